From an optimization exercise on the open Yosys and OpenROAD flow, aimed at small area and a short achievable clock period; shortcuts taken in it are not production practice.
Where RTL was checked, it was by simulation tests only, not by an equivalence proof against the original.
Order is by start time. A run may have started before the one above it ended, and the first run may already hold edits.
The series may have gaps, and a smaller design here may also do less where the tests do not look.
Only the layout flow was run in runs 2 to 11, 15 and 21; the RTL was not checked for function there.
No activity file was given, so power comes from the tool's default toggle rates.

==> flow/design.v <==
module alu(input wire [1:0] op,input wire [15:0]i0,i1,output wire [15:0] o,output wire cout);
	wire [14:0] c;
	alu_slice _i0(op,i0[0],i1[0],op[0],o[0],c[0]);
	alu_slice _i1(op,i0[1],i1[1],c[0],o[1],c[1]);
	alu_slice _i2(op,i0[2],i1[2],c[1],o[2],c[2]);
	alu_slice _i3(op,i0[3],i1[3],c[2],o[3],c[3]);
	alu_slice _i4(op,i0[4],i1[4],c[3],o[4],c[4]);
	alu_slice _i5(op,i0[5],i1[5],c[4],o[5],c[5]);	
	alu_slice _i6(op,i0[6],i1[6],c[5],o[6],c[6]);
	alu_slice _i7(op,i0[7],i1[7],c[6],o[7],c[7]);	
	alu_slice _i8(op,i0[8],i1[8],c[7],o[8],c[8]);
	alu_slice _i9(op,i0[9],i1[9],c[8],o[9],c[9]);	
	alu_slice _i10(op,i0[10],i1[10],c[9],o[10],c[10]);
	alu_slice _i11(op,i0[11],i1[11],c[10],o[11],c[11]);
	alu_slice _i12(op,i0[12],i1[12],c[11],o[12],c[12]);
	alu_slice _i13(op,i0[13],i1[13],c[12],o[13],c[13]);
	alu_slice _i14(op,i0[14],i1[14],c[13],o[14],c[14]);
	alu_slice _i15(op,i0[15],i1[15],c[14],o[15],cout);
endmodule
module fa(input wire i0,i1,cin,output wire sum,cout);
	wire t0,t1,t2;
	xor _i0(sum,i0,i1,cin);
	and _i1(t0,i0,i1);
	and _i2(t1,i1,cin);
	and _t3(t2,cin,i0);
	or _i4(cout,t0,t1,t2);
endmodule 
module addsub(input wire addsub,i0,i1,cin,output wire sumdiff,cout);
	wire t;
	xor _i1(t,i1,addsub);
	fa _i0(i0,t,cin,sumdiff,cout);
endmodule
module alu_slice(input wire[1:0] op,input wire i0,i1,cin,output wire o,cout);
	wire t_sumdiff,t_and,t_or,t_andor;
	addsub _i0(op[0],i0,i1,cin,t_sumdiff,cout);
	and _i1(t_and,i0,i1);
	or _i2(t_or,i0,i1);
	mux2 _i3(t_and,t_or,op[0],t_andor);
	mux2 _i4(t_sumdiff,t_andor,op[1],o);
endmodule
module mux2(D0, D1, S, Y);
output Y;
input D0, D1, S;
wire T1, T2, Sbar;
and (T1, D1, S), (T2, D0, Sbar);
not (Sbar, S);
or (Y, T1, T2);
endmodule
module invert (input wire i, output wire o);
   assign o = !i;
endmodule
module and2 (input wire i0, i1, output wire o);
  assign o = i0 & i1;
endmodule
module or2 (input wire i0, i1, output wire o);
  assign o = i0 | i1;
endmodule
module xor2 (input wire i0, i1, output wire o);
  assign o = i0 ^ i1;
endmodule
module nand2 (input wire i0, i1, output wire o);
   wire t;
   and2 and2_0 (i0, i1, t);
   invert invert_0 (t, o);
endmodule
module nor2 (input wire i0, i1, output wire o);
   wire t;
   or2 or2_0 (i0, i1, t);
   invert invert_0 (t, o);
endmodule
module xnor2 (input wire i0, i1, output wire o);
   wire t;
   xor2 xor2_0 (i0, i1, t);
   invert invert_0 (t, o);
endmodule
module and3 (input wire i0, i1, i2, output wire o);
   wire t;
   and2 and2_0 (i0, i1, t);
   and2 and2_1 (i2, t, o);
endmodule
module or3 (input wire i0, i1, i2, output wire o);
   wire t;
   or2 or2_0 (i0, i1, t);
   or2 or2_1 (i2, t, o);
endmodule
module nor3 (input wire i0, i1, i2, output wire o);
   wire t;
   or2 or2_0 (i0, i1, t);
   nor2 nor2_0 (i2, t, o);
endmodule
module nand3 (input wire i0, i1, i2, output wire o);
   wire t;
   and2 and2_0 (i0, i1, t);
   nand2 nand2_1 (i2, t, o);
endmodule
module xor3 (input wire i0, i1, i2, output wire o);
   wire t;
   xor2 xor2_0 (i0, i1, t);
   xor2 xor2_1 (i2, t, o);
endmodule
module xnor3 (input wire i0, i1, i2, output wire o);
   wire t;
   xor2 xor2_0 (i0, i1, t);
   xnor2 xnor2_0 (i2, t, o);
endmodule
module mux4 (input wire [0:3] i, input wire j1, j0, output wire o);
  wire  t0, t1;
  mux2 mux2_0 (i[0], i[1], j1, t0);
  mux2 mux2_1 (i[2], i[3], j1, t1);
  mux2 mux2_2 (t0, t1, j0, o);
endmodule
module mux8 (input wire [0:7] i, input wire j2, j1, j0, output wire o);
  wire  t0, t1;
  mux4 mux4_0 (i[0:3], j2, j1, t0);
  mux4 mux4_1 (i[4:7], j2, j1, t1);
  mux2 mux2_0 (t0, t1, j0, o);
endmodule
module demux2 (input wire i, j, output wire o0, o1);
  assign o0 = (j==0)?i:1'b0;
  assign o1 = (j==1)?i:1'b0;
endmodule
module demux4 (input wire i, j1, j0, output wire [0:3] o);
  wire  t0, t1;
  demux2 demux2_0 (i, j1, t0, t1);
  demux2 demux2_1 (t0, j0, o[0], o[1]);
  demux2 demux2_2 (t1, j0, o[2], o[3]);
endmodule
module demux8 (input wire i, j2, j1, j0, output wire [0:7] o);
  wire  t0, t1;
  demux2 demux2_0 (i, j2, t0, t1);
  demux4 demux4_0 (t0, j1, j0, o[0:3]);
  demux4 demux4_1 (t1, j1, j0, o[4:7]);
endmodule
module df (input wire clk, in, output wire out);
  reg df_out;
  always@(posedge clk) df_out <= in;
  assign out = df_out;
endmodule
module dfr (input wire clk, reset, in, output wire out);
  wire reset_, df_in;
  invert invert_0 (reset, reset_);
  and2 and2_0 (in, reset_, df_in);
  df df_0 (clk, df_in, out);
endmodule
module dfrl (input wire clk, reset, load, in, output wire out);
  wire _in;
  mux2 mux2_0(out, in, load, _in);
  dfr dfr_1(clk, reset, _in, out);
endmodule
module reg16(input wire clk,reset,load,input wire [15:0]din,output wire [15:0]r);
	dfrl d0(clk,reset,load,din[0],r[0]);
	dfrl d1(clk,reset,load,din[1],r[1]);
	dfrl d2(clk,reset,load,din[2],r[2]);
	dfrl d3(clk,reset,load,din[3],r[3]);
	dfrl d4(clk,reset,load,din[4],r[4]);
	dfrl d5(clk,reset,load,din[5],r[5]);
	dfrl d6(clk,reset,load,din[6],r[6]);
	dfrl d7(clk,reset,load,din[7],r[7]);
	dfrl d8(clk,reset,load,din[8],r[8]);
	dfrl d9(clk,reset,load,din[9],r[9]);
	dfrl d10(clk,reset,load,din[10],r[10]);
	dfrl d11(clk,reset,load,din[11],r[11]);
	dfrl d12(clk,reset,load,din[12],r[12]);
	dfrl d13(clk,reset,load,din[13],r[13]);
	dfrl d14(clk,reset,load,din[14],r[14]);
	dfrl d15(clk,reset,load,din[15],r[15]);
endmodule
module reg_file (input wire clk, reset, wr, input wire [2:0] rd_addr_a, rd_addr_b, wr_addr, input wire [15:0] d_in, output wire [15:0] d_out_a, d_out_b);
	wire [0:7]load;
	wire [0:15]r0,r1,r2,r3,r4,r5,r6,r7;
	demux8 dmx(wr,wr_addr[2],wr_addr[1],wr_addr[0],load);
	reg16 reg0(clk,reset,load[0],d_in,r0);
	reg16 reg1(clk,reset,load[1],d_in,r1);
	reg16 reg2(clk,reset,load[2],d_in,r2);
	reg16 reg3(clk,reset,load[3],d_in,r3);
	reg16 reg4(clk,reset,load[4],d_in,r4);
	reg16 reg5(clk,reset,load[5],d_in,r5);
	reg16 reg6(clk,reset,load[6],d_in,r6);
	reg16 reg7(clk,reset,load[7],d_in,r7);
	mux128_16 mm0(r0,r1,r2,r3,r4,r5,r6,r7,rd_addr_a[2],rd_addr_a[1],rd_addr_a[0],d_out_a);
	mux128_16 mm1(r0,r1,r2,r3,r4,r5,r6,r7,rd_addr_b[2],rd_addr_b[1],rd_addr_b[0],d_out_b);
endmodule
module mux128_16(input wire [15:0]i0,i1,i2,i3,i4,i5,i6,i7,input wire s0,s1,s2,output wire [15:0]o);
	mux8 mx0({i0[0],i1[0],i2[0],i3[0],i4[0],i5[0],i6[0],i7[0]},s2,s1,s0,o[0]);
	mux8 mx1({i0[1],i1[1],i2[1],i3[1],i4[1],i5[1],i6[1],i7[1]},s2,s1,s0,o[1]);
	mux8 mx2({i0[2],i1[2],i2[2],i3[2],i4[2],i5[2],i6[2],i7[2]},s2,s1,s0,o[2]);
	mux8 mx3({i0[3],i1[3],i2[3],i3[3],i4[3],i5[3],i6[3],i7[3]},s2,s1,s0,o[3]);
	mux8 mx4({i0[4],i1[4],i2[4],i3[4],i4[4],i5[4],i6[4],i7[4]},s2,s1,s0,o[4]);
	mux8 mx5({i0[5],i1[5],i2[5],i3[5],i4[5],i5[5],i6[5],i7[5]},s2,s1,s0,o[5]);
	mux8 mx6({i0[6],i1[6],i2[6],i3[6],i4[6],i5[6],i6[6],i7[6]},s2,s1,s0,o[6]);
	mux8 mx7({i0[7],i1[7],i2[7],i3[7],i4[7],i5[7],i6[7],i7[7]},s2,s1,s0,o[7]);
	mux8 mx8({i0[8],i1[8],i2[8],i3[8],i4[8],i5[8],i6[8],i7[8]},s2,s1,s0,o[8]);
	mux8 mx9({i0[9],i1[9],i2[9],i3[9],i4[9],i5[9],i6[9],i7[9]},s2,s1,s0,o[9]);
	mux8 mx10({i0[10],i1[10],i2[10],i3[10],i4[10],i5[10],i6[10],i7[10]},s2,s1,s0,o[10]);
	mux8 mx11({i0[11],i1[11],i2[11],i3[11],i4[11],i5[11],i6[11],i7[11]},s2,s1,s0,o[11]);
	mux8 mx12({i0[12],i1[12],i2[12],i3[12],i4[12],i5[12],i6[12],i7[12]},s2,s1,s0,o[12]);
	mux8 mx13({i0[13],i1[13],i2[13],i3[13],i4[13],i5[13],i6[13],i7[13]},s2,s1,s0,o[13]);
	mux8 mx14({i0[14],i1[14],i2[14],i3[14],i4[14],i5[14],i6[14],i7[14]},s2,s1,s0,o[14]);
	mux8 mx15({i0[15],i1[15],i2[15],i3[15],i4[15],i5[15],i6[15],i7[15]},s2,s1,s0,o[15]);
endmodule
module mux2for16(input wire [15:0] din_regular, alu_out, input wire selector, output wire [15:0]din_final);
	mux2 m0(din_regular[0], alu_out[0], selector, din_final[0]);
	mux2 m1(din_regular[1], alu_out[1], selector, din_final[1]);
	mux2 m2(din_regular[2], alu_out[2], selector, din_final[2]);
	mux2 m3(din_regular[3], alu_out[3], selector, din_final[3]);
	mux2 m4(din_regular[4], alu_out[4], selector, din_final[4]);
	mux2 m5(din_regular[5], alu_out[5], selector, din_final[5]);
	mux2 m6(din_regular[6], alu_out[6], selector, din_final[6]);
	mux2 m7(din_regular[7], alu_out[7], selector, din_final[7]);
	mux2 m8(din_regular[8], alu_out[8], selector, din_final[8]);
	mux2 m9(din_regular[9], alu_out[9], selector, din_final[9]);
	mux2 m10(din_regular[10], alu_out[10], selector, din_final[10]);
	mux2 m11(din_regular[11], alu_out[11], selector, din_final[11]);
	mux2 m12(din_regular[12], alu_out[12], selector, din_final[12]);
	mux2 m13(din_regular[13], alu_out[13], selector, din_final[13]);
	mux2 m14(din_regular[14], alu_out[14], selector, din_final[14]);
	mux2 m15(din_regular[15], alu_out[15], selector, din_final[15]);
endmodule
module reg_alu (input wire clk, reset, sel, wr, input wire [1:0] op, input wire [2:0] rd_addr_a,
		rd_addr_b, wr_addr, input wire [15:0] d_in, output wire [15:0] d_out_a, d_out_b, output wire cout);
	wire [15:0] alu_out;
	wire [15:0] newdin;
	mux2for16 select(d_in, alu_out, sel, newdin);
	reg_file new_reg(clk, reset, wr, rd_addr_a, rd_addr_b, wr_addr, newdin, d_out_a, d_out_b);
	alu calc(op, d_out_a, d_out_b, alu_out, cout);
endmodule
==> flow/run.sh <==
#!/bin/bash
# synth_recipe.tcl (not shown) runs the flow's synth.tcl, then flattens the netlist and writes it again
# the make line also repeats each setting of config.mk as NAME=value (left out here)
make -C /OpenROAD-flow-scripts/flow DESIGN_CONFIG=/design/flow/config.mk WORK_HOME=/design/flow/orfs CLKGATE_MAP_FILE= SYNTH_SCRIPT=/design/flow/synth_recipe.tcl finish
==> flow/config.mk <==
export PLATFORM = sky130hd
export DESIGN_NAME = reg_alu
export DESIGN_NICKNAME = reg_alu
export VERILOG_FILES = /design/flow/design.v
export SDC_FILE = /design/flow/constraint.sdc
export NUM_CORES = 4
export LEC_CHECK = 0
export ABC_CLOCK_PERIOD_IN_PS = 5000
export CAP_MARGIN = 20
export CORE_MARGIN = 2
export CORE_UTILIZATION = 40
export SETUP_SLACK_MARGIN = 4
export SLEW_MARGIN = 20
==> flow/constraint.sdc <==
create_clock -name core_clock -period 12.0 [get_ports {clk}]
set_input_delay 2.4000 -clock core_clock [delete_from_list [all_inputs] [get_ports {clk}]]
set_output_delay 2.4000 -clock core_clock [all_outputs]
set_load 0.01 [all_outputs]
==> results_dict.tcl, run 1 <==
set metrics [dict create \
    status "timing/DRC/antenna clean" \
    rsz0062_at_grt "true" \
    drt-total-wl_um 23800 \
    synthCells 901 \
    critPathSlowestCell "mux4_2" \
    cp_top_family "adder cells" \
    grt_pass1_wl_um 36900 \
    vias 6639 \
    syn_avg_cell_area_um2 9.01 \
    hold_violations 0 \
    ios 64 \
    drt_iter0_drc 567 \
    required_ns 9.60 \
    fp-row-count 52 \
    synth-seq-cells 128 \
    final_max_slew_viol_count 0 \
    gp_congestion 0.849 \
    grt_pass1_vias 6360 \
    fin_nets 966 \
    drt-wirelength-per-cell_um 19.8 \
    cp-end-kind "output pin" \
    path_max_fanout 6 \
    n_antenna_cell 0 \
    setup_viol 0 \
    dieArea_um2 21500 \
    portBuffers 63 \
    period_needed_ns 11.32 \
    setup_ws_ns 0.679 \
    max_slew_margin_pct 23.0 \
    multiInputGateArea_um2 5110 \
    grt_max_degree 66 \
    clk_latency_ns 0.42 \
    max_stage_delay_ns 0.55 \
    cts.sinks 128 \
    antenna_found_initial 2 \
    die_x_um 146 \
    power_density_nw_per_um2 115 \
    worstPathCellList "buf_12 > mux4_2 > mux2i_4 > xnor2_2 > fa_2 > inv_2 > fa_2 > fa_2 > fa_2 > fa_2 > fa_2 > fa_2 > fa_2 > fa_2 > fa_2 > fa_2 > fa_2 > fa_2 > fa_2 > fa_2 > inv_2 > clkdlybuf4s15_2" \
    synth_cell_types 36 \
    postCtsHoldBufs 0 \
    p_leak_nw 3.60 \
    syn_to_final_growth_pct 18.4 \
    cts_tree "built" \
    path_buf_inv 4 \
    max_cap_viol_count 0 \
    grt_usage_pct 22.3 \
    clockBufferDepth 2 \
    ys_seq_area_share_pct 31.6 \
    hp-class "reg2reg" \
    ff2ff_setup_slack_ns 4.67 \
    ys_warn_count 1 \
    worstMarginPinSlew_ns 1.15 \
    crit_path_frequent_cell "fa_2" \
    die_h_um 146 \
    finClkSkew_ns 0.0103 \
    clk_pin_slew_worst_paths_ns 0.05 \
    via_per_inst 5.53 \
    firstDrtPassIters 5 \
    crit_type "in2out" \
    finalCritPeriodShare_pct 94.3 \
    post-route-drc-count 0 \
    fin_setup_tns_ns 0 \
    cts_buffers 17 \
    drive_gt1_share_pct 20.6 \
    regArea_um2 2560 \
    synth_area_um2 8120 \
    vdd_drop_max_uv 60.4 \
    fmax_mhz 88.3 \
    fillers 1868 \
    hpwl_um 15900 \
    core-area_um2 20100 \
    start_util_pct 40.4 \
    syn_nets 947 \
    h-tree-depth 4 \
    cp.arrival_ns 8.92 \
    cts-root-buf "clkbuf_16" \
    antenna_left 0 \
    start_kind "primary input" \
    grt.overflow.total 0 \
    dp_slack_ns 0.150 \
]
==> Yosys cell counts <==
cell,count,area (µm²)
nand4_1,2,12.5
clkbuf_1,37,139
nand3_1,7,35.0
maj3_2,2,22.5
dfxtp_1,128,2560
a41oi_1,1,8.76
clkinv_1,1,3.75
o21ai_0,21,105
maj3_1,12,120
nor2b_1,8,50.1
mux2i_1,39,390
buf_2,7,35.0
o211ai_2,1,12.5
fa_1,15,300
buf_1,3,11.3
buf_12,2,40.0
o22ai_1,1,6.26
a31oi_4,13,277
inv_1,37,139
a21oi_1,114,571
xnor2_1,15,131
a22oi_1,10,75.1
and2_1,1,6.26
a211oi_1,8,60.1
o21ai_1,4,20.0
nor3_1,3,15.0
nor2_1,41,154
or2_1,1,6.26
nand2b_1,5,31.3
nand2_1,253,950
a22oi_2,1,12.5
nand3b_1,2,15.0
buf_4,36,270
mux4_1,21,552
buf_6,11,124
mux4_2,38,856
==> tightest hold or removal path, delay by kind of cell, from the launching register on <==
family	cells	cell delay (ns)
flip-flops	1	0.32
AND/OR/NAND/NOR	1	0.05
AO/OA/AOI/OAI	1	0.05
==> cell usage in the layout, fill, tap and decap left out, drive strengths merged, types with 25 or more instances in the layout <==
cell type | netlist | routed
clkdlybuf4s50 | 0 | 55
inv | 37 | 37
nor2 | 41 | 41
clkbuf | 37 | 25
dfxtp | 128 | 128
mux4 | 59 | 59
a21oi | 114 | 114
mux2i | 39 | 39
nand2 | 253 | 253
buf | 59 | 37
o21ai | 25 | 25
==> metrics by stage <==
stage	power, mW	utilization [%]	hold WS, ns	instances	instance area, µm²
final	1.10	47.8	0.469	1201	9610
after global routing	1.14	47.8	0.484	1201	9610
after CTS	1.10	47.2	0.467	1199	9480
after detailed placement	0.613	43.5	0.460	1166	8750
after global placement	0.612	43.5	0.456	1166	8750
after floorplan	0.569	-	0.440	901	8220
==> cell type report <==
type / count / area share (%)
clock buffer: 24 / 5.12
inverter: 38 / 1.48
sequential: 128 / 26.7
tap: 270 / 3.52
clock inverter: 6 / 0.599
multi-input combinational: 639 / 53.2
timing repair buffer: 96 / 9.44
==> worst paths after layout <==
path              cells after the start                               from                                  to
setup reg to reg                     24  new_reg.reg7.d1.dfr_1.df_0.df_out  new_reg.reg3.d15.dfr_1.df_0.df_out
hold reg to reg                       2  new_reg.reg4.d4.dfr_1.df_0.df_out   new_reg.reg4.d4.dfr_1.df_0.df_out
setup / recovery                     22                       rd_addr_b[0]                                cout
hold / removal                        2  new_reg.reg4.d4.dfr_1.df_0.df_out   new_reg.reg4.d4.dfr_1.df_0.df_out
==> power by group <==
| group | leakage [nW] | switching, mW | internal [mW] |
|---|---|---|---|
| clock | 0.272 | 0.184 | 0.303 |
| sequential | 1.04 | 0.00784 | 0.435 |
| combinational | 2.29 | 0.103 | 0.0722 |
==> cell families after synthesis <==
logic type | Yosys count | synth area share [%]
AO/OA/AOI/OAI | 174 | 14.1
multiplexers | 98 | 22.1
AND/OR/NAND/NOR | 323 | 15.7
buffers and inverters | 134 | 9.38
adder cells (fa/ha/maj) | 29 | 5.46
flip-flops | 128 | 31.6
XOR/XNOR | 15 | 1.62
==> what timing repair did <==
| action | 4_1_cts | 5_1_grt |
|---|---|---|
| pin swaps | 7 | 11 |
| setup endpoints to repair | 33 | 34 |
| gates resized for setup | 46 | 31 |
| buffers inserted | 3 | 2 |
| cloned | 0 | 0 |
==> metal layers <==
layer / routed length (µm) / global-route usage, % / vias to the layer above
met5: 26 / 0 / -
met4: 247 / 5.78 / 4
met3: 1800 / 4.59 / 26
met2: 10700 / 34.2 / 262
met1: 10900 / 32.3 / 3225
li1: - / - / 3122
==> run 2, diff against run 1 <==
==> flow/design.v (replaced) <==
module alu (input wire reset, sel, input wire [1:0] op, input wire [15:0] a, b, d,
	    output wire [15:0] w, output wire cout);
	wire inv = op[0] & ~op[1];
	wire [15:0] bx = b ^ {16{inv}};
	wire [15:0] g = a & bx;
	wire [15:0] t = a | bx;
	wire [15:0] p = a ^ bx;
	wire [16:0] c;
	wire [3:0] gg, pp;
	assign c[0] = inv;
	genvar k;
	generate
		for (k = 0; k < 4; k = k + 1) begin : grp
			wire [3:0] gi = g[4*k +: 4], ti = t[4*k +: 4];
			assign gg[k] = gi[3] | (ti[3] & gi[2]) | (ti[3] & ti[2] & gi[1]) | (ti[3] & ti[2] & ti[1] & gi[0]);
			assign pp[k] = &ti;
			assign c[4*k+1] = gi[0] | (ti[0] & c[4*k]);
			assign c[4*k+2] = gi[1] | (ti[1] & gi[0]) | (ti[1] & ti[0] & c[4*k]);
			assign c[4*k+3] = gi[2] | (ti[2] & gi[1]) | (ti[2] & ti[1] & gi[0]) | (ti[2] & ti[1] & ti[0] & c[4*k]);
		end
	endgenerate
	assign c[4]  = gg[0] | (pp[0] & c[0]);
	assign c[8]  = gg[1] | (pp[1] & gg[0]) | (pp[1] & pp[0] & c[0]);
	assign c[12] = gg[2] | (pp[2] & gg[1]) | (pp[2] & pp[1] & gg[0]) | (pp[2] & pp[1] & pp[0] & c[0]);
	assign c[16] = gg[3] | (pp[3] & gg[2]) | (pp[3] & pp[2] & gg[1]) | (pp[3] & pp[2] & pp[1] & gg[0])
	             | (pp[3] & pp[2] & pp[1] & pp[0] & c[0]);
	assign cout = c[16];
	wire [15:0] s = p ^ c[15:0];
	wire [15:0] r = op[1] ? (op[0] ? t : g) : s;
	assign w = (sel ? r : d) & {16{~reset}};
endmodule
module wrdec (input wire reset, wr, input wire [2:0] addr, output wire [7:0] ld, nld);
	genvar i;
	generate
		for (i = 0; i < 8; i = i + 1) begin : g
			assign ld[i] = (wr & (addr == i)) | reset;
			assign nld[i] = ~ld[i];
		end
	endgenerate
endmodule
module dec3 (input wire [2:0] addr, output wire [7:0] y);
	genvar i;
	generate
		for (i = 0; i < 8; i = i + 1) begin : g
			assign y[i] = (addr == i);
		end
	endgenerate
endmodule
module hold16 (input wire ld, nld, input wire [15:0] d, q, output wire [15:0] y);
	assign y = ({16{ld}} & d) | ({16{nld}} & q);
endmodule
module rdmux (input wire [7:0] sel, input wire [127:0] q, output wire [15:0] o);
	assign o = ({16{sel[0]}} & q[15:0])    | ({16{sel[1]}} & q[31:16])
	         | ({16{sel[2]}} & q[47:32])   | ({16{sel[3]}} & q[63:48])
	         | ({16{sel[4]}} & q[79:64])   | ({16{sel[5]}} & q[95:80])
	         | ({16{sel[6]}} & q[111:96])  | ({16{sel[7]}} & q[127:112]);
endmodule
module reg_alu (input wire clk, reset, sel, wr, input wire [1:0] op, input wire [2:0] rd_addr_a,
		rd_addr_b, wr_addr, input wire [15:0] d_in, output wire [15:0] d_out_a, d_out_b, output wire cout);
	wire [15:0] wdata;
	wire [7:0] ld, nld, ra, rb;
	wire [127:0] y;
	reg [15:0] r0, r1, r2, r3, r4, r5, r6, r7;
	wire [127:0] q = {r7, r6, r5, r4, r3, r2, r1, r0};
	wrdec wdec (.reset(reset), .wr(wr), .addr(wr_addr), .ld(ld), .nld(nld));
	dec3 adec (.addr(rd_addr_a), .y(ra));
	dec3 bdec (.addr(rd_addr_b), .y(rb));
	genvar i;
	generate
		for (i = 0; i < 8; i = i + 1) begin : row
			hold16 h (.ld(ld[i]), .nld(nld[i]), .d(wdata), .q(q[16*i +: 16]), .y(y[16*i +: 16]));
		end
	endgenerate
	always @(posedge clk) begin
		r0 <= y[15:0];
		r1 <= y[31:16];
		r2 <= y[47:32];
		r3 <= y[63:48];
		r4 <= y[79:64];
		r5 <= y[95:80];
		r6 <= y[111:96];
		r7 <= y[127:112];
	end
	rdmux ma (.sel(ra), .q(q), .o(d_out_a));
	rdmux mb (.sel(rb), .q(q), .o(d_out_b));
	alu calc (.reset(reset), .sel(sel), .op(op), .a(d_out_a), .b(d_out_b), .d(d_in), .w(wdata), .cout(cout));
endmodule
--- a/flow/config.mk
+++ b/flow/config.mk
@@ -12,2 +12,3 @@
 export SETUP_SLACK_MARGIN = 4
 export SLEW_MARGIN = 20
+export SYNTH_HIERARCHICAL = 1
==> run 2 against run 1 <==
- total power increased by 30%
- wire length increased by 14%
- worst hold slack improved by 0.035 ns
- critical endpoint unchanged
- largest cell class unchanged
- largest power group is now registers
==> results_dict.tcl, run 2 <==
set metrics [dict create \
    status "timing/DRC/antenna clean" \
    firstDrtPassIters 6 \
    gp_congestion 0.923 \
    cts.sinks 128 \
    hpwl_um 17400 \
    synth_area_um2 7650 \
    ys_top_cells_by_count "dfxtp_1, a22oi_1, a22o_1" \
    antenna_found_initial 0 \
    syn_nets 825 \
    ios 64 \
    synthTopCellsByArea "dfxtp_1, a22oi_1, a22o_1" \
    path_buf_inv 3 \
    synth_edf_count 0 \
    cts-root-buf "clkbuf_16" \
    max_stage_delay_ns 0.50 \
    fin_nets 888 \
    synth-seq-cells 128 \
    cts_buffers 17 \
    postPlaceCellArea_um2 7950 \
    cp_top_family "compound AO/OA/AOI/OAI gates" \
    fin_setup_tns_ns 0 \
    hp-class "reg2reg" \
    grt_pass1_vias 7028 \
    clk_pin_slew_worst_paths_ns 0.06 \
    drive_gt1_share_pct 22.7 \
    p_leak_nw 3.62 \
    final_max_slew_viol_count 0 \
    synth_most_common_cell "dfxtp_1" \
    worstPathCellList "buf_2 > nor3b_4 > buf_6 > a22oi_2 > nand4_1 > or3b_4 > a2111o_1 > a2111oi_4 > nor4_4 > o21ai_2 > a21oi_1 > o21bai_1 > clkbuf_2" \
    core-area_um2 18800 \
    vias 7053 \
    max_cap_viol_count 0 \
    grt.overflow.total 0 \
    h-tree-depth 4 \
    period_needed_ns 7.85 \
    max_slew_margin_pct 19.6 \
    worstMarginPinSlew_ns 1.21 \
    die_x_um 142 \
    vdd_drop_max_uv 96.9 \
    synthCells 762 \
    clk_latency_ns 0.43 \
    setup_viol 0 \
    path_max_fanout 9 \
    grt_usage_pct 26.6 \
    yosys_most_used_dff "dfxtp_1" \
    finClkSkew_ns 0.00717 \
    drt-total-wl_um 27100 \
    via_per_inst 6.58 \
    syn_avg_cell_area_um2 10.0 \
    antenna_left 0 \
    dieArea_um2 20300 \
    cp-end-kind "output pin" \
    rsz0062_at_grt "false" \
    required_ns 9.60 \
    cp.arrival_ns 5.45 \
    drt_iter0_drc 779 \
    final_common_cell "dfxtp_1" \
    hold_violations 0 \
    fmax_mhz 127 \
    ys_warn_count 7 \
    cts_tree "built" \
    ys_seq_area_share_pct 33.5 \
    finalCritPeriodShare_pct 65.4 \
    n_antenna_cell 0 \
    layout_common_cells "dfxtp_1, a22oi_1, a22o_1, clkdlybuf4s50_1, buf_4" \
    syn_to_final_growth_pct 17.4 \
    synth_top_area_share_pct 33.5 \
    postCtsHoldBufs 0 \
    die_h_um 142 \
    start_kind "primary input" \
    clockBufferDepth 2 \
    critPathSlowestCell "a2111oi_4" \
    grt_max_degree 33 \
    crit_type "in2out" \
    start_util_pct 40.8 \
    grt_pass1_wl_um 40700 \
    synth_cell_types 53 \
    portBuffers 63 \
    fp-row-count 50 \
    design_area_um2 8980 \
    drt-wirelength-per-cell_um 25.2 \
    post-route-drc-count 0 \
    yosysTopAreaCell "dfxtp_1" \
    synthArstFlopShare_pct 0 \
    power_density_nw_per_um2 161 \
]
-- run 2: changes by cell type after synthesis, sizes merged, moves of 26 or more --
cell / previous run / this run
a21oi: 114 / 18
nand2: 253 / 17
clkbuf: 37 / 9
mux4: 59 / 0
a22o: 0 / 128
a22oi: 11 / 128
mux2i: 39 / 13
nand4: 2 / 33
ha: 0 / 29
-- run 2: final timing paths --
| kind | cells after the start | slack [ns] | startpoint | end |
|---|---|---|---|---|
| max reg2reg | 14 | 7.27 | r6[0] | r4[13] |
| min reg2reg | 1 | 0.50 | r3[10] | r3[10] |
| max | 13 | 4.15 | rd_addr_b[0] | cout |
| min | 1 | 0.50 | r3[10] | r3[10] |
-- run 2: area by class of cell --
type / count / area (µm²)
well taps: 234 / 293
multi-input cells: 512 / 4260
flip-flops and latches: 128 / 2560
inverters: 41 / 154
repair buffers: 125 / 1160
fillers: 1731 / 9790
clock buffers: 22 / 464
clock inverters: 10 / 87.6
-- run 2: worst reg2reg max path: stages, from the launching register on --
cell	delay, ns
dfxtp_1	0.35
a22oi_2	0.23
nand4_1	0.28
or3b_4	0.47
a2111o_1	0.48
a2111oi_4	0.50
nor4_4	0.09
buf_4	0.15
nor3_1	0.18
nor2_1	0.09
fa_1	0.41
xnor2_1	0.20
nand2_1	0.09
a311oi_2	0.88
a22o_1	0.28
-- run 2: layer usage --
layer	share of wire [%]	track usage (%)
met5	0	0
met1	40	32.8
met4	4.4	14.7
met3	8.8	6.22
met2	47	42.9
-- run 2: cell families (layout without fill, tap and decap cells) --
group | Yosys count | count (layout) | share of synthesized area [%]
AOI/OAI and AO/OA | 328 | 328 | 34.7
DFF | 128 | 128 | 33.5
buffers and inverters | 122 | 198 | 13.1
and+or+nand+nor | 114 | 114 | 8.59
adders and majority gates | 32 | 32 | 5.53
xor gates and xnor gates | 23 | 23 | 2.63
muxes | 15 | 15 | 2.00
-- run 2: report_power, final --
group	internal [mW]	switching, mW	leakage (nW)
registers	0.486	0.0557	1.06
clock network	0.294	0.190	0.270
logic	0.191	0.225	2.29
-- run 2: modules after synthesis (local to each module, per instance) --
| module | flops+latches | cell area [µm²] |
|---|---|---|
| alu | 0 | 1650 |
| dec3 | 0 | 65.1 |
| hold16 | 0 | 196 |
| rdmux | 0 | 779 |
| reg_alu | 128 | 2560 |
| wrdec | 0 | 180 |
-- run 2: timing repair --
item	CTS	global route
cloned	0	1
buffers inserted	35	5
setup endpoints to repair	1	1
gates resized for setup	41	19
hold endpoints to repair	0	0
pin swaps	10	7
-- run 2: through the flow --
step / worst slack [ns] / std cells / hold slack, ns / power (mW) / utilization [%]
2_1_floorplan: 4.24 / 762 / 0.464 / 0.801 / -
3_3_place_gp: 2.61 / 997 / 0.476 / 0.912 / 42.2
4_1_cts: 4.06 / 1066 / 0.502 / 1.42 / 47.5
6_report: 4.15 / 1072 / 0.504 / 1.44 / 47.8
5_1_grt: 4.01 / 1072 / 0.521 / 1.50 / 47.8
3_5_place_dp: 2.81 / 999 / 0.483 / 0.926 / 42.4
==> run 3, diff against run 2 <==
==> flow/design.v (replaced) <==
module alu (input wire reset, sel, input wire [1:0] op, input wire [15:0] a, b, d,
	    output wire [15:0] w, output wire cout);
	wire inv, s_d, s_sum, s_lg, s_or;
	wire [15:0] g, p;
	wire [16:0] c;
	wire [3:0] gg, pp;
	aluctl ctl (.reset(reset), .sel(sel), .op(op), .inv(inv), .s_d(s_d), .s_sum(s_sum), .s_lg(s_lg), .s_or(s_or));
	assign c[0] = inv;
	genvar i, k;
	generate
		for (i = 0; i < 16; i = i + 1) begin : bs
			pgen pg (.a(a[i]), .b(b[i]), .inv(inv), .g(g[i]), .p(p[i]));
			wsel ws (.s_d(s_d), .s_sum(s_sum), .s_lg(s_lg), .s_or(s_or), .d(d[i]), .p(p[i]), .g(g[i]), .c(c[i]), .w(w[i]));
		end
		for (k = 0; k < 4; k = k + 1) begin : grp
			cla4 cl (.g(g[4*k +: 4]), .t(p[4*k +: 4]), .ci(c[4*k]), .c(c[4*k+1 +: 3]), .gg(gg[k]), .pp(pp[k]));
		end
	endgenerate
	cla4top ct (.g(gg), .p(pp), .ci(c[0]), .c4(c[4]), .c8(c[8]), .c12(c[12]), .c16(c[16]));
	assign cout = c[16];
endmodule
module aluctl (input wire reset, sel, input wire [1:0] op, output wire inv, s_d, s_sum, s_lg, s_or);
	assign inv = op[0] & ~op[1];
	assign s_d = ~sel & ~reset;
	assign s_sum = sel & ~op[1] & ~reset;
	assign s_lg = sel & op[1] & ~reset;
	assign s_or = sel & op[1] & op[0] & ~reset;
endmodule
module pgen (input wire a, b, inv, output wire g, p);
	wire bx = b ^ inv;
	assign g = a & bx;
	assign p = a ^ bx;
endmodule
module wsel (input wire s_d, s_sum, s_lg, s_or, d, p, g, c, output wire w);
	assign w = (s_d & d) | (s_sum & (p ^ c)) | (s_lg & g) | (s_or & p);
endmodule
module cla4 (input wire [3:0] g, t, input wire ci, output wire [2:0] c, output wire gg, pp);
	assign c[0] = g[0] | (t[0] & ci);
	assign c[1] = g[1] | (t[1] & g[0]) | (t[1] & t[0] & ci);
	assign c[2] = g[2] | (t[2] & g[1]) | (t[2] & t[1] & g[0]) | (t[2] & t[1] & t[0] & ci);
	assign gg = g[3] | (t[3] & g[2]) | (t[3] & t[2] & g[1]) | (t[3] & t[2] & t[1] & g[0]);
	assign pp = &t;
endmodule
module cla4top (input wire [3:0] g, p, input wire ci, output wire c4, c8, c12, c16);
	assign c4  = g[0] | (p[0] & ci);
	assign c8  = g[1] | (p[1] & g[0]) | (p[1] & p[0] & ci);
	assign c12 = g[2] | (p[2] & g[1]) | (p[2] & p[1] & g[0]) | (p[2] & p[1] & p[0] & ci);
	assign c16 = g[3] | (p[3] & g[2]) | (p[3] & p[2] & g[1]) | (p[3] & p[2] & p[1] & g[0])
	           | (p[3] & p[2] & p[1] & p[0] & ci);
endmodule
module wrdec (input wire reset, wr, input wire [2:0] addr, output wire [7:0] ld, nld);
	genvar i;
	generate
		for (i = 0; i < 8; i = i + 1) begin : g
			assign ld[i] = (wr & (addr == i)) | reset;
			assign nld[i] = ~ld[i];
		end
	endgenerate
endmodule
module dec3 (input wire [2:0] addr, output wire [7:0] y);
	genvar i;
	generate
		for (i = 0; i < 8; i = i + 1) begin : g
			assign y[i] = (addr == i);
		end
	endgenerate
endmodule
module hold1 (input wire ld, nld, d, q, output wire y);
	assign y = (ld & d) | (nld & q);
endmodule
module rd8 (input wire [7:0] s, q, output wire o);
	assign o = |(s & q);
endmodule
module reg_alu (input wire clk, reset, sel, wr, input wire [1:0] op, input wire [2:0] rd_addr_a,
		rd_addr_b, wr_addr, input wire [15:0] d_in, output wire [15:0] d_out_a, d_out_b, output wire cout);
	wire [15:0] wdata;
	wire [7:0] ld, nld, ra, rb;
	wire [127:0] y;
	reg [15:0] r0, r1, r2, r3, r4, r5, r6, r7;
	wire [127:0] q = {r7, r6, r5, r4, r3, r2, r1, r0};
	wrdec wdec (.reset(reset), .wr(wr), .addr(wr_addr), .ld(ld), .nld(nld));
	dec3 adec (.addr(rd_addr_a), .y(ra));
	dec3 bdec (.addr(rd_addr_b), .y(rb));
	genvar i, j;
	generate
		for (i = 0; i < 8; i = i + 1) begin : row
			for (j = 0; j < 16; j = j + 1) begin : col
				hold1 h (.ld(ld[i]), .nld(nld[i]), .d(wdata[j]), .q(q[16*i+j]), .y(y[16*i+j]));
			end
		end
		for (j = 0; j < 16; j = j + 1) begin : rd
			rd8 ma (.s(ra), .q({q[112+j], q[96+j], q[80+j], q[64+j], q[48+j], q[32+j], q[16+j], q[j]}), .o(d_out_a[j]));
			rd8 mb (.s(rb), .q({q[112+j], q[96+j], q[80+j], q[64+j], q[48+j], q[32+j], q[16+j], q[j]}), .o(d_out_b[j]));
		end
	endgenerate
	always @(posedge clk) begin
		r0 <= y[15:0];
		r1 <= y[31:16];
		r2 <= y[47:32];
		r3 <= y[63:48];
		r4 <= y[79:64];
		r5 <= y[95:80];
		r6 <= y[111:96];
		r7 <= y[127:112];
	end
	alu calc (.reset(reset), .sel(sel), .op(op), .a(d_out_a), .b(d_out_b), .d(d_in), .w(wdata), .cout(cout));
endmodule
--- a/flow/config.mk
+++ b/flow/config.mk
@@ -10,5 +10,5 @@
 export CORE_MARGIN = 2
 export CORE_UTILIZATION = 40
-export SETUP_SLACK_MARGIN = 4
+export SETUP_SLACK_MARGIN = 5
 export SLEW_MARGIN = 20
 export SYNTH_HIERARCHICAL = 1
==> run 3 against run 2 <==
- non-clock buffer count rose by 16
- clock power rose by 15%
- sequential cell count did not move
- combinational power rose by 12%
- final cell count fell by 11%
- synthesized cell count fell by 21%
- total power rose by 10%
- first-iteration DRC count rose by 39%
- sequential share of layout area rose by 0.89 points
- via count fell by 4.2%
- maximum frequency rose by 10%
- clock-buffer cell count fell by 4
==> results_dict.tcl, run 3 <==
set metrics [dict create \
    status "timing/DRC/antenna clean" \
    start_kind "primary input" \
    core-area_um2 15200 \
    grt.overflow.total 0 \
    rr_worst_depth 15 \
    synth_top_area_share_pct 41.1 \
    gp_congestion 0.891 \
    drt_iter0_drc 1080 \
    die_x_um 129 \
    n_antenna_cell 0 \
    path_max_fanout 8 \
    die_h_um 129 \
    setup_ws_ns 4.88 \
    worstMarginPinSlew_ns 1.10 \
    setup_viol 0 \
    power_density_nw_per_um2 182 \
    vias 6754 \
    max_cap_viol_count 0 \
    grt_pass1_vias 6527 \
    cp-startpoint "rd_addr_b[2]" \
    ff2ff_setup_slack_ns 8.31 \
    ys_warn_count 7 \
    cp.arrival_ns 4.72 \
    hp-class "reg2reg" \
    r2r-start "r3[1]" \
    portBuffers 63 \
    via_per_inst 7.05 \
    finClkSkew_ns 0.00982 \
    synth_area_um2 6240 \
    ys_top_cells_by_count "a22o_1, a22oi_1, dfxtp_1" \
    max_slew_margin_pct 26.7 \
    layout_common_cells "a22o_1, dfxtp_1, a22oi_1, buf_4, clkdlybuf4s50_1" \
    clk_latency_ns 0.43 \
    fin_setup_tns_ns 0 \
    synth_edf_count 0 \
    synthCells 602 \
    syn_to_final_growth_pct 39.5 \
    syn_nets 649 \
    cts_buffers 17 \
    cts_tree "built" \
    required_ns 9.60 \
    clk_pin_slew_worst_paths_ns 0.06 \
    dp_slack_ns 3.39 \
    start_util_pct 41.1 \
    final_max_slew_viol_count 0 \
    crit_type "in2out" \
    fin_nets 805 \
    fin_cells 958 \
    grt_usage_pct 30.5 \
    post-route-drc-count 0 \
    multiInputGateArea_um2 3880 \
    fillers 1294 \
    cp-end-kind "output pin" \
    vdd_drop_max_uv 116 \
    hold_start "r0[12]" \
    period_needed_ns 7.12 \
    yosys_most_used_dff "dfxtp_1" \
    synth_cell_types 28 \
    h-tree-depth 4 \
    hold_violations 0 \
    hpwl_um 14600 \
    min_path_cells 1 \
    ios 64 \
    regArea_um2 2560 \
    dpl.cell_count 864 \
    antenna_found_initial 0 \
    fp-row-count 45 \
    clockBufferDepth 2 \
    p_leak_nw 3.47 \
    syn_avg_cell_area_um2 10.4 \
    antenna_left 0 \
    timing.hold.ws_ns 0.499 \
    fmax_mhz 141 \
    yosysTopAreaCell "dfxtp_1" \
    grt_max_degree 20 \
    cts-root-buf "clkbuf_16" \
    finalCritPeriodShare_pct 59.3 \
    ys_seq_area_share_pct 41.1 \
    firstDrtPassIters 6 \
    drt-wirelength-per-cell_um 27.0 \
    rsz0062_at_grt "true" \
    grt_pass1_wl_um 38000 \
    cts.sinks 128 \
    drive_gt1_share_pct 22.1 \
    drt-total-wl_um 25900 \
    dieArea_um2 16600 \
    synthArstFlopShare_pct 0 \
    synth-seq-cells 128 \
    synthTopCellsByArea "dfxtp_1, a22o_1, a22oi_1" \
]
run 3: cell types whose count changed after synthesis, sizes merged, moves of 6 or more:
cell | before | now
a21o | 5 | 19
a21oi | 18 | 11
a222oi | 0 | 16
buf | 72 | 4
clkbuf | 9 | 0
ha | 29 | 16
inv | 41 | 17
mux2i | 13 | 0
nand2 | 17 | 8
nor2 | 24 | 6
o211ai | 6 | 0
o21ai | 12 | 20
xnor2 | 7 | 16
run 3: Yosys stat by module (local to each module, per instance), a selection:
module / cells / flip-flops and latches / times used / cell area, µm²
aluctl: 5 / 0 / 1 / 37.5
hold1: 1 / 0 / 128 / 8.76
rd8: 5 / 0 / 32 / 36.3
pgen: 2 / 0 / 16 / 21.3
reg_alu: 128 / 128 / 1 / 2560
cla4: 10 / 0 / 4 / 57.6
dec3: 8 / 0 / 2 / 65.1
cla4top: 5 / 0 / 1 / 38.8
wrdec: 24 / 0 / 1 / 180
wsel: 4 / 0 / 16 / 27.5
run 3: final timing paths:
path / end
worst min-delay path: r0[12]
worst min register to register: r0[12]
worst max register to register: r6[15]
worst max-delay path: cout
run 3: critical path, stage by stage:
cell     delay, ns
buf_12        0.12
nor3b_4       0.15
buf_4         0.18
a22oi_2       0.15
nand4_1       0.26
xor2_4        0.27
ha_4          0.23
a21oi_2       0.14
o21ai_2       0.07
a21o_1        0.18
a21o_1        0.23
a31o_1        0.21
buf_2         0.13
run 3: area by class of cell:
class | instances | area share (%)
Clock buffer | 18 | 5.04
Clock inverter | 13 | 2.16
Inverter | 17 | 0.733
Multi-Input combinational cell | 453 | 44.6
Sequential cell | 128 | 29.4
Tap cell | 188 | 2.70
Timing Repair Buffer | 141 | 15.4
run 3: cell families (layout without fill, tap and decap cells):
group,count (synthesis),in the layout,share of synthesized area [%]
compound gates,336,336,42.5
buf+inv,21,189,1.58
simple gates,69,69,7.18
fa+ha+maj,16,16,3.21
flops,128,128,41.1
xor+xnor,32,32,4.49
run 3: repair_timing:
item / in CTS / in global routing
hold buffers: 0 / 0
gates resized for setup: 79 / 23
buffers inserted: 56 / 7
endpoints found under the setup margin: 17 / 2
pin swaps: 30 / 21
run 3: power breakdown:
part	leakage, nW	internal [mW]	switching [mW]	total [mW]
Sequential	1.06	0.501	0.0669	0.568
Clock	0.298	0.352	0.203	0.555
Combinational	2.12	0.233	0.232	0.465
run 3: metrics by stage:
stage | total power [mW] | util [%] | instance area, µm²
after floorplan | 0.806 | - | 6310
after CTS | 1.55 | 56.1 | 8530
final | 1.59 | 57.3 | 8710
after global placement | 0.941 | 47.8 | 7270
after global routing | 1.64 | 57.3 | 8710
after detailed placement | 0.950 | 47.8 | 7270
run 3: routing by layer:
metal | track usage, % | up-vias | routed length [µm]
li1 | - | 2878 | -
met1 | 39.3 | 3264 | 10300
met2 | 47.1 | 497 | 11700
met3 | 7.07 | 115 | 2530
met4 | 17.3 | 0 | 1380
met5 | 0 | - | 0
==> run 4, diff against run 3 <==
--- a/flow/config.mk
+++ b/flow/config.mk
@@ -10,5 +10,5 @@
 export CORE_MARGIN = 2
 export CORE_UTILIZATION = 40
-export SETUP_SLACK_MARGIN = 5
+export SETUP_SLACK_MARGIN = 4
 export SLEW_MARGIN = 20
 export SYNTH_HIERARCHICAL = 1
==> run 4 against run 3 <==
- core utilization is 4.9 points lower
- via count is 4.1% lower
- largest power group unchanged
- critical path depth is 2 lower
- area after synthesis stayed put
- critical endpoint unchanged
- largest cell class unchanged
==> results_dict.tcl, run 4 <==
set metrics [dict create \
    vdd_drop_max_uv 106 \
    synth_cell_types 28 \
    yosysTopAreaCell "dfxtp_1" \
    p_leak_nw 3.14 \
    cts.sinks 128 \
    drive_gt1_share_pct 11.9 \
    fin_setup_tns_ns 0 \
    grt_usage_pct 29.9 \
    drt-total-wl_um 25000 \
    grt_pass1_vias 6162 \
    cts_tree "built" \
    drt-wirelength-per-cell_um 27.4 \
    start_kind "primary input" \
    postCtsHoldBufs 0 \
    power_mw 1.49 \
    ys_top_cells_by_count "a22o_1, a22oi_1, dfxtp_1" \
    firstDrtPassIters 8 \
    synthTopCellsByArea "dfxtp_1, a22o_1, a22oi_1" \
    hp-class "reg2reg" \
    hold_violations 0 \
    syn_nets 649 \
    period_needed_ns 7.82 \
    grt_pass1_wl_um 36500 \
    portBuffers 63 \
    cts-root-buf "clkbuf_16" \
    grt.overflow.total 0 \
    start_util_pct 41.1 \
    antenna_left 0 \
    cp-end-kind "output pin" \
    h-tree-depth 4 \
    finalCritPeriodShare_pct 65.2 \
    path_max_fanout 16 \
    synthArstFlopShare_pct 0 \
    finClkSkew_ns 0.00888 \
    final_max_slew_viol_count 0 \
    design_area_um2 7970 \
    critPathSlowestCell "clkdlybuf4s50_1" \
    fp-row-count 45 \
    cts_buffers 17 \
    yosys_most_used_dff "dfxtp_1" \
    rsz0062_at_grt "false" \
    max_slew_margin_pct 25.6 \
    synthCells 602 \
    syn_avg_cell_area_um2 10.4 \
    path_buf_inv 2 \
    vias 6474 \
    die_x_um 129 \
    post-route-drc-count 0 \
    syn_to_final_growth_pct 27.7 \
    clk_latency_ns 0.43 \
    synth-seq-cells 128 \
    cp.arrival_ns 5.42 \
    ios 64 \
    synth_edf_count 0 \
    crit_type "in2out" \
    setup_viol 0 \
    postPlaceCellArea_um2 7260 \
    fin_cells 911 \
    gp_congestion 0.904 \
    dieArea_um2 16600 \
    clk_pin_slew_worst_paths_ns 0.06 \
    synth_area_um2 6240 \
    grt_max_degree 20 \
    hpwl_um 14400 \
    drt_iter0_drc 1169 \
    fmax_mhz 128 \
    dp_slack_ns 3.74 \
    worstMarginPinSlew_ns 1.12 \
    fin_nets 756 \
    required_ns 9.60 \
    worstPathCellList "dlygate4sd2_1 > and3b_4 > a22oi_1 > nand4_1 > ha_1 > a21oi_1 > o21ai_1 > a21o_1 > a21o_1 > a31o_1 > clkdlybuf4s50_1" \
    core-area_um2 15200 \
    ys_seq_area_share_pct 41.1 \
    status "timing/DRC/antenna clean" \
    synth_top_area_share_pct 41.1 \
    antenna_found_initial 1 \
    power_density_nw_per_um2 187 \
    dpl.cell_count 868 \
    setup_ws_ns 4.18 \
    ys_warn_count 7 \
    cp_top_family "compound AO/OA/AOI/OAI gates" \
    layout_common_cells "a22oi_1, a22o_1, dfxtp_1, clkdlybuf4s50_1, nand4_1" \
    die_h_um 129 \
    clockBufferDepth 2 \
    max_cap_viol_count 0 \
    max_stage_delay_ns 0.47 \
    crit_path_frequent_cell "a21o_1" \
    via_per_inst 7.11 \
]
## run 4: cell count changes in the layout (fill, tap and decap cells not counted), sizes merged
cell | before | now
diode | 0 | 1
clkbuf | 18 | 21
buf | 85 | 29
dlymetal6s2s | 1 | 0
clkinv | 5 | 8
clkinvlp | 3 | 2
dlygate4sd2 | 1 | 3
clkdlybuf4s50 | 54 | 57
bufinv | 4 | 3
## run 4: per-layer routing
metal	part of all wire, %	vias to the layer above	GRT usage, %	wire length, µm
met3	12	71	11.2	3110
li1	-	2783	-	-
met2	42	483	42.7	10500
met4	3.2	0	12.8	791
met1	42	3137	40.4	10500
met5	0	-	1.18	0
## run 4: cell type report
cell class                 count  area (µm²)
fill                        1345        7230
multi-input combinational    453        3650
timing repair buffer          92         850
antenna                        1        2.50
inverter                      17        63.8
sequential                   128        2560
tap                          188         235
clock inverter                14         165
clock buffer                  18         439
## run 4: worst paths after layout
kind	start	endpoint	slack [ns]	depth (start not counted)
max	rd_addr_a[2]	cout	4.18	11
max reg2reg	r0[1]	r2[15]	8.42	14
min	r0[8]	r0[8]	0.50	1
min reg2reg	r0[8]	r0[8]	0.50	1
## run 4: cells by family (layout without fill, tap and decap cells)
group | count (synthesis) | in the layout | share of synthesized area, %
compound gates | 336 | 336 | 42.5
xor+xnor | 32 | 32 | 4.49
fa+ha+maj | 16 | 16 | 3.21
buf+inv | 21 | 141 | 1.58
flops | 128 | 128 | 41.1
other cells | 0 | 1 | 0
simple gates | 69 | 69 | 7.18
## run 4: worst reg2reg max path, stage by stage, from the launching register on
cell and delay (ns):
dfxtp_1 0.33, a22oi_1 0.18, nand4_1 0.18, xor2_1 0.18, ha_1 0.37, a21oi_1 0.18
o21ai_1 0.08, a21o_1 0.19, a21o_1 0.28, a21o_1 0.23, a21o_1 0.20, a31o_1 0.24
xnor2_1 0.12, o21ai_1 0.49, a22o_1 0.25
## run 4: through the flow
step	utilization, %	hold WS [ns]
after detailed placement	47.8	0.483
final	52.4	0.503
after CTS	51.9	0.499
after global routing	52.4	0.512
after global placement	47.8	0.476
after floorplan	-	0.463
## run 4: repair_timing
item | in CTS | in global routing
endpoints found under the setup margin | 1 | 1
pin swaps | 0 | 0
gates resized for setup | 14 | 8
buffers inserted | 0 | 10
## run 4: report_power, final
group	switching, mW	internal (mW)	total (mW)
logic	0.210	0.185	0.395
registers	0.0632	0.501	0.564
clock network	0.201	0.331	0.532
total	0.474	1.02	1.49
## run 4: modules after synthesis, one instance, submodules excluded, excerpt
module / flops+latches / copies in the design / cell area (µm²) / cells
wsel: 0 / 16 / 27.5 / 4
pgen: 0 / 16 / 21.3 / 2
dec3: 0 / 2 / 65.1 / 8
rd8: 0 / 32 / 36.3 / 5
wrdec: 0 / 1 / 180 / 24
aluctl: 0 / 1 / 37.5 / 5
hold1: 0 / 128 / 8.76 / 1
cla4top: 0 / 1 / 38.8 / 5
reg_alu: 128 / 1 / 2560 / 128
cla4: 0 / 4 / 57.6 / 10
==> run 5, diff against run 4 <==
==> flow/flow/run.sh (new file) <==
#!/bin/bash
set -e
echo 'export BUFFER_PORTS_ARGS = -buffer_cell sky130_fd_sc_hd__buf_2' >> config.mk
bash standard.sh > standard.log 2>&1
==> flow/standard.sh (new file) <==
#!/bin/bash
# synth_recipe.tcl (not shown) runs the flow's synth.tcl, then flattens the netlist and writes it again
# the make line also repeats each setting of config.mk as NAME=value (left out here)
make -C /OpenROAD-flow-scripts/flow DESIGN_CONFIG=/design/flow/config.mk WORK_HOME=/design/flow/orfs CLKGATE_MAP_FILE= SYNTH_SCRIPT=/design/flow/synth_recipe.tcl "${@:-finish}"
--- a/flow/config.mk
+++ b/flow/config.mk
@@ -10,5 +10,8 @@
 export CORE_MARGIN = 2
 export CORE_UTILIZATION = 40
+export CTS_BUF_LIST = sky130_fd_sc_hd__clkbuf_4
+export CTS_CLUSTER_SIZE = 16
 export SETUP_SLACK_MARGIN = 4
 export SLEW_MARGIN = 20
 export SYNTH_HIERARCHICAL = 1
+export BUFFER_PORTS_ARGS = -buffer_cell sky130_fd_sc_hd__buf_2
removed: flow/run.sh
==> run 5 against run 4 <==
- still clean
- wire length fell by 2.7%
- clock-buffer cell count unchanged
- clock power fell by 35%
- sequential power hardly changed
- area after synthesis did not move
- die area unchanged
- sequential cell count unchanged
- clock skew rose by 0.0099 ns
- critical path depth grew 1
- highest routed layer unchanged
==> results_dict.tcl, run 5 <==
set metrics [dict create \
    status "timing/DRC/antenna clean" \
    die_h_um 129 \
    use_met3_pct 8.98 \
    ios 64 \
    synthTopCellsByArea "dfxtp_1, a22o_1, a22oi_1" \
    clk_pin_slew_worst_paths_ns 0.11 \
    firstDrtPassIters 8 \
    grt_max_degree 20 \
    syn_avg_cell_area_um2 10.4 \
    met2_usage_pct 45.5 \
    p_leak_nw 3.01 \
    hold_violations 0 \
    top_usage_layer "met2" \
    syn_to_final_growth_pct 16.7 \
    drt-total-wl_um 24300 \
    power_density_nw_per_um2 175 \
    cts_tree "built" \
    fmax_mhz 128 \
    regArea_um2 2560 \
    synth_cell_types 28 \
    synth_top_area_share_pct 41.1 \
    fin_nets 744 \
    intPower_uw 842 \
    start_util_pct 41.1 \
    synthCells 602 \
    grt_pass1_vias 6263 \
    grt_usage_pct 29.1 \
    start_kind "primary input" \
    synth-seq-cells 128 \
    synthArstFlopShare_pct 0 \
    fin_setup_tns_ns 0 \
    cp.arrival_ns 5.40 \
    max_cap_viol_count 0 \
    cp-end-kind "output pin" \
    gp_congestion 0.892 \
    syn_nets 649 \
    hpwl_um 14700 \
    die_x_um 129 \
    vdd_drop_max_uv 74.1 \
    synth_area_um2 6240 \
    core-area_um2 15200 \
    ys_top_cells_by_count "a22o_1, a22oi_1, dfxtp_1" \
    min_path_cells 1 \
    timing.hold.ws_ns 0.515 \
    cts-root-buf "clkbuf_4" \
    use_met1_pct 37.2 \
    clk_latency_ns 0.56 \
    period_needed_ns 7.80 \
    required_ns 9.60 \
    yosysTopAreaCell "dfxtp_1" \
    antenna_found_initial 1 \
    clockPowerShare_pct 27.2 \
    antenna_left 0 \
    final_max_slew_viol_count 0 \
    setup_viol 0 \
    max_slew_margin_pct 31.7 \
    worstMarginPinSlew_ns 1.02 \
    hp-class "reg2reg" \
    finClkSkew_ns 0.0188 \
    fillers 1452 \
    postCtsHoldBufs 0 \
    path_max_fanout 16 \
    ff2ff_setup_slack_ns 8.37 \
    min_to "r7[4]" \
    hold_start "r7[4]" \
    drt-wirelength-per-cell_um 27.0 \
    layout_common_cells "a22oi_1, a22o_1, dfxtp_1, buf_2, nand4_1" \
    ys_seq_area_share_pct 41.1 \
    via_per_inst 7.21 \
    portBuffers 63 \
    p_seq_share_pct 44.1 \
    ys_warn_count 7 \
    fp-row-count 45 \
    p_switching_uw 433 \
    drive_gt1_share_pct 18.5 \
    combPwrFrac_pct 28.8 \
    grt_pass1_wl_um 36400 \
    synth_edf_count 0 \
    multiInputGateArea_um2 3650 \
    vias 6471 \
    dieArea_um2 16600 \
    post_cts_buffers 0 \
    grt.overflow.total 0 \
    yosys_most_used_dff "dfxtp_1" \
    swShare_pct 33.9 \
    h-tree-depth 4 \
    rr_worst_depth 14 \
    cts.sinks 128 \
    cts_buffers 17 \
    r2r-start "r0[1]" \
    ctsResizeCount 0 \
    crit_type "in2out" \
    drt_iter0_drc 941 \
    finalCritPeriodShare_pct 65.0 \
    post-route-drc-count 0 \
    rsz0062_at_grt "false" \
    clockBufferDepth 2 \
    r2r_end "r6[15]" \
]
-- run 5: cell counts after synthesis --
No cell type changed its count.
-- run 5: metal layers --
layer | share of wire, % | vias to the layer above
met1 | 41 | 3162
li1 | - | 2765
met4 | 3.7 | 0
met2 | 45 | 451
met5 | 0 | -
met3 | 10 | 93
-- run 5: power groups by stage --
stage / logic, mW / clock network, mW / registers [mW]
global route: 0.396 / 0.366 / 0.569
finish: 0.367 / 0.346 / 0.562
CTS: 0.359 / 0.348 / 0.558
detailed placement: 0.357 / 0 / 0.567
floorplan: 0.254 / 0 / 0.551
global placement: 0.347 / 0 / 0.564
-- run 5: Yosys stat by module (local to each module, per instance), a selection --
| module | cell area [µm²] | flops+latches | copies in the design |
|---|---|---|---|
| wsel | 27.5 | 0 | 16 |
| reg_alu | 2560 | 128 | 1 |
| hold1 | 8.76 | 0 | 128 |
| dec3 | 65.1 | 0 | 2 |
| rd8 | 36.3 | 0 | 32 |
| aluctl | 37.5 | 0 | 1 |
| wrdec | 180 | 0 | 1 |
| pgen | 21.3 | 0 | 16 |
| cla4top | 38.8 | 0 | 1 |
| cla4 | 57.6 | 0 | 4 |
-- run 5: worst max-delay path, stage by stage --
cell and delay (ns):
buf_2 0.18, nor3b_4 0.83, a22oi_1 0.18, nand4_1 0.20
xor2_1 0.17, ha_1 0.32, a21oi_1 0.18, o21ai_1 0.09
a21o_1 0.20, a21o_1 0.26, a31o_1 0.24, buf_2 0.13
-- run 5: worst max path at each step --
stage          depth (start not counted)   end         start
6_report                              12  cout  rd_addr_b[2]
5_1_grt                               12  cout  rd_addr_b[2]
4_1_cts                               12  cout  rd_addr_b[2]
3_5_place_dp                          12  cout  rd_addr_b[2]
3_3_place_gp                          12  cout  rd_addr_b[2]
2_1_floorplan                         10  cout  rd_addr_b[2]
-- run 5: cells by family (layout without fill, tap and decap cells) --
group | after synthesis | count (layout) | synth area share [%]
compound gates | 336 | 336 | 42.5
xor+xnor | 32 | 32 | 4.49
fa+ha+maj | 16 | 16 | 3.21
buf+inv | 21 | 128 | 1.58
flops | 128 | 128 | 41.1
other cells | 0 | 1 | 0
simple gates | 69 | 69 | 7.18
-- run 5: final cells by class --
type	count	area share (%)
Sequential cell	128	35.2
Clock inverter	13	2.66
Clock buffer	18	1.86
Multi-Input combinational cell	453	50.1
Inverter	17	0.876
Antenna cell	1	0.0344
Tap cell	188	3.23
Timing Repair Buffer	80	6.08
-- run 5: metrics by stage --
step           cell area [µm²]  utilization, %  setup slack [ns]  std cells  total power [mW]
2_1_floorplan             6240               -              4.48        602             0.805
3_3_place_gp              6940            45.7              4.06        866             0.911
3_5_place_dp              6950            45.7              4.33        866             0.924
4_1_cts                   7280            47.9              4.30        897              1.26
5_1_grt                   7280            47.9              4.12        898              1.33
6_report                  7280            47.9              4.20        898              1.27
==> run 6, diff against run 5 <==
==> flow/flow/run.sh (replaced) <==
#!/bin/bash
set -e
echo 'export BUFFER_PORTS_ARGS = -buffer_cell sky130_fd_sc_hd__buf_1' >> config.mk
bash standard.sh > standard.log 2>&1
--- a/flow/config.mk
+++ b/flow/config.mk
@@ -15,3 +15,3 @@
 export SLEW_MARGIN = 20
 export SYNTH_HIERARCHICAL = 1
-export BUFFER_PORTS_ARGS = -buffer_cell sky130_fd_sc_hd__buf_2
+export BUFFER_PORTS_ARGS = -buffer_cell sky130_fd_sc_hd__buf_1
==> run 6 against run 5 <==
- via count is 1.2% lower
- register-to-register slack worse by 0.05 ns
- critical endpoint unchanged
- sequential share of layout area is 0.43 points higher
- largest cell class unchanged
- wire length is 1.6% lower
==> results_dict.tcl, run 6 <==
set metrics [dict create \
    synth_edf_count 0 \
    layout_common_cells "a22oi_1, a22o_1, dfxtp_1, buf_1, nand4_1" \
    synth_top_area_share_pct 41.1 \
    finalCritPeriodShare_pct 63.7 \
    final_max_slew_viol_count 0 \
    critPathSlowestCell "and3b_2" \
    fin_nets 746 \
    combPwrFrac_pct 28.5 \
    synth_area_um2 6240 \
    grt_pass1_wl_um 35200 \
    finClkSkew_ns 0.0157 \
    drt-total-wl_um 23900 \
    drt_iter0_drc 1082 \
    fmax_mhz 131 \
    die_x_um 129 \
    clk_pin_slew_worst_paths_ns 0.10 \
    clockPowerShare_pct 26.6 \
    max_stage_delay_ns 0.45 \
    cp-startpoint "rd_addr_b[1]" \
    hp-class "reg2reg" \
    ios 64 \
    p_switching_uw 431 \
    clockBufferDepth 2 \
    h-tree-depth 4 \
    power_density_nw_per_um2 174 \
    setup_ws_ns 4.36 \
    start_kind "primary input" \
    ys_warn_count 7 \
    cp-end-kind "output pin" \
    grt_max_degree 20 \
    path_buf_inv 2 \
    p_seq_share_pct 45.0 \
    intPower_uw 821 \
    rsz0062_at_grt "false" \
    p_leak_nw 2.81 \
    clk_latency_ns 0.56 \
    crit_type "in2out" \
    required_ns 9.60 \
    dieArea_um2 16600 \
    swShare_pct 34.4 \
    path_max_fanout 16 \
    worstPathCellList "buf_1 > and3b_2 > a22oi_1 > nand4_1 > xor2_1 > ha_1 > a21oi_1 > o21ai_1 > a21o_1 > a21o_1 > a31o_1 > buf_1" \
    cts-root-buf "clkbuf_4" \
    dp_slack_ns 4.44 \
    r2r-start "r0[1]" \
    syn_avg_cell_area_um2 10.4 \
    antenna_found_initial 1 \
    gp_congestion 0.894 \
    vias 6395 \
    vdd_drop_max_uv 60.2 \
    die_h_um 129 \
    synthCells 602 \
    via_per_inst 7.10 \
    cp_top_family "compound AO/OA/AOI/OAI gates" \
    synth_cell_types 28 \
    period_needed_ns 7.64 \
    hpwl_um 14300 \
    drive_gt1_share_pct 9.97 \
    yosysTopAreaCell "dfxtp_1" \
    syn_nets 649 \
    fin_setup_tns_ns 0 \
    yosys_most_used_dff "dfxtp_1" \
    setup_viol 0 \
    drt-wirelength-per-cell_um 26.5 \
    start_util_pct 41.1 \
    syn_to_final_growth_pct 15.3 \
    core-area_um2 15200 \
    hold_violations 0 \
    ys_top_cells_by_count "a22o_1, a22oi_1, dfxtp_1" \
    max_cap_viol_count 0 \
    firstDrtPassIters 6 \
    cts_tree "built" \
    cp.arrival_ns 5.24 \
    grt_pass1_vias 5941 \
    portBuffers 63 \
    cts_buffers 17 \
    max_slew_margin_pct 27.4 \
    grt.overflow.total 0 \
    fp-row-count 45 \
    status "timing/DRC/antenna clean" \
    hold_start "r5[13]" \
    ys_seq_area_share_pct 41.1 \
    worstMarginPinSlew_ns 1.09 \
    postCtsHoldBufs 0 \
    grt_usage_pct 28.6 \
    synth-seq-cells 128 \
    synthArstFlopShare_pct 0 \
    antenna_left 0 \
    ctsResizeCount 0 \
    post_cts_buffers 0 \
    synthTopCellsByArea "dfxtp_1, a22o_1, a22oi_1" \
    post-route-drc-count 0 \
    cts.sinks 128 \
]
[run 6: cell counts after synthesis]
No cell type changed its count.
[run 6: modules after synthesis, one instance, submodules excluded, excerpt]
| module | flops+latches | cell area [µm²] | copies in the design | cells |
|---|---|---|---|---|
| wrdec | 0 | 180 | 1 | 24 |
| cla4 | 0 | 57.6 | 4 | 10 |
| hold1 | 0 | 8.76 | 128 | 1 |
| pgen | 0 | 21.3 | 16 | 2 |
| dec3 | 0 | 65.1 | 2 | 8 |
| reg_alu | 128 | 2560 | 1 | 128 |
[run 6: layout make-up]
cell class / instances / area (µm²)
Inverter: 17 / 63.8
Sequential cell: 128 / 2560
Fill cell: 1455 / 8010
Antenna cell: 1 / 2.50
Tap cell: 188 / 235
Clock buffer: 20 / 150
Clock inverter: 12 / 166
Multi-Input combinational cell: 453 / 3640
Timing Repair Buffer: 82 / 379
[run 6: cell families (layout without fill, tap and decap cells)]
logic type | Yosys count | in the layout | synth area share [%]
DFF | 128 | 128 | 41.1
and+or+nand+nor | 69 | 69 | 7.18
xor gates and xnor gates | 32 | 32 | 4.49
buffers and inverters | 21 | 131 | 1.58
other | 0 | 1 | 0
adders and majority gates | 16 | 16 | 3.21
AOI/OAI and AO/OA | 336 | 336 | 42.5
[run 6: final timing paths]
path	to	slack, ns	depth (start not counted)
max	cout	4.36	12
min	r5[13]	0.51	1
max reg2reg	r6[15]	8.32	14
min reg2reg	r5[13]	0.51	1
[run 6: metal layers]
metal / vias to the layer above / GRT usage, % / wire [µm]
met3: 58 / 8.57 / 3090
met5: - / 0 / 0
met4: 0 / 11.1 / 669
met1: 3080 / 39.3 / 9790
met2: 489 / 41.9 / 10300
li1: 2768 / - / -
[run 6: stage by stage]
step	cell area [µm²]	instances	hold slack (ns)	power (mW)	utilization, %
after floorplan	6240	602	0.463	0.805	-
after global placement	6880	868	0.476	0.906	45.2
after detailed placement	6880	868	0.481	0.916	45.2
after CTS	7190	900	0.512	1.24	47.3
after global routing	7200	901	0.532	1.31	47.3
final	7200	901	0.513	1.25	47.3
[run 6: power groups by stage]
stage	Combinational, mW	Clock (mW)	Sequential, mW
after floorplan	0.254	0	0.551
after global placement	0.341	0	0.565
after detailed placement	0.349	0	0.567
after CTS	0.351	0.333	0.558
after global routing	0.383	0.354	0.570
final	0.356	0.332	0.563
==> run 7, diff against run 6 <==
--- a/flow/design.v
+++ b/flow/design.v
@@ -2,21 +2,48 @@
 	    output wire [15:0] w, output wire cout);
 	wire inv, s_d, s_sum, s_lg, s_or;
-	wire [15:0] g, p;
-	wire [16:0] c;
-	wire [3:0] gg, pp;
+	wire [15:0] ng, nt, p;            
+	wire [7:0] g2, t2;                
+	wire [3:0] ng4, nt4;              
+	wire [1:0] g8, t8;                
+	wire [15:0] c;                    
 	aluctl ctl (.reset(reset), .sel(sel), .op(op), .inv(inv), .s_d(s_d), .s_sum(s_sum), .s_lg(s_lg), .s_or(s_or));
-	assign c[0] = inv;
-	genvar i, k;
+	genvar i;
 	generate
-		for (i = 0; i < 16; i = i + 1) begin : bs
-			pgen pg (.a(a[i]), .b(b[i]), .inv(inv), .g(g[i]), .p(p[i]));
-			wsel ws (.s_d(s_d), .s_sum(s_sum), .s_lg(s_lg), .s_or(s_or), .d(d[i]), .p(p[i]), .g(g[i]), .c(c[i]), .w(w[i]));
+		pgen0 pg0 (.a(a[0]), .b(b[0]), .inv(inv), .ng(ng[0]), .nt(nt[0]), .p(p[0]));
+		for (i = 1; i < 16; i = i + 1) begin : bs
+			pgen pg (.a(a[i]), .b(b[i]), .inv(inv), .ng(ng[i]), .nt(nt[i]), .p(p[i]));
 		end
-		for (k = 0; k < 4; k = k + 1) begin : grp
-			cla4 cl (.g(g[4*k +: 4]), .t(p[4*k +: 4]), .ci(c[4*k]), .c(c[4*k+1 +: 3]), .gg(gg[k]), .pp(pp[k]));
+		for (i = 0; i < 8; i = i + 1) begin : l1
+			gtn2p n (.ngh(ng[2*i+1]), .nth(nt[2*i+1]), .ngl(ng[2*i]), .ntl(nt[2*i]), .g(g2[i]), .t(t2[i]));
+		end
+		for (i = 0; i < 4; i = i + 1) begin : l2
+			gtp2n n (.gh(g2[2*i+1]), .th(t2[2*i+1]), .gl(g2[2*i]), .tl(t2[2*i]), .ng(ng4[i]), .nt(nt4[i]));
+		end
+		for (i = 0; i < 2; i = i + 1) begin : l3
+			gtn2p n (.ngh(ng4[2*i+1]), .nth(nt4[2*i+1]), .ngl(ng4[2*i]), .ntl(nt4[2*i]), .g(g8[i]), .t(t8[i]));
 		end
 	endgenerate
-	cla4top ct (.g(gg), .p(pp), .ci(c[0]), .c4(c[4]), .c8(c[8]), .c12(c[12]), .c16(c[16]));
-	assign cout = c[16];
+	gtp g16 (.g(g8[1]), .t(t8[1]), .c(g8[0]), .co(cout));
+	assign c[0] = inv;
+	ninv c1i (.a(ng[0]), .y(c[1]));
+	assign c[2] = g2[0];
+	gtn c3i (.ng(ng[2]), .nt(nt[2]), .c(c[2]), .co(c[3]));
+	ninv c4i (.a(ng4[0]), .y(c[4]));
+	gtn c5i (.ng(ng[4]), .nt(nt[4]), .c(c[4]), .co(c[5]));
+	gtp c6i (.g(g2[2]), .t(t2[2]), .c(c[4]), .co(c[6]));
+	gtn c7i (.ng(ng[6]), .nt(nt[6]), .c(c[6]), .co(c[7]));
+	assign c[8] = g8[0];
+	gtn c9i (.ng(ng[8]), .nt(nt[8]), .c(c[8]), .co(c[9]));
+	gtp c10i (.g(g2[4]), .t(t2[4]), .c(c[8]), .co(c[10]));
+	gtn c11i (.ng(ng[10]), .nt(nt[10]), .c(c[10]), .co(c[11]));
+	gtn c12i (.ng(ng4[2]), .nt(nt4[2]), .c(c[8]), .co(c[12]));
+	gtn c13i (.ng(ng[12]), .nt(nt[12]), .c(c[12]), .co(c[13]));
+	gtp c14i (.g(g2[6]), .t(t2[6]), .c(c[12]), .co(c[14]));
+	gtn c15i (.ng(ng[14]), .nt(nt[14]), .c(c[14]), .co(c[15]));
+	generate
+		for (i = 0; i < 16; i = i + 1) begin : ws
+			wsel s (.s_d(s_d), .s_sum(s_sum), .s_lg(s_lg), .s_or(s_or), .d(d[i]), .p(p[i]), .ng(ng[i]), .c(c[i]), .w(w[i]));
+		end
+	endgenerate
 endmodule
 module aluctl (input wire reset, sel, input wire [1:0] op, output wire inv, s_d, s_sum, s_lg, s_or);
@@ -27,25 +54,51 @@
 	assign s_or = sel & op[1] & op[0] & ~reset;
 endmodule
-module pgen (input wire a, b, inv, output wire g, p);
-	wire bx = b ^ inv;
-	assign g = a & bx;
-	assign p = a ^ bx;
+module pgen (input wire a, b, inv, output wire ng, nt, p);
+	wire bx;
+	xor2m x (.a(b), .b(inv), .y(bx));
+	gtbit gt (.a(a), .b(bx), .ng(ng), .nt(nt), .p(p));
 endmodule
-module wsel (input wire s_d, s_sum, s_lg, s_or, d, p, g, c, output wire w);
-	assign w = (s_d & d) | (s_sum & (p ^ c)) | (s_lg & g) | (s_or & p);
+module xor2m (input wire a, b, output wire y);
+	assign y = a ^ b;
 endmodule
-module cla4 (input wire [3:0] g, t, input wire ci, output wire [2:0] c, output wire gg, pp);
-	assign c[0] = g[0] | (t[0] & ci);
-	assign c[1] = g[1] | (t[1] & g[0]) | (t[1] & t[0] & ci);
-	assign c[2] = g[2] | (t[2] & g[1]) | (t[2] & t[1] & g[0]) | (t[2] & t[1] & t[0] & ci);
-	assign gg = g[3] | (t[3] & g[2]) | (t[3] & t[2] & g[1]) | (t[3] & t[2] & t[1] & g[0]);
-	assign pp = &t;
+module gtbit (input wire a, b, output wire ng, nt, p);
+	assign ng = ~(a & b);
+	assign nt = ~(a | b);
+	xor2m pp (.a(a), .b(b), .y(p));
 endmodule
-module cla4top (input wire [3:0] g, p, input wire ci, output wire c4, c8, c12, c16);
-	assign c4  = g[0] | (p[0] & ci);
-	assign c8  = g[1] | (p[1] & g[0]) | (p[1] & p[0] & ci);
-	assign c12 = g[2] | (p[2] & g[1]) | (p[2] & p[1] & g[0]) | (p[2] & p[1] & p[0] & ci);
-	assign c16 = g[3] | (p[3] & g[2]) | (p[3] & p[2] & g[1]) | (p[3] & p[2] & p[1] & g[0])
-	           | (p[3] & p[2] & p[1] & p[0] & ci);
+module pgen0 (input wire a, b, inv, output wire ng, nt, p);
+	wire bx;
+	xor2m x (.a(b), .b(inv), .y(bx));
+	gtbit0 gt (.a(a), .b(bx), .ci(inv), .ng(ng), .nt(nt), .p(p));
+endmodule
+module gtbit0 (input wire a, b, ci, output wire ng, nt, p);
+	wire ng0;
+	assign ng0 = ~(a & b);
+	assign nt = ~(a | b);
+	xor2m pp (.a(a), .b(b), .y(p));
+	gtn2p1 cg (.ng(ng0), .nt(nt), .nci(~ci), .ngo(ng));
+endmodule
+module gtn2p1 (input wire ng, nt, nci, output wire ngo);
+	assign ngo = ng & (nt | nci);
+endmodule
+module gtn2p (input wire ngh, nth, ngl, ntl, output wire g, t);
+	assign g = ~(ngh & (nth | ngl));
+	assign t = ~(nth | ntl);
+endmodule
+module gtp2n (input wire gh, th, gl, tl, output wire ng, nt);
+	assign ng = ~(gh | (th & gl));
+	assign nt = ~(th & tl);
+endmodule
+module gtp (input wire g, t, c, output wire co);
+	assign co = g | (t & c);
+endmodule
+module gtn (input wire ng, nt, c, output wire co);
+	assign co = ~ng | (~nt & c);
+endmodule
+module ninv (input wire a, output wire y);
+	assign y = ~a;
+endmodule
+module wsel (input wire s_d, s_sum, s_lg, s_or, d, p, ng, c, output wire w);
+	assign w = (s_d & d) | (s_sum & (p ^ c)) | (s_lg & ~ng) | (s_or & p);
 endmodule
 module wrdec (input wire reset, wr, input wire [2:0] addr, output wire [7:0] ld, nld);
==> run 7 against run 6 <==
- largest cell class unchanged
- via count grew 1.3%
- largest power group unchanged
- final cell count grew 6.7%
- die area grew 2.5%
- synthesized cell count grew 6.0%
==> results_dict.tcl, run 7 <==
set metrics [dict create \
    vdd_drop_max_uv 81.3 \
    start_kind "primary input" \
    crit_type "in2out" \
    syn_nets 669 \
    fin_setup_tns_ns 0 \
    setup_viol 0 \
    drt_iter0_drc 847 \
    ys_warn_count 7 \
    grt_max_degree 20 \
    cts.sinks 128 \
    fmax_mhz 133 \
    synth_area_um2 6410 \
    fp-row-count 46 \
    dieArea_um2 17000 \
    drt-wirelength-per-cell_um 24.8 \
    grt_pass1_vias 6176 \
    worstMarginPinSlew_ns 1.14 \
    clk_latency_ns 0.54 \
    die_x_um 131 \
    max_cap_viol_count 0 \
    grt_usage_pct 27.8 \
    setup_ws_ns 4.46 \
    finalCritPeriodShare_pct 62.8 \
    finClkSkew_ns 0.0245 \
    max_slew_margin_pct 24.3 \
    post_cts_buffers 0 \
    rsz0062_at_grt "false" \
    clockBufferDepth 2 \
    p_leak_nw 2.99 \
    synthCells 638 \
    fin_nets 763 \
    status "timing/DRC/antenna clean" \
    period_needed_ns 7.54 \
    ctsResizeCount 0 \
    clk_pin_slew_worst_paths_ns 0.10 \
    gp_congestion 0.905 \
    syn_avg_cell_area_um2 10.0 \
    die_h_um 131 \
    post-route-drc-count 0 \
    grt_pass1_wl_um 35600 \
    start_util_pct 40.6 \
    cts_buffers 17 \
    core-area_um2 15800 \
    firstDrtPassIters 6 \
    final_max_slew_viol_count 0 \
    grt.overflow.total 0 \
    antenna_found_initial 0 \
    required_ns 9.60 \
    layout_common_cells "a22o_1, a22oi_1, dfxtp_1, buf_1, xor2_1" \
    vias 6478 \
    power_density_nw_per_um2 168 \
    ios 64 \
    h-tree-depth 4 \
    antenna_left 0 \
    hpwl_um 14600 \
    portBuffers 63 \
    final_common_cell "a22o_1" \
    cts_tree "built" \
    cp-end-kind "output pin" \
    n_antenna_cell 0 \
    via_per_inst 6.74 \
    postCtsHoldBufs 0 \
    hp-class "reg2reg" \
    drive_gt1_share_pct 12.2 \
    dp_slack_ns 4.52 \
    cts-root-buf "clkbuf_4" \
    path_max_fanout 16 \
    syn_to_final_growth_pct 14.6 \
    drt-total-wl_um 23800 \
    cp.arrival_ns 5.14 \
    hold_violations 0 \
]
[run 7: per-stage QoR]
| step | std cells | area [µm²] | utilization (%) | power [mW] | hold WS, ns |
|---|---|---|---|---|---|
| after global routing | 961 | 7340 | 46.6 | 1.29 | 0.526 |
| after CTS | 961 | 7340 | 46.6 | 1.23 | 0.511 |
| after detailed placement | 929 | 7060 | 44.7 | 0.927 | 0.481 |
| after floorplan | 638 | 6410 | - | 0.816 | 0.463 |
| final | 961 | 7340 | 46.6 | 1.23 | 0.516 |
| after global placement | 929 | 7060 | 44.7 | 0.917 | 0.477 |
[run 7: power by group]
group / total (mW) / internal, mW / switching, mW
registers: 0.564 / 0.500 / 0.0640
clock network: 0.304 / 0.146 / 0.159
logic: 0.366 / 0.143 / 0.223
[run 7: layout make-up]
class | instances | area [µm²]
Inverter | 28 | 105
Fill cell | 1550 | 8430
Multi-Input combinational cell | 478 | 3760
Sequential cell | 128 | 2560
Timing Repair Buffer | 79 | 357
Tap cell | 216 | 270
Clock buffer | 19 | 143
Clock inverter | 13 | 145
[run 7: per-layer routing]
metal | wire length [µm] | vias up | global-route usage [%]
li1 | - | 2829 | -
met1 | 10000 | 3147 | 37.9
met2 | 10600 | 442 | 42.7
met3 | 2490 | 60 | 5.86
met4 | 735 | 0 | 12.0
met5 | 0 | - | 0
[run 7: critical path, stage by stage]
cell and delay, ns:
buf_1 0.27, and3b_2 0.55, a22oi_1 0.16, nand4_1 0.15, xor2_1 0.26, nor2_1 0.08, o21a_1 0.22, o21ai_2 0.24
a21oi_2 0.11, o21ai_2 0.36, a21o_1 0.17, buf_1 0.15
[run 7: path summary, 6_finish.rpt]
check	from	to	slack, ns	cells past startpoint
worst min register to register	r2[6]	r2[6]	0.52	1
worst max register to register	r0[0]	r7[15]	8.51	16
worst max-delay path	rd_addr_b[0]	cout	4.46	12
worst min-delay path	r2[6]	r2[6]	0.52	1
==> run 8, diff against run 7 <==
--- a/flow/design.v
+++ b/flow/design.v
@@ -128,11 +128,13 @@
 		rd_addr_b, wr_addr, input wire [15:0] d_in, output wire [15:0] d_out_a, d_out_b, output wire cout);
 	wire [15:0] wdata;
-	wire [7:0] ld, nld, ra, rb;
+	wire [7:0] ld, nld, ra0, ra1, rb0, rb1;
 	wire [127:0] y;
 	reg [15:0] r0, r1, r2, r3, r4, r5, r6, r7;
 	wire [127:0] q = {r7, r6, r5, r4, r3, r2, r1, r0};
 	wrdec wdec (.reset(reset), .wr(wr), .addr(wr_addr), .ld(ld), .nld(nld));
-	dec3 adec (.addr(rd_addr_a), .y(ra));
-	dec3 bdec (.addr(rd_addr_b), .y(rb));
+	dec3 adec0 (.addr(rd_addr_a), .y(ra0));
+	dec3 adec1 (.addr(rd_addr_a), .y(ra1));
+	dec3 bdec0 (.addr(rd_addr_b), .y(rb0));
+	dec3 bdec1 (.addr(rd_addr_b), .y(rb1));
 	genvar i, j;
 	generate
@@ -143,6 +145,6 @@
 		end
 		for (j = 0; j < 16; j = j + 1) begin : rd
-			rd8 ma (.s(ra), .q({q[112+j], q[96+j], q[80+j], q[64+j], q[48+j], q[32+j], q[16+j], q[j]}), .o(d_out_a[j]));
-			rd8 mb (.s(rb), .q({q[112+j], q[96+j], q[80+j], q[64+j], q[48+j], q[32+j], q[16+j], q[j]}), .o(d_out_b[j]));
+			rd8 ma (.s(j < 8 ? ra0 : ra1), .q({q[112+j], q[96+j], q[80+j], q[64+j], q[48+j], q[32+j], q[16+j], q[j]}), .o(d_out_a[j]));
+			rd8 mb (.s(j < 8 ? rb0 : rb1), .q({q[112+j], q[96+j], q[80+j], q[64+j], q[48+j], q[32+j], q[16+j], q[j]}), .o(d_out_b[j]));
 		end
 	endgenerate
--- a/flow/config.mk
+++ b/flow/config.mk
@@ -10,6 +10,5 @@
 export CORE_MARGIN = 2
 export CORE_UTILIZATION = 40
-export CTS_BUF_LIST = sky130_fd_sc_hd__clkbuf_4
-export CTS_CLUSTER_SIZE = 16
+export CTS_BUF_LIST = sky130_fd_sc_hd__clkbuf_8
 export SETUP_SLACK_MARGIN = 4
 export SLEW_MARGIN = 20
==> run 8 against run 7 <==
- largest cell class unchanged
- clock skew down 0.0088 ns
- clock-buffer cell count up 2
- non-clock buffer count increased by 6
- sequential power barely moved
- area after synthesis increased by 2.0%
- combinational power is 4% higher
- clock power increased by 31%
- wire length is 4.2% higher
==> results_dict.tcl, run 8 <==
set metrics [dict create \
    status "timing/DRC/antenna clean" \
    layout_common_cells "a22o_1, a22oi_1, dfxtp_1, buf_1, xor2_1" \
    syn_avg_cell_area_um2 9.99 \
    cts_buffers 17 \
    vdd_drop_max_uv 74.3 \
    cts-root-buf "clkbuf_8" \
    ctsResizeCount 0 \
    antenna_found_initial 0 \
    fmax_mhz 131 \
    fin_setup_tns_ns 0 \
    path_max_fanout 16 \
    drive_gt1_share_pct 13.0 \
    firstDrtPassIters 6 \
    max_slew_margin_pct 22.7 \
    syn_nets 685 \
    portBuffers 63 \
    hp-class "reg2reg" \
    final_common_cell "a22o_1" \
    p_leak_nw 3.13 \
    critPathSlowestCell "nor3_2" \
    grt.overflow.total 0 \
    ios 64 \
    postCtsHoldBufs 0 \
    timing.hold.ws_ns 0.504 \
    crit_type "in2out" \
    clk_pin_slew_worst_paths_ns 0.07 \
    drt_iter0_drc 965 \
    max_cap_viol_count 0 \
    die_x_um 132 \
    final_max_slew_viol_count 0 \
    finClkSkew_ns 0.0157 \
    grt_usage_pct 28.2 \
    grt_pass1_vias 6306 \
    path_buf_inv 2 \
    core-area_um2 15900 \
    vias 6676 \
    die_h_um 132 \
    dpl.cell_count 950 \
    via_per_inst 6.79 \
    post-route-drc-count 0 \
    worstPathCellList "buf_1 > nor3_2 > a22oi_1 > nand4_1 > xor2_1 > nor2_1 > o21a_1 > o21ai_2 > a21oi_2 > o21ai_2 > a21o_1 > buf_1" \
    start_kind "primary input" \
    synth_area_um2 6540 \
    fin_nets 785 \
    cts.sinks 128 \
    max_stage_delay_ns 0.72 \
    start_util_pct 41.0 \
    dieArea_um2 17400 \
    cp-end-kind "output pin" \
    cp_top_family "compound AO/OA/AOI/OAI gates" \
    period_needed_ns 7.66 \
    gp_congestion 0.923 \
    required_ns 9.60 \
    drt-total-wl_um 24800 \
    worstMarginPinSlew_ns 1.15 \
    power_density_nw_per_um2 176 \
    grt_pass1_wl_um 37600 \
    post_cts_buffers 0 \
    hold_violations 0 \
    grt_max_degree 20 \
    clk_latency_ns 0.46 \
    hpwl_um 16300 \
    clockBufferDepth 2 \
    antenna_left 0 \
    cts_tree "built" \
    syn_to_final_growth_pct 16.6 \
    finalCritPeriodShare_pct 63.8 \
    drt-wirelength-per-cell_um 25.3 \
    h-tree-depth 4 \
    synthCells 654 \
    n_antenna_cell 0 \
    fin_cells 983 \
    fp-row-count 46 \
    rsz0062_at_grt "false" \
    setup_viol 0 \
    ys_warn_count 7 \
    cp.arrival_ns 5.26 \
]
-- run 8: worst paths after layout --
| check | slack, ns | depth (start not counted) | startpoint | endpoint |
|---|---|---|---|---|
| max | 4.34 | 12 | rd_addr_b[1] | cout |
| min | 0.50 | 1 | r7[11] | r7[11] |
| max reg2reg | 8.51 | 16 | r5[0] | r6[15] |
| min reg2reg | 0.50 | 1 | r7[11] | r7[11] |
-- run 8: final cells by class --
cell class	count	area [µm²]
inverter	28	105
fill	1530	8320
tap	216	270
sequential	128	2560
timing repair buffer	85	399
clock buffer	21	289
multi-input combinational	494	3860
clock inverter	11	138
-- run 8: metal layers --
layer,part of all wire (%),vias up,track usage [%]
met5,0,-,0
met4,3.0,0,9.84
met3,13,74,9.88
met2,42,448,40.8
met1,43,3239,39.0
li1,-,2915,-
-- run 8: power breakdown --
part           internal, mW  switching [mW]  leakage, nW  total [mW]
logic                 0.146           0.235         1.86       0.381
registers             0.500          0.0633         1.06       0.564
clock network         0.225           0.172        0.212       0.397
-- run 8: stage by stage --
stage	setup slack, ns	utilization, %	power (mW)	area (µm²)
final	4.34	47.8	1.34	7620
after global routing	4.13	47.8	1.40	7620
after CTS	4.18	47.7	1.33	7600
after detailed placement	4.24	45.0	0.939	7180
after global placement	4.13	45.0	0.922	7170
after floorplan	4.88	-	0.817	6540
-- run 8: worst reg2reg max path: cells and delay by family (launching register included) --
kind	cells	cell delay, ns
compound gates	10	2.27
buf+inv	2	0.17
simple gates	2	0.28
xor+xnor	2	0.36
flops	1	0.32
==> run 9, diff against run 8 <==
--- a/flow/config.mk
+++ b/flow/config.mk
@@ -11,5 +11,5 @@
 export CORE_UTILIZATION = 40
 export CTS_BUF_LIST = sky130_fd_sc_hd__clkbuf_8
-export SETUP_SLACK_MARGIN = 4
+export SETUP_SLACK_MARGIN = 4.5
 export SLEW_MARGIN = 20
 export SYNTH_HIERARCHICAL = 1
==> run 9 against run 8 <==
- still clean
- sequential power about the same
- final cell count stayed put
- die area is the same
- clock skew fell by 0.0033 ns
- area after synthesis is the same
- global-route usage about the same
- first-iteration DRC count decreased by 7.2%
- critical path type unchanged
==> results_dict.tcl, run 9 <==
set metrics [dict create \
    status "timing/DRC/antenna clean" \
    cts-root-buf "clkbuf_8" \
    cts.sinks 128 \
    syn_nets 685 \
    max_stage_delay_ns 0.33 \
    start_util_pct 41.0 \
    synth_area_um2 6540 \
    drt-total-wl_um 24900 \
    ys_warn_count 7 \
    fin_setup_tns_ns 0 \
    cts_tree "built" \
    die_h_um 132 \
    gp_congestion 0.923 \
    grt_pass1_wl_um 37600 \
    die_x_um 132 \
    clockBufferDepth 2 \
    ios 64 \
    via_per_inst 6.78 \
    max_cap_viol_count 0 \
    dieArea_um2 17400 \
    cp-end-kind "output pin" \
    drt-wirelength-per-cell_um 25.3 \
    grt_usage_pct 28.2 \
    required_ns 9.60 \
    hp-class "reg2reg" \
    vias 6664 \
    fp-row-count 46 \
    hold_violations 0 \
    hpwl_um 16300 \
    wl_met2_um 10300 \
    vdd_drop_max_uv 74.0 \
    syn_to_final_growth_pct 17.2 \
    antenna_left 0 \
    n_antenna_cell 0 \
    worstMarginPinSlew_ns 1.13 \
    multiInputGateArea_um2 3890 \
    post-route-drc-count 0 \
    path_max_fanout 16 \
    final_common_cell "a22o_1" \
    fmax_mhz 137 \
    clk_latency_ns 0.46 \
    critPathSlowestCell "and3b_2" \
    wirelength_met1_um 10700 \
    portBuffers 63 \
    syn_avg_cell_area_um2 9.99 \
    finalCritPeriodShare_pct 60.8 \
    clk_pin_slew_worst_paths_ns 0.07 \
    path_buf_inv 2 \
    cts_buffers 17 \
    worstPathCellList "buf_2 > and3b_2 > a22oi_1 > nand4_1 > xor2_2 > nor2_1 > o21a_1 > o21ai_2 > a21oi_2 > o21ai_2 > a21o_1 > buf_1" \
    final_util_pct 48.1 \
    fillers 1520 \
    rsz0062_at_grt "false" \
    highest_layer "met4" \
    crit_path_frequent_cell "o21ai_2" \
    drive_gt1_share_pct 14.1 \
    ff2ff_setup_slack_ns 8.55 \
    h-tree-depth 4 \
    regArea_um2 2560 \
    antenna_found_initial 0 \
    layout_common_cells "a22o_1, a22oi_1, dfxtp_1, buf_1, xor2_1" \
    power_density_nw_per_um2 175 \
    cp.arrival_ns 4.89 \
    synthCells 654 \
    start_kind "primary input" \
    cp_top_family "compound AO/OA/AOI/OAI gates" \
    p_leak_nw 3.15 \
    final_max_slew_viol_count 0 \
    firstDrtPassIters 8 \
    grt_pass1_vias 6327 \
    fin_nets 785 \
    core-area_um2 15900 \
    setup_viol 0 \
    finClkSkew_ns 0.0125 \
    max_slew_margin_pct 24.0 \
    met3_length_um 3150 \
    grt.overflow.total 0 \
    crit_type "in2out" \
    period_needed_ns 7.29 \
    drt_iter0_drc 896 \
    power_mw 1.34 \
    grt_max_degree 20 \
]
[run 9: power breakdown]
part / leakage (nW) / switching, mW / internal, mW
clock network: 0.212 / 0.171 / 0.225
registers: 1.06 / 0.0638 / 0.500
logic: 1.88 / 0.236 / 0.147
total: 3.15 / 0.472 / 0.872
[run 9: area by class of cell]
class,instances,area share (%)
multi-input cells,494,50.8
flip-flops and latches,128,33.4
repair buffers,85,5.34
clock buffers,21,3.77
well taps,216,3.53
clock inverters,11,1.80
inverters,28,1.37
[run 9: timing repair]
item,in CTS,in global routing
gates resized for setup,4,8
endpoints found under the setup margin,1,1
pin swaps,0,1
setup buffers,0,1
hold buffers,0,0
[run 9: worst paths after layout]
| check | from | end | cells after the start |
|---|---|---|---|
| worst min register to register | r7[11] | r7[11] | 1 |
| worst min-delay path | r7[11] | r7[11] | 1 |
| worst max register to register | r5[0] | r5[15] | 16 |
| worst max-delay path | rd_addr_b[1] | cout | 12 |
[run 9: per-layer routing]
metal  vias to the layer above  track usage [%]
li1                       2913                -
met2                       459             40.7
met5                         -                0
met3                        61             10.0
met1                      3231             39.0
met4                         0             9.96
[run 9: through the flow]
| step | hold slack, ns | area, µm² | worst slack, ns | instances |
|---|---|---|---|---|
| after detailed placement | 0.482 | 7180 | 4.24 | 950 |
| final | 0.503 | 7660 | 4.71 | 983 |
| after CTS | 0.503 | 7620 | 4.52 | 982 |
| after global routing | 0.520 | 7660 | 4.55 | 983 |
| after floorplan | 0.463 | 6540 | 4.88 | 654 |
| after global placement | 0.476 | 7170 | 4.13 | 950 |
==> run 10, diff against run 9 <==
--- a/flow/config.mk
+++ b/flow/config.mk
@@ -11,5 +11,5 @@
 export CORE_UTILIZATION = 40
 export CTS_BUF_LIST = sky130_fd_sc_hd__clkbuf_8
-export SETUP_SLACK_MARGIN = 4.5
+export SETUP_SLACK_MARGIN = 5
 export SLEW_MARGIN = 20
 export SYNTH_HIERARCHICAL = 1
==> run 10 against run 9 <==
- register-to-register slack improved by 0.03 ns
- synthesized cell count unchanged
- clock-buffer cell count fell by 3
- worst setup slack improved by 0.28 ns
- final area rose by 8.5%
- clock skew shrank 0.00077 ns
- area after synthesis stayed put
- critical endpoint unchanged
- via count grew 3.8%
- global-route usage down 0.089 points
- die area unchanged
==> results_dict.tcl, run 10 <==
set metrics [dict create \
    status "timing/DRC/antenna clean" \
    grt_max_degree 20 \
    cp.arrival_ns 4.62 \
    drt-total-wl_um 25700 \
    start_util_pct 41.0 \
    final_max_slew_viol_count 0 \
    syn_to_final_growth_pct 27.2 \
    grt_usage_pct 28.2 \
    vdd_drop_max_uv 80.3 \
    cp_top_family "simple AND/OR/NAND/NOR gates" \
    synth_area_um2 6540 \
    power_density_nw_per_um2 168 \
    max_stage_delay_ns 0.32 \
    ys_warn_count 7 \
    setup_viol 0 \
    p_leak_nw 3.45 \
    synthCells 654 \
    hold_violations 0 \
    hp-class "reg2reg" \
    fin_nets 824 \
    fp-row-count 46 \
    dpl.cell_count 945 \
    vias 6918 \
    dieArea_um2 17400 \
    syn_nets 685 \
    finClkSkew_ns 0.0117 \
    worstPathCellList "buf_12 > buf_8 > and3b_2 > buf_4 > a22oi_2 > nand4_1 > xor2_2 > nor2_2 > nor2_2 > nand2_2 > o21ai_4 > a21o_1 > clkbuf_2" \
    path_buf_inv 4 \
    ios 64 \
    die_h_um 132 \
    start_kind "primary input" \
    die_x_um 132 \
    drt-wirelength-per-cell_um 25.1 \
    final_common_cell "a22o_1" \
    hpwl_um 16400 \
    gp_congestion 0.913 \
    post-route-drc-count 0 \
    cp-end-kind "output pin" \
    clockBufferDepth 2 \
    grt.overflow.total 0 \
    fin_cells 1023 \
    required_ns 9.60 \
    postPlaceCellArea_um2 7140 \
    worstMarginPinSlew_ns 1.17 \
    path_max_fanout 7 \
    drt_iter0_drc 989 \
    max_cap_viol_count 0 \
    antenna_left 0 \
    rsz0062_at_grt "true" \
    cts_tree "built" \
    critPathSlowestCell "xor2_2" \
    antenna_found_initial 0 \
    finalCritPeriodShare_pct 58.5 \
    firstDrtPassIters 7 \
    cts_buffers 17 \
    postCtsHoldBufs 0 \
    fillers 1466 \
    crit_path_frequent_cell "nor2_2" \
    syn_avg_cell_area_um2 9.99 \
    portBuffers 63 \
    via_per_inst 6.76 \
    clk_pin_slew_worst_paths_ns 0.07 \
    cts-root-buf "clkbuf_8" \
    grt_pass1_vias 6409 \
    max_slew_margin_pct 21.4 \
    final_util_pct 52.2 \
    drive_gt1_share_pct 22.2 \
    design_area_um2 8310 \
    layout_common_cells "a22o_1, dfxtp_1, a22oi_1, buf_1, buf_4" \
    fmax_mhz 143 \
    grt_pass1_wl_um 37700 \
    core-area_um2 15900 \
    period_needed_ns 7.02 \
    clk_latency_ns 0.44 \
    power_mw 1.40 \
    h-tree-depth 4 \
    crit_type "in2out" \
    fin_setup_tns_ns 0 \
    cts.sinks 128 \
]
-- run 10: routing by layer --
layer / part of all wire, % / wire [µm] / up-vias / track usage, %
met2: 43 / 11000 / 475 / 40.7
met5: 0 / 0 / - / 0
met4: 3.0 / 760 / 0 / 11.5
met1: 43 / 11000 / 3409 / 39.8
li1: - / - / 2969 / -
met3: 11 / 2910 / 65 / 7.19
-- run 10: repair_timing --
| action | in CTS | in global routing |
|---|---|---|
| buffers inserted | 24 | 19 |
| pin swaps | 8 | 26 |
| gates resized for setup | 35 | 51 |
| endpoints found under the setup margin | 3 | 2 |
| gates cloned | 0 | 2 |
-- run 10: report_power, final --
group	total, mW	switching (mW)	internal, mW	leakage [nW]
Sequential	0.568	0.0676	0.500	1.06
Clock	0.397	0.169	0.228	0.218
Combinational	0.432	0.252	0.180	2.18
-- run 10: metrics by stage --
| stage | setup WS, ns | hold WS, ns |
|---|---|---|
| finish | 4.98 | 0.505 |
| global route | 4.94 | 0.514 |
| CTS | 4.99 | 0.501 |
| detailed placement | 3.94 | 0.480 |
| global placement | 4.12 | 0.476 |
| floorplan | 5.12 | 0.463 |
-- run 10: worst register-to-register path: stages (launching register included) --
cell and delay, ns:
dfxtp_1 0.37, a22oi_2 0.18, nand4_1 0.22, xor2_2 0.23, nor2_1 0.07, o21a_1 0.21, o21ai_2 0.19, a21oi_2 0.11
o21ai_4 0.20, buf_4 0.17, inv_1 0.05, o21ai_2 0.18, a21o_1 0.18, inv_1 0.06, o21ai_2 0.12, xor2_1 0.08
a221o_1 0.45, a22o_1 0.26
-- run 10: area by class of cell --
class / count / area (µm²) / area share (%)
clock buffer: 18 / 248 / 2.98
multi-input combinational: 494 / 4100 / 49.3
tap: 216 / 270 / 3.25
sequential: 128 / 2560 / 30.8
timing repair buffer: 124 / 853 / 10.3
antenna: 1 / 2.50 / 0.0301
clock inverter: 14 / 174 / 2.09
inverter: 28 / 105 / 1.26
-- run 10: path summary, 6_finish.rpt --
kind	from	to	slack, ns	depth (start not counted)
worst max-delay path	rd_addr_b[0]	cout	4.98	13
worst min-delay path	r7[15]	r7[15]	0.50	1
worst max register to register	r2[0]	r5[15]	8.58	17
worst min register to register	r7[15]	r7[15]	0.50	1
==> run 11, diff against run 10 <==
==> flow/flow/run.sh (replaced) <==
#!/bin/bash
# The standard layout with two changes:
#  - the port buffers placed at global placement use the smallest buffer
#    cell instead of the delay cell buffer_ports picks by default (every
#    input and output port still gets its own buffer; later repair steps
#    resize them as timing needs);
#  - after the standard synthesis, each combinational cell is swapped to the
#    smallest drive strength of its family (flow/downsize.tcl), so that
#    sizing is left to the placement-aware repair steps.
set -e
echo 'export BUFFER_PORTS_ARGS = -buffer_cell sky130_fd_sc_hd__buf_1' >> config.mk
bash standard.sh synth > synth.log 2>&1
ODB_FILE=orfs/results/sky130hd/reg_alu/base/1_synth.odb openroad -no_init -exit flow/downsize.tcl > downsize.log 2>&1
bash standard.sh > standard.log 2>&1
==> flow/flow/downsize.tcl (new file) <==
# Swap each combinational cell of the synthesized netlist to the smallest
# drive strength of its family (same function and pins). Yosys/ABC sizes
# gates against a fixed load model; the placement-aware repair steps that
# follow in the standard flow upsize again where timing needs it.
set odb_file $::env(ODB_FILE)
read_db $odb_file
set db [ord::get_db]
set block [ord::get_db_block]
set swapped 0
foreach inst [$block getInsts] {
  set master [$inst getMaster]
  set name [$master getName]
  if {![regexp {^(sky130_fd_sc_hd__[a-z0-9]+)_([0-9]+)$} $name -> base drive]} { continue }
  if {[regexp {__(df|dl|sdf|edf|sedf|conb|tap|fill|decap|clk|lpflow|probe|dly)} $name]} { continue }
  set best $master
  foreach n {0 1 2 3 4 6 8 12 16} {
    set m [$db findMaster ${base}_$n]
    if {$m eq "NULL" || $m eq ""} { continue }
    if {[$m getWidth] < [$best getWidth]} { set best $m }
  }
  if {$best ne $master} {
    if {[$inst swapMaster $best]} { incr swapped }
  }
}
puts "downsize: swapped $swapped instances"
write_db $odb_file
--- a/flow/config.mk
+++ b/flow/config.mk
@@ -11,5 +11,5 @@
 export CORE_UTILIZATION = 40
 export CTS_BUF_LIST = sky130_fd_sc_hd__clkbuf_8
-export SETUP_SLACK_MARGIN = 5
+export SETUP_SLACK_MARGIN = 4.5
 export SLEW_MARGIN = 20
 export SYNTH_HIERARCHICAL = 1
==> run 11 against run 10 <==
- total power is 1.4% higher
- global-route usage is 0.85 points higher
- final area fell by 7.4%
- non-clock buffer count decreased by 39
- highest routed layer unchanged
- first-iteration DRC count fell by 11%
- worst setup slack lost 0.35 ns
- still clean on timing, DRC and antenna
- combinational power down 15%
- clock skew about the same
==> results_dict.tcl, run 11 <==
set metrics [dict create \
    status "timing/DRC/antenna clean" \
    cp-end-kind "output pin" \
    max_cap_viol_count 0 \
    power_density_nw_per_um2 184 \
    crit_cells 11 \
    die_h_um 130 \
    critPathSlowestCell "and3b_1" \
    gp_congestion 0.897 \
    cp_top_family "compound AO/OA/AOI/OAI gates" \
    ios 64 \
    fin_nets 785 \
    setup_viol 0 \
    r2r_end "r0[15]" \
    min_path_cells 1 \
    ys_warn_count 7 \
    start_kind "primary input" \
    fin_setup_tns_ns 0 \
    via_per_inst 6.82 \
    dp_slack_ns 3.12 \
    max_slew_margin_pct 23.8 \
    drt_iter0_drc 881 \
    finalCritPeriodShare_pct 61.4 \
    firstDrtPassIters 6 \
    clk_latency_ns 0.46 \
    dieArea_um2 17000 \
    met2_usage_pct 41.2 \
    cts.sinks 128 \
    start_util_pct 40.6 \
    n_antenna_cell 0 \
    antenna_left 0 \
    h-tree-depth 4 \
    worstPathCellList "buf_2 > and3b_1 > a22oi_1 > nand4_1 > xor2_1 > nor2_1 > o21ai_1 > a21oi_1 > o21ai_0 > a21o_1 > buf_1" \
    power_mw 1.42 \
    vdd_drop_max_uv 88.2 \
    final_max_slew_viol_count 0 \
    fp-row-count 46 \
    rr_worst_depth 16 \
    fin_cells 982 \
    fmax_mhz 136 \
    finClkSkew_ns 0.0116 \
    drt-wirelength-per-cell_um 25.2 \
    grt_max_degree 20 \
    post-route-drc-count 0 \
    cp.arrival_ns 4.96 \
    cts_buffers 17 \
    syn_avg_cell_area_um2 9.79 \
    grt_usage_pct 29.0 \
    max_stage_delay_ns 0.40 \
    vias 6695 \
    synthCells 654 \
    use_met3_pct 7.78 \
    cts_tree "built" \
    grt_pass1_wl_um 36700 \
    clk_pin_slew_worst_paths_ns 0.08 \
    core-area_um2 15800 \
    synth_area_um2 6400 \
    layout_common_cells "a22o_1, a22oi_1, dfxtp_1, buf_1, xor2_1" \
    hold_violations 0 \
    path_buf_inv 2 \
    final_common_cell "a22o_1" \
    period_needed_ns 7.36 \
    top_usage_layer "met2" \
    clockBufferDepth 2 \
    p_leak_nw 3.19 \
    drt-total-wl_um 24700 \
    r2r-start "r0[4]" \
    grt.overflow.total 0 \
    worstMarginPinSlew_ns 1.14 \
    ff2ff_setup_slack_ns 8.07 \
    syn_to_final_growth_pct 20.4 \
    use_met1_pct 40.9 \
    hold_start "r7[9]" \
    min_to "r7[9]" \
    path_max_fanout 16 \
    die_x_um 130 \
    rsz0062_at_grt "false" \
    drive_gt1_share_pct 10.2 \
    dpl.cell_count 947 \
    required_ns 9.60 \
    portBuffers 63 \
    cts-root-buf "clkbuf_8" \
    hpwl_um 16200 \
    postCtsHoldBufs 0 \
    syn_nets 685 \
    hp-class "reg2reg" \
    cp-startpoint "rd_addr_b[1]" \
    crit_type "in2out" \
    setup_ws_ns 4.64 \
    antenna_found_initial 0 \
    grt_pass1_vias 6250 \
]
run 11: what timing repair did:
item / 4_1_cts / 5_1_grt
setup buffers: 2 / 2
resized for setup: 26 / 6
endpoints found under the setup margin: 1 / 1
pin swaps: 1 / 0
run 11: through the flow:
stage / util, % / hold slack [ns] / area (µm²)
5_1_grt: 48.8 / 0.517 / 7700
6_report: 48.8 / 0.508 / 7700
3_5_place_dp: 44.7 / 0.484 / 7050
2_1_floorplan: - / 0.463 / 6400
4_1_cts: 48.6 / 0.504 / 7670
3_3_place_gp: 44.7 / 0.475 / 7050
run 11: final cells by class:
cell class                      count  area, µm²
Fill cell                        1481       8070
Multi-Input combinational cell    494       3840
Sequential cell                   128       2560
Timing Repair Buffer               85        412
Tap cell                          216        270
Clock buffer                       19        262
Clock inverter                     12        254
Inverter                           28        105
run 11: worst max path at each step:
stage	end
3_3_place_gp	cout
3_5_place_dp	cout
4_1_cts	cout
2_1_floorplan	cout
6_report	cout
5_1_grt	cout
run 11: metal layers:
metal,up-vias,share of wire (%)
met4,0,3.8
met3,90,11
met5,-,0
met2,494,42
li1,2908,-
met1,3203,43
run 11: power by group:
group / internal (mW) / switching, mW / total (mW)
clock network: 0.302 / 0.179 / 0.481
registers: 0.500 / 0.0670 / 0.567
logic: 0.144 / 0.224 / 0.368
==> run 12, diff against run 11 <==
--- a/flow/design.v
+++ b/flow/design.v
@@ -1,5 +1,5 @@
 module alu (input wire reset, sel, input wire [1:0] op, input wire [15:0] a, b, d,
 	    output wire [15:0] w, output wire cout);
-	wire inv, s_d, s_sum, s_lg, s_or;
+	wire inv, s_d, s_sum, nslg, s_or;
 	wire [15:0] ng, nt, p;            
 	wire [7:0] g2, t2;                
@@ -7,5 +7,5 @@
 	wire [1:0] g8, t8;                
 	wire [15:0] c;                    
-	aluctl ctl (.reset(reset), .sel(sel), .op(op), .inv(inv), .s_d(s_d), .s_sum(s_sum), .s_lg(s_lg), .s_or(s_or));
+	aluctl ctl (.reset(reset), .sel(sel), .op(op), .inv(inv), .s_d(s_d), .s_sum(s_sum), .nslg(nslg), .s_or(s_or));
 	genvar i;
 	generate
@@ -24,5 +24,7 @@
 		end
 	endgenerate
-	gtp g16 (.g(g8[1]), .t(t8[1]), .c(g8[0]), .co(cout));
+	wire g8c;
+	gn2p l3c (.ngh(ng4[1]), .nth(nt4[1]), .ngl(ng4[0]), .g(g8c));
+	gtp g16 (.g(g8[1]), .t(t8[1]), .c(g8c), .co(cout));
 	assign c[0] = inv;
 	ninv c1i (.a(ng[0]), .y(c[1]));
@@ -43,13 +45,13 @@
 	generate
 		for (i = 0; i < 16; i = i + 1) begin : ws
-			wsel s (.s_d(s_d), .s_sum(s_sum), .s_lg(s_lg), .s_or(s_or), .d(d[i]), .p(p[i]), .ng(ng[i]), .c(c[i]), .w(w[i]));
+			wsel s (.s_d(s_d), .s_sum(s_sum), .nslg(nslg), .s_or(s_or), .d(d[i]), .p(p[i]), .ng(ng[i]), .c(c[i]), .w(w[i]));
 		end
 	endgenerate
 endmodule
-module aluctl (input wire reset, sel, input wire [1:0] op, output wire inv, s_d, s_sum, s_lg, s_or);
+module aluctl (input wire reset, sel, input wire [1:0] op, output wire inv, s_d, s_sum, nslg, s_or);
 	assign inv = op[0] & ~op[1];
 	assign s_d = ~sel & ~reset;
 	assign s_sum = sel & ~op[1] & ~reset;
-	assign s_lg = sel & op[1] & ~reset;
+	assign nslg = ~(sel & op[1] & ~reset);
 	assign s_or = sel & op[1] & op[0] & ~reset;
 endmodule
@@ -86,4 +88,7 @@
 	assign t = ~(nth | ntl);
 endmodule
+module gn2p (input wire ngh, nth, ngl, output wire g);
+	assign g = ~(ngh & (nth | ngl));
+endmodule
 module gtp2n (input wire gh, th, gl, tl, output wire ng, nt);
 	assign ng = ~(gh | (th & gl));
@@ -99,6 +104,6 @@
 	assign y = ~a;
 endmodule
-module wsel (input wire s_d, s_sum, s_lg, s_or, d, p, ng, c, output wire w);
-	assign w = (s_d & d) | (s_sum & (p ^ c)) | (s_lg & ~ng) | (s_or & p);
+module wsel (input wire s_d, s_sum, nslg, s_or, d, p, ng, c, output wire w);
+	assign w = (s_d & d) | (s_sum & (p ^ c)) | (~nslg & ~ng) | (s_or & p);
 endmodule
 module wrdec (input wire reset, wr, input wire [2:0] addr, output wire [7:0] ld, nld);
==> flow/flow/run.sh (replaced) <==
#!/bin/bash
set -e
echo 'export BUFFER_PORTS_ARGS = -buffer_cell sky130_fd_sc_hd__buf_1' >> config.mk
bash standard.sh > standard.log 2>&1
--- a/flow/config.mk
+++ b/flow/config.mk
@@ -11,4 +11,6 @@
 export CORE_UTILIZATION = 40
 export CTS_BUF_LIST = sky130_fd_sc_hd__clkbuf_8
+export CTS_CLUSTER_DIAMETER = 80
+export CTS_CLUSTER_SIZE = 30
 export SETUP_SLACK_MARGIN = 4.5
 export SLEW_MARGIN = 20
removed: flow/flow/downsize.tcl
==> run 12 against run 11 <==
- still clean on timing, DRC and antenna
- synthesized cell count decreased by 2.3%
- clock-buffer cell count unchanged
- final cell count decreased by 1.9%
- non-clock buffer count decreased by 5
- critical endpoint unchanged
==> results_dict.tcl, run 12 <==
set metrics [dict create \
    synth_area_um2 6480 \
    cp.arrival_ns 4.95 \
    critPathSlowestCell "buf_1" \
    clk_latency_ns 0.44 \
    fin_setup_tns_ns 0 \
    required_ns 9.60 \
    cts.sinks 128 \
    rsz0062_at_grt "false" \
    layout_common_cells "a22oi_1, a22o_1, dfxtp_1, buf_1, xor2_1" \
    via_per_inst 6.73 \
    hold_violations 0 \
    gp_congestion 0.984 \
    power_density_nw_per_um2 175 \
    hpwl_um 16200 \
    finalCritPeriodShare_pct 61.3 \
    cp-startpoint "rd_addr_a[1]" \
    synthCells 639 \
    max_cap_viol_count 0 \
    cp-end-kind "output pin" \
    syn_to_final_growth_pct 17.1 \
    start_kind "primary input" \
    grt_pass1_vias 6091 \
    fillers 1555 \
    max_stage_delay_ns 0.55 \
    drt-total-wl_um 23600 \
    fp-row-count 46 \
    grt_usage_pct 26.7 \
    post-route-drc-count 0 \
    r2r-start "r0[0]" \
    r2r_end "r1[15]" \
    finClkSkew_ns 0.0102 \
    ff2ff_setup_slack_ns 8.52 \
    cts-root-buf "clkbuf_8" \
    core-area_um2 15900 \
    postCtsHoldBufs 0 \
    vias 6477 \
    rr_worst_depth 16 \
    cts_buffers 17 \
    grt.overflow.total 0 \
    hp-class "reg2reg" \
    firstDrtPassIters 8 \
    cts_tree "built" \
    syn_avg_cell_area_um2 10.1 \
    ys_warn_count 7 \
    drt_iter0_drc 913 \
    final_max_slew_viol_count 0 \
    crit_type "in2out" \
    grt_max_degree 20 \
    crit_path_frequent_cell "buf_1" \
    antenna_left 0 \
    die_h_um 131 \
    drive_gt1_share_pct 13.7 \
    die_x_um 131 \
    max_slew_margin_pct 31.3 \
    h-tree-depth 4 \
    status "timing/DRC/antenna clean" \
    dieArea_um2 17200 \
    grt_pass1_wl_um 36000 \
    path_max_fanout 16 \
    n_antenna_cell 0 \
    drt-wirelength-per-cell_um 24.5 \
    setup_viol 0 \
    p_leak_nw 2.95 \
    worstMarginPinSlew_ns 1.03 \
    clockBufferDepth 2 \
    clk_pin_slew_worst_paths_ns 0.07 \
    fin_nets 765 \
    power_mw 1.33 \
    vdd_drop_max_uv 79.3 \
    crit_path_end "cout" \
    fmax_mhz 136 \
    period_needed_ns 7.35 \
    syn_nets 670 \
    portBuffers 63 \
    ios 64 \
    worstPathCellList "buf_1 > nor3b_4 > a22oi_1 > nand4_1 > nor2_1 > o21a_1 > o21ai_2 > a21oi_2 > o21ai_1 > a21o_1 > buf_1" \
    dp_slack_ns 4.19 \
    start_util_pct 40.8 \
    post_cts_buffers 0 \
    antenna_found_initial 0 \
    setup_ws_ns 4.65 \
]
[run 12: cell types whose count changed in the layout (fill, tap and decap cells not counted), moves of 4 or more]
cell | before | now
a21oi_2 | 0 | 5
and3b_2 | 3 | 12
bufinv_16 | 7 | 3
buf_4 | 22 | 17
o21ai_0 | 15 | 0
o2bb2ai_1 | 0 | 16
a22o_1 | 144 | 128
o21ai_2 | 2 | 18
a21oi_1 | 7 | 2
clkinv_2 | 0 | 4
inv_1 | 28 | 15
and3b_1 | 10 | 0
[run 12: repair_timing]
action,in CTS,in global routing
gates resized for setup,7,6
endpoints found under the hold margin,0,0
endpoints found under the setup margin,1,1
[run 12: worst min path at each step]
stage | from | end | slack [ns] | depth (start not counted)
final | r7[9] | r7[9] | 0.51 | 1
after global placement | r0[10] | r0[10] | 0.48 | 1
after floorplan | r0[0] | r0[0] | 0.46 | 1
after CTS | r7[2] | r7[2] | 0.50 | 1
after global routing | r0[3] | r0[3] | 0.52 | 1
after detailed placement | r7[2] | r7[2] | 0.48 | 1
[run 12: cell type report]
class	instances	area [µm²]	area share, %
Multi-Input combinational cell	495	3930	51.8
Timing Repair Buffer	80	368	4.85
Tap cell	216	270	3.56
Sequential cell	128	2560	33.8
Inverter	12	45.0	0.594
Clock buffer	19	262	3.45
Clock inverter	13	146	1.93
[run 12: report_power, final]
part           internal, mW  switching [mW]
combinational         0.145           0.233
sequential            0.501          0.0646
clock                 0.213           0.170
total                 0.859           0.468
[run 12: through the flow]
stage / util (%) / area (µm²) / instances / hold slack [ns]
6_report: 47.7 / 7580 / 963 / 0.506
4_1_cts: 47.5 / 7550 / 963 / 0.500
3_5_place_dp: 44.7 / 7110 / 931 / 0.481
3_3_place_gp: 44.7 / 7100 / 931 / 0.476
5_1_grt: 47.7 / 7580 / 963 / 0.520
2_1_floorplan: - / 6480 / 639 / 0.463
[run 12: worst max-delay path, delay by kind of cell]
| family | cells | cell delay, ns |
|---|---|---|
| buf+inv | 2 | 0.69 |
| compound gates | 6 | 1.08 |
| simple gates | 3 | 0.77 |
[run 12: routing by layer]
metal	GRT usage, %	share of wire [%]
met1	38.3	45
met4	9.60	2.3
met2	39.3	43
met3	5.90	9.8
met5	0	0
==> run 13, diff against run 12 <==
--- a/flow/config.mk
+++ b/flow/config.mk
@@ -11,6 +11,4 @@
 export CORE_UTILIZATION = 40
 export CTS_BUF_LIST = sky130_fd_sc_hd__clkbuf_8
-export CTS_CLUSTER_DIAMETER = 80
-export CTS_CLUSTER_SIZE = 30
 export SETUP_SLACK_MARGIN = 4.5
 export SLEW_MARGIN = 20
==> run 13 against run 12 <==
- final cell count stayed put
- critical path depth stayed put
- sequential power hardly changed
- clock skew stayed put
- via count stayed put
- combinational power hardly changed
- sequential cell count stayed put
- global-route usage stayed put
- largest power group unchanged
==> results_dict.tcl, run 13 <==
set metrics [dict create \
    dieArea_um2 17200 \
    syn_nets 670 \
    p_leak_nw 2.95 \
    cp.arrival_ns 4.95 \
    cts-root-buf "clkbuf_8" \
    path_buf_inv 2 \
    layout_common_cells "a22oi_1, a22o_1, dfxtp_1, buf_1, xor2_1" \
    grt_pass1_wl_um 36000 \
    cp_top_family "compound AO/OA/AOI/OAI gates" \
    start_util_pct 40.8 \
    finalCritPeriodShare_pct 61.3 \
    power_density_nw_per_um2 175 \
    regArea_um2 2560 \
    die_x_um 131 \
    fin_cells 963 \
    period_needed_ns 7.35 \
    drt_iter0_drc 913 \
    rsz0062_at_grt "false" \
    fmax_mhz 136 \
    cts_buffers 17 \
    firstDrtPassIters 8 \
    grt.overflow.total 0 \
    ios 64 \
    path_max_fanout 16 \
    cts_tree "built" \
    finClkSkew_ns 0.0102 \
    via_per_inst 6.73 \
    hp-class "reg2reg" \
    clk_latency_ns 0.44 \
    drt-wirelength-per-cell_um 24.5 \
    fp-row-count 46 \
    syn_to_final_growth_pct 17.1 \
    cp-end-kind "output pin" \
    drive_gt1_share_pct 13.7 \
    grt_max_degree 20 \
    grt_usage_pct 26.7 \
    clk_pin_slew_worst_paths_ns 0.07 \
    fin_nets 765 \
    syn_avg_cell_area_um2 10.1 \
    max_cap_viol_count 0 \
    dpl.cell_count 931 \
    gp_congestion 0.984 \
    post_cts_buffers 0 \
    fillers 1555 \
    hold_violations 0 \
    final_max_slew_viol_count 0 \
    crit_type "in2out" \
    ys_warn_count 7 \
    crit_path_frequent_cell "buf_1" \
    die_h_um 131 \
    vias 6477 \
    antenna_found_initial 0 \
    required_ns 9.60 \
    vdd_drop_max_uv 79.3 \
    hpwl_um 16200 \
    post-route-drc-count 0 \
    status "timing/DRC/antenna clean" \
    multiInputGateArea_um2 3930 \
    n_antenna_cell 0 \
    antenna_left 0 \
    synth_area_um2 6480 \
    portBuffers 63 \
    setup_viol 0 \
    max_stage_delay_ns 0.55 \
    synthCells 639 \
    h-tree-depth 4 \
    cts.sinks 128 \
    core-area_um2 15900 \
    worstMarginPinSlew_ns 1.03 \
    fin_setup_tns_ns 0 \
    start_kind "primary input" \
    drt-total-wl_um 23600 \
    grt_pass1_vias 6091 \
    max_slew_margin_pct 31.3 \
    critPathSlowestCell "buf_1" \
    worstPathCellList "buf_1 > nor3b_4 > a22oi_1 > nand4_1 > nor2_1 > o21a_1 > o21ai_2 > a21oi_2 > o21ai_1 > a21o_1 > buf_1" \
    clockBufferDepth 2 \
]
[run 13: worst reg2reg max path: cells and delay by family, from the launching register on]
family          cells  cell delay [ns]
compound gates     10             2.23
xor+xnor            2             0.36
buf+inv             2             0.14
flops               1             0.34
simple gates        2             0.30
[run 13: cell type report]
class	count	area share (%)
inverter	12	0.594
clock buffer	19	3.45
sequential	128	33.8
multi-input combinational	495	51.8
tap	216	3.56
clock inverter	13	1.93
timing repair buffer	80	4.85
[run 13: final timing paths]
path                start  endpoint  slack (ns)  depth (start not counted)
max          rd_addr_a[1]      cout        4.65                         11
min                 r7[9]     r7[9]        0.51                          1
max reg2reg         r0[0]    r1[15]        8.52                         16
min reg2reg         r7[9]     r7[9]        0.51                          1
[run 13: routing by layer]
metal	routed length, µm	vias to the layer above	track usage (%)
li1	-	2863	-
met1	10500	3189	38.3
met2	10200	378	39.3
met3	2310	47	5.90
met4	544	0	9.60
met5	0	-	0
[run 13: what timing repair did]
item	4_1_cts	5_1_grt
hold buffers	0	0
gates resized for setup	7	6
setup endpoints to repair	1	1
pin swaps	0	0
[run 13: stage by stage]
step | instance area [µm²] | utilization (%) | total power, mW | hold slack (ns) | setup slack (ns)
after CTS | 7550 | 47.5 | 1.32 | 0.500 | 4.51
after global placement | 7100 | 44.7 | 0.921 | 0.476 | 4.32
after global routing | 7580 | 47.7 | 1.38 | 0.520 | 4.50
final | 7580 | 47.7 | 1.33 | 0.506 | 4.65
after floorplan | 6480 | - | 0.817 | 0.463 | 4.98
after detailed placement | 7110 | 44.7 | 0.937 | 0.481 | 4.19
[run 13: power by group]
group | total [mW] | leakage [nW] | switching [mW] | internal [mW]
Sequential | 0.566 | 1.06 | 0.0646 | 0.501
Clock | 0.383 | 0.219 | 0.170 | 0.213
Combinational | 0.378 | 1.67 | 0.233 | 0.145
Total | 1.33 | 2.95 | 0.468 | 0.859
==> run 14, diff against run 13 <==
--- a/flow/config.mk
+++ b/flow/config.mk
@@ -9,6 +9,7 @@
 export CAP_MARGIN = 20
 export CORE_MARGIN = 2
-export CORE_UTILIZATION = 40
+export CORE_UTILIZATION = 65
 export CTS_BUF_LIST = sky130_fd_sc_hd__clkbuf_8
+export PLACE_DENSITY = 0.75
 export SETUP_SLACK_MARGIN = 4.5
 export SLEW_MARGIN = 20
==> run 14 against run 13 <==
- non-clock buffer count fell by 3
- critical path depth rose by 1
- clock-buffer cell count rose by 1
- area after synthesis did not move
- largest cell class unchanged
==> results_dict.tcl, run 14 <==
set metrics [dict create \
    p_leak_nw 2.93 \
    cp-startpoint "rd_addr_b[0]" \
    vias 6798 \
    grt_pass1_wl_um 34300 \
    p_switching_uw 474 \
    firstDrtPassIters 7 \
    r2r-start "r3[0]" \
    clockPowerShare_pct 28.2 \
    gp_congestion 0.977 \
    antenna_left 0 \
    fmax_mhz 136 \
    finClkSkew_ns 0.00676 \
    ios 64 \
    finalCritPeriodShare_pct 61.3 \
    clockBufferDepth 2 \
    cts_tree "built" \
    timing.hold.ws_ns 0.503 \
    setup_viol 0 \
    die_x_um 104 \
    n_antenna_cell 0 \
    drive_gt1_share_pct 14.1 \
    power_density_nw_per_um2 177 \
    drt_iter0_drc 1185 \
    max_slew_margin_pct 24.4 \
    hpwl_um 15000 \
    rsz0062_at_grt "false" \
    swShare_pct 36.0 \
    core-area_um2 9730 \
    worstMarginPinSlew_ns 1.13 \
    ys_warn_count 7 \
    clk_latency_ns 0.45 \
    max_cap_viol_count 0 \
    portBuffers 63 \
    vdd_drop_max_uv 84.4 \
    synthCells 639 \
    syn_to_final_growth_pct 15.1 \
    path_max_fanout 16 \
    via_per_inst 7.76 \
    fin_cells 876 \
    hold_violations 0 \
    die_h_um 104 \
    start_util_pct 66.6 \
    required_ns 9.60 \
    r2r_end "r2[15]" \
    drt-wirelength-per-cell_um 26.3 \
    p_seq_share_pct 43.0 \
    crit_type "in2out" \
    grt_max_degree 20 \
    syn_nets 670 \
    h-tree-depth 4 \
    cts.sinks 128 \
    crit_path_end "cout" \
    setup_ws_ns 4.64 \
    period_needed_ns 7.36 \
    intPower_uw 844 \
    hp-class "reg2reg" \
    final_max_slew_viol_count 0 \
    cts-root-buf "clkbuf_8" \
    fin_nets 762 \
    ff2ff_setup_slack_ns 8.41 \
    layout_common_cells "a22oi_1, a22o_1, dfxtp_1, buf_1, xor2_1" \
    dpl.cell_count 845 \
    syn_avg_cell_area_um2 10.1 \
    drt-total-wl_um 23000 \
    antenna_found_initial 0 \
    post_cts_buffers 0 \
    fin_setup_tns_ns 0 \
    status "timing/DRC/antenna clean" \
    grt.overflow.total 0 \
    grt_pass1_vias 6176 \
    fillers 725 \
    clk_pin_slew_worst_paths_ns 0.07 \
    fp-row-count 36 \
    dp_slack_ns 4.07 \
    start_kind "primary input" \
    cp.arrival_ns 4.96 \
    post-route-drc-count 0 \
    combPwrFrac_pct 28.8 \
    rr_worst_depth 16 \
    grt_usage_pct 41.2 \
    cts_buffers 17 \
    synth_area_um2 6480 \
    cp-end-kind "output pin" \
    dieArea_um2 10800 \
]
run 14: final cells by class:
cell class | count | area [µm²] | share of cell area (%)
Sequential cell | 128 | 2560 | 34.4
Timing Repair Buffer | 77 | 349 | 4.68
Tap cell | 133 | 166 | 2.23
Inverter | 12 | 45.0 | 0.604
Clock buffer | 20 | 275 | 3.69
Multi-Input combinational cell | 495 | 3940 | 52.9
Clock inverter | 11 | 115 | 1.54
run 14: per-layer routing:
layer	vias to the layer above	global-route usage, %	wire, µm
li1	2860	-	-
met1	3215	57.1	8800
met2	616	56.8	9470
met3	107	17.2	3880
met4	0	16.2	889
met5	-	0.476	0
run 14: through the flow:
step	power (mW)	area (µm²)	util, %
after floorplan	0.817	6480	-
after global placement	0.911	6960	71.6
after detailed placement	0.930	6970	71.6
after CTS	1.29	7410	76.2
after global routing	1.36	7460	76.6
final	1.32	7460	76.6
run 14: worst min-delay path by stage:
stage | start | end | slack [ns] | cells past startpoint
floorplan | r0[0] | r0[0] | 0.46 | 1
global placement | r2[10] | r2[10] | 0.48 | 1
detailed placement | r5[7] | r5[7] | 0.48 | 1
CTS | r7[0] | r7[0] | 0.50 | 1
global route | r7[14] | r7[14] | 0.52 | 1
finish | r3[14] | r3[14] | 0.50 | 1
run 14: timing repair:
item                                    4_1_cts  5_1_grt
resized for setup                            11       13
hold buffers                                  0        0
gates cloned                                  0        0
endpoints found under the setup margin        1        1
run 14: power by group through the flow:
stage	registers, mW	clock network, mW	logic [mW]
floorplan	0.553	0	0.265
global placement	0.565	0	0.346
detailed placement	0.569	0	0.361
CTS	0.562	0.369	0.364
global route	0.573	0.386	0.402
finish	0.567	0.372	0.379
run 14: worst max-delay path, cell delays in order:
cell,delay [ns]
buf_2,0.26
nor3b_4,0.54
a22oi_1,0.14
nand4_1,0.23
xor2_1,0.28
nor2_1,0.08
o21a_1,0.21
o21ai_2,0.21
a21oi_2,0.10
o21ai_1,0.21
a21o_1,0.14
buf_1,0.14
==> run 15, diff against run 14 <==
--- a/flow/design.v
+++ b/flow/design.v
@@ -128,5 +128,11 @@
 endmodule
 module rd8 (input wire [7:0] s, q, output wire o);
-	assign o = |(s & q);
+	wire y0, y1;
+	aoi222 u0 (.a0(s[0]), .b0(q[0]), .a1(s[1]), .b1(q[1]), .a2(s[2]), .b2(q[2]), .y(y0));
+	aoi222 u1 (.a0(s[3]), .b0(q[3]), .a1(s[4]), .b1(q[4]), .a2(s[5]), .b2(q[5]), .y(y1));
+	assign o = ~(y0 & y1 & ~((s[6] & q[6]) | (s[7] & q[7])));
+endmodule
+module aoi222 (input wire a0, b0, a1, b1, a2, b2, output wire y);
+	assign y = ~((a0 & b0) | (a1 & b1) | (a2 & b2));
 endmodule
 module reg_alu (input wire clk, reset, sel, wr, input wire [1:0] op, input wire [2:0] rd_addr_a,
--- a/flow/config.mk
+++ b/flow/config.mk
@@ -9,7 +9,6 @@
 export CAP_MARGIN = 20
 export CORE_MARGIN = 2
-export CORE_UTILIZATION = 65
+export CORE_UTILIZATION = 40
 export CTS_BUF_LIST = sky130_fd_sc_hd__clkbuf_8
-export PLACE_DENSITY = 0.75
 export SETUP_SLACK_MARGIN = 4.5
 export SLEW_MARGIN = 20
==> run 15 against run 14 <==
- total power increased by 0.57%
- worst hold slack got worse by 0.00072 ns
- sequential share of layout area is 0.087 points higher
- clock power increased by 5%
- synthesized cell count fell by 5.0%
- combinational power decreased by 2%
- largest power group unchanged
- highest routed layer unchanged
==> results_dict.tcl, run 15 <==
set metrics [dict create \
    status "timing/DRC/antenna clean" \
    cp.arrival_ns 4.96 \
    drt-total-wl_um 21300 \
    die_h_um 130 \
    hold_violations 0 \
    vias 6246 \
    grt.overflow.total 0 \
    ff2ff_setup_slack_ns 8.24 \
    drive_gt1_share_pct 15.1 \
    crit_cells 12 \
    via_per_inst 6.76 \
    die_x_um 130 \
    cp-end-kind "output pin" \
    max_stage_delay_ns 0.50 \
    antenna_found_initial 0 \
    cp_top_family "compound AO/OA/AOI/OAI gates" \
    path_max_fanout 16 \
    p_leak_nw 2.94 \
    drt-wirelength-per-cell_um 23.1 \
    critPathSlowestCell "a222oi_1" \
    synthCells 607 \
    syn_to_final_growth_pct 17.0 \
    design_area_um2 7440 \
    clk_latency_ns 0.44 \
    portBuffers 63 \
    ys_warn_count 7 \
    dp_slack_ns 4.14 \
    start_kind "primary input" \
    crit_path_end "cout" \
    final_max_slew_viol_count 0 \
    cts_tree "built" \
    syn_nets 638 \
    finClkSkew_ns 0.0103 \
    fin_nets 726 \
    cts_buffers 17 \
    ios 64 \
    firstDrtPassIters 7 \
    h-tree-depth 4 \
    setup_viol 0 \
    start_util_pct 40.5 \
    vdd_drop_max_uv 69.1 \
    final_util_pct 47.3 \
    core-area_um2 15700 \
    cts-root-buf "clkbuf_8" \
    postCtsHoldBufs 0 \
    finalCritPeriodShare_pct 61.3 \
    max_cap_viol_count 0 \
    required_ns 9.60 \
    cp-startpoint "rd_addr_b[1]" \
    worstMarginPinSlew_ns 0.951 \
    syn_avg_cell_area_um2 10.5 \
    drt_iter0_drc 1092 \
    layout_common_cells "a22o_1, dfxtp_1, a222oi_1, buf_1, xor2_1" \
    power_density_nw_per_um2 178 \
    hpwl_um 15300 \
    crit_type "in2out" \
    power_mw 1.33 \
    setup_ws_ns 4.64 \
    grt_usage_pct 25.2 \
    max_slew_margin_pct 36.1 \
    clk_pin_slew_worst_paths_ns 0.07 \
    path_buf_inv 2 \
    grt_max_degree 20 \
    period_needed_ns 7.36 \
    antenna_left 0 \
    rr_worst_depth 16 \
    dieArea_um2 16900 \
    hp-class "reg2reg" \
    postPlaceCellArea_um2 6920 \
    n_antenna_cell 0 \
    cts.sinks 128 \
    gp_congestion 0.920 \
    worstPathCellList "buf_4 > and3b_2 > a222oi_1 > nand3_1 > xor2_2 > nor2_1 > o21a_1 > o21ai_2 > a21oi_2 > o21ai_2 > a21o_1 > clkbuf_2" \
    grt_pass1_vias 5824 \
    fin_setup_tns_ns 0 \
    grt_pass1_wl_um 33300 \
    r2r-start "r3[0]" \
    clockBufferDepth 2 \
    r2r_end "r2[15]" \
    fp-row-count 46 \
    synth_area_um2 6360 \
    fmax_mhz 136 \
    crit_path_frequent_cell "o21ai_2" \
    rsz0062_at_grt "false" \
    post-route-drc-count 0 \
]
run 15: cell count changes in the layout (fill, tap and decap cells not counted), sizes merged:
cell and delta:
a222oi +64, a22oi -96, buf -1, bufinv +1, clkbuf -5, clkinv +1
inv +1, nand3 +32, nand4 -32
run 15: per-stage QoR:
step	cells	hold slack (ns)
floorplan	607	0.460
global placement	892	0.475
global route	924	0.515
finish	924	0.502
CTS	924	0.503
detailed placement	892	0.481
run 15: area by class of cell:
class / count / area (µm²)
well taps: 216 / 270
fillers: 1486 / 8270
clock buffers: 18 / 248
multi-input cells: 463 / 3810
inverters: 12 / 45.0
clock inverters: 14 / 166
repair buffers: 73 / 332
flip-flops and latches: 128 / 2560
run 15: where the power goes:
group / switching, mW / leakage [nW] / internal (mW)
Clock: 0.178 / 0.206 / 0.210
Sequential: 0.0653 / 1.06 / 0.501
Combinational: 0.224 / 1.68 / 0.146
Total: 0.468 / 2.94 / 0.858
run 15: per-layer routing:
metal	vias up	share of wire, %	GRT usage, %
li1	2784	-	-
met1	3064	46	38.0
met5	-	0	0
met4	0	0.81	6.58
met2	376	43	36.1
met3	22	10	5.58
run 15: worst min path at each step:
stage	start	to	depth (start not counted)
after floorplan	r0[0]	r0[0]	1
after global placement	r4[1]	r4[1]	1
after detailed placement	r6[1]	r6[1]	1
after CTS	r6[1]	r6[1]	1
after global routing	r7[0]	r7[0]	1
final	r5[0]	r5[0]	1
run 15: worst reg2reg max path, stage by stage (launching register included):
cell      delay, ns
dfxtp_1        0.33
a222oi_1       0.46
nand3_1        0.25
xor2_2         0.28
nor2_1         0.07
o21a_1         0.21
o21ai_2        0.20
a21oi_2        0.13
o21ai_2        0.27
inv_1          0.08
o21ai_2        0.20
a21o_1         0.17
inv_1          0.05
o21ai_2        0.11
xor2_1         0.08
a221o_1        0.47
a22o_1         0.26
run 15: repair_timing:
action	in CTS	in global routing
resized for setup	18	12
setup buffers	0	0
setup endpoints to repair	1	1
pin swaps	0	5
gates cloned	0	0
==> run 16, diff against run 15 <==
--- a/flow/design.v
+++ b/flow/design.v
@@ -72,15 +72,10 @@
 	wire bx;
 	xor2m x (.a(b), .b(inv), .y(bx));
-	gtbit0 gt (.a(a), .b(bx), .ci(inv), .ng(ng), .nt(nt), .p(p));
+	xor2m pp (.a(a), .b(bx), .y(p));
+	ngc0 cg (.a(a), .b(b), .ci(inv), .ng(ng));
+	assign nt = ~(a | bx);
 endmodule
-module gtbit0 (input wire a, b, ci, output wire ng, nt, p);
-	wire ng0;
-	assign ng0 = ~(a & b);
-	assign nt = ~(a | b);
-	xor2m pp (.a(a), .b(b), .y(p));
-	gtn2p1 cg (.ng(ng0), .nt(nt), .nci(~ci), .ngo(ng));
-endmodule
-module gtn2p1 (input wire ng, nt, nci, output wire ngo);
-	assign ngo = ng & (nt | nci);
+module ngc0 (input wire a, b, ci, output wire ng);
+	assign ng = ~((a & (b | ci)) | (ci & ~b));
 endmodule
 module gtn2p (input wire ngh, nth, ngl, ntl, output wire g, t);
@@ -139,13 +134,11 @@
 		rd_addr_b, wr_addr, input wire [15:0] d_in, output wire [15:0] d_out_a, d_out_b, output wire cout);
 	wire [15:0] wdata;
-	wire [7:0] ld, nld, ra0, ra1, rb0, rb1;
+	wire [7:0] ld, nld, ra, rb;
 	wire [127:0] y;
 	reg [15:0] r0, r1, r2, r3, r4, r5, r6, r7;
 	wire [127:0] q = {r7, r6, r5, r4, r3, r2, r1, r0};
 	wrdec wdec (.reset(reset), .wr(wr), .addr(wr_addr), .ld(ld), .nld(nld));
-	dec3 adec0 (.addr(rd_addr_a), .y(ra0));
-	dec3 adec1 (.addr(rd_addr_a), .y(ra1));
-	dec3 bdec0 (.addr(rd_addr_b), .y(rb0));
-	dec3 bdec1 (.addr(rd_addr_b), .y(rb1));
+	dec3 adec (.addr(rd_addr_a), .y(ra));
+	dec3 bdec (.addr(rd_addr_b), .y(rb));
 	genvar i, j;
 	generate
@@ -156,6 +149,6 @@
 		end
 		for (j = 0; j < 16; j = j + 1) begin : rd
-			rd8 ma (.s(j < 8 ? ra0 : ra1), .q({q[112+j], q[96+j], q[80+j], q[64+j], q[48+j], q[32+j], q[16+j], q[j]}), .o(d_out_a[j]));
-			rd8 mb (.s(j < 8 ? rb0 : rb1), .q({q[112+j], q[96+j], q[80+j], q[64+j], q[48+j], q[32+j], q[16+j], q[j]}), .o(d_out_b[j]));
+			rd8 ma (.s(ra), .q({q[112+j], q[96+j], q[80+j], q[64+j], q[48+j], q[32+j], q[16+j], q[j]}), .o(d_out_a[j]));
+			rd8 mb (.s(rb), .q({q[112+j], q[96+j], q[80+j], q[64+j], q[48+j], q[32+j], q[16+j], q[j]}), .o(d_out_b[j]));
 		end
 	endgenerate
==> run 16 against run 15 <==
- still clean on timing, DRC and antenna
- sequential cell count did not move
- clock skew about the same
- combinational power about the same
==> results_dict.tcl, run 16 <==
set metrics [dict create \
    status "timing/DRC/antenna clean" \
    core-area_um2 15200 \
    start_kind "primary input" \
    synth_area_um2 6220 \
    rr_worst_depth 15 \
    power_mw 1.31 \
    dp_slack_ns 4.55 \
    firstDrtPassIters 9 \
    cts_tree "built" \
    max_cap_viol_count 0 \
    synthCells 588 \
    setup_ws_ns 4.62 \
    vdd_drop_max_uv 92.0 \
    die_h_um 129 \
    clk_latency_ns 0.44 \
    grt_usage_pct 28.7 \
    grt_pass1_wl_um 35800 \
    grt.overflow.total 0 \
    ios 64 \
    syn_nets 619 \
    ys_warn_count 7 \
    fp-row-count 45 \
    p_leak_nw 2.91 \
    fmax_mhz 136 \
    cp-startpoint "rd_addr_b[1]" \
    drive_gt1_share_pct 14.1 \
    portBuffers 63 \
    cts-root-buf "clkbuf_8" \
    fin_setup_tns_ns 0 \
    n_antenna_cell 0 \
    antenna_found_initial 0 \
    die_x_um 129 \
    final_max_slew_viol_count 0 \
    gp_congestion 0.831 \
    cp.arrival_ns 4.98 \
    dieArea_um2 16600 \
    crit_path_end "cout" \
    drt-wirelength-per-cell_um 27.0 \
    drt-total-wl_um 23900 \
    cts_buffers 17 \
    design_area_um2 7280 \
    postPlaceCellArea_um2 6850 \
    syn_avg_cell_area_um2 10.6 \
    crit_type "in2out" \
    r2r-start "r0[1]" \
    fin_nets 716 \
    ff2ff_setup_slack_ns 8.35 \
    clk_pin_slew_worst_paths_ns 0.07 \
    cp-end-kind "output pin" \
    max_slew_margin_pct 19.9 \
    antenna_left 0 \
    r2r_end "r3[15]" \
    finalCritPeriodShare_pct 61.5 \
    path_max_fanout 16 \
    fillers 1435 \
    start_util_pct 40.9 \
    post-route-drc-count 0 \
    hp-class "reg2reg" \
    vias 6422 \
    grt_pass1_vias 6151 \
    layout_common_cells "a22o_1, dfxtp_1, a222oi_1, buf_1, xor2_1" \
    clockBufferDepth 2 \
    rsz0062_at_grt "false" \
    syn_to_final_growth_pct 17.0 \
    power_density_nw_per_um2 179 \
    h-tree-depth 4 \
    worstMarginPinSlew_ns 1.20 \
    timing.hold.ws_ns 0.499 \
    hold_violations 0 \
    cts.sinks 128 \
    finClkSkew_ns 0.00985 \
    hpwl_um 14300 \
    period_needed_ns 7.38 \
    via_per_inst 7.26 \
    grt_max_degree 20 \
    setup_viol 0 \
    drt_iter0_drc 1216 \
    required_ns 9.60 \
]
-- run 16: changes by cell type in the layout (fill, tap and decap cells not counted), moves of 4 or more --
cell / change
clkbuf_8: +5
and3b_2: -8
buf_4: +7
clkbuf_2: +4
-- run 16: area by class of cell --
type,count,area [µm²],share of cell area [%]
sequential,128,2560,35.2
multi-input combinational,445,3650,50.1
clock buffer,23,317,4.35
clock inverter,8,86.3,1.19
tap,188,235,3.23
timing repair buffer,82,387,5.31
inverter,11,41.3,0.567
-- run 16: worst min path at each step --
stage | start | end | slack, ns | depth (start not counted)
after global routing | r7[3] | r7[3] | 0.51 | 1
after detailed placement | r3[7] | r3[7] | 0.48 | 1
after CTS | r3[7] | r3[7] | 0.50 | 1
final | r4[8] | r4[8] | 0.50 | 1
after floorplan | r0[0] | r0[0] | 0.46 | 1
after global placement | r0[5] | r0[5] | 0.47 | 1
-- run 16: per-layer routing --
metal / global-route usage, % / wire length (µm) / up-vias
met5: 0 / 0 / -
met4: 12.7 / 635 / 0
met3: 7.11 / 2740 / 63
met2: 45.4 / 11000 / 482
met1: 37.1 / 9480 / 3140
li1: - / - / 2737
-- run 16: report_power, final --
group	leakage, nW	internal (mW)	switching, mW
clock	0.221	0.214	0.162
sequential	1.06	0.501	0.0615
combinational	1.63	0.145	0.223
total	2.91	0.860	0.446
-- run 16: repair_timing --
action | in CTS | in global routing
setup buffers | 0 | 0
setup endpoints to repair | 0 | 1
gates resized for setup | 0 | 10
hold buffers | 0 | 0
-- run 16: through the flow --
stage	cells	util [%]
finish	885	47.9
global route	885	47.9
CTS	885	47.7
detailed placement	854	45.1
global placement	854	45.1
floorplan	588	-
-- run 16: worst max-delay path, cell delays in order --
cell and delay, ns:
clkbuf_2 0.15, nor3b_2 0.18, buf_4 0.21, a222oi_1 0.36
nand3_1 0.21, xor2_1 0.28, nor2_1 0.10, o21ai_2 0.26
a21oi_2 0.16, o21ai_1 0.34, a21o_1 0.17, buf_1 0.15
==> run 17, diff against run 16 <==
--- a/flow/config.mk
+++ b/flow/config.mk
@@ -11,5 +11,5 @@
 export CORE_UTILIZATION = 40
 export CTS_BUF_LIST = sky130_fd_sc_hd__clkbuf_8
-export SETUP_SLACK_MARGIN = 4.5
+export SETUP_SLACK_MARGIN = 4.8
 export SLEW_MARGIN = 20
 export SYNTH_HIERARCHICAL = 1
==> run 17 against run 16 <==
- clock power barely moved
- register-to-register slack better by 0.07 ns
- first-iteration DRC count down 1.3%
- die area stayed put
- worst hold slack improved by 0.0017 ns
- wire length grew 0.13%
- sequential share of layout area decreased by 0.77 points
- clock skew shrank 0.00058 ns
- clock-buffer cell count did not move
- sequential cell count is the same
- maximum frequency is 2.9% higher
- critical path type unchanged
- largest cell class unchanged
- highest routed layer unchanged
==> results_dict.tcl, run 17 <==
set metrics [dict create \
    status "timing/DRC/antenna clean" \
    hp-class "reg2reg" \
    syn_nets 619 \
    worstMarginPinSlew_ns 1.24 \
    start_kind "primary input" \
    power_density_nw_per_um2 178 \
    synthCells 588 \
    dieArea_um2 16600 \
    multiInputGateArea_um2 3770 \
    required_ns 9.60 \
    syn_avg_cell_area_um2 10.6 \
    antenna_found_initial 0 \
    vdd_drop_max_uv 92.2 \
    crit_type "in2out" \
    finClkSkew_ns 0.00927 \
    grt.overflow.total 0 \
    clockBufferDepth 2 \
    hold_violations 0 \
    clk_latency_ns 0.43 \
    max_cap_viol_count 0 \
    via_per_inst 7.15 \
    cts-root-buf "clkbuf_8" \
    p_leak_nw 2.95 \
    die_x_um 129 \
    cts_buffers 17 \
    vias 6369 \
    drive_gt1_share_pct 16.6 \
    period_needed_ns 7.17 \
    postCtsHoldBufs 0 \
    firstDrtPassIters 8 \
    cts.sinks 128 \
    drt_iter0_drc 1200 \
    fillers 1418 \
    core-area_um2 15200 \
    start_util_pct 40.9 \
    postPlaceCellArea_um2 6850 \
    antenna_left 0 \
    drt-total-wl_um 23900 \
    rsz0062_at_grt "false" \
    fmax_mhz 140 \
    gp_congestion 0.831 \
    die_h_um 129 \
    swShare_pct 34.3 \
    cts_tree "built" \
    final_max_slew_viol_count 0 \
    n_antenna_cell 0 \
    combPwrFrac_pct 29.0 \
    ios 64 \
    path_max_fanout 16 \
    grt_usage_pct 28.7 \
    clockPowerShare_pct 28.4 \
    layout_common_cells "a22o_1, dfxtp_1, a222oi_1, buf_1, xor2_1" \
    portBuffers 63 \
    p_seq_share_pct 42.6 \
    fp-row-count 45 \
    synth_area_um2 6220 \
    grt_pass1_wl_um 35900 \
    regArea_um2 2560 \
    max_slew_margin_pct 17.4 \
    hpwl_um 14300 \
    ys_warn_count 7 \
    fin_setup_tns_ns 0 \
    p_switching_uw 453 \
    syn_to_final_growth_pct 19.6 \
    grt_max_degree 20 \
    clk_pin_slew_worst_paths_ns 0.07 \
    h-tree-depth 4 \
    grt_pass1_vias 6160 \
    drt-wirelength-per-cell_um 26.8 \
    post-route-drc-count 0 \
    cp-end-kind "output pin" \
    setup_viol 0 \
    finalCritPeriodShare_pct 59.7 \
    design_area_um2 7440 \
    intPower_uw 869 \
    cp.arrival_ns 4.77 \
    fin_nets 722 \
]
==> run 17: changes by cell type in the layout (fill, tap and decap cells not counted), sizes merged <==
cell	delta
buf	+12
clkbuf	-6
==> run 17: layout make-up <==
type	instances	share of cell area (%)
sequential	128	34.4
tap	188	3.16
timing repair buffer	88	5.80
multi-input combinational	445	50.6
clock inverter	8	1.16
inverter	11	0.555
clock buffer	23	4.25
==> run 17: worst paths after layout <==
path,depth (start not counted),from,endpoint,slack (ns)
worst max-delay path,12,rd_addr_b[1],cout,4.83
worst min-delay path,1,r4[8],r4[8],0.50
worst max register to register,14,r0[0],r3[15],8.42
worst min register to register,1,r4[8],r4[8],0.50
==> run 17: per-stage QoR <==
step	setup slack (ns)	power [mW]	hold WS (ns)	utilization [%]	instances
after floorplan	4.90	0.814	0.460	-	588
after global placement	4.65	0.909	0.473	45.1	854
after detailed placement	4.55	0.925	0.479	45.1	854
after CTS	4.81	1.30	0.501	47.9	885
after global routing	4.78	1.38	0.514	48.9	891
final	4.83	1.32	0.501	48.9	891
==> run 17: critical path: stages <==
cell and delay (ns):
buf_2 0.15, nor3b_2 0.17, buf_4 0.21, a222oi_1 0.46, nand3_1 0.22, xor2_1 0.22
nor2_1 0.23, o21ai_2 0.09, a21oi_2 0.24, o21ai_2 0.09, a21o_1 0.16, buf_1 0.12
==> run 17: per-layer routing <==
layer / vias up / routed length (µm) / GRT usage, %
met5: - / 0 / 0
met4: 0 / 567 / 12.5
met3: 51 / 2670 / 7.32
met2: 439 / 11200 / 45.4
met1: 3138 / 9430 / 37.2
li1: 2741 / - / -
==> run 17: power by group through the flow <==
stage / registers (mW) / logic [mW] / clock network (mW)
floorplan: 0.551 / 0.263 / 0
global placement: 0.562 / 0.347 / 0
detailed placement: 0.567 / 0.358 / 0
CTS: 0.559 / 0.362 / 0.379
global route: 0.570 / 0.412 / 0.401
finish: 0.563 / 0.383 / 0.376
==> run 17: repair_timing <==
item,in CTS,in global routing
gates resized for setup,13,15
endpoints found under the setup margin,1,1
buffers inserted,0,6
pin swaps,0,12
==> run 18, diff against run 17 <==
--- a/flow/config.mk
+++ b/flow/config.mk
@@ -11,5 +11,5 @@
 export CORE_UTILIZATION = 40
 export CTS_BUF_LIST = sky130_fd_sc_hd__clkbuf_8
-export SETUP_SLACK_MARGIN = 4.8
+export SETUP_SLACK_MARGIN = 5
 export SLEW_MARGIN = 20
 export SYNTH_HIERARCHICAL = 1
==> run 18 against run 17 <==
- die area is the same
- synthesized cell count is the same
- wire length grew 4.0%
- area after synthesis is the same
- maximum frequency grew 3.2%
- final cell count grew 1.0%
- still clean on timing, DRC and antenna
==> results_dict.tcl, run 18 <==
set metrics [dict create \
    firstDrtPassIters 10 \
    cp-end-kind "output pin" \
    drt-total-wl_um 24800 \
    vias 6472 \
    final_max_slew_viol_count 0 \
    cts_tree "built" \
    ys_warn_count 7 \
    layout_common_cells "a22o_1, dfxtp_1, a222oi_1, buf_1, xor2_1" \
    antenna_left 0 \
    dieArea_um2 16600 \
    cts_buffers 17 \
    fin_cells 900 \
    syn_to_final_growth_pct 23.5 \
    grt_usage_pct 28.9 \
    hold_violations 0 \
    cts-root-buf "clkbuf_8" \
    required_ns 9.60 \
    drt-wirelength-per-cell_um 27.6 \
    fp-row-count 45 \
    setup_viol 0 \
    via_per_inst 7.19 \
    h-tree-depth 4 \
    cp.arrival_ns 4.54 \
    status "timing/DRC/antenna clean" \
    grt_pass1_wl_um 35600 \
    path_max_fanout 8 \
    syn_avg_cell_area_um2 10.6 \
    period_needed_ns 6.94 \
    ios 64 \
    clk_latency_ns 0.44 \
    worstMarginPinSlew_ns 1.06 \
    core-area_um2 15200 \
    crit_type "in2out" \
    gp_congestion 0.891 \
    fmax_mhz 144 \
    die_h_um 129 \
    dpl.cell_count 854 \
    finClkSkew_ns 0.00885 \
    power_density_nw_per_um2 184 \
    drive_gt1_share_pct 21.2 \
    portBuffers 63 \
    die_x_um 129 \
    hpwl_um 14300 \
    synth_area_um2 6220 \
    max_slew_margin_pct 29.3 \
    post-route-drc-count 0 \
    finalCritPeriodShare_pct 57.9 \
    grt.overflow.total 0 \
    antenna_found_initial 0 \
    vdd_drop_max_uv 88.7 \
    hp-class "reg2reg" \
    synthCells 588 \
    start_util_pct 40.9 \
    p_leak_nw 3.04 \
    syn_nets 619 \
    start_kind "primary input" \
    fillers 1353 \
    clockBufferDepth 2 \
    drt_iter0_drc 1240 \
    grt_max_degree 20 \
    cts.sinks 128 \
    max_cap_viol_count 0 \
    rsz0062_at_grt "true" \
    fin_nets 731 \
    fin_setup_tns_ns 0 \
    n_antenna_cell 0 \
    grt_pass1_vias 6224 \
    clk_pin_slew_worst_paths_ns 0.07 \
]
==> run 18: area by class of cell <==
type	instances	area, µm²	area share, %
Multi-Input combinational cell	445	3830	49.9
Sequential cell	128	2560	33.4
Timing Repair Buffer	97	531	6.91
Clock buffer	19	262	3.41
Tap cell	188	235	3.06
Clock inverter	12	214	2.79
Inverter	11	41.3	0.538
==> run 18: final timing paths <==
| path | endpoint | from | cells past startpoint | slack [ns] |
|---|---|---|---|---|
| worst max-delay path | cout | rd_addr_b[0] | 11 | 5.06 |
| worst min-delay path | r7[4] | r7[4] | 1 | 0.51 |
| worst max register to register | r7[15] | r0[0] | 15 | 8.43 |
| worst min register to register | r7[4] | r7[4] | 1 | 0.51 |
==> run 18: per-stage QoR <==
step	instance area (µm²)	hold slack, ns	total power [mW]	util [%]	worst slack (ns)
final	7680	0.507	1.42	50.5	5.06
after global routing	7680	0.516	1.47	50.5	4.96
after CTS	7470	0.501	1.38	49.2	5.01
after detailed placement	6860	0.481	0.926	45.1	4.69
after global placement	6860	0.474	0.909	45.1	4.78
after floorplan	6240	0.460	0.815	-	5.02
==> run 18: timing repair <==
item | CTS | global route
setup endpoints to repair | 1 | 1
hold buffers | 0 | 0
resized for setup | 24 | 41
pin swaps | 14 | 28
gates cloned | 0 | 2
setup buffers | 3 | 10
==> run 18: worst max-delay path: stages <==
cell and delay (ns):
buf_4 0.15, nor3_4 0.07, clkbuf_4 0.22, a222oi_1 0.40, nand3_1 0.25, mux2i_2 0.23, o21ai_2 0.27, a21oi_2 0.11
o21ai_2 0.19, a21o_1 0.14, buf_2 0.12
==> run 18: where the power goes <==
| part | internal (mW) | switching [mW] | total, mW | leakage (nW) |
|---|---|---|---|---|
| Clock | 0.276 | 0.171 | 0.448 | 0.239 |
| Sequential | 0.501 | 0.0621 | 0.563 | 1.06 |
| Combinational | 0.165 | 0.240 | 0.404 | 1.74 |
| Total | 0.942 | 0.473 | 1.42 | 3.04 |
==> run 18: metal layers <==
| metal | GRT usage, % | part of all wire, % | vias to the layer above | wire (µm) |
|---|---|---|---|---|
| met2 | 41.5 | 43 | 461 | 10600 |
| li1 | - | - | 2762 | - |
| met3 | 8.73 | 12 | 87 | 2910 |
| met1 | 38.8 | 41 | 3162 | 10200 |
| met5 | 0.882 | 0 | - | 0 |
| met4 | 15.2 | 4.5 | 0 | 1120 |
==> run 19, diff against run 18 <==
==> flow/flow/run.sh (replaced) <==
#!/bin/bash
# The standard layout with two changes:
#  - the port buffers placed at global placement use the smallest buffer
#    cell instead of the delay cell buffer_ports picks by default (every
#    input and output port still gets its own buffer; later repair steps
#    resize them as timing needs);
#  - clock tree synthesis uses a strong root buffer and small leaf buffers.
set -e
echo 'export BUFFER_PORTS_ARGS = -buffer_cell sky130_fd_sc_hd__buf_1' >> config.mk
echo 'export CTS_ARGS = -sink_clustering_enable -repair_clock_nets -root_buf sky130_fd_sc_hd__clkbuf_16 -buf_list sky130_fd_sc_hd__clkbuf_4 -sink_clustering_buffer sky130_fd_sc_hd__clkbuf_4' >> config.mk
bash standard.sh > standard.log 2>&1
--- a/flow/config.mk
+++ b/flow/config.mk
@@ -10,7 +10,7 @@
 export CORE_MARGIN = 2
 export CORE_UTILIZATION = 40
-export CTS_BUF_LIST = sky130_fd_sc_hd__clkbuf_8
-export SETUP_SLACK_MARGIN = 5
+export SETUP_SLACK_MARGIN = 4.5
 export SLEW_MARGIN = 20
 export SYNTH_HIERARCHICAL = 1
 export BUFFER_PORTS_ARGS = -buffer_cell sky130_fd_sc_hd__buf_1
+export CTS_ARGS = -sink_clustering_enable -repair_clock_nets -root_buf sky130_fd_sc_hd__clkbuf_16 -buf_list sky130_fd_sc_hd__clkbuf_4 -sink_clustering_buffer sky130_fd_sc_hd__clkbuf_4
==> run 19 against run 18 <==
- maximum frequency down 5.8%
- worst hold slack is essentially flat
- still clean
- sequential power about the same
- worst setup slack got worse by 0.43 ns
==> results_dict.tcl, run 19 <==
set metrics [dict create \
    status "timing/DRC/antenna clean" \
    fin_setup_tns_ns 0 \
    drt-total-wl_um 23900 \
    portBuffers 63 \
    clk_pin_slew_worst_paths_ns 0.10 \
    crit_type "in2out" \
    finalCritPeriodShare_pct 61.4 \
    max_cap_viol_count 0 \
    dieArea_um2 16600 \
    vdd_drop_max_uv 74.3 \
    layout_common_cells "a22o_1, dfxtp_1, a222oi_1, buf_1, xor2_1" \
    grt_pass1_vias 6208 \
    ios 64 \
    hold_start "r4[8]" \
    cp-end-kind "output pin" \
    hp-class "reg2reg" \
    swShare_pct 35.9 \
    firstDrtPassIters 8 \
    core-area_um2 15200 \
    synthCells 588 \
    period_needed_ns 7.37 \
    clockBufferDepth 2 \
    syn_to_final_growth_pct 14.8 \
    p_leak_nw 2.84 \
    cts_tree "built" \
    max_slew_margin_pct 18.7 \
    drive_gt1_share_pct 13.6 \
    final_max_slew_viol_count 0 \
    grt_usage_pct 28.6 \
    fillers 1460 \
    path_max_fanout 16 \
    gp_congestion 0.831 \
    antenna_found_initial 0 \
    start_util_pct 40.9 \
    intPower_uw 783 \
    post_cts_buffers 0 \
    ff2ff_setup_slack_ns 8.36 \
    regArea_um2 2560 \
    setup_ws_ns 4.63 \
    fp-row-count 45 \
    fmax_mhz 136 \
    setup_viol 0 \
    dp_slack_ns 4.55 \
    ys_warn_count 7 \
    hpwl_um 14300 \
    power_density_nw_per_um2 171 \
    h-tree-depth 4 \
    multiInputGateArea_um2 3650 \
    grt_max_degree 20 \
    syn_avg_cell_area_um2 10.6 \
    hold_violations 0 \
    top_usage_layer "met2" \
    via_per_inst 7.19 \
    power_mw 1.22 \
    use_met1_pct 36.5 \
    grt_pass1_wl_um 35700 \
    r2r_end "r3[15]" \
    die_h_um 129 \
    rsz0062_at_grt "false" \
    start_kind "primary input" \
    grt.overflow.total 0 \
    die_x_um 129 \
    cts-root-buf "clkbuf_16" \
    post-route-drc-count 0 \
    p_seq_share_pct 46.0 \
    synth_area_um2 6220 \
    required_ns 9.60 \
    combPwrFrac_pct 30.1 \
    fin_nets 716 \
    cp-startpoint "rd_addr_b[1]" \
    p_switching_uw 438 \
    rr_worst_depth 14 \
    cp.arrival_ns 4.97 \
    clockPowerShare_pct 23.9 \
    drt_iter0_drc 1126 \
    worstMarginPinSlew_ns 1.22 \
    crit_path_end "cout" \
    antenna_left 0 \
    met2_usage_pct 45.3 \
    n_antenna_cell 0 \
    clk_latency_ns 0.36 \
    cts.sinks 128 \
    finClkSkew_ns 0.0121 \
    drt-wirelength-per-cell_um 27.0 \
    r2r-start "r0[0]" \
    syn_nets 619 \
    vias 6363 \
    use_met3_pct 8.57 \
    cts_buffers 17 \
]
run 19: stage by stage:
stage	std cells	area [µm²]	util, %	hold slack [ns]
2_1_floorplan	588	6220	-	0.460
3_3_place_gp	854	6850	45.1	0.473
3_5_place_dp	854	6850	45.1	0.479
4_1_cts	885	7120	46.8	0.509
5_1_grt	885	7140	47.0	0.523
6_report	885	7140	47.0	0.508
run 19: critical path, stage by stage:
cell and delay (ns):
clkbuf_2 0.16, nor3b_2 0.19, buf_4 0.22, a222oi_1 0.40, nand3_1 0.24, mux2i_2 0.24, o21ai_2 0.31, a21oi_2 0.16
o21ai_1 0.34, a21o_1 0.17, buf_1 0.15
run 19: final cells by class:
type,count,area share [%]
multi-input combinational,445,51.1
sequential,128,35.9
timing repair buffer,82,5.41
tap,188,3.29
clock buffer,20,2.35
clock inverter,11,1.37
inverter,11,0.578
run 19: what timing repair did:
action                                 4_1_cts  5_1_grt
endpoints found under the hold margin        0        0
hold buffers                                 0        0
setup endpoints to repair                    0        1
gates resized for setup                      0       11
run 19: power by group through the flow:
stage | Clock, mW | Combinational (mW) | Sequential, mW
3_3_place_gp | 0 | 0.347 | 0.562
3_5_place_dp | 0 | 0.358 | 0.567
4_1_cts | 0.292 | 0.360 | 0.558
2_1_floorplan | 0 | 0.263 | 0.551
6_report | 0.291 | 0.368 | 0.562
5_1_grt | 0.315 | 0.395 | 0.570
run 19: worst min path at each step:
| stage | end | slack [ns] | cells past startpoint |
|---|---|---|---|
| after detailed placement | r3[7] | 0.48 | 1 |
| after CTS | r0[1] | 0.51 | 1 |
| final | r4[8] | 0.51 | 1 |
| after global routing | r7[3] | 0.52 | 1 |
| after global placement | r0[5] | 0.47 | 1 |
| after floorplan | r0[0] | 0.46 | 1 |
run 19: routing by layer:
metal / routed length (µm) / vias to the layer above
li1: - / 2744
met1: 9730 / 3146
met2: 11200 / 423
met3: 2460 / 50
met4: 518 / 0
met5: 0 / -
==> run 20, diff against run 19 <==
--- a/flow/flow/run.sh
+++ b/flow/flow/run.sh
@@ -8,4 +8,4 @@
 set -e
 echo 'export BUFFER_PORTS_ARGS = -buffer_cell sky130_fd_sc_hd__buf_1' >> config.mk
-echo 'export CTS_ARGS = -sink_clustering_enable -repair_clock_nets -root_buf sky130_fd_sc_hd__clkbuf_16 -buf_list sky130_fd_sc_hd__clkbuf_4 -sink_clustering_buffer sky130_fd_sc_hd__clkbuf_4' >> config.mk
+echo 'export CTS_ARGS = -sink_clustering_enable -sink_clustering_size 8 -sink_clustering_max_diameter 40 -repair_clock_nets -root_buf sky130_fd_sc_hd__clkbuf_16 -buf_list sky130_fd_sc_hd__clkbuf_4 -sink_clustering_buffer sky130_fd_sc_hd__clkbuf_4' >> config.mk
 bash standard.sh > standard.log 2>&1
==> flow/config.mk (replaced) <==
export PLATFORM = sky130hd
export DESIGN_NAME = reg_alu
export DESIGN_NICKNAME = reg_alu
export VERILOG_FILES = /design/flow/design.v
export SDC_FILE = /design/flow/constraint.sdc
export NUM_CORES = 4
export LEC_CHECK = 0
export ABC_CLOCK_PERIOD_IN_PS = 5000
export CAP_MARGIN = 20
export CORE_MARGIN = 2
export CORE_UTILIZATION = 40
export SETUP_SLACK_MARGIN = 4.8
export SLEW_MARGIN = 20
export SYNTH_HIERARCHICAL = 1
export BUFFER_PORTS_ARGS = -buffer_cell sky130_fd_sc_hd__buf_1
export CTS_ARGS = -sink_clustering_enable -sink_clustering_size 8 -sink_clustering_max_diameter 40 -repair_clock_nets -root_buf sky130_fd_sc_hd__clkbuf_16 -buf_list sky130_fd_sc_hd__clkbuf_4 -sink_clustering_buffer sky130_fd_sc_hd__clkbuf_4
==> run 20 against run 19 <==
- clock power hardly changed
- clock skew is 0.0049 ns higher
- still clean on timing, DRC and antenna
- global-route usage hardly changed
- die area stayed put
- sequential share of layout area is 0.79 points lower
- first-iteration DRC count is 12% higher
- via count is 0.75% higher
==> results_dict.tcl, run 20 <==
set metrics [dict create \
    use_met1_pct 36.6 \
    final_max_slew_viol_count 0 \
    cts-root-buf "clkbuf_16" \
    drt-total-wl_um 23800 \
    vias 6411 \
    max_slew_margin_pct 17.1 \
    hpwl_um 14300 \
    antenna_found_initial 0 \
    clockBufferDepth 2 \
    ys_warn_count 7 \
    required_ns 9.60 \
    hold_violations 0 \
    portBuffers 63 \
    synthCells 588 \
    design_area_um2 7300 \
    core-area_um2 15200 \
    met2_usage_pct 45.2 \
    finClkSkew_ns 0.0170 \
    dieArea_um2 16600 \
    hold_start "r1[2]" \
    syn_avg_cell_area_um2 10.6 \
    grt_usage_pct 28.6 \
    fmax_mhz 140 \
    post-route-drc-count 0 \
    setup_viol 0 \
    firstDrtPassIters 8 \
    cp.arrival_ns 4.74 \
    r2r-start "r0[0]" \
    antenna_left 0 \
    cp-end-kind "output pin" \
    clk_pin_slew_worst_paths_ns 0.10 \
    drt-wirelength-per-cell_um 26.8 \
    path_buf_inv 3 \
    p_leak_nw 2.87 \
    drive_gt1_share_pct 16.2 \
    finalCritPeriodShare_pct 59.5 \
    vdd_drop_max_uv 73.3 \
    via_per_inst 7.20 \
    cts.sinks 128 \
    grt_max_degree 20 \
    rsz0062_at_grt "false" \
    power_density_nw_per_um2 169 \
    cp-startpoint "rd_addr_b[1]" \
    start_util_pct 40.9 \
    fin_setup_tns_ns 0 \
    fin_nets 722 \
    fillers 1445 \
    status "timing/DRC/antenna clean" \
    grt_pass1_vias 6219 \
    period_needed_ns 7.14 \
    crit_type "in2out" \
    postCtsHoldBufs 0 \
    max_cap_viol_count 0 \
    cts_buffers 17 \
    critPathSlowestCell "a222oi_1" \
    cts_tree "built" \
    cp_top_family "compound AO/OA/AOI/OAI gates" \
    drt_iter0_drc 1265 \
    gp_congestion 0.831 \
    ios 64 \
    postPlaceCellArea_um2 6850 \
    die_h_um 129 \
    syn_to_final_growth_pct 17.4 \
    worstPathCellList "buf_2 > nor3b_2 > buf_4 > a222oi_1 > nand3_1 > xor2_1 > nor2_1 > o21ai_2 > a21oi_2 > o21ai_2 > a21o_1 > buf_1" \
    layout_common_cells "a22o_1, dfxtp_1, a222oi_1, buf_1, xor2_1" \
    h-tree-depth 4 \
    path_max_fanout 16 \
    syn_nets 619 \
    grt.overflow.total 0 \
    die_x_um 129 \
    hp-class "reg2reg" \
    clk_latency_ns 0.36 \
    top_usage_layer "met2" \
    fp-row-count 45 \
    crit_path_frequent_cell "o21ai_2" \
    max_stage_delay_ns 0.45 \
    synth_area_um2 6220 \
    grt_pass1_wl_um 35700 \
    n_antenna_cell 0 \
    start_kind "primary input" \
    use_met3_pct 8.81 \
    worstMarginPinSlew_ns 1.24 \
]
## run 20: changes by cell type in the layout (fill, tap and decap cells not counted), moves of 6 or more
cell and change:
buf_2 +6, buf_4 +6, clkbuf_2 -6, xor2_1 -11
xor2_2 +11
## run 20: per-layer routing
layer | wire length, µm | share of wire (%)
met1 | 9640 | 40
met2 | 11000 | 46
met3 | 2530 | 11
met4 | 655 | 2.7
met5 | 0 | 0
## run 20: where the power goes
group / leakage [nW] / switching, mW / internal [mW]
Clock: 0.149 / 0.153 / 0.137
Sequential: 1.06 / 0.0616 / 0.501
Combinational: 1.67 / 0.229 / 0.154
## run 20: final cells by class
type	instances	area [µm²]	area share, %
Multi-Input combinational cell	445	3770	51.6
Timing Repair Buffer	88	432	5.91
Tap cell	188	235	3.22
Sequential cell	128	2560	35.1
Clock buffer	20	168	2.30
Clock inverter	11	97.6	1.34
Inverter	11	41.3	0.565
## run 20: path summary, 6_finish.rpt
path	end	slack, ns	cells past startpoint
worst min-delay path	r1[2]	0.51	1
worst min register to register	r1[2]	0.51	1
worst max-delay path	cout	4.86	12
worst max register to register	r3[15]	8.42	14
## run 20: what timing repair did
action / in CTS / in global routing
pin swaps: 0 / 13
endpoints found under the setup margin: 1 / 1
buffers inserted: 0 / 6
gates resized for setup: 13 / 15
## run 20: through the flow
step	hold slack, ns	utilization [%]	cells	power [mW]	worst slack [ns]
6_report	0.510	48.0	891	1.24	4.86
5_1_grt	0.523	48.0	891	1.30	4.78
4_1_cts	0.509	47.0	885	1.21	4.81
3_5_place_dp	0.479	45.1	854	0.925	4.55
3_3_place_gp	0.473	45.1	854	0.909	4.65
2_1_floorplan	0.460	-	588	0.814	4.90
==> run 21, diff against run 20 <==
--- a/flow/design.v
+++ b/flow/design.v
@@ -123,11 +123,5 @@
 endmodule
 module rd8 (input wire [7:0] s, q, output wire o);
-	wire y0, y1;
-	aoi222 u0 (.a0(s[0]), .b0(q[0]), .a1(s[1]), .b1(q[1]), .a2(s[2]), .b2(q[2]), .y(y0));
-	aoi222 u1 (.a0(s[3]), .b0(q[3]), .a1(s[4]), .b1(q[4]), .a2(s[5]), .b2(q[5]), .y(y1));
-	assign o = ~(y0 & y1 & ~((s[6] & q[6]) | (s[7] & q[7])));
-endmodule
-module aoi222 (input wire a0, b0, a1, b1, a2, b2, output wire y);
-	assign y = ~((a0 & b0) | (a1 & b1) | (a2 & b2));
+	assign o = |(s & q);
 endmodule
 module reg_alu (input wire clk, reset, sel, wr, input wire [1:0] op, input wire [2:0] rd_addr_a,
--- a/flow/flow/run.sh
+++ b/flow/flow/run.sh
@@ -8,4 +8,4 @@
 set -e
 echo 'export BUFFER_PORTS_ARGS = -buffer_cell sky130_fd_sc_hd__buf_1' >> config.mk
-echo 'export CTS_ARGS = -sink_clustering_enable -sink_clustering_size 8 -sink_clustering_max_diameter 40 -repair_clock_nets -root_buf sky130_fd_sc_hd__clkbuf_16 -buf_list sky130_fd_sc_hd__clkbuf_4 -sink_clustering_buffer sky130_fd_sc_hd__clkbuf_4' >> config.mk
+echo 'export CTS_ARGS = -sink_clustering_enable -repair_clock_nets -root_buf sky130_fd_sc_hd__clkbuf_16 -buf_list sky130_fd_sc_hd__clkbuf_4 -sink_clustering_buffer sky130_fd_sc_hd__clkbuf_4' >> config.mk
 bash standard.sh > standard.log 2>&1
--- a/flow/config.mk
+++ b/flow/config.mk
@@ -14,3 +14,3 @@
 export SYNTH_HIERARCHICAL = 1
 export BUFFER_PORTS_ARGS = -buffer_cell sky130_fd_sc_hd__buf_1
-export CTS_ARGS = -sink_clustering_enable -sink_clustering_size 8 -sink_clustering_max_diameter 40 -repair_clock_nets -root_buf sky130_fd_sc_hd__clkbuf_16 -buf_list sky130_fd_sc_hd__clkbuf_4 -sink_clustering_buffer sky130_fd_sc_hd__clkbuf_4
+export CTS_ARGS = -sink_clustering_enable -repair_clock_nets -root_buf sky130_fd_sc_hd__clkbuf_16 -buf_list sky130_fd_sc_hd__clkbuf_4 -sink_clustering_buffer sky130_fd_sc_hd__clkbuf_4
==> run 21 against run 20 <==
- non-clock buffer count decreased by 4
- worst setup slack improved by 0.0065 ns
- final area increased by 1.9%
- clock power increased by 33%
- critical path depth decreased by 2
- largest cell class unchanged
==> results_dict.tcl, run 21 <==
set metrics [dict create \
    status "timing/DRC/antenna clean" \
    max_slew_margin_pct 32.1 \
    portBuffers 63 \
    ys_warn_count 7 \
    clockBufferDepth 2 \
    drt-total-wl_um 24300 \
    hpwl_um 14300 \
    layout_common_cells "a22oi_1, a22o_1, dfxtp_1, buf_1, xor2_1" \
    core-area_um2 15700 \
    h-tree-depth 4 \
    synthCells 620 \
    rsz0062_at_grt "false" \
    vias 6433 \
    fmax_mhz 140 \
    finalCritPeriodShare_pct 59.4 \
    syn_to_final_growth_pct 17.4 \
    fp-row-count 46 \
    clk_pin_slew_worst_paths_ns 0.11 \
    syn_nets 651 \
    max_stage_delay_ns 0.60 \
    power_density_nw_per_um2 177 \
    multiInputGateArea_um2 3780 \
    drt_iter0_drc 735 \
    drt-wirelength-per-cell_um 25.6 \
    period_needed_ns 7.13 \
    max_cap_viol_count 0 \
    vdd_drop_max_uv 89.3 \
    power_mw 1.32 \
    dpl.cell_count 914 \
    clk_latency_ns 0.38 \
    required_ns 9.60 \
    setup_viol 0 \
    antenna_found_initial 0 \
    via_per_inst 6.79 \
    finClkSkew_ns 0.0151 \
    die_h_um 130 \
    synth_area_um2 6340 \
    fin_setup_tns_ns 0 \
    grt_usage_pct 28.7 \
    syn_avg_cell_area_um2 10.2 \
    die_x_um 130 \
    cts.sinks 128 \
    final_max_slew_viol_count 0 \
    postPlaceCellArea_um2 7010 \
    dieArea_um2 16900 \
    hp-class "reg2reg" \
    grt_pass1_wl_um 35800 \
    cts_tree "built" \
    ios 64 \
    p_leak_nw 2.85 \
    postCtsHoldBufs 0 \
    fin_cells 948 \
    n_antenna_cell 0 \
    gp_congestion 0.879 \
    timing.hold.ws_ns 0.510 \
    start_kind "primary input" \
    worstMarginPinSlew_ns 1.02 \
    critPathSlowestCell "and3_2" \
    antenna_left 0 \
    grt_pass1_vias 6307 \
    start_util_pct 40.3 \
    regArea_um2 2560 \
    cts_buffers 17 \
    cts-root-buf "clkbuf_16" \
    cp-end-kind "output pin" \
    design_area_um2 7440 \
    fillers 1473 \
    crit_path_frequent_cell "buf_1" \
    post-route-drc-count 0 \
    firstDrtPassIters 6 \
    worstPathCellList "buf_1 > and3_2 > a22oi_1 > nand4_1 > mux2i_2 > o21ai_2 > a21oi_2 > o21ai_1 > a21o_1 > buf_1" \
    crit_type "in2out" \
    cp.arrival_ns 4.73 \
    grt.overflow.total 0 \
    fin_nets 750 \
    path_max_fanout 16 \
    drive_gt1_share_pct 13.8 \
    grt_max_degree 20 \
    hold_violations 0 \
]
run 21: changes by cell type in the layout (fill, tap and decap cells not counted), sizes merged, moves of 7 or more:
| cell | previous run | this run |
|---|---|---|
| a22oi | 32 | 128 |
| a222oi | 64 | 0 |
| nand3 | 32 | 0 |
| nand4 | 0 | 32 |
| buf | 88 | 81 |
run 21: metal layers:
layer / up-vias / GRT usage (%) / part of all wire (%)
met4: 0 / 15.9 / 5.1
met1: 3083 / 35.1 / 38
met2: 416 / 46.9 / 48
met3: 124 / 6.48 / 9.1
li1: 2810 / - / -
met5: - / 0 / 0
run 21: layout make-up:
type                            count  share of cell area (%)
Tap cell                          216                    3.63
Multi-Input combinational cell    477                    50.8
Clock buffer                       17                    1.95
Clock inverter                     15                    3.24
Inverter                           11                   0.555
Sequential cell                   128                    34.4
Timing Repair Buffer               84                    5.35
run 21: worst paths after layout:
check,slack [ns],startpoint,cells past startpoint,end
worst min-delay path,0.51,r5[7],1,r5[7]
worst max-delay path,4.87,rd_addr_a[2],10,cout
worst max register to register,8.64,r2[2],15,r5[15]
worst min register to register,0.51,r5[7],1,r5[7]
run 21: through the flow:
step,setup slack [ns],util [%]
3_3_place_gp,4.85,44.6
5_1_grt,4.80,47.4
2_1_floorplan,4.92,-
4_1_cts,4.83,47.1
3_5_place_dp,4.80,44.6
6_report,4.87,47.4
run 21: critical path, delay by kind of cell:
family / cells / cell delay [ns]
multiplexers: 1 / 0.13
buffers and inverters: 2 / 0.42
AND/OR/NAND/NOR: 2 / 0.83
AO/OA/AOI/OAI: 5 / 0.94
run 21: where the power goes:
group | leakage, nW | total (mW) | switching (mW) | internal (mW)
clock network | 0.189 | 0.387 | 0.169 | 0.219
logic | 1.60 | 0.367 | 0.223 | 0.144
registers | 1.06 | 0.563 | 0.0619 | 0.501
run 21: what timing repair did:
item,4_1_cts,5_1_grt
pin swaps,0,0
resized for setup,4,7
buffers inserted,0,2
setup endpoints to repair,1,1
==> run 22, diff against run 21 <==
--- a/flow/design.v
+++ b/flow/design.v
@@ -123,5 +123,11 @@
 endmodule
 module rd8 (input wire [7:0] s, q, output wire o);
-	assign o = |(s & q);
+	wire y0, y1;
+	aoi222 u0 (.a0(s[0]), .b0(q[0]), .a1(s[1]), .b1(q[1]), .a2(s[2]), .b2(q[2]), .y(y0));
+	aoi222 u1 (.a0(s[3]), .b0(q[3]), .a1(s[4]), .b1(q[4]), .a2(s[5]), .b2(q[5]), .y(y1));
+	assign o = ~(y0 & y1 & ~((s[6] & q[6]) | (s[7] & q[7])));
+endmodule
+module aoi222 (input wire a0, b0, a1, b1, a2, b2, output wire y);
+	assign y = ~((a0 & b0) | (a1 & b1) | (a2 & b2));
 endmodule
 module reg_alu (input wire clk, reset, sel, wr, input wire [1:0] op, input wire [2:0] rd_addr_a,
==> run 22 against run 21 <==
- first-iteration DRC count is 72% higher
- area after synthesis shrank 1.9%
- die area is 1.8% lower
- still clean on timing, DRC and antenna
- core utilization is 0.67 points higher
- sequential share of layout area grew 0.66 points
- combinational power increased by 4%
- clock power shrank 25%
- non-clock buffer count up 4
- final cell count is 6.0% lower
- sequential power barely moved
==> results_dict.tcl, run 22 <==
set metrics [dict create \
    die_x_um 129 \
    fmax_mhz 140 \
    status "timing/DRC/antenna clean" \
    ys_warn_count 7 \
    vias 6411 \
    hpwl_um 14300 \
    clk_latency_ns 0.36 \
    cts.sinks 128 \
    clockBufferDepth 2 \
    core-area_um2 15200 \
    power_density_nw_per_um2 169 \
    cp.arrival_ns 4.74 \
    cts_tree "built" \
    drt-wirelength-per-cell_um 26.8 \
    cts_buffers 17 \
    grt_pass1_wl_um 35700 \
    drive_gt1_share_pct 16.2 \
    min_path_cells 1 \
    timing.hold.ws_ns 0.510 \
    vdd_drop_max_uv 73.3 \
    min_to "r1[2]" \
    setup_viol 0 \
    die_h_um 129 \
    ios 64 \
    design_area_um2 7300 \
    fp-row-count 45 \
    hold_start "r1[2]" \
    r2r-start "r0[0]" \
    final_max_slew_viol_count 0 \
    layout_common_cells "a22o_1, dfxtp_1, a222oi_1, buf_1, xor2_1" \
    n_antenna_cell 0 \
    finClkSkew_ns 0.0170 \
    grt.overflow.total 0 \
    synth_area_um2 6220 \
    antenna_found_initial 0 \
    required_ns 9.60 \
    fin_nets 722 \
    power_mw 1.24 \
    period_needed_ns 7.14 \
    setup_ws_ns 4.86 \
    max_slew_margin_pct 17.1 \
    grt_usage_pct 28.6 \
    syn_to_final_growth_pct 17.4 \
    grt_max_degree 20 \
    rsz0062_at_grt "false" \
    ff2ff_setup_slack_ns 8.42 \
    via_per_inst 7.20 \
    dp_slack_ns 4.55 \
    drt_iter0_drc 1265 \
    r2r_end "r3[15]" \
    cp-end-kind "output pin" \
    synthCells 588 \
    finalCritPeriodShare_pct 59.5 \
    hp-class "reg2reg" \
    portBuffers 63 \
    p_leak_nw 2.87 \
    path_max_fanout 16 \
    cts-root-buf "clkbuf_16" \
    gp_congestion 0.831 \
    fin_setup_tns_ns 0 \
    hold_violations 0 \
    postPlaceCellArea_um2 6850 \
    antenna_left 0 \
    postCtsHoldBufs 0 \
    rr_worst_depth 14 \
    crit_type "in2out" \
    clk_pin_slew_worst_paths_ns 0.10 \
    worstMarginPinSlew_ns 1.24 \
    h-tree-depth 4 \
    grt_pass1_vias 6219 \
    dieArea_um2 16600 \
    post-route-drc-count 0 \
    max_cap_viol_count 0 \
    drt-total-wl_um 23800 \
    start_kind "primary input" \
    firstDrtPassIters 8 \
    start_util_pct 40.9 \
    syn_avg_cell_area_um2 10.6 \
    syn_nets 619 \
]
run 22: per-stage QoR:
step                      utilization, %  cells
after floorplan                        -    588
after global placement              45.1    854
after detailed placement            45.1    854
after CTS                           47.0    885
after global routing                48.0    891
final                               48.0    891
run 22: timing repair:
item                                    4_1_cts  5_1_grt
buffers inserted                              0        6
endpoints found under the setup margin        1        1
pin swaps                                     0       13
resized for setup                            13       15
endpoints found under the hold margin         0        0
run 22: worst max path at each step:
stage / cells past startpoint / start / endpoint / slack [ns]
final: 12 / rd_addr_b[1] / cout / 4.86
after detailed placement: 11 / rd_addr_b[2] / cout / 4.55
after global placement: 10 / rd_addr_a[2] / cout / 4.65
after CTS: 12 / rd_addr_b[1] / cout / 4.81
after floorplan: 8 / rd_addr_b[2] / cout / 4.90
after global routing: 11 / rd_addr_b[1] / cout / 4.78
run 22: worst max-delay path, stage by stage:
cell and delay, ns:
buf_2 0.15, nor3b_2 0.17, buf_4 0.21, a222oi_1 0.45, nand3_1 0.22, xor2_1 0.21, nor2_1 0.23, o21ai_2 0.09
a21oi_2 0.23, o21ai_2 0.09, a21o_1 0.16, buf_1 0.12
run 22: report_power, final:
| group | internal (mW) | switching, mW | total (mW) |
|---|---|---|---|
| Clock | 0.137 | 0.153 | 0.290 |
| Combinational | 0.154 | 0.229 | 0.383 |
| Sequential | 0.501 | 0.0616 | 0.562 |
| Total | 0.792 | 0.444 | 1.24 |
run 22: cell type report:
class | instances | area [µm²]
sequential | 128 | 2560
clock inverter | 11 | 97.6
timing repair buffer | 88 | 432
clock buffer | 20 | 168
tap | 188 | 235
fill | 1445 | 7900
inverter | 11 | 41.3
multi-input combinational | 445 | 3770
run 22: routing by layer:
layer  wire, µm  share of wire [%]  GRT usage [%]  up-vias
li1           -                  -              -     2741
met1       9640                 40           36.6     3149
met2      11000                 46           45.2      451
met3       2530                 11           8.81       70
met4        655                2.7           11.4        0
met5          0                  0              0        -
==> run 23, diff against run 22 <==
--- a/flow/config.mk
+++ b/flow/config.mk
@@ -10,5 +10,5 @@
 export CORE_MARGIN = 2
 export CORE_UTILIZATION = 40
-export SETUP_SLACK_MARGIN = 4.8
+export SETUP_SLACK_MARGIN = 5
 export SLEW_MARGIN = 20
 export SYNTH_HIERARCHICAL = 1
==> run 23 against run 22 <==
- via count grew 2.4%
- area after synthesis is the same
- worst setup slack gained 0.18 ns
- worst hold slack gained 0.0039 ns
- critical endpoint unchanged
- largest cell class unchanged
==> results_dict.tcl, run 23 <==
set metrics [dict create \
    status "timing/DRC/antenna clean" \
    clockPowerShare_pct 28.2 \
    p_seq_share_pct 41.8 \
    portBuffers 63 \
    synth_area_um2 6220 \
    fin_nets 731 \
    cts_tree "built" \
    ys_warn_count 7 \
    drt-wirelength-per-cell_um 27.8 \
    cts.sinks 128 \
    final_max_slew_viol_count 0 \
    die_h_um 129 \
    dieArea_um2 16600 \
    combPwrFrac_pct 30.0 \
    max_cap_viol_count 0 \
    antenna_left 0 \
    worstPathCellList "buf_12 > nor3b_4 > buf_6 > a222oi_1 > nand3_1 > xor2_2 > nor2_2 > o21ai_2 > a21oi_2 > o21ai_2 > a21o_1 > buf_2" \
    drive_gt1_share_pct 20.9 \
    cts-root-buf "clkbuf_16" \
    hp-class "reg2reg" \
    crit_path_frequent_cell "o21ai_2" \
    cp.arrival_ns 4.56 \
    grt_pass1_wl_um 35700 \
    grt_max_degree 20 \
    p_leak_nw 2.99 \
    grt_pass1_vias 6258 \
    crit_type "in2out" \
    finalCritPeriodShare_pct 58.0 \
    power_density_nw_per_um2 178 \
    hold_violations 0 \
    post-route-drc-count 0 \
    firstDrtPassIters 7 \
    grt_usage_pct 28.9 \
    power_mw 1.35 \
    final_util_pct 49.9 \
    worstMarginPinSlew_ns 1.06 \
    cp-end-kind "output pin" \
    clk_pin_slew_worst_paths_ns 0.11 \
    syn_nets 619 \
    intPower_uw 884 \
    gp_congestion 0.891 \
    max_stage_delay_ns 0.37 \
    fin_cells 900 \
    drt-total-wl_um 25000 \
    ios 64 \
    cts_buffers 17 \
    clockBufferDepth 2 \
    hpwl_um 14300 \
    fmax_mhz 144 \
    core-area_um2 15200 \
    layout_common_cells "a22o_1, dfxtp_1, a222oi_1, buf_1, xor2_1" \
    fp-row-count 45 \
    vias 6562 \
    path_buf_inv 3 \
    cp_top_family "compound AO/OA/AOI/OAI gates" \
    finClkSkew_ns 0.0113 \
    required_ns 9.60 \
    start_kind "primary input" \
    syn_avg_cell_area_um2 10.6 \
    syn_to_final_growth_pct 22.0 \
    dpl.cell_count 854 \
    drt_iter0_drc 1135 \
    vdd_drop_max_uv 78.3 \
    via_per_inst 7.29 \
    clk_latency_ns 0.37 \
    swShare_pct 34.5 \
    path_max_fanout 8 \
    period_needed_ns 6.96 \
    h-tree-depth 4 \
    timing.hold.ws_ns 0.514 \
    start_util_pct 40.9 \
    die_x_um 129 \
    critPathSlowestCell "a222oi_1" \
    n_antenna_cell 0 \
    p_switching_uw 465 \
    setup_viol 0 \
    synthCells 588 \
    grt.overflow.total 0 \
    antenna_found_initial 0 \
    fin_setup_tns_ns 0 \
    rsz0062_at_grt "true" \
    max_slew_margin_pct 29.5 \
]
[run 23: timing repair]
item	CTS	global route
cloned	0	3
endpoints found under the setup margin	1	1
hold buffers	0	0
gates resized for setup	24	44
buffers inserted	4	8
pin swaps	16	27
[run 23: path summary, 6_finish.rpt]
path	start	endpoint	slack, ns	cells past startpoint
hold reg to reg	r0[1]	r0[1]	0.51	1
setup reg to reg	r3[1]	r7[15]	8.41	16
hold / removal	r0[1]	r0[1]	0.51	1
setup / recovery	rd_addr_b[1]	cout	5.04	12
[run 23: per-layer routing]
metal | GRT usage (%) | vias up | routed length [µm]
met5 | 0.882 | - | 0
li1 | - | 2755 | -
met4 | 14.6 | 0 | 1040
met2 | 41.5 | 514 | 10800
met1 | 38.6 | 3213 | 10200
met3 | 9.85 | 80 | 3090
[run 23: through the flow]
step	worst slack, ns	area (µm²)
3_5_place_dp	4.69	6860
3_3_place_gp	4.78	6860
4_1_cts	5.01	7370
5_1_grt	4.95	7590
2_1_floorplan	5.02	6240
6_report	5.04	7590
[run 23: layout make-up]
type	instances	area, µm²
well taps	188	235
clock inverters	13	218
flip-flops and latches	128	2560
inverters	11	41.3
clock buffers	18	153
repair buffers	97	541
fillers	1360	7620
multi-input cells	445	3840
[run 23: power by group through the flow]
stage          Clock [mW]  Sequential, mW  Combinational, mW
4_1_cts             0.383           0.559              0.372
3_3_place_gp            0           0.563              0.346
3_5_place_dp            0           0.568              0.359
6_report            0.380           0.563              0.405
5_1_grt             0.400           0.571              0.432
2_1_floorplan           0           0.551              0.263
==> run 24, diff against run 23 <==
--- a/flow/design.v
+++ b/flow/design.v
@@ -1,5 +1,6 @@
 module alu (input wire reset, sel, input wire [1:0] op, input wire [15:0] a, b, d,
 	    output wire [15:0] w, output wire cout);
-	wire inv, s_d, s_sum, nslg, s_or;
+	wire inv, s_d, s_sum, nsand, s_or;
+	wire [15:0] o;
 	wire [15:0] ng, nt, p;            
 	wire [7:0] g2, t2;                
@@ -7,5 +8,5 @@
 	wire [1:0] g8, t8;                
 	wire [15:0] c;                    
-	aluctl ctl (.reset(reset), .sel(sel), .op(op), .inv(inv), .s_d(s_d), .s_sum(s_sum), .nslg(nslg), .s_or(s_or));
+	aluctl ctl (.reset(reset), .sel(sel), .op(op), .inv(inv), .s_d(s_d), .s_sum(s_sum), .nsand(nsand), .s_or(s_or));
 	genvar i;
 	generate
@@ -45,13 +46,14 @@
 	generate
 		for (i = 0; i < 16; i = i + 1) begin : ws
-			wsel s (.s_d(s_d), .s_sum(s_sum), .nslg(nslg), .s_or(s_or), .d(d[i]), .p(p[i]), .ng(ng[i]), .c(c[i]), .w(w[i]));
+			or2m orr (.a(a[i]), .b(b[i]), .y(o[i]));
+			wsel s (.s_d(s_d), .s_sum(s_sum), .nsand(nsand), .s_or(s_or), .d(d[i]), .p(p[i]), .ng(ng[i]), .o(o[i]), .c(c[i]), .w(w[i]));
 		end
 	endgenerate
 endmodule
-module aluctl (input wire reset, sel, input wire [1:0] op, output wire inv, s_d, s_sum, nslg, s_or);
-	assign inv = op[0] & ~op[1];
+module aluctl (input wire reset, sel, input wire [1:0] op, output wire inv, s_d, s_sum, nsand, s_or);
+	assign inv = op[0];
 	assign s_d = ~sel & ~reset;
 	assign s_sum = sel & ~op[1] & ~reset;
-	assign nslg = ~(sel & op[1] & ~reset);
+	assign nsand = ~(sel & op[1] & ~op[0] & ~reset);
 	assign s_or = sel & op[1] & op[0] & ~reset;
 endmodule
@@ -99,6 +101,9 @@
 	assign y = ~a;
 endmodule
-module wsel (input wire s_d, s_sum, nslg, s_or, d, p, ng, c, output wire w);
-	assign w = (s_d & d) | (s_sum & (p ^ c)) | (~nslg & ~ng) | (s_or & p);
+module wsel (input wire s_d, s_sum, nsand, s_or, d, p, ng, o, c, output wire w);
+	assign w = (s_d & d) | (s_sum & (p ^ c)) | (~nsand & ~ng) | (s_or & o);
+endmodule
+module or2m (input wire a, b, output wire y);
+	assign y = a | b;
 endmodule
 module wrdec (input wire reset, wr, input wire [2:0] addr, output wire [7:0] ld, nld);
--- a/flow/config.mk
+++ b/flow/config.mk
@@ -10,5 +10,5 @@
 export CORE_MARGIN = 2
 export CORE_UTILIZATION = 40
-export SETUP_SLACK_MARGIN = 5
+export SETUP_SLACK_MARGIN = 4.8
 export SLEW_MARGIN = 20
 export SYNTH_HIERARCHICAL = 1
==> run 24 against run 23 <==
- wire length grew 1.1%
- register-to-register slack better by 0.05 ns
- synthesized cell count is 2.7% higher
- total power decreased by 0.31%
- critical path type unchanged
- highest routed layer unchanged
==> results_dict.tcl, run 24 <==
set metrics [dict create \
    status "timing/DRC/antenna clean" \
    fmax_mhz 140 \
    postPlaceCellArea_um2 6970 \
    postCtsHoldBufs 0 \
    worstMarginPinSlew_ns 1.05 \
    die_h_um 130 \
    period_needed_ns 7.16 \
    portBuffers 63 \
    final_max_slew_viol_count 0 \
    dieArea_um2 16800 \
    drt-total-wl_um 25300 \
    max_slew_margin_pct 29.9 \
    ios 64 \
    drt-wirelength-per-cell_um 26.8 \
    max_cap_viol_count 0 \
    start_util_pct 41.3 \
    grt_pass1_vias 6251 \
    hold_start "r6[6]" \
    h-tree-depth 4 \
    cts-root-buf "clkbuf_16" \
    wl_met2_um 11400 \
    wirelength_met1_um 10200 \
    cp-startpoint "rd_addr_b[1]" \
    firstDrtPassIters 9 \
    antenna_left 0 \
    synthCells 604 \
    cp.arrival_ns 4.76 \
    clk_pin_slew_worst_paths_ns 0.11 \
    hp-class "reg2reg" \
    grt_max_degree 21 \
    finClkSkew_ns 0.0159 \
    cp-end-kind "output pin" \
    fin_nets 751 \
    start_kind "primary input" \
    die_x_um 130 \
    final_util_pct 49.8 \
    cts_buffers 17 \
    path_max_fanout 16 \
    syn_to_final_growth_pct 20.5 \
    rsz0062_at_grt "false" \
    ys_warn_count 7 \
    syn_avg_cell_area_um2 10.5 \
    core-area_um2 15300 \
    hpwl_um 14500 \
    via_per_inst 7.03 \
    layout_common_cells "a22o_1, dfxtp_1, a222oi_1, buf_1, buf_4" \
    drt_iter0_drc 1412 \
    crit_type "in2out" \
    cts_tree "built" \
    gp_congestion 0.850 \
    r2r-start "r3[1]" \
    design_area_um2 7630 \
    required_ns 9.60 \
    p_leak_nw 2.98 \
    fp-row-count 45 \
    setup_viol 0 \
    synth_area_um2 6330 \
    highest_layer "met4" \
    vias 6633 \
    antenna_found_initial 0 \
    grt_usage_pct 29.0 \
    power_density_nw_per_um2 176 \
    vdd_drop_max_uv 100 \
    post-route-drc-count 0 \
    clk_latency_ns 0.37 \
    drive_gt1_share_pct 19.1 \
    fin_setup_tns_ns 0 \
    cts.sinks 128 \
    grt_pass1_wl_um 36500 \
    syn_nets 635 \
    grt.overflow.total 0 \
    hold_violations 0 \
    finalCritPeriodShare_pct 59.7 \
    n_antenna_cell 0 \
    met3_length_um 2880 \
    clockBufferDepth 2 \
]
-- run 24: path summary, 6_finish.rpt --
check,to,slack [ns],cells past startpoint
worst min-delay path,r6[6],0.51,1
worst max register to register,r2[15],8.46,15
worst min register to register,r6[6],0.51,1
worst max-delay path,cout,4.84,11
-- run 24: power breakdown --
part           switching, mW  internal (mW)
registers             0.0648          0.504
logic                  0.263          0.189
clock network          0.168          0.155
-- run 24: layer usage --
| layer | track usage [%] | vias to the layer above |
|---|---|---|
| met2 | 46.5 | 484 |
| met5 | 0 | - |
| met1 | 38.3 | 3258 |
| li1 | - | 2813 |
| met4 | 10.4 | 0 |
| met3 | 6.68 | 78 |
-- run 24: layout make-up --
| type | count | area, µm² |
|---|---|---|
| Inverter | 11 | 41.3 |
| Clock buffer | 17 | 145 |
| Sequential cell | 128 | 2560 |
| Fill cell | 1472 | 7690 |
| Multi-Input combinational cell | 461 | 3900 |
| Tap cell | 211 | 264 |
| Clock inverter | 15 | 166 |
| Timing Repair Buffer | 101 | 549 |
-- run 24: what timing repair did --
item | CTS | global route
pin swaps | 1 | 20
buffers inserted | 2 | 18
setup endpoints to repair | 1 | 1
gates resized for setup | 11 | 27
gates cloned | 0 | 1
-- run 24: worst max-delay path: stages --
cell and delay, ns:
buf_2 0.23, and3b_4 0.35, a222oi_1 0.39, nand3_1 0.23, xor2_2 0.23, nor2_1 0.09, o21ai_2 0.28, a21oi_4 0.12
o21ai_2 0.17, a21o_1 0.14, clkbuf_2 0.13
-- run 24: stage by stage --
stage / worst slack, ns / power (mW) / std cells / hold WS [ns]
floorplan: 4.89 / 0.858 / 604 / 0.460
global placement: 4.08 / 0.964 / 890 / 0.473
detailed placement: 4.42 / 0.979 / 890 / 0.477
CTS: 4.82 / 1.30 / 924 / 0.509
global route: 4.77 / 1.41 / 944 / 0.532
finish: 4.84 / 1.34 / 944 / 0.514
==> run 25, diff against run 24 <==
==> flow/flow/run.sh (replaced) <==
#!/bin/bash
# The standard layout with two changes:
#  - the port buffers placed at global placement use the smallest buffer
#    cell instead of the delay cell buffer_ports picks by default (every
#    input and output port still gets its own buffer; later repair steps
#    resize them as timing needs);
#  - clock tree synthesis uses a strong root buffer and small leaf buffers,
#    and adds no dummy loads to balance the leaves.
set -e
echo 'export BUFFER_PORTS_ARGS = -buffer_cell sky130_fd_sc_hd__buf_1' >> config.mk
echo 'export CTS_ARGS = -sink_clustering_enable -repair_clock_nets -dont_use_dummy_load -root_buf sky130_fd_sc_hd__clkbuf_16 -buf_list sky130_fd_sc_hd__clkbuf_4 -sink_clustering_buffer sky130_fd_sc_hd__clkbuf_4' >> config.mk
bash standard.sh > standard.log 2>&1
--- a/flow/config.mk
+++ b/flow/config.mk
@@ -14,3 +14,3 @@
 export SYNTH_HIERARCHICAL = 1
 export BUFFER_PORTS_ARGS = -buffer_cell sky130_fd_sc_hd__buf_1
-export CTS_ARGS = -sink_clustering_enable -repair_clock_nets -root_buf sky130_fd_sc_hd__clkbuf_16 -buf_list sky130_fd_sc_hd__clkbuf_4 -sink_clustering_buffer sky130_fd_sc_hd__clkbuf_4
+export CTS_ARGS = -sink_clustering_enable -repair_clock_nets -dont_use_dummy_load -root_buf sky130_fd_sc_hd__clkbuf_16 -buf_list sky130_fd_sc_hd__clkbuf_4 -sink_clustering_buffer sky130_fd_sc_hd__clkbuf_4
==> run 25 against run 24 <==
- worst setup slack improved by 0.022 ns
- wire length decreased by 0.19%
- non-clock buffer count unchanged
- maximum frequency increased by 0.30%
- synthesized cell count unchanged
- area after synthesis unchanged
- combinational power about the same
- critical endpoint unchanged
==> results_dict.tcl, run 25 <==
set metrics [dict create \
    status "timing/DRC/antenna clean" \
    max_cap_viol_count 0 \
    ys_warn_count 7 \
    die_x_um 130 \
    rsz0062_at_grt "false" \
    finClkSkew_ns 0.0503 \
    start_kind "primary input" \
    grt_pass1_wl_um 36300 \
    syn_avg_cell_area_um2 10.5 \
    grt_pass1_vias 6194 \
    final_max_slew_viol_count 0 \
    power_mw 1.24 \
    vias 6635 \
    hold_violations 0 \
    syn_to_final_growth_pct 17.9 \
    h-tree-depth 4 \
    fp-row-count 45 \
    power_density_nw_per_um2 166 \
    gp_congestion 0.850 \
    postCtsHoldBufs 0 \
    portBuffers 63 \
    hp-class "reg2reg" \
    cts.sinks 128 \
    clk_latency_ns 0.38 \
    crit_type "in2out" \
    start_util_pct 41.3 \
    finalCritPeriodShare_pct 59.5 \
    hold_start "r4[11]" \
    fin_setup_tns_ns 0 \
    clockBufferDepth 2 \
    core-area_um2 15300 \
    hpwl_um 14500 \
    drt_iter0_drc 1442 \
    grt.overflow.total 0 \
    layout_common_cells "a22o_1, dfxtp_1, a222oi_1, buf_1, buf_4" \
    setup_viol 0 \
    fin_nets 751 \
    clk_pin_slew_worst_paths_ns 0.08 \
    dieArea_um2 16800 \
    grt_max_degree 21 \
    vdd_drop_max_uv 83.6 \
    path_max_fanout 16 \
    drive_gt1_share_pct 17.8 \
    cp-startpoint "rd_addr_b[1]" \
    fmax_mhz 140 \
    max_slew_margin_pct 27.8 \
    antenna_found_initial 0 \
    die_h_um 130 \
    cp-end-kind "output pin" \
    via_per_inst 7.14 \
    cts-root-buf "clkbuf_16" \
    post-route-drc-count 0 \
    r2r-start "r3[1]" \
    timing.hold.ws_ns 0.507 \
    worstMarginPinSlew_ns 1.08 \
    cts_buffers 17 \
    drt-wirelength-per-cell_um 27.2 \
    syn_nets 635 \
    period_needed_ns 7.14 \
    n_antenna_cell 0 \
    synthCells 604 \
    p_leak_nw 2.92 \
    grt_usage_pct 29.0 \
    fin_cells 929 \
    cts_tree "built" \
    cp.arrival_ns 4.74 \
    final_util_pct 48.7 \
    synth_area_um2 6330 \
    dpl.cell_count 890 \
    required_ns 9.60 \
    antenna_left 0 \
    firstDrtPassIters 10 \
    drt-total-wl_um 25300 \
    ios 64 \
]
[run 25: worst paths after layout]
| path | endpoint | depth (start not counted) | slack, ns |
|---|---|---|---|
| setup reg to reg | r2[15] | 15 | 8.49 |
| setup / recovery | cout | 12 | 4.86 |
| hold reg to reg | r4[11] | 1 | 0.51 |
| hold / removal | r4[11] | 1 | 0.51 |
[run 25: worst max-delay path, stage by stage]
cell      delay [ns]
buf_2           0.18
nor3b_2         0.18
buf_4           0.23
a222oi_1        0.39
nand3_1         0.23
xor2_2          0.21
nor2_1          0.20
nor2_1          0.11
a21oi_2         0.24
o21ai_2         0.08
a21o_1          0.17
clkbuf_2        0.12
[run 25: power breakdown]
group          internal (mW)  leakage, nW  total, mW  switching, mW
clock network         0.0775       0.0859      0.215          0.137
registers              0.504         1.06      0.569         0.0645
logic                  0.189         1.77      0.452          0.263
[run 25: stage by stage]
stage / setup slack, ns / instance area [µm²]
finish: 4.86 / 7460
CTS: 4.82 / 7160
global route: 4.77 / 7460
floorplan: 4.89 / 6330
global placement: 4.08 / 6960
detailed placement: 4.42 / 6970
[run 25: layer usage]
layer	part of all wire (%)	wire length, µm	global-route usage (%)	up-vias
li1	-	-	-	2793
met1	39	9940	38.1	3231
met2	46	11600	46.5	544
met3	12	3070	7.01	67
met4	2.8	717	10.2	0
met5	0	0	0	-
[run 25: final cells by class]
| type | instances | area, µm² |
|---|---|---|
| clock buffers | 17 | 145 |
| fillers | 1485 | 7850 |
| inverters | 11 | 41.3 |
| multi-input cells | 461 | 3900 |
| flip-flops and latches | 128 | 2560 |
| well taps | 211 | 264 |
| repair buffers | 101 | 549 |
[run 25: timing repair]
item,4_1_cts,5_1_grt
endpoints found under the setup margin,1,1
gates resized for setup,11,27
endpoints found under the hold margin,0,0
buffers inserted,2,18
pin swaps,1,20
cloned,0,1
==> run 26, diff against run 25 <==
==> flow/flow/run.sh (replaced) <==
#!/bin/bash
# The standard layout with two changes:
#  - the port buffers placed at global placement use the smallest buffer
#    cell instead of the delay cell buffer_ports picks by default (every
#    input and output port still gets its own buffer; later repair steps
#    resize them as timing needs);
#  - clock tree synthesis uses a strong root buffer and mid-size leaf buffers,
#    and adds no dummy loads to balance the leaves.
set -e
echo 'export BUFFER_PORTS_ARGS = -buffer_cell sky130_fd_sc_hd__buf_1' >> config.mk
echo 'export CTS_ARGS = -sink_clustering_enable -repair_clock_nets -dont_use_dummy_load -root_buf sky130_fd_sc_hd__clkbuf_16 -buf_list sky130_fd_sc_hd__clkbuf_8 -sink_clustering_buffer sky130_fd_sc_hd__clkbuf_8' >> config.mk
bash standard.sh > standard.log 2>&1
--- a/flow/config.mk
+++ b/flow/config.mk
@@ -14,3 +14,3 @@
 export SYNTH_HIERARCHICAL = 1
 export BUFFER_PORTS_ARGS = -buffer_cell sky130_fd_sc_hd__buf_1
-export CTS_ARGS = -sink_clustering_enable -repair_clock_nets -dont_use_dummy_load -root_buf sky130_fd_sc_hd__clkbuf_16 -buf_list sky130_fd_sc_hd__clkbuf_4 -sink_clustering_buffer sky130_fd_sc_hd__clkbuf_4
+export CTS_ARGS = -sink_clustering_enable -repair_clock_nets -dont_use_dummy_load -root_buf sky130_fd_sc_hd__clkbuf_16 -buf_list sky130_fd_sc_hd__clkbuf_8 -sink_clustering_buffer sky130_fd_sc_hd__clkbuf_8
==> run 26 against run 25 <==
- area after synthesis unchanged
- final cell count is 0.11% lower
- synthesized cell count is the same
- highest routed layer unchanged
- global-route usage rose by 0.19 points
- worst setup slack worse by 0.027 ns
- via count is 0.92% lower
- critical path depth decreased by 1
- clock power increased by about 30%
- maximum frequency decreased by 0.38%
- critical endpoint unchanged
- largest cell class unchanged
- combinational power about the same
==> results_dict.tcl, run 26 <==
set metrics [dict create \
    status "timing/DRC/antenna clean" \
    hold_violations 0 \
    synth_area_um2 6330 \
    worstMarginPinSlew_ns 1.03 \
    finClkSkew_ns 0.0306 \
    postCtsHoldBufs 0 \
    syn_to_final_growth_pct 19.3 \
    final_util_pct 49.3 \
    dieArea_um2 16800 \
    n_antenna_cell 0 \
    critPathSlowestCell "a222oi_1" \
    via_per_inst 7.08 \
    portBuffers 63 \
    rsz0062_at_grt "false" \
    p_switching_uw 474 \
    h-tree-depth 4 \
    path_max_fanout 16 \
    highest_layer "met4" \
    setup_viol 0 \
    clockBufferDepth 2 \
    drt-total-wl_um 25400 \
    clk_pin_slew_worst_paths_ns 0.06 \
    die_x_um 130 \
    crit_type "in2out" \
    fin_nets 750 \
    start_kind "primary input" \
    die_h_um 130 \
    vias 6574 \
    wl_met2_um 11400 \
    syn_avg_cell_area_um2 10.5 \
    path_buf_inv 2 \
    hp-class "reg2reg" \
    grt_pass1_wl_um 36400 \
    p_seq_share_pct 43.9 \
    fp-row-count 45 \
    cp-end-kind "output pin" \
    multiInputGateArea_um2 3900 \
    antenna_left 0 \
    combPwrFrac_pct 34.7 \
    required_ns 9.60 \
    hpwl_um 14500 \
    core-area_um2 15300 \
    finalCritPeriodShare_pct 59.7 \
    start_util_pct 41.3 \
    post-route-drc-count 0 \
    cts.sinks 128 \
    firstDrtPassIters 10 \
    antenna_found_initial 0 \
    drive_gt1_share_pct 17.7 \
    grt_pass1_vias 6230 \
    intPower_uw 826 \
    swShare_pct 36.4 \
    clockPowerShare_pct 21.5 \
    final_max_slew_viol_count 0 \
    max_stage_delay_ns 0.38 \
    max_cap_viol_count 0 \
    max_slew_margin_pct 31.2 \
    syn_nets 635 \
    p_leak_nw 2.95 \
    fillers 1473 \
    vdd_drop_max_uv 92.0 \
    period_needed_ns 7.17 \
    grt_usage_pct 29.1 \
    drt_iter0_drc 1496 \
    drt-wirelength-per-cell_um 27.4 \
    cp.arrival_ns 4.77 \
    grt_max_degree 21 \
    gp_congestion 0.850 \
    ys_warn_count 7 \
    regArea_um2 2560 \
    crit_path_frequent_cell "nor2_1" \
    clk_latency_ns 0.37 \
    power_density_nw_per_um2 172 \
    met3_length_um 3290 \
    cts-root-buf "clkbuf_16" \
    cts_buffers 17 \
    fmax_mhz 139 \
    cts_tree "built" \
    layout_common_cells "a22o_1, dfxtp_1, a222oi_1, buf_1, buf_4" \
    synthCells 604 \
    worstPathCellList "buf_2 > and3b_4 > a222oi_1 > nand3_1 > xor2_2 > nor2_1 > nor2_1 > a21oi_2 > o21ai_2 > a21o_1 > clkbuf_2" \
    grt.overflow.total 0 \
    wirelength_met1_um 9910 \
    ios 64 \
    fin_setup_tns_ns 0 \
    cp_top_family "simple AND/OR/NAND/NOR gates" \
]
run 26: worst reg2reg max path: stages, from the launching register on:
cell,delay (ns)
dfxtp_1,0.33
a222oi_1,0.37
nand3_1,0.23
xor2_2,0.23
nor2_1,0.09
o21ai_2,0.27
a21oi_4,0.12
o21ai_2,0.28
inv_1,0.08
o21ai_2,0.27
a21o_1,0.19
inv_1,0.05
o21ai_2,0.11
xor2_1,0.08
a221o_1,0.46
a22o_1,0.27
run 26: layout make-up:
type                       instances  share of cell area [%]
timing repair buffer             100                    7.14
clock buffer                      17                    3.25
multi-input combinational        461                    51.6
sequential                       128                    33.9
inverter                          11                   0.547
tap                              211                    3.50
run 26: final timing paths:
check	to	from	slack [ns]	cells past startpoint
setup reg to reg	r2[15]	r3[1]	8.46	15
setup / recovery	cout	rd_addr_b[1]	4.83	11
hold reg to reg	r1[9]	r1[9]	0.50	1
hold / removal	r1[9]	r1[9]	0.50	1
run 26: stage by stage:
step	setup WS, ns	cell area [µm²]	cells	hold slack, ns	power [mW]
after floorplan	4.89	6330	604	0.460	0.858
after global placement	4.08	6960	890	0.473	0.964
after detailed placement	4.42	6970	890	0.477	0.979
after CTS	4.82	7260	909	0.497	1.26
after global routing	4.76	7550	928	0.519	1.36
final	4.83	7550	928	0.501	1.30
run 26: routing by layer:
layer / track usage [%] / up-vias
met5: 0 / -
met4: 9.99 / 0
met3: 8.12 / 74
met2: 46.7 / 550
met1: 37.9 / 3157
li1: - / 2793
run 26: timing repair:
action,in CTS,in global routing
cloned,0,1
buffers inserted,2,17
endpoints found under the setup margin,1,1
resized for setup,11,26
pin swaps,1,23
run 26: power groups by stage:
stage	registers (mW)	clock network (mW)	logic (mW)
final	0.570	0.279	0.451
after global routing	0.577	0.302	0.480
after CTS	0.565	0.283	0.410
after detailed placement	0.573	0	0.406
after global placement	0.569	0	0.395
after floorplan	0.557	0	0.301
==> run 27, diff against run 26 <==
==> flow/flow/run.sh (replaced) <==
#!/bin/bash
# The standard layout with two changes:
#  - the port buffers placed at global placement use the smallest buffer
#    cell instead of the delay cell buffer_ports picks by default (every
#    input and output port still gets its own buffer; later repair steps
#    resize them as timing needs);
#  - clock tree synthesis uses a strong root buffer and small leaf buffers,
#    and adds no dummy loads to balance the leaves.
set -e
echo 'export BUFFER_PORTS_ARGS = -buffer_cell sky130_fd_sc_hd__buf_1' >> config.mk
echo 'export CTS_ARGS = -sink_clustering_enable -repair_clock_nets -dont_use_dummy_load -root_buf sky130_fd_sc_hd__clkbuf_16 -buf_list sky130_fd_sc_hd__clkbuf_4 -sink_clustering_buffer sky130_fd_sc_hd__clkbuf_4' >> config.mk
bash standard.sh > standard.log 2>&1
==> flow/config.mk (replaced) <==
export PLATFORM = sky130hd
export DESIGN_NAME = reg_alu
export DESIGN_NICKNAME = reg_alu
export VERILOG_FILES = /design/flow/design.v
export SDC_FILE = /design/flow/constraint.sdc
export NUM_CORES = 4
export LEC_CHECK = 0
export ABC_CLOCK_PERIOD_IN_PS = 5000
export CAP_MARGIN = 20
export CORE_MARGIN = 2
export CORE_UTILIZATION = 40
export SETUP_SLACK_MARGIN = 5
export SLEW_MARGIN = 20
export SYNTH_HIERARCHICAL = 1
export BUFFER_PORTS_ARGS = -buffer_cell sky130_fd_sc_hd__buf_1
export CTS_ARGS = -sink_clustering_enable -repair_clock_nets -dont_use_dummy_load -root_buf sky130_fd_sc_hd__clkbuf_16 -buf_list sky130_fd_sc_hd__clkbuf_4 -sink_clustering_buffer sky130_fd_sc_hd__clkbuf_4
==> run 27 against run 26 <==
- still clean on timing, DRC and antenna
- synthesized cell count unchanged
- die area is the same
- clock-buffer cell count is the same
- final cell count increased by 1.6%
- critical endpoint unchanged
- largest power group unchanged
==> results_dict.tcl, run 27 <==
set metrics [dict create \
    worstMarginPinSlew_ns 1.09 \
    fin_cells 943 \
    highest_layer "met4" \
    synthCells 604 \
    power_density_nw_per_um2 164 \
    cts_tree "built" \
    grt_usage_pct 30.3 \
    dp_slack_ns 4.64 \
    die_x_um 130 \
    ys_warn_count 7 \
    vdd_drop_max_uv 82.5 \
    rsz0062_at_grt "true" \
    grt_pass1_wl_um 37600 \
    start_util_pct 41.3 \
    cts.sinks 128 \
    required_ns 9.60 \
    core-area_um2 15300 \
    status "timing/DRC/antenna clean" \
    clk_pin_slew_worst_paths_ns 0.07 \
    firstDrtPassIters 10 \
    grt.overflow.total 0 \
    p_leak_nw 3.04 \
    setup_ws_ns 4.94 \
    period_needed_ns 7.06 \
    crit_path_frequent_cell "buf_2" \
    clockBufferDepth 2 \
    crit_type "in2out" \
    antenna_found_initial 0 \
    syn_avg_cell_area_um2 10.5 \
    portBuffers 63 \
    multiInputGateArea_um2 3960 \
    power_mw 1.26 \
    setup_viol 0 \
    cts-root-buf "clkbuf_16" \
    critPathSlowestCell "a222oi_1" \
    drt-wirelength-per-cell_um 27.9 \
    max_stage_delay_ns 0.45 \
    fp-row-count 45 \
    fmax_mhz 142 \
    drt-total-wl_um 26300 \
    n_antenna_cell 0 \
    antenna_left 0 \
    start_kind "primary input" \
    max_cap_viol_count 0 \
    syn_to_final_growth_pct 21.2 \
    finClkSkew_ns 0.0354 \
    layout_common_cells "a22o_1, dfxtp_1, a222oi_1, buf_1, buf_4" \
    drt_iter0_drc 1438 \
    path_max_fanout 16 \
    vias 6674 \
    wl_met2_um 11400 \
    syn_nets 635 \
    die_h_um 130 \
    grt_max_degree 21 \
    post-route-drc-count 0 \
    gp_congestion 0.885 \
    max_slew_margin_pct 27.2 \
    met3_length_um 3510 \
    grt_pass1_vias 6333 \
    cp.arrival_ns 4.66 \
    fin_setup_tns_ns 0 \
    hpwl_um 14900 \
    clk_latency_ns 0.37 \
    hp-class "reg2reg" \
    dpl.cell_count 889 \
    h-tree-depth 4 \
    dieArea_um2 16800 \
    worstPathCellList "buf_2 > nor3b_2 > buf_4 > a222oi_1 > nand3_2 > nor2_2 > o21ai_2 > a21oi_2 > o21ai_1 > a21o_1 > buf_2" \
    drive_gt1_share_pct 20.6 \
    wirelength_met1_um 10500 \
    via_per_inst 7.08 \
    fillers 1427 \
    fin_nets 765 \
    finalCritPeriodShare_pct 58.8 \
    hold_violations 0 \
    cp-end-kind "output pin" \
    final_max_slew_viol_count 0 \
    synth_area_um2 6330 \
    timing.hold.ws_ns 0.508 \
    ios 64 \
    cts_buffers 17 \
    regArea_um2 2560 \
]
## run 27: changes by cell type in the layout (fill, tap and decap cells not counted), sizes merged
| cell | before | now |
|---|---|---|
| buf | 98 | 112 |
| and3b | 7 | 8 |
## run 27: layout make-up
cell class | instances | area share [%]
flip-flops and latches | 128 | 33.4
clock buffers | 17 | 1.89
inverters | 11 | 0.538
repair buffers | 114 | 9.15
multi-input cells | 462 | 51.6
well taps | 211 | 3.44
## run 27: worst paths after layout
check | depth (start not counted) | to | start | slack, ns
worst min register to register | 1 | r0[12] | r0[12] | 0.51
worst max-delay path | 11 | cout | rd_addr_a[1] | 4.94
worst min-delay path | 1 | r0[12] | r0[12] | 0.51
worst max register to register | 16 | r7[15] | r0[1] | 8.35
## run 27: per-stage QoR
step / utilization [%] / instance area, µm²
2_1_floorplan: - / 6350
3_3_place_gp: 45.4 / 6960
3_5_place_dp: 45.5 / 6970
4_1_cts: 48.8 / 7470
5_1_grt: 50.1 / 7670
6_report: 50.1 / 7670
## run 27: worst max-delay path, delay by kind of cell
family,cells,cell delay [ns]
compound gates,5,1.10
simple gates,3,0.62
buf+inv,3,0.52
## run 27: routing by layer
metal | GRT usage, % | up-vias
li1 | - | 2830
met1 | 39.8 | 3194
met2 | 46.9 | 571
met3 | 9.68 | 79
met4 | 10.8 | 0
met5 | 0 | -
## run 27: where the power goes
part,switching (mW),total [mW],internal (mW)
registers,0.0645,0.569,0.504
clock network,0.138,0.215,0.0775
logic,0.271,0.472,0.201
total,0.474,1.26,0.783
## run 27: timing repair
item / in CTS / in global routing
setup buffers: 21 / 11
hold buffers: 0 / 0
cloned: 2 / 3
setup endpoints to repair: 1 / 1
hold endpoints to repair: 0 / 0
resized for setup: 42 / 23
pin swaps: 32 / 15
==> run 28, diff against run 27 <==
--- a/flow/config.mk
+++ b/flow/config.mk
@@ -10,5 +10,5 @@
 export CORE_MARGIN = 2
 export CORE_UTILIZATION = 40
-export SETUP_SLACK_MARGIN = 5
+export SETUP_SLACK_MARGIN = 4.6
 export SLEW_MARGIN = 20
 export SYNTH_HIERARCHICAL = 1
==> run 28 against run 27 <==
- still clean
- synthesized cell count did not move
- global-route usage fell by 1.3 points
- total power down 4.4%
- clock power barely moved
- combinational power down 11%
- worst setup slack got worse by 0.25 ns
- clock-buffer cell count did not move
- first-iteration DRC count decreased by 3.1%
==> results_dict.tcl, run 28 <==
set metrics [dict create \
    syn_nets 635 \
    max_cap_viol_count 0 \
    hold_violations 0 \
    ys_warn_count 7 \
    ff2ff_setup_slack_ns 8.48 \
    die_h_um 130 \
    syn_avg_cell_area_um2 10.5 \
    hp-class "reg2reg" \
    status "timing/DRC/antenna clean" \
    setup_ws_ns 4.69 \
    crit_path_end "cout" \
    portBuffers 63 \
    dpl.cell_count 890 \
    vdd_drop_max_uv 83.9 \
    period_needed_ns 7.31 \
    fp-row-count 45 \
    crit_type "in2out" \
    max_slew_margin_pct 28.5 \
    die_x_um 130 \
    fmax_mhz 137 \
    drive_gt1_share_pct 12.3 \
    power_density_nw_per_um2 167 \
    gp_congestion 0.850 \
    worstPathCellList "clkbuf_2 > and3b_2 > a222oi_1 > nand3_1 > xor2_1 > nor2_1 > o21ai_2 > a21oi_2 > o21ai_1 > a21o_1 > buf_1" \
    drt-wirelength-per-cell_um 27.4 \
    h-tree-depth 4 \
    clockBufferDepth 2 \
    vias 6501 \
    cts_buffers 17 \
    fin_setup_tns_ns 0 \
    fillers 1504 \
    cts_tree "built" \
    finClkSkew_ns 0.0478 \
    hpwl_um 14500 \
    cp.arrival_ns 4.91 \
    cts-root-buf "clkbuf_16" \
    dp_slack_ns 4.42 \
    fin_cells 910 \
    setup_viol 0 \
    p_leak_nw 2.80 \
    grt_pass1_wl_um 36300 \
    max_stage_delay_ns 0.43 \
    postCtsHoldBufs 0 \
    worstMarginPinSlew_ns 1.07 \
    grt_pass1_vias 6190 \
    start_util_pct 41.3 \
    firstDrtPassIters 10 \
    r2r-start "r3[1]" \
    required_ns 9.60 \
    layout_common_cells "a22o_1, dfxtp_1, a222oi_1, buf_1, xor2_1" \
    grt_max_degree 21 \
    core-area_um2 15300 \
    synthCells 604 \
    clk_pin_slew_worst_paths_ns 0.09 \
    cp-startpoint "rd_addr_b[1]" \
    rr_worst_depth 15 \
    path_max_fanout 16 \
    cp-end-kind "output pin" \
    syn_to_final_growth_pct 13.4 \
    drt_iter0_drc 1394 \
    fin_nets 732 \
    ios 64 \
    rsz0062_at_grt "false" \
    synth_area_um2 6330 \
    cts.sinks 128 \
    dieArea_um2 16800 \
    final_max_slew_viol_count 0 \
    via_per_inst 7.14 \
    post-route-drc-count 0 \
    critPathSlowestCell "and3b_2" \
    grt.overflow.total 0 \
    start_kind "primary input" \
    drt-total-wl_um 24900 \
    n_antenna_cell 0 \
    finalCritPeriodShare_pct 60.9 \
    r2r_end "r2[15]" \
    antenna_found_initial 0 \
    antenna_left 0 \
    clk_latency_ns 0.37 \
    grt_usage_pct 28.9 \
]
==> run 28: worst max-delay path: cells and delay by family <==
kind                      cells  cell delay [ns]
buffers and inverters         2             0.36
AOI/OAI and AO/OA             5             1.13
and+or+nand+nor               3             0.72
xor gates and xnor gates      1             0.28
==> run 28: through the flow <==
stage	area, µm²	power [mW]	hold WS (ns)	utilization, %
final	7180	1.20	0.508	46.9
after global placement	6960	0.964	0.473	45.4
after global routing	7180	1.26	0.525	46.9
after CTS	7140	1.19	0.502	46.7
after detailed placement	6970	0.979	0.477	45.5
after floorplan	6330	0.858	0.460	-
==> run 28: worst min path at each step <==
stage	start	end	slack [ns]	depth (start not counted)
after floorplan	r0[0]	r0[0]	0.46	1
after global placement	r0[13]	r0[13]	0.47	1
after detailed placement	r4[5]	r4[5]	0.48	1
after CTS	r0[0]	r0[0]	0.50	1
after global routing	r6[13]	r6[13]	0.53	1
final	r6[6]	r6[6]	0.51	1
==> run 28: what timing repair did <==
item / CTS / global route
setup buffers: 2 / 0
endpoints found under the hold margin: 0 / 0
endpoints found under the setup margin: 1 / 1
gates resized for setup: 2 / 8
pin swaps: 1 / 0
==> run 28: metal layers <==
layer,global-route usage [%],share of wire (%),vias to the layer above
met5,0,0,-
met4,10.2,2.5,0
met3,7.01,12,55
met2,46.5,45,497
met1,38.1,40,3181
li1,-,-,2768
==> run 28: final cells by class <==
class	instances	area, µm²	area share (%)
well taps	211	264	3.68
multi-input cells	460	3760	52.3
repair buffers	83	408	5.68
flip-flops and latches	128	2560	35.7
clock buffers	17	145	2.02
inverters	11	41.3	0.575
==> run 28: report_power, final <==
group	internal (mW)	switching, mW
Clock	0.0774	0.136
Sequential	0.504	0.0646
Combinational	0.168	0.251
Total	0.750	0.452
==> run 29, diff against run 28 <==
--- a/flow/config.mk
+++ b/flow/config.mk
@@ -10,5 +10,5 @@
 export CORE_MARGIN = 2
 export CORE_UTILIZATION = 40
-export SETUP_SLACK_MARGIN = 4.6
+export SETUP_SLACK_MARGIN = 4.4
 export SLEW_MARGIN = 20
 export SYNTH_HIERARCHICAL = 1
==> run 29 against run 28 <==
- still clean
- non-clock buffer count down 1
- critical path depth down 1
- via count down 0.43%
- global-route usage about the same
- area after synthesis unchanged
- clock power about the same
- total power down 0.25%
- maximum frequency down 2.3%
- first-iteration DRC count down 1.4%
- die area unchanged
- largest cell class unchanged
==> results_dict.tcl, run 29 <==
set metrics [dict create \
    power_density_nw_per_um2 168 \
    dpl.cell_count 890 \
    period_needed_ns 7.48 \
    min_path_cells 1 \
    max_slew_margin_pct 29.9 \
    fillers 1506 \
    intPower_uw 748 \
    via_per_inst 7.12 \
    post-route-drc-count 0 \
    rsz0062_at_grt "false" \
    vdd_drop_max_uv 84.3 \
    swShare_pct 37.6 \
    crit_path_frequent_cell "buf_1" \
    grt_usage_pct 28.9 \
    p_leak_nw 2.79 \
    syn_avg_cell_area_um2 10.5 \
    fin_cells 909 \
    multiInputGateArea_um2 3730 \
    regArea_um2 2560 \
    path_max_fanout 16 \
    cp_top_family "compound AO/OA/AOI/OAI gates" \
    gp_congestion 0.850 \
    worstPathCellList "buf_1 > and3b_2 > a222oi_1 > nand3_1 > mux2i_1 > o21ai_2 > a21oi_2 > o21ai_1 > a21o_1 > buf_1" \
    drt-wirelength-per-cell_um 27.4 \
    syn_to_final_growth_pct 12.8 \
    status "timing/DRC/antenna clean" \
    firstDrtPassIters 9 \
    hold_start "r2[9]" \
    dp_slack_ns 4.42 \
    cp.arrival_ns 5.08 \
    grt_pass1_wl_um 36300 \
    fp-row-count 45 \
    die_x_um 130 \
    critPathSlowestCell "and3b_2" \
    vias 6473 \
    crit_cells 10 \
    ios 64 \
    clockBufferDepth 2 \
    setup_ws_ns 4.52 \
    hpwl_um 14500 \
    p_switching_uw 450 \
    clk_pin_slew_worst_paths_ns 0.06 \
    max_stage_delay_ns 0.45 \
    finalCritPeriodShare_pct 62.3 \
    r2r-start "r3[1]" \
    worstMarginPinSlew_ns 1.05 \
    cts-root-buf "clkbuf_16" \
    core-area_um2 15300 \
    start_kind "primary input" \
    syn_nets 635 \
    fmax_mhz 134 \
    cp-end-kind "output pin" \
    combPwrFrac_pct 34.7 \
    rr_worst_depth 15 \
    synth_area_um2 6330 \
    required_ns 9.60 \
    grt_max_degree 21 \
    hold_violations 0 \
    synthCells 604 \
    h-tree-depth 4 \
    dieArea_um2 16800 \
    grt.overflow.total 0 \
    max_cap_viol_count 0 \
    ys_warn_count 7 \
    fin_setup_tns_ns 0 \
    power_mw 1.20 \
    finClkSkew_ns 0.0475 \
    grt_pass1_vias 6189 \
    portBuffers 63 \
    n_antenna_cell 0 \
    ff2ff_setup_slack_ns 8.49 \
    die_h_um 130 \
    cts_tree "built" \
    setup_viol 0 \
    path_buf_inv 2 \
    r2r_end "r2[15]" \
    clk_latency_ns 0.37 \
    crit_type "in2out" \
    layout_common_cells "a22o_1, dfxtp_1, a222oi_1, buf_1, xor2_1" \
    cts.sinks 128 \
    hp-class "reg2reg" \
    antenna_found_initial 0 \
    antenna_left 0 \
    final_max_slew_viol_count 0 \
    start_util_pct 41.3 \
    drt-total-wl_um 24900 \
    min_to "r2[9]" \
    drive_gt1_share_pct 11.5 \
    clockPowerShare_pct 17.8 \
    fin_nets 731 \
    p_seq_share_pct 47.5 \
    cts_buffers 17 \
    drt_iter0_drc 1374 \
]
-- run 29: layout make-up --
class | count | share of cell area, %
inverter | 11 | 0.578
timing repair buffer | 82 | 5.55
sequential | 128 | 35.9
tap | 211 | 3.70
clock buffer | 17 | 2.03
multi-input combinational | 460 | 52.3
-- run 29: power groups by stage --
stage | sequential, mW | combinational [mW] | clock (mW)
floorplan | 0.557 | 0.301 | 0
global placement | 0.569 | 0.395 | 0
detailed placement | 0.573 | 0.406 | 0
CTS | 0.565 | 0.408 | 0.217
global route | 0.577 | 0.445 | 0.236
finish | 0.569 | 0.416 | 0.213
-- run 29: through the flow --
stage | instance area (µm²) | utilization, % | hold slack [ns]
floorplan | 6330 | - | 0.460
global placement | 6960 | 45.4 | 0.473
detailed placement | 6970 | 45.5 | 0.477
CTS | 7110 | 46.4 | 0.502
global route | 7140 | 46.6 | 0.525
finish | 7140 | 46.6 | 0.505
-- run 29: timing repair --
item                                    in CTS  in global routing
setup buffers                                0                  1
gates resized for setup                      0                  1
hold buffers                                 0                  0
endpoints found under the setup margin       0                  1
-- run 29: how the worst max path moves through the flow --
stage	startpoint	endpoint	slack, ns
final	rd_addr_b[1]	cout	4.52
after global routing	rd_addr_a[2]	cout	4.40
after CTS	rd_addr_b[2]	cout	4.46
after detailed placement	rd_addr_b[2]	cout	4.42
after global placement	rd_addr_b[2]	cout	4.08
after floorplan	rd_addr_b[2]	cout	4.89
-- run 29: routing by layer --
layer | track usage, % | vias to the layer above | wire [µm]
met5 | 0 | - | 0
met4 | 10.4 | 0 | 560
met3 | 7.26 | 60 | 3030
met2 | 46.4 | 501 | 11300
met1 | 37.8 | 3153 | 10000
li1 | - | 2759 | -

==> what the ideal ports hide <==
The results above use ideal ports. As a check the final layouts listed here were re-extracted and re-timed, cells and wires unchanged.
Step 1: set_driving_cell puts a clkbuf_16 on clk and a buf_2 on each other input, an assumption about the parent block.
Step 2 moves the port delays by t, midway between the first and last clock arrival at a register: inputs arrive t later, outputs are due t later. That takes back most of the time a late clock gives input paths.
Slacks: no drivers / after step 1 / after step 2; pairs: no drivers / after step 1.
run	t (ns)	setup WS [ns]	worst data-port slew with drivers (ns)
run 1	0.457	0.679 / 0.544 / 0.544	0.13
run 2	0.470	4.149 / 4.128 / 4.128	0.05
run 3	0.465	4.883 / 4.837 / 4.837	0.06
run 4	0.467	4.176 / 4.146 / 4.146	0.04
run 5	0.587	4.205 / 4.182 / 4.182	0.04
run 6	0.585	4.358 / 4.336 / 4.336	0.04
run 7	0.564	4.459 / 4.421 / 4.421	0.05
run 8	0.491	4.339 / 4.301 / 4.301	0.06
run 9	0.488	4.706 / 4.670 / 4.670	0.06
run 10	0.467	4.983 / 4.892 / 4.892	0.14
run 11	0.487	4.638 / 4.603 / 4.603	0.04
run 12	0.468	4.648 / 4.601 / 4.601	0.05
run 13	0.468	4.648 / 4.601 / 4.601	0.05
run 14	0.484	4.644 / 4.621 / 4.621	0.04
run 15	0.466	4.642 / 4.601 / 4.601	0.06
run 16	0.469	4.622 / 4.596 / 4.596	0.03
run 17	0.469	4.833 / 4.811 / 4.811	0.03
run 18	0.474	5.057 / 5.029 / 5.029	0.04
run 19	0.402	4.630 / 4.604 / 4.604	0.03
run 20	0.398	4.861 / 4.839 / 4.839	0.03
run 21	0.410	4.868 / 4.845 / 4.845	0.04
run 22	0.398	4.861 / 4.839 / 4.839	0.03
run 23	0.404	5.039 / 4.988 / 4.988	0.07
run 24	0.403	4.836 / 4.806 / 4.806	0.03
run 25	0.393	4.858 / 4.832 / 4.832	0.03
run 26	0.395	4.831 / 4.797 / 4.797	0.03
run 27	0.399	4.942 / 4.853 / 4.853	0.12
run 28	0.392	4.694 / 4.665 / 4.665	0.03
run 29	0.391	4.523 / 4.495 / 4.495	0.03
After both steps every run listed still meets setup and hold. The setup slack of run 1, which loses most, moves by -0.135 ns with the drivers and by -0.135 ns with both steps.
